This design comes from an exercise in tuning for small area, a short achievable clock period and few clock cycles on the open sky130 flow, not from production work.
Only simulation tests tie the RTL to the original design; equivalence was not proved.
Order is by start time. A run may have started before the one above it ended, and the first run may already hold edits.
Not every run is shown, and edits may drop behaviour that the tests do not exercise.

File: flow/design.v
`timescale 1ns/10ps
module  CONV(
	input				clk,
	input				reset,
	output	reg			busy,	
	input				ready,	
	output	reg [11:0]	iaddr,
	input		[19:0]	idata,	
	output	reg  		cwr,
	output	reg [11:0]	caddr_wr,
	output	reg [19:0]	cdata_wr,
	output	reg 		crd,
	output	reg [11:0]	caddr_rd,
	input		[19:0] 	cdata_rd,
	output	reg	[2:0] 	csel
	);
localparam 	K1 = 20'sh0A89E,
			K2 = 20'sh092D5,
			K3 = 20'sh06D43,
			K4 = 20'sh01004,
			K5 = 20'shF8F71,
			K6 = 20'shF6E54,
			K7 = 20'shFA6D7,
			K8 = 20'shFC834,
			K9 = 20'shFAC19,
			bias = 20'sh01310;
reg 		[5:0] 	x, y;
reg 		[4:0] 	state, next;
reg signed	[39:0] 	sum;
reg signed	[19:0] 	data, kernel; 
wire 	[11:0]	position;
assign	position = (y << 6) + x;
wire 	[39:0] 	multi;
assign	multi = data * kernel;
wire bigger;
assign bigger = (cdata_rd > cdata_wr);
always @ (posedge clk or posedge reset) begin
	if(reset) begin
		busy <= 0;
		iaddr <= 0;
		cwr <= 0;
		caddr_wr <= 0;
		cdata_wr <= 0;
		crd <= 0;
		caddr_rd <= 0;
		csel <= 0;
		state <= 0;
		sum <= 0;
		x <= 0;
		y <= 0;
	end
	else begin
		if(!busy) begin
			if(ready) begin
				busy <= 1;
			end
		end
		else begin
			state <= next;
			case (state)
				5'd0: begin
					iaddr <= position - 65;
					sum <=  0;
					csel <= 3'b000;
					cwr <= 0;
				end
				5'd1: begin
					data <= $signed(idata);
					kernel <= K1;
				end
				5'd2: begin
					iaddr <= position - 64;
					if(x != 0 && y != 0) begin
						sum <= sum + multi;
					end
				end
				5'd3: begin
					data <= $signed(idata);
					kernel <= K2;
				end
				5'd4: begin
					iaddr <= position - 63;
					if(y != 0) begin
						sum <= sum + multi;
					end
				end
				5'd5: begin
					data <= $signed(idata);
					kernel <= K3;
				end
				5'd6: begin
					iaddr <= position - 1;
					if(x != 63 && y != 0) begin
						sum <= sum + multi;
					end
				end
				5'd7: begin
					data <= $signed(idata);
					kernel <= K4;
				end
				5'd8: begin
					iaddr <= position;
					if(x != 0) begin
						sum <= sum + multi;	
					end
				end
				5'd9: begin
					data <= $signed(idata);
					kernel <= K5;
				end
				5'd10: begin
					iaddr <= position + 1;
					sum <= sum + multi;
				end
				5'd11: begin
					data <= $signed(idata);
					kernel <= K6;
				end
				5'd12: begin
					iaddr <= position + 63;
					if(x != 63) begin
						sum <= sum + multi; 
					end
				end
				5'd13: begin
					data <= $signed(idata);
					kernel <= K7;
				end
				5'd14: begin
					iaddr <= position + 64;
					if(x != 0 && y != 63) begin
						sum <= sum + multi;
					end
				end
				5'd15: begin
					data <= $signed(idata);
					kernel <= K8;
				end
				5'd16: begin
					iaddr <= position + 65;
					if(y != 63) begin
						sum <= sum + multi;
					end
				end
				5'd17: begin
					data <= $signed(idata);
					kernel <= K9;
				end
				5'd18: begin
					if(x != 63 && y != 63) begin
						sum <= sum + multi;
					end
				end
				5'd19: begin
					if(sum[15] == 1) begin
						cdata_wr <= sum[35:16] + bias + 1;
					end
					else begin
						cdata_wr <= sum[35:16] + bias;
					end
				end
				5'd20: begin
					csel <= 3'b001;
					cwr <= 1;
					caddr_wr <= position;
					if(cdata_wr[19] == 1) begin
						cdata_wr <= 0; 
					end				
					if(x == 63 && y == 63) begin
						x <= 0;
						y <= 0;
					end
					else begin
						if(x == 63) begin
							x <= 0;
							y <= y + 1;
						end
						else begin
							x <= x + 1;
						end
					end
				end
				5'd21: begin
					cwr <= 0;
					crd <= 1;
					cdata_wr <= 0;
					caddr_rd <= 0;
					caddr_wr <= 0;
				end
				5'd22: begin  
					caddr_rd <= caddr_rd + 1;
					if(bigger) begin
						cdata_wr <= cdata_rd;
					end
				end
				5'd23: begin
					caddr_rd <= caddr_rd + 63;
					if(bigger) begin
						cdata_wr <= cdata_rd;
					end
				end
				5'd24: begin
					caddr_rd <= caddr_rd + 1;
					if(bigger) begin
						cdata_wr <= cdata_rd;
					end		
				end
				5'd25: begin
					cwr <= 1;
					crd <= 0;
					csel <= 3'b011;
					if(caddr_rd[6:0] == 7'b1111111) begin  
						caddr_rd <= caddr_rd + 1;					
					end
					else begin
						caddr_rd <= caddr_rd - 63;						
					end									
					if(bigger) begin
						cdata_wr <= cdata_rd;
					end
				end
				5'd26: begin
					if(caddr_wr == 1023) begin
						csel <= 3'b000;
						cwr <= 0;
						crd <= 0;
						busy <= 0;
					end
					else begin
						csel <= 3'b001;
						cwr <= 0;
						crd <= 1;
						cdata_wr <= 0;
						caddr_wr <= caddr_wr + 1;
					end
				end
			endcase
		end
	end
end
always @ (*) begin
	next = 0;
	if(busy) begin 
		if(state >= 0 && state <= 19) begin
			next = state + 1;
		end
		else if(state == 20) begin
			if(x == 63 && y == 63) 
				next = 5'd21;
			else 
				next = 5'd0;		
		end
		else if(state >= 21 && state <= 25) begin
			next = state + 1;
		end
		else if(state == 26) begin	
			if(caddr_wr == 1023) 
				next = 5'd26;
			else	
				next = 5'd22;
		end
		else begin
			next = 0;
		end
	end
end
endmodule
File: flow/run.sh
#!/bin/bash
# synth_recipe.tcl (not shown) runs the flow's synth.tcl, then flattens the netlist and writes it again
# the make line also repeats each setting of config.mk as NAME=value (left out here)
make -C /OpenROAD-flow-scripts/flow DESIGN_CONFIG=/design/flow/config.mk WORK_HOME=/design/flow/orfs CLKGATE_MAP_FILE= SYNTH_SCRIPT=/design/flow/synth_recipe.tcl finish
File: flow/config.mk
export PLATFORM = sky130hd
export DESIGN_NAME = CONV
export DESIGN_NICKNAME = CONV
export VERILOG_FILES = /design/flow/design.v
export SDC_FILE = /design/flow/constraint.sdc
export NUM_CORES = 4
export LEC_CHECK = 0
export CAP_MARGIN = 20
export CORE_MARGIN = 2
export CORE_UTILIZATION = 40
export SLEW_MARGIN = 20
File: flow/constraint.sdc
create_clock -name core_clock -period 10.0 [get_ports {clk}]
set_input_delay 2.0000 -clock core_clock [delete_from_list [all_inputs] [get_ports {clk}]]
set_output_delay 2.0000 -clock core_clock [all_outputs]
set_load 0.01 [all_outputs]
==> impl_metrics.toml, run 1 <==
[run_status]
run_status = "timing/DRC/antenna clean"

[synth]
ys_ff_latch = 151
ys_seq_area_share_pct = 15.93
synth_most_common_cell = "inv_1"
synth_edf_count = 37
yosys-top-cells-area = "fa_1 (34%), dfrtp_1 (11%), inv_1 (10%)"
syn_area_um2 = 24890
yosys-top-cells-count = "inv_1 (682), fa_1 (421), nand2_1 (302)"
synth_top_area_cell = "fa_1"
yosysWarnings = 1
synthCells = 2821
synthFlopType = "dfrtp_1"
syn_area_per_cell_um2 = 8.823
synth_nets = 3452
async_reset_ff_share_pct = 75.50
synth_cell_types = 88
synth_top_area_share_pct = 33.86

[finish]
nNetsFinal = 3459
utilization_pct = 44.03
design_area_um2 = 27120
layout-area-overhead-vs-synth_pct = 8.968
drive_above_1_share_pct = 2.465

[place]
dpl.hpwl_mm = 50.39
io_buffers = 103
gp_congestion = 0.8812
place_area_um2 = 26520

[route]
wl_per_cell_um = 17.44
drtIter0Drc = 1026
met3_length_mm = 2.311
wl_met2_mm = 33.43
vias = 18919
viasPerCell = 5.144
routed_wl_mm = 64.14
ant_nets = 0
top_layer = "met4"
drtPass1Iterations = 5
drc = 0
m1WireLength_mm = 27.05

[clocking]
root_buffer = "clkbuf_16"
path_clk_slew_ps = 70
cts-buffers-inserted = 17
clk_latency_ps = 490
cts-hold-fix-buffers = 0
cts_tree = "built"
cts_resized = 0
cts.sinks = 151
htreeDepth = 4
clockBufferDepth = 2
postCtsSetupBuffers = 0

[sta]
skew_ps = 15.25
worst_slew_pin_slew_ps = 1179
fin_crit_sh_pct = 81.95
min_period_ps = 8195
setup-violations-final = 0
worst_slew_margin_rel_pct = 21.38
tns_ps = 0
hold_viol_final = 0
rsz0062_at_grt = "false"
fmax_mhz = 122.0
slew_violations = 0

[worst_setup_path]
required_ps = 10380
setup.worst_path.end_class = "flip-flop"
cp_slowest_cell = "edfxtp_1"
crit_path_start_kind = "flip-flop"
worst-setup-path-type = "flip-flop to flip-flop"
crit_top_cell = "fa_1"
path_max_fanout = 20
slowest_delay_ps = 900
arrival_ps = 8570
path_cells = "nand2_1 > inv_1 > fa_1 > inv_1 > fa_1 > fa_1 > inv_1 > fa_1 > fa_1 > fa_1 > inv_1 > fa_1 > inv_1 > ha_1 > nand4_1 > or3_1 > a211oi_2 > o211ai_1 > a311oi_2 > nor3_1 > o41ai_1"

[floorplan]
start_util_pct = 40.41
num_rows = 91
dieArea_um2 = 64240
dieWidth_um = 253.5
die_y_um = 253.5
io_pins = 105
core-area_um2 = 61600

[hold_path]
hold_path.class = "flip-flop to flip-flop"

[grt]
antenna_found_initial = 0
grt_overflow = 0
grt_pass1_vias = 20636
grt_pass1_wl_mm = 107.7
grt_max_degree = 65
grt.total_usage_pct = 21.23

[job]
maxCapViolCount = 0
==> registers in the layout, indices dropped and copies added, names as in the netlist, 12 cells and up <==
signal    count
caddr_rd     12
caddr_wr     12
cdata_wr     20
data         20
iaddr        12
kernel       17
sum          36
==> final cells by class <==
cell class / instances / area [um2]
Antenna cell: 1 / 2.502
Clock buffer: 20 / 479.2
Clock inverter: 11 / 105.1
Fill cell: 5990 / 34480
Inverter: 684 / 2570
Multi-Input combinational cell: 1859 / 17830
Sequential cell: 151 / 3964
Tap cell: 837 / 1047
Timing Repair Buffer: 115 / 1129
==> final timing paths <==
check                          start     endpoint  slack, ps  cells past startpoint
max                        kernel[0]      sum[34]       1800                     21
min                           sum[4]       sum[4]        500                      2
max reg2reg                kernel[0]      sum[34]       1800                     21
min reg2reg                   sum[4]       sum[4]        500                      2
max in group asynchronous      reset     iaddr[1]       6590                      3
min in group asynchronous      reset  caddr_rd[9]       1970                      2
==> per-stage QoR <==
step                instances  setup slack, ps  hold WS (ps)
CTS                      3676             1774         500.1
finish                   3678             1805         498.8
floorplan                2821             2838         443.2
global route             3677             1242         512.2
global placement         3645             1971         462.9
detailed placement       3645             1819         476.4
==> layout by cell type (no fill, tap or decap), types with 24 or more instances in the layout <==
| cell type | count |
|---|---|
| a21o_1 | 24 |
| a21oi_1 | 109 |
| a22o_1 | 30 |
| and2_1 | 163 |
| clkdlybuf4s50_1 | 103 |
| dfrtp_1 | 114 |
| edfxtp_1 | 37 |
| fa_1 | 421 |
| ha_1 | 167 |
| inv_1 | 681 |
| mux2i_1 | 24 |
| nand2_1 | 302 |
| nand3_1 | 41 |
| nor2_1 | 120 |
| nor3_1 | 29 |
| o21ai_0 | 99 |
| xnor2_1 | 67 |
==> kinds of logic after synthesis <==
kind of cell    after synthesis  synth area share (%)
compound gates              412                 10.78
xor+xnor                     82                 2.885
fa+ha+maj                   588                 42.26
buf+inv                     811                 12.51
flops                       151                 15.93
mux                          28                 1.191
other cells                   1               0.01507
simple gates                748                 14.43
==> critical path: cells and delay by family, from the launching register on <==
family                   cells  cell delay, ps
AO/OA/AOI/OAI                4            1190
adder cells (fa/ha/maj)      8            3840
buffers and inverters        5             690
flip-flops                   1             900
AND/OR/NAND/NOR              4            1440
==> routing by layer <==
metal | global-route usage, % | up-vias
met2 | 37.67 | 390
li1 | - | 8735
met4 | 5.985 | 0
met1 | 26.92 | 9712
met5 | 0 | -
met3 | 2.960 | 82
Testbench counts, summed over its fixed seeds: cycles 1,093,656.
Power of run 1 is not shown: the default activity estimate is doubtful for this run.
--- run 2: outline of the changes from run 1 ---
flow/design.v: 267 -> 1414 lines; modules unchanged: 0
  CONV: edited, 266 -> 1413 lines, shown in part
==> module CONV, changes in run 2, first 73 of 1666 lines <==
@@ -1,266 +1,1413 @@
-module  CONV(
+module CONV(
 	input				clk,
 	input				reset,
-	output	reg			busy,	
-	input				ready,	
-	output	reg [11:0]	iaddr,
-	input		[19:0]	idata,	
+	output	reg			busy,
+	input				ready,
+	output	reg	[11:0]	iaddr,
+	input		[19:0]	idata,
 	output	reg  		cwr,
 	output	reg [11:0]	caddr_wr,
 	output	reg [19:0]	cdata_wr,
 	output	reg 		crd,
-	output	reg [11:0]	caddr_rd,
+	output		[11:0]	caddr_rd,
 	input		[19:0] 	cdata_rd,
-	output	reg	[2:0] 	csel
+	output		[2:0] 	csel
 	);
-localparam 	K1 = 20'sh0A89E,
-			K2 = 20'sh092D5,
-			K3 = 20'sh06D43,
-			K4 = 20'sh01004,
-			K5 = 20'shF8F71,
-			K6 = 20'shF6E54,
-			K7 = 20'shFA6D7,
-			K8 = 20'shFC834,
-			K9 = 20'shFAC19,
-			bias = 20'sh01310;
-reg 		[5:0] 	x, y;
-reg 		[4:0] 	state, next;
-reg signed	[39:0] 	sum;
-reg signed	[19:0] 	data, kernel; 
-wire 	[11:0]	position;
-assign	position = (y << 6) + x;
-wire 	[39:0] 	multi;
-assign	multi = data * kernel;
-wire bigger;
-assign bigger = (cdata_rd > cdata_wr);
-always @ (posedge clk or posedge reset) begin
-	if(reset) begin
-		busy <= 0;
-		iaddr <= 0;
-		cwr <= 0;
-		caddr_wr <= 0;
-		cdata_wr <= 0;
-		crd <= 0;
-		caddr_rd <= 0;
-		csel <= 0;
-		state <= 0;
-		sum <= 0;
-		x <= 0;
-		y <= 0;
+localparam [35:0] C0 = {20'h01310, 16'h8000};
+reg  [12:0] L;         
+reg  [1:0]  ph;        
+reg         scan_done;
+reg         g;         
+wire        run = (busy | ready) & ~scan_done;
+wire        cend = (ph == 2'd2);
+wire [12:0] Linc = L + 13'd1;
+wire [12:0] Ln  = (run & cend) ? Linc : L;
+wire [1:0]  phn = ~run ? ph : cend ? ((Linc[12:6] == 7'd0) ? 2'd1 : 2'd0) : ph + 2'd1;
+wire [6:0]  rown = Ln[12:6] + {5'd0, phn} - 7'd1;
+always @(posedge clk or posedge reset) begin
+	if (reset) begin
+		L <= 13'd0;
+		ph <= 2'd1;
+		scan_done <= 1'b0;
==> impl_metrics.toml, run 2 <==
[grt]
grt_use_met2_pct = 35.65
grtUsageMet1_pct = 36.21
grt.total_usage_pct = 24.35
antenna_found_initial = 1
top_usage_layer = "met1"
grt_use_met3_pct = 4.172
grt_pass1_wl_mm = 144.7
grt_overflow = 0
grt_max_degree = 82
grt_pass1_vias = 23300

[sta]
hold_viol_final = 0
tns_ps = 0
setup-violations-final = 0
fmax_mhz = 189.4
fin_crit_sh_pct = 52.79
slew_violations = 0
skew_ps = 23.94
min_period_ps = 5279
worst_slew_pin_slew_ps = 1202
worst_slew_margin_rel_pct = 19.01
rsz0062_at_grt = "false"

[finish]
diodes = 0
layout-area-overhead-vs-synth_pct = 10.70
final_common_cell = "inv_1"
final_cell_mix = "inv_1 (535), fa_1 (371), dfxtp_1 (291)"
nNetsFinal = 3889
drive_above_1_share_pct = 7.811
fin_cells = 4281

[worst_setup_path]
required_ps = 10480
timing.rr.end = "A2c[16]"
crit_path_start_kind = "flip-flop"
arrival_ps = 5750
reg2regPathDepth = 14
path_max_fanout = 74
worst-setup-path-type = "flip-flop to flip-flop"
r2r-start = "ph1[0]"
setup.worst_path.end_class = "flip-flop"
regToRegSetupSlack_ps = 4720

[clocking]
clockBufferDepth = 3
cts_resized = 0
cts_tree = "built"
path_clk_slew_ps = 70
postCtsSetupBuffers = 0
clk_latency_ps = 610
cts-buffers-inserted = 45
cts.sinks = 374
cts-hold-fix-buffers = 0
root_buffer = "clkbuf_16"
htreeDepth = 2

[floorplan]
dieArea_um2 = 78740
core-area_um2 = 75820
die_y_um = 280.6
start_util_pct = 40.37
io_pins = 105
dieWidth_um = 280.6
num_rows = 101

[synth]
synth_most_common_cell = "inv_1"
synth_nets = 3893
async_reset_ff_share_pct = 6.684
synth_cell_types = 73
synth_top_area_cell = "fa_1"
yosys-top-cells-area = "fa_1 (24%), dfxtp_1 (19%), ha_1 (8.5%)"
synthFlopType = "dfxtp_1"
ys_ff_latch = 374
synth_edf_count = 52
syn_area_per_cell_um2 = 9.354
yosys-top-cells-count = "inv_1 (536), fa_1 (371), dfxtp_1 (297)"
ys_seq_area_share_pct = 26.58
yosysWarnings = 1
syn_area_um2 = 30610
synthCells = 3272
synth_top_area_share_pct = 24.27

[place]
io_buffers = 102
gp_congestion = 0.9731
dp_cells = 4199
dpl.hpwl_mm = 74.71

[hold_path]
whs_endpoint = "e2"
hold_path.class = "flip-flop to flip-flop"
worstHoldPathCells = 1
worstHoldStart = "col0_1"

[route]
routed_wl_mm = 94.37
vias = 23078
drtPass1Iterations = 9
viasPerCell = 5.391
ant_nets = 0
wl_per_cell_um = 22.04
drc = 0
drtIter0Drc = 2390

[job]
maxCapViolCount = 0

[run_status]
run_status = "timing/DRC/antenna clean"
## run 2: cell types whose count changed after synthesis, moves of 56 or more
| cell | change |
|---|---|
| nor2b_1 | +87 |
| dfxtp_1 | +297 |
| mux2_2 | +134 |
| a21oi_1 | +56 |
| nor2_1 | +152 |
| inv_1 | -146 |
| dfrtp_1 | -90 |
| and2_1 | -131 |
## run 2: how the worst max path moves through the flow
stage            from      end  slack, ps  cells after the start
3_5_place_dp    ready        g       4770                     16
3_3_place_gp    ready        g       4790                     16
5_1_grt        ph1[0]  A0c[16]       4610                     14
2_1_floorplan   ready        g       5600                     15
4_1_cts        ph1[0]  A2c[16]       4850                     14
6_report       ph1[0]  A2c[16]       4720                     14
## run 2: through the flow
stage / setup slack (ps) / hold slack (ps) / instance area (um2) / utilization (%)
CTS: 4854 / 380.6 / 33870 / 44.67
floorplan: 5605 / 346.8 / 30610 / -
global placement: 4795 / 357.6 / 32350 / 42.67
finish: 4721 / 382.1 / 33880 / 44.68
detailed placement: 4765 / 360.3 / 32350 / 42.67
global route: 4606 / 390.3 / 33880 / 44.68
## run 2: worst max-delay path, cell delays in order, from the launching register on
cell and delay [ps]:
dfxtp_4 800, inv_2 380, nand2_2 330, buf_4 510, inv_1 80, buf_4 280, a21boi_0 220, nor2_1 90
fa_1 550, inv_1 60, fa_1 450, fa_1 530, inv_1 60, fa_1 460, mux2_2 270
## run 2: cells by family after synthesis
kind of cell    after synthesis  share of synthesized area, %
compound gates              532                         10.80
xor+xnor                     62                         1.774
fa+ha+maj                   578                         32.73
buf+inv                     711                         8.846
flops                       374                         26.58
mux                         205                         7.277
other cells                   2                       0.02454
simple gates                808                         11.97
## run 2: layer usage
layer  vias to the layer above  share of wire (%)
met5                         -              0.012
met4                         2                3.4
met3                       172                8.7
met2                      1065                 42
met1                     11329                 46
li1                      10510                  -
## run 2: cell type report
cell class,count,area [um2]
sequential,374,8150
clock inverter,24,287.8
fill,7402,41940
multi-input combinational,2187,19800
clock buffer,58,1235
inverter,540,2027
timing repair buffer,120,1156
tap,978,1224
Testbench counts for the RTL of run 2, summed over its fixed seeds: cycles 146,784.
Power of run 2 is not shown: the default activity estimate is doubtful for this run.
==> run 3: too many edits to list; what changed since run 2 <==
flow/design.v: 1414 -> 1305 lines; modules unchanged: 0
  CONV: edited, 1413 -> 1304 lines, shown in part
==> module CONV, changes in run 3, first 71 of 2547 lines <==
@@ -14,5 +14,4 @@
 	output		[2:0] 	csel
 	);
-localparam [35:0] C0 = {20'h01310, 16'h8000};
 reg  [12:0] L;         
 reg  [1:0]  ph;        
@@ -40,1319 +39,1208 @@
 	g <= rown[6];
 end
+reg [19:0] p0;
+reg [2:0]  phq;        
+reg        vq, cendq, firstq, x0q, x62q, x63q, col0q, row0q;
+always @(posedge clk) begin
+	p0     <= g ? 20'd0 : idata;
+	phq    <= {ph == 2'd2, ph == 2'd1, ph == 2'd0};
+	cendq  <= cend;
+	firstq <= (ph == 2'd0) | ((L[12:6] == 7'd0) & (ph == 2'd1));
+	x0q    <= (L[5:0] == 6'd0);
+	x62q   <= (L[5:0] == 6'd62);
+	x63q   <= (L[5:0] == 6'd63);
+	col0q  <= (L == 13'd0);
+	row0q  <= (L[12:6] == 7'd0);
+end
 reg [19:0] p;
 reg [21:0] p3;
-reg [2:0]  ph1;        
-reg        v1, cend1, x0_1, x63_1, first1, col0_1;
-wire [21:0] idata3 = {{2{idata[19]}}, idata} + {idata[19], idata, 1'b0};
+reg        v1, cend1, first1, x62_1, x63_1, col0_1, row0_1;
+reg [2:0] sL0;
+reg [2:0] sL1;
+reg [2:0] sC0;
+reg [2:0] sC1;
+reg [2:0] sR0;
+reg actR0;
+reg [2:0] sR1;
+reg actR1;
 always @(posedge clk or posedge reset) begin
-	if (reset) v1 <= 1'b0;
-	else v1 <= run;
+	if (reset) begin
+		vq <= 1'b0;
+		v1 <= 1'b0;
+	end else begin
+		vq <= run;
+		v1 <= vq;
+	end
 end
 always @(posedge clk) begin
-	p     <= g ? 20'd0 : idata;
-	p3    <= g ? 22'd0 : idata3;
-	ph1   <= {ph == 2'd2, ph == 2'd1, ph == 2'd0};
-	cend1 <= cend;
-	x0_1  <= (L[5:0] == 6'd0);
-	x63_1 <= (L[5:0] == 6'd63);
-	first1 <= (ph == 2'd0) | ((L[12:6] == 7'd0) & (ph == 2'd1));
-	col0_1 <= (L == 13'd0);
+	p      <= p0;
+	p3     <= {{2{p0[19]}}, p0} + {p0[19], p0, 1'b0};
+	cend1  <= cendq;
+	first1 <= firstq;
+	x62_1  <= x62q;
+	x63_1  <= x63q;
+	col0_1 <= col0q;
+	row0_1 <= row0q;
+	sL0 <= phq;
+	sL1 <= phq;
+	sC0 <= phq;
+	sC1 <= phq;
+	sR0 <= x0q ? 3'b000 : phq;
+	actR0 <= ~x0q;
--- a/flow/config.mk
+++ b/flow/config.mk
@@ -6,6 +6,8 @@
 export NUM_CORES = 4
 export LEC_CHECK = 0
+export ABC_CLOCK_PERIOD_IN_PS = 3000
 export CAP_MARGIN = 20
 export CORE_MARGIN = 2
 export CORE_UTILIZATION = 40
+export SETUP_SLACK_MARGIN = 5
 export SLEW_MARGIN = 20
==> impl_metrics.toml, run 3 <==
[run_status]
run_status = "timing/DRC/antenna clean"

[worst_setup_path]
regToRegSetupSlack_ps = 5170
arrival_ps = 5310
reg2regPathDepth = 11
cp_slowest_cell = "nand2_1"
required_ps = 10480
path_buf_inv = 4
setup.worst_path.end_class = "flip-flop"
slowest_delay_ps = 600
crit_top_cell = "fa_1"
critical-path-top-delay-family = "adder cells"
path_cells = "buf_4 > clkinv_1 > buf_4 > nand2_1 > nand2_1 > fa_1 > fa_1 > fa_1 > inv_1 > fa_1 > mux2_2"
path_max_fanout = 51
cp.depth = 11
crit_path_start_kind = "flip-flop"
worst-setup-path-type = "flip-flop to flip-flop"

[finish]
nNetsFinal = 3578
layout-area-overhead-vs-synth_pct = 12.27
diodes = 0
final_common_cell = "inv_1"
drive_above_1_share_pct = 9.629
fillCellCount = 6982
final_cell_mix = "inv_1 (487), fa_1 (346), dfxtp_1 (337)"

[synth]
synthFlopType = "dfxtp_1"
syn_area_um2 = 29750
synth_nets = 3561
yosys-top-cells-area = "fa_1 (23%), dfxtp_1 (23%), ha_1 (6.6%)"
yosys-top-cells-count = "inv_1 (488), fa_1 (346), dfxtp_1 (342)"
synth_most_common_cell = "inv_1"
yosysWarnings = 1
synth_top_area_share_pct = 23.29
synth_edf_count = 52
syn_area_per_cell_um2 = 9.866
synth_cell_types = 73
synthCells = 3015
async_reset_ff_share_pct = 6.190
synth_top_area_cell = "fa_1"
ys_ff_latch = 420
ys_seq_area_share_pct = 30.46

[place]
dpl.hpwl_mm = 69.77
gp_congestion = 0.9670
io_buffers = 102

[floorplan]
core-area_um2 = 73330
dieWidth_um = 276.7
dieArea_um2 = 76560
io_pins = 105
start_util_pct = 40.56
die_y_um = 276.7
num_rows = 99

[clocking]
clk_latency_ps = 620
path_clk_slew_ps = 70
postCtsSetupBuffers = 0
cts-buffers-inserted = 52
clockBufferDepth = 3
htreeDepth = 2
root_buffer = "clkbuf_16"
cts.sinks = 420
cts_tree = "built"

[grt]
grt_pass1_wl_mm = 142.9
grt_overflow = 0
antenna_found_initial = 1
grt_max_degree = 148
grt_pass1_vias = 22685
grt.total_usage_pct = 24.50

[sta]
setup-violations-final = 0
fmax_mhz = 206.9
skew_ps = 34.04
fin_crit_sh_pct = 48.34
slew_violations = 0
tns_ps = 0
min_period_ps = 4834
rsz0062_at_grt = "false"
hold_viol_final = 0
worst_slew_pin_slew_ps = 1147
worst_slew_margin_rel_pct = 23.53

[job]
maxCapViolCount = 0

[hold_path]
hold_path.class = "flip-flop to flip-flop"
worstHoldPathCells = 0

[route]
drtPass1Iterations = 8
routed_wl_mm = 92.75
drtIter0Drc = 2351
drc = 0
ant_nets = 0
wl_per_cell_um = 23.00
vias = 22030
viasPerCell = 5.462
run 3: cell count changes after synthesis, sizes merged, moves of 20 or more:
cell    delta
inv       -51
fa        -25
nor2     -121
a21oi     -53
dfxtp     +45
o211ai    +40
a21boi    -31
o21ai     -42
ha        -50
a22oi     +31
o221ai    +20
nor2b     -27
o22ai     +20
run 3: logic make-up after synthesis:
kind of cell	Yosys count	share of synthesized area, %
simple gates	649	9.960
flops	420	30.46
buf+inv	663	8.526
compound gates	496	11.26
other cells	2	0.02525
mux	216	7.937
xor+xnor	66	1.943
fa+ha+maj	503	29.89
run 3: cell type report:
class                      count  area [um2]  share of cell area, %
multi-input combinational   1932       18190                  54.47
inverter                     495        1858                  5.563
clock inverter                24       330.3                 0.9891
clock buffer                  72        1489                  4.458
sequential                   420        9069                  27.15
tap                          959        1200                  3.593
timing repair buffer         131        1259                  3.769
run 3: metrics by stage:
step	area (um2)	instances	utilization, %	worst slack, ps	hold slack [ps]
global route	33400	4033	45.54	5003	341.6
detailed placement	31570	3937	43.05	4811	312.8
CTS	33390	4033	45.53	5110	327.9
finish	33400	4033	45.54	5166	326.5
floorplan	29750	3015	-	5528	309.6
global placement	31560	3937	43.04	4819	310.6
run 3: path summary, 6_finish.rpt:
kind                       endpoint    from
max                         A0c[18]  sL0[1]
min                           x63_1    x63q
max reg2reg                 A0c[18]  sL0[1]
min reg2reg                   x63_1    x63q
max in group asynchronous      L[6]   reset
min in group asynchronous      busy   reset
run 3: metal layers:
| metal | GRT usage (%) | part of all wire [%] |
|---|---|---|
| met2 | 36.58 | 43 |
| met5 | 0 | 0.011 |
| met3 | 6.657 | 11 |
| met4 | 7.957 | 3.5 |
| met1 | 34.39 | 43 |
run 3: repair_timing:
action | in CTS | in global routing
hold buffers | 0 | 0
gates resized for setup | 0 | 2
setup endpoints to repair | 0 | 8
run 3: worst reg2reg max path, cell delays in order, from the launching register on:
cell and delay, ps:
dfxtp_2 310, buf_4 530, clkinv_1 300, buf_4 300, nand2_1 620, nand2_1 350
fa_1 590, fa_1 430, fa_1 490, inv_1 50, fa_1 470, mux2_2 270
Testbench counts for the RTL of run 3, summed over its fixed seeds: cycles 146,796.
Power of run 3 is not shown: the default activity estimate is doubtful for this run.
==> run 4: changes to the inputs <==
==> flow/flow/run.sh (new file) <==
#!/bin/bash
export SETUP_SLACK_MARGIN=7
cp standard.sh standard_copy.sh.log 2>/dev/null
bash standard.sh > standard.log 2>&1
==> flow/standard.sh (new file) <==
#!/bin/bash
# synth_recipe.tcl (not shown) runs the flow's synth.tcl, then flattens the netlist and writes it again
# the make line also repeats each setting of config.mk as NAME=value (left out here)
make -C /OpenROAD-flow-scripts/flow DESIGN_CONFIG=/design/flow/config.mk WORK_HOME=/design/flow/orfs CLKGATE_MAP_FILE= SYNTH_SCRIPT=/design/flow/synth_recipe.tcl "${@:-finish}"
--- a/flow/config.mk
+++ b/flow/config.mk
@@ -10,4 +10,3 @@
 export CORE_MARGIN = 2
 export CORE_UTILIZATION = 40
-export SETUP_SLACK_MARGIN = 5
 export SLEW_MARGIN = 20
removed: flow/run.sh
==> impl_metrics.toml, run 4 <==
[synth]
synth-simple-area-share_pct = 9.960
async_reset_ff_share_pct = 6.190
synth_most_common_cell = "inv_1"
syn_area_um2 = 29750
yosys.area_share.adder_pct = 29.89
synthCells = 3015
synth_top_family_by_area = "adder cells"
ys_ff_latch = 420
syn_area_per_cell_um2 = 9.866
synth_cell_types = 73
yosysWarnings = 1
synthMuxAreaShare_pct = 7.937
yosys-top-cells-count = "inv_1 (488), fa_1 (346), dfxtp_1 (342)"
synthFlopType = "dfxtp_1"
yosys-top-cells-area = "fa_1 (23%), dfxtp_1 (23%), ha_1 (6.6%)"
synth_nets = 3561
synthXorXnorAreaFrac_pct = 1.943
synth_edf_count = 52
synth_top_area_cell = "fa_1"
ys_seq_area_share_pct = 30.46
synth_top_area_share_pct = 23.29
synth_compound_area_share_pct = 11.26

[sta]
worst_slew_pin_slew_ps = 964.8
setup-violations-final = 0
hold_viol_final = 0
rsz0062_at_grt = "true"
slew_violations = 0
worst_slew_margin_rel_pct = 35.68
fin_crit_sh_pct = 38.27
fmax_mhz = 261.3
skew_ps = 40.11
tns_ps = 0
min_period_ps = 3827

[hold_path]
worstHoldStart = "row0q"
hold_path.class = "flip-flop to flip-flop"
worstHoldPathCells = 0
whs_endpoint = "row0_1"

[floorplan]
core-area_um2 = 73330
io_pins = 105
num_rows = 99
start_util_pct = 40.56
die_y_um = 276.7
dieWidth_um = 276.7
dieArea_um2 = 76560

[clocking]
htreeDepth = 2
clockBufferDepth = 3
root_buffer = "clkbuf_16"
cts-buffers-inserted = 51
clk_latency_ps = 640
cts.sinks = 420
cts_tree = "built"
path_clk_slew_ps = 60

[finish]
final_cell_mix = "inv_1 (375), dfxtp_1 (301), nand2_1 (240)"
layout-area-overhead-vs-synth_pct = 31.12
nNetsFinal = 3862
final_common_cell = "inv_1"
fillCellCount = 6373
drive_above_1_share_pct = 32.93
design_area_um2 = 39000

[job]
maxCapViolCount = 0

[route]
top_layer = "met5"
drc = 0
viasPerCell = 5.741
drtIter0Drc = 2467
drtPass1Iterations = 11
vias = 24799
ant_nets = 0
wl_per_cell_um = 26.69
routed_wl_mm = 115.3
wl_met2_mm = 48.36
met3_length_mm = 15.09
m1WireLength_mm = 43.96

[grt]
grt_overflow = 0
grt_max_degree = 52
antenna_found_initial = 5
grt_pass1_wl_mm = 171.2
grt.total_usage_pct = 29.96
grt_pass1_vias = 25874

[place]
io_buffers = 102
dpl.hpwl_mm = 75.10
place_area_um2 = 31970
gp_congestion = 0.9973

[worst_setup_path]
crit_path_start_kind = "flip-flop"
timing.rr.end = "A2c[17]"
path_cells = "nor3_2 > nor3b_2 > xor2_1 > buf_2"
arrival_ps = 1830
regToRegSetupSlack_ps = 6300
setup.worst_path.end_class = "primary output"
worst-setup-path-type = "flip-flop to primary output"
r2r-start = "p[16]"
cp_slowest_cell = "edfxtp_1"
required_ps = 8000
startpoint = "caddr_wr[7]"
path_max_fanout = 3
slowest_delay_ps = 430
reg2regPathDepth = 9

[run_status]
run_status = "timing/DRC/antenna clean"
## run 4: cell counts after synthesis
No cell type changed its count.
## run 4: metrics by stage
stage | std cells | utilization (%) | hold WS [ps] | setup WS, ps
floorplan | 3015 | - | 309.6 | 5819
global placement | 3935 | 43.60 | 313.0 | 5164
detailed placement | 3935 | 43.60 | 316.4 | 5123
CTS | 4252 | 51.58 | 318.6 | 6184
global route | 4319 | 53.19 | 316.4 | 6073
finish | 4320 | 53.19 | 323.1 | 6173
## run 4: final cells by class
cell class | count | area (um2) | share of cell area (%)
multi-input cells | 1935 | 20190 | 51.76
flip-flops and latches | 420 | 9165 | 23.50
repair buffers | 411 | 4633 | 11.88
inverters | 495 | 2019 | 5.178
clock buffers | 69 | 1414 | 3.625
well taps | 959 | 1200 | 3.076
clock inverters | 27 | 361.6 | 0.9271
repair inverters | 2 | 17.52 | 0.04491
diodes | 2 | 5.005 | 0.01283
## run 4: kinds of logic after synthesis
group / count (synthesis)
adders and majority gates: 503
AOI/OAI and AO/OA: 496
other: 2
muxes: 216
DFF: 420
buffers and inverters: 663
and+or+nand+nor: 649
xor gates and xnor gates: 66
## run 4: layer usage
layer / vias up / global-route usage [%]
met4: 4 / 15.40
met5: - / 0
met3: 479 / 11.29
met1: 12253 / 37.98
met2: 1502 / 44.54
li1: 10561 / -
## run 4: how the worst max path moves through the flow
stage,depth (start not counted),slack (ps),endpoint
final,4,6170,caddr_rd[11]
after detailed placement,9,5120,A2c[14]
after global placement,9,5160,A2c[14]
after global routing,4,6070,caddr_rd[11]
after floorplan,16,5820,g
after CTS,4,6180,caddr_rd[11]
## run 4: critical path: cells and delay by family, from the launching register on
kind	cells	cell delay, ps
XOR/XNOR	1	160
AND/OR/NAND/NOR	2	440
flip-flops	1	430
buffers and inverters	1	150
## run 4: timing repair
action,CTS,global route
endpoints found under the setup margin,287,247
pin swaps,156,118
resized for setup,773,192
cloned,33,0
endpoints found under the hold margin,0,0
hold buffers,0,0
buffers inserted,188,66
Power of run 4 is not shown: the default activity estimate is doubtful for this run.
==> run 5: changes to the inputs <==
--- a/flow/design.v
+++ b/flow/design.v
@@ -11,5 +11,5 @@
 	output	reg [19:0]	cdata_wr,
 	output	reg 		crd,
-	output		[11:0]	caddr_rd,
+	output	reg	[11:0]	caddr_rd,
 	input		[19:0] 	cdata_rd,
 	output		[2:0] 	csel
@@ -40,21 +40,7 @@
 	g <= rown[6];
 end
-reg [19:0] p0;
-reg [2:0]  phq;        
-reg        vq, cendq, firstq, x0q, x62q, x63q, col0q, row0q;
-always @(posedge clk) begin
-	p0     <= g ? 20'd0 : idata;
-	phq    <= {ph == 2'd2, ph == 2'd1, ph == 2'd0};
-	cendq  <= cend;
-	firstq <= (ph == 2'd0) | ((L[12:6] == 7'd0) & (ph == 2'd1));
-	x0q    <= (L[5:0] == 6'd0);
-	x62q   <= (L[5:0] == 6'd62);
-	x63q   <= (L[5:0] == 6'd63);
-	col0q  <= (L == 13'd0);
-	row0q  <= (L[12:6] == 7'd0);
-end
 reg [19:0] p;
 reg [21:0] p3;
-reg        v1, cend1, first1, x62_1, x63_1, col0_1, row0_1;
+reg        v1, cend1, first1, x62_1, col0_1, row0_1, cinit1;
 reg [2:0] sL0;
 reg [2:0] sL1;
@@ -65,22 +51,20 @@
 reg [2:0] sR1;
 reg actR1;
+wire [2:0]  phq = {ph == 2'd2, ph == 2'd1, ph == 2'd0};
+wire        x0q = (L[5:0] == 6'd0);
+wire [21:0] idata3 = {{2{idata[19]}}, idata} + {idata[19], idata, 1'b0};
 always @(posedge clk or posedge reset) begin
-	if (reset) begin
-		vq <= 1'b0;
-		v1 <= 1'b0;
-	end else begin
-		vq <= run;
-		v1 <= vq;
-	end
+	if (reset) v1 <= 1'b0;
+	else v1 <= run;
 end
 always @(posedge clk) begin
-	p      <= p0;
-	p3     <= {{2{p0[19]}}, p0} + {p0[19], p0, 1'b0};
-	cend1  <= cendq;
-	first1 <= firstq;
-	x62_1  <= x62q;
-	x63_1  <= x63q;
-	col0_1 <= col0q;
-	row0_1 <= row0q;
+	p      <= g ? 20'd0 : idata;
+	p3     <= g ? 22'd0 : idata3;
+	cend1  <= cend;
+	first1 <= (ph == 2'd0) | ((L[12:6] == 7'd0) & (ph == 2'd1));
+	x62_1  <= (L[5:0] == 6'd62);
+	col0_1 <= (L == 13'd0);
+	row0_1 <= (L[12:6] == 7'd0);
+	cinit1 <= (L[5:0] == 6'd0) & ((ph == 2'd0) | ((L[12:6] == 7'd0) & (ph == 2'd1)));
 	sL0 <= phq;
 	sL1 <= phq;
@@ -92,9 +76,12 @@
 	actR1 <= ~x0q;
 end
-reg [35:0] A0s, A0c, A1s, A1c, A2s, A2c;   
+reg [35:0] RAs, RAc, RBs, RBc, RCs, RCc;
 wire [35:0] INJ = row0_1 ? (x62_1 ? 36'h47c816091 : 36'hb58421121) : (x62_1 ? 36'h6b13968a3 : 36'h8fada1933);
-wire [35:0] aLs = first1 ? INJ : A2s;
-wire [35:0] aLc = first1 ? 36'd0 : A2c;
-wire [35:0] CINIT = v1 ? 36'h41639f130 : 36'hd6a81f120;
+wire [35:0] aLs = first1 ? INJ : RCs;
+wire [35:0] aLc = first1 ? 36'd0 : RCc;
+wire [35:0] aCs = cinit1 ? (row0_1 ? 36'hd6a81f120 : 36'h41639f130) : first1 ? RCs : RBs;
+wire [35:0] aCc = cinit1 ? 36'd0 : first1 ? RCc : RBc;
+wire [35:0] aRs = first1 ? RBs : RAs;
+wire [35:0] aRc = first1 ? RBc : RAc;
 wire tL_w1 = (~p[0] & sL0[2]);
 wire tL_w2 = (~p[0] & sL0[0]) | (~p[1] & sL0[2]);
@@ -593,72 +580,72 @@
 wire tC_w126 = (p[18] & sC1[0]) | (~p[18] & sC1[1]) | (~p[19] & sC1[2]);
 wire tC_w127 = (~p[19] & sC1[0]) | (p[19] & (sC1[1] | sC1[2]));
-wire tC_w128 = A1s[12] ^ A1c[12];
-wire tC_w129 = A1s[12] & A1c[12];
-wire tC_w130 = A1s[13] ^ A1c[13] ^ tC_w14;
-wire tC_w131 = (A1s[13] & A1c[13]) | (A1s[13] & tC_w14) | (A1c[13] & tC_w14);
-wire tC_w132 = A1s[14] ^ A1c[14] ^ tC_w15;
-wire tC_w133 = (A1s[14] & A1c[14]) | (A1s[14] & tC_w15) | (A1c[14] & tC_w15);
+wire tC_w128 = aCs[12] ^ aCc[12];
+wire tC_w129 = aCs[12] & aCc[12];
+wire tC_w130 = aCs[13] ^ aCc[13] ^ tC_w14;
+wire tC_w131 = (aCs[13] & aCc[13]) | (aCs[13] & tC_w14) | (aCc[13] & tC_w14);
+wire tC_w132 = aCs[14] ^ aCc[14] ^ tC_w15;
+wire tC_w133 = (aCs[14] & aCc[14]) | (aCs[14] & tC_w15) | (aCc[14] & tC_w15);
 wire tC_w134 = tC_w33 ^ tC_w51;
 wire tC_w135 = tC_w33 & tC_w51;
-wire tC_w136 = A1s[15] ^ A1c[15] ^ tC_w16;
-wire tC_w137 = (A1s[15] & A1c[15]) | (A1s[15] & tC_w16) | (A1c[15] & tC_w16);
+wire tC_w136 = aCs[15] ^ aCc[15] ^ tC_w16;
+wire tC_w137 = (aCs[15] & aCc[15]) | (aCs[15] & tC_w16) | (aCc[15] & tC_w16);
 wire tC_w138 = tC_w34 ^ tC_w52 ^ tC_w71;
 wire tC_w139 = (tC_w34 & tC_w52) | (tC_w34 & tC_w71) | (tC_w52 & tC_w71);
-wire tC_w140 = A1s[16] ^ A1c[16] ^ tC_w17;
-wire tC_w141 = (A1s[16] & A1c[16]) | (A1s[16] & tC_w17) | (A1c[16] & tC_w17);
+wire tC_w140 = aCs[16] ^ aCc[16] ^ tC_w17;
+wire tC_w141 = (aCs[16] & aCc[16]) | (aCs[16] & tC_w17) | (aCc[16] & tC_w17);
 wire tC_w142 = tC_w35 ^ tC_w53 ^ tC_w72;
 wire tC_w143 = (tC_w35 & tC_w53) | (tC_w35 & tC_w72) | (tC_w53 & tC_w72);
-wire tC_w144 = A1s[17] ^ A1c[17] ^ tC_w18;
-wire tC_w145 = (A1s[17] & A1c[17]) | (A1s[17] & tC_w18) | (A1c[17] & tC_w18);
+wire tC_w144 = aCs[17] ^ aCc[17] ^ tC_w18;
+wire tC_w145 = (aCs[17] & aCc[17]) | (aCs[17] & tC_w18) | (aCc[17] & tC_w18);
 wire tC_w146 = tC_w36 ^ tC_w54 ^ tC_w73;
 wire tC_w147 = (tC_w36 & tC_w54) | (tC_w36 & tC_w73) | (tC_w54 & tC_w73);
-wire tC_w148 = A1s[18] ^ A1c[18] ^ tC_w19;
-wire tC_w149 = (A1s[18] & A1c[18]) | (A1s[18] & tC_w19) | (A1c[18] & tC_w19);
+wire tC_w148 = aCs[18] ^ aCc[18] ^ tC_w19;
+wire tC_w149 = (aCs[18] & aCc[18]) | (aCs[18] & tC_w19) | (aCc[18] & tC_w19);
 wire tC_w150 = tC_w37 ^ tC_w55 ^ tC_w74;
 wire tC_w151 = (tC_w37 & tC_w55) | (tC_w37 & tC_w74) | (tC_w55 & tC_w74);
-wire tC_w152 = A1s[19] ^ A1c[19] ^ tC_w20;
-wire tC_w153 = (A1s[19] & A1c[19]) | (A1s[19] & tC_w20) | (A1c[19] & tC_w20);
+wire tC_w152 = aCs[19] ^ aCc[19] ^ tC_w20;
+wire tC_w153 = (aCs[19] & aCc[19]) | (aCs[19] & tC_w20) | (aCc[19] & tC_w20);
 wire tC_w154 = tC_w38 ^ tC_w56 ^ tC_w75;
 wire tC_w155 = (tC_w38 & tC_w56) | (tC_w38 & tC_w75) | (tC_w56 & tC_w75);
-wire tC_w156 = A1s[20] ^ A1c[20] ^ tC_w39;
-wire tC_w157 = (A1s[20] & A1c[20]) | (A1s[20] & tC_w39) | (A1c[20] & tC_w39);
+wire tC_w156 = aCs[20] ^ aCc[20] ^ tC_w39;
+wire tC_w157 = (aCs[20] & aCc[20]) | (aCs[20] & tC_w39) | (aCc[20] & tC_w39);
 wire tC_w158 = tC_w57 ^ tC_w76;
 wire tC_w159 = tC_w57 & tC_w76;
-wire tC_w160 = A1s[21] ^ A1c[21] ^ tC_w40;
-wire tC_w161 = (A1s[21] & A1c[21]) | (A1s[21] & tC_w40) | (A1c[21] & tC_w40);
+wire tC_w160 = aCs[21] ^ aCc[21] ^ tC_w40;
+wire tC_w161 = (aCs[21] & aCc[21]) | (aCs[21] & tC_w40) | (aCc[21] & tC_w40);
 wire tC_w162 = tC_w58 ^ tC_w77;
 wire tC_w163 = tC_w58 & tC_w77;
-wire tC_w164 = A1s[22] ^ A1c[22] ^ tC_w59;
-wire tC_w165 = (A1s[22] & A1c[22]) | (A1s[22] & tC_w59) | (A1c[22] & tC_w59);
-wire tC_w166 = A1s[23] ^ A1c[23];
-wire tC_w167 = A1s[23] & A1c[23];
-wire tC_w168 = A1s[24] ^ A1c[24];
-wire tC_w169 = A1s[24] & A1c[24];
-wire tC_w170 = A1s[25] ^ A1c[25];
-wire tC_w171 = A1s[25] & A1c[25];
-wire tC_w172 = A1s[4] ^ A1c[4];
-wire tC_w173 = A1s[4] & A1c[4];
-wire tC_w174 = A1s[5] ^ A1c[5] ^ tC_w6;
-wire tC_w175 = (A1s[5] & A1c[5]) | (A1s[5] & tC_w6) | (A1c[5] & tC_w6);
-wire tC_w176 = A1s[6] ^ A1c[6] ^ tC_w7;
-wire tC_w177 = (A1s[6] & A1c[6]) | (A1s[6] & tC_w7) | (A1c[6] & tC_w7);
-wire tC_w178 = A1s[7] ^ A1c[7] ^ tC_w8;
-wire tC_w179 = (A1s[7] & A1c[7]) | (A1s[7] & tC_w8) | (A1c[7] & tC_w8);
+wire tC_w164 = aCs[22] ^ aCc[22] ^ tC_w59;
+wire tC_w165 = (aCs[22] & aCc[22]) | (aCs[22] & tC_w59) | (aCc[22] & tC_w59);
+wire tC_w166 = aCs[23] ^ aCc[23];
+wire tC_w167 = aCs[23] & aCc[23];
+wire tC_w168 = aCs[24] ^ aCc[24];
+wire tC_w169 = aCs[24] & aCc[24];
+wire tC_w170 = aCs[25] ^ aCc[25];
+wire tC_w171 = aCs[25] & aCc[25];
+wire tC_w172 = aCs[4] ^ aCc[4];
+wire tC_w173 = aCs[4] & aCc[4];
+wire tC_w174 = aCs[5] ^ aCc[5] ^ tC_w6;
+wire tC_w175 = (aCs[5] & aCc[5]) | (aCs[5] & tC_w6) | (aCc[5] & tC_w6);
+wire tC_w176 = aCs[6] ^ aCc[6] ^ tC_w7;
+wire tC_w177 = (aCs[6] & aCc[6]) | (aCs[6] & tC_w7) | (aCc[6] & tC_w7);
+wire tC_w178 = aCs[7] ^ aCc[7] ^ tC_w8;
+wire tC_w179 = (aCs[7] & aCc[7]) | (aCs[7] & tC_w8) | (aCc[7] & tC_w8);
 wire tC_w180 = tC_w26 ^ tC_w44;
 wire tC_w181 = tC_w26 & tC_w44;
-wire tC_w182 = A1s[8] ^ A1c[8] ^ tC_w9;
-wire tC_w183 = (A1s[8] & A1c[8]) | (A1s[8] & tC_w9) | (A1c[8] & tC_w9);
+wire tC_w182 = aCs[8] ^ aCc[8] ^ tC_w9;
+wire tC_w183 = (aCs[8] & aCc[8]) | (aCs[8] & tC_w9) | (aCc[8] & tC_w9);
 wire tC_w184 = tC_w27 ^ tC_w45 ^ tC_w64;
 wire tC_w185 = (tC_w27 & tC_w45) | (tC_w27 & tC_w64) | (tC_w45 & tC_w64);
-wire tC_w186 = A1s[9] ^ A1c[9] ^ tC_w10;
-wire tC_w187 = (A1s[9] & A1c[9]) | (A1s[9] & tC_w10) | (A1c[9] & tC_w10);
+wire tC_w186 = aCs[9] ^ aCc[9] ^ tC_w10;
+wire tC_w187 = (aCs[9] & aCc[9]) | (aCs[9] & tC_w10) | (aCc[9] & tC_w10);
 wire tC_w188 = tC_w28 ^ tC_w46 ^ tC_w65;
 wire tC_w189 = (tC_w28 & tC_w46) | (tC_w28 & tC_w65) | (tC_w46 & tC_w65);
-wire tC_w190 = A1s[10] ^ A1c[10] ^ tC_w11;
-wire tC_w191 = (A1s[10] & A1c[10]) | (A1s[10] & tC_w11) | (A1c[10] & tC_w11);
+wire tC_w190 = aCs[10] ^ aCc[10] ^ tC_w11;
+wire tC_w191 = (aCs[10] & aCc[10]) | (aCs[10] & tC_w11) | (aCc[10] & tC_w11);
 wire tC_w192 = tC_w29 ^ tC_w47 ^ tC_w66;
 wire tC_w193 = (tC_w29 & tC_w47) | (tC_w29 & tC_w66) | (tC_w47 & tC_w66);
-wire tC_w194 = A1s[11] ^ A1c[11] ^ tC_w12;
-wire tC_w195 = (A1s[11] & A1c[11]) | (A1s[11] & tC_w12) | (A1c[11] & tC_w12);
+wire tC_w194 = aCs[11] ^ aCc[11] ^ tC_w12;
+wire tC_w195 = (aCs[11] & aCc[11]) | (aCs[11] & tC_w12) | (aCc[11] & tC_w12);
 wire tC_w196 = tC_w30 ^ tC_w48 ^ tC_w67;
 wire tC_w197 = (tC_w30 & tC_w48) | (tC_w30 & tC_w67) | (tC_w48 & tC_w67);
@@ -719,30 +706,30 @@
 wire tC_w252 = tC_w81 ^ tC_w100 ^ tC_w118;
 wire tC_w253 = (tC_w81 & tC_w100) | (tC_w81 & tC_w118) | (tC_w100 & tC_w118);
-wire tC_w254 = tC_w171 ^ A1s[26] ^ A1c[26];
-wire tC_w255 = (tC_w171 & A1s[26]) | (tC_w171 & A1c[26]) | (A1s[26] & A1c[26]);
+wire tC_w254 = tC_w171 ^ aCs[26] ^ aCc[26];
+wire tC_w255 = (tC_w171 & aCs[26]) | (tC_w171 & aCc[26]) | (aCs[26] & aCc[26]);
 wire tC_w256 = tC_w82 ^ tC_w101 ^ tC_w119;
 wire tC_w257 = (tC_w82 & tC_w101) | (tC_w82 & tC_w119) | (tC_w101 & tC_w119);
-wire tC_w258 = A1s[27] ^ A1c[27] ^ tC_w83;
-wire tC_w259 = (A1s[27] & A1c[27]) | (A1s[27] & tC_w83) | (A1c[27] & tC_w83);
+wire tC_w258 = aCs[27] ^ aCc[27] ^ tC_w83;
+wire tC_w259 = (aCs[27] & aCc[27]) | (aCs[27] & tC_w83) | (aCc[27] & tC_w83);
 wire tC_w260 = tC_w102 ^ tC_w120;
 wire tC_w261 = tC_w102 & tC_w120;
-wire tC_w262 = A1s[28] ^ A1c[28] ^ tC_w84;
-wire tC_w263 = (A1s[28] & A1c[28]) | (A1s[28] & tC_w84) | (A1c[28] & tC_w84);
+wire tC_w262 = aCs[28] ^ aCc[28] ^ tC_w84;
+wire tC_w263 = (aCs[28] & aCc[28]) | (aCs[28] & tC_w84) | (aCc[28] & tC_w84);
 wire tC_w264 = tC_w103 ^ tC_w121;
 wire tC_w265 = tC_w103 & tC_w121;
-wire tC_w266 = A1s[29] ^ A1c[29] ^ tC_w85;
-wire tC_w267 = (A1s[29] & A1c[29]) | (A1s[29] & tC_w85) | (A1c[29] & tC_w85);
+wire tC_w266 = aCs[29] ^ aCc[29] ^ tC_w85;
+wire tC_w267 = (aCs[29] & aCc[29]) | (aCs[29] & tC_w85) | (aCc[29] & tC_w85);
 wire tC_w268 = tC_w104 ^ tC_w122;
 wire tC_w269 = tC_w104 & tC_w122;
-wire tC_w270 = A1s[30] ^ A1c[30] ^ tC_w86;
-wire tC_w271 = (A1s[30] & A1c[30]) | (A1s[30] & tC_w86) | (A1c[30] & tC_w86);
+wire tC_w270 = aCs[30] ^ aCc[30] ^ tC_w86;
+wire tC_w271 = (aCs[30] & aCc[30]) | (aCs[30] & tC_w86) | (aCc[30] & tC_w86);
 wire tC_w272 = tC_w105 ^ tC_w123;
 wire tC_w273 = tC_w105 & tC_w123;
-wire tC_w274 = A1s[31] ^ A1c[31] ^ tC_w106;
-wire tC_w275 = (A1s[31] & A1c[31]) | (A1s[31] & tC_w106) | (A1c[31] & tC_w106);
-wire tC_w276 = A1s[2] ^ A1c[2];
-wire tC_w277 = A1s[2] & A1c[2];
-wire tC_w278 = A1s[3] ^ A1c[3] ^ tC_w4;
-wire tC_w279 = (A1s[3] & A1c[3]) | (A1s[3] & tC_w4) | (A1c[3] & tC_w4);
+wire tC_w274 = aCs[31] ^ aCc[31] ^ tC_w106;
+wire tC_w275 = (aCs[31] & aCc[31]) | (aCs[31] & tC_w106) | (aCc[31] & tC_w106);
+wire tC_w276 = aCs[2] ^ aCc[2];
+wire tC_w277 = aCs[2] & aCc[2];
+wire tC_w278 = aCs[3] ^ aCc[3] ^ tC_w4;
+wire tC_w279 = (aCs[3] & aCc[3]) | (aCs[3] & tC_w4) | (aCc[3] & tC_w4);
 wire tC_w280 = tC_w172 ^ tC_w5 ^ tC_w23;
 wire tC_w281 = (tC_w172 & tC_w5) | (tC_w172 & tC_w23) | (tC_w5 & tC_w23);
@@ -801,14 +788,14 @@
 wire tC_w334 = tC_w271 ^ tC_w273 ^ tC_w274;
 wire tC_w335 = (tC_w271 & tC_w273) | (tC_w271 & tC_w274) | (tC_w273 & tC_w274);
-wire tC_w336 = tC_w275 ^ A1s[32] ^ A1c[32];
-wire tC_w337 = (tC_w275 & A1s[32]) | (tC_w275 & A1c[32]) | (A1s[32] & A1c[32]);
-wire tC_w338 = A1s[33] ^ A1c[33];
-wire tC_w339 = A1s[33] & A1c[33];
-wire tC_w340 = A1s[34] ^ A1c[34];
-wire tC_w341 = A1s[34] & A1c[34];
-wire tC_w342 = A1s[0] ^ A1c[0];
-wire tC_w343 = A1s[0] & A1c[0];
-wire tC_w344 = A1s[1] ^ A1c[1] ^ tC_w2;
-wire tC_w345 = (A1s[1] & A1c[1]) | (A1s[1] & tC_w2) | (A1c[1] & tC_w2);
+wire tC_w336 = tC_w275 ^ aCs[32] ^ aCc[32];
+wire tC_w337 = (tC_w275 & aCs[32]) | (tC_w275 & aCc[32]) | (aCs[32] & aCc[32]);
+wire tC_w338 = aCs[33] ^ aCc[33];
+wire tC_w339 = aCs[33] & aCc[33];
+wire tC_w340 = aCs[34] ^ aCc[34];
+wire tC_w341 = aCs[34] & aCc[34];
+wire tC_w342 = aCs[0] ^ aCc[0];
+wire tC_w343 = aCs[0] & aCc[0];
+wire tC_w344 = aCs[1] ^ aCc[1] ^ tC_w2;
+wire tC_w345 = (aCs[1] & aCc[1]) | (aCs[1] & tC_w2) | (aCc[1] & tC_w2);
 wire tC_w346 = tC_w276 ^ tC_w3 ^ tC_w21;
 wire tC_w347 = (tC_w276 & tC_w3) | (tC_w276 & tC_w21) | (tC_w3 & tC_w21);
@@ -877,6 +864,6 @@
 wire tC_w410 = tC_w339 ^ tC_w340 ^ tC_w127;
 wire tC_w411 = (tC_w339 & tC_w340) | (tC_w339 & tC_w127) | (tC_w340 & tC_w127);
-wire tC_w412 = tC_w341 ^ A1s[35] ^ A1c[35];
-wire tC_w413 = (tC_w341 & A1s[35]) | (tC_w341 & A1c[35]) | (A1s[35] & A1c[35]);
+wire tC_w412 = tC_w341 ^ aCs[35] ^ aCc[35];
+wire tC_w413 = (tC_w341 & aCs[35]) | (tC_w341 & aCc[35]) | (aCs[35] & aCc[35]);
 wire [35:0] tCs = {tC_w411, tC_w409, tC_w407, tC_w405, tC_w403, tC_w401, tC_w399, tC_w397, tC_w395, tC_w393, tC_w391, tC_w389, tC_w387, tC_w385, tC_w383, tC_w381, tC_w379, tC_w377, tC_w375, tC_w373, tC_w371, tC_w369, tC_w367, tC_w365, tC_w363, tC_w361, tC_w359, tC_w357, tC_w355, tC_w353, tC_w351, tC_w349, tC_w347, tC_w345, tC_w343, tC_w342};
 wire [35:0] tCc = {tC_w412, tC_w410, tC_w408, tC_w406, tC_w404, tC_w402, tC_w400, tC_w398, tC_w396, tC_w394, tC_w392, tC_w390, tC_w388, tC_w386, tC_w384, tC_w382, tC_w380, tC_w378, tC_w376, tC_w374, tC_w372, tC_w370, tC_w368, tC_w366, tC_w364, tC_w362, tC_w360, tC_w358, tC_w356, tC_w354, tC_w352, tC_w350, tC_w348, tC_w346, tC_w344, tC_w1};
@@ -992,46 +979,46 @@
 wire tR_w110 = (p3[20] & sR1[0]) | (~p[18] & sR1[1]) | (~p3[20] & sR1[2]);
 wire tR_w111 = (~p3[21] & sR1[0]) | (p[19] & sR1[1]) | (p3[21] & sR1[2]);
-wire tR_w112 = A0s[13] ^ A0c[13];
-wire tR_w113 = A0s[13] & A0c[13];
-wire tR_w114 = A0s[14] ^ A0c[14] ^ tR_w15;
-wire tR_w115 = (A0s[14] & A0c[14]) | (A0s[14] & tR_w15) | (A0c[14] & tR_w15);
-wire tR_w116 = A0s[15] ^ A0c[15] ^ tR_w16;
-wire tR_w117 = (A0s[15] & A0c[15]) | (A0s[15] & tR_w16) | (A0c[15] & tR_w16);
-wire tR_w118 = A0s[16] ^ A0c[16] ^ tR_w17;
-wire tR_w119 = (A0s[16] & A0c[16]) | (A0s[16] & tR_w17) | (A0c[16] & tR_w17);
-wire tR_w120 = A0s[17] ^ A0c[17] ^ tR_w18;
-wire tR_w121 = (A0s[17] & A0c[17]) | (A0s[17] & tR_w18) | (A0c[17] & tR_w18);
-wire tR_w122 = A0s[18] ^ A0c[18] ^ tR_w19;
-wire tR_w123 = (A0s[18] & A0c[18]) | (A0s[18] & tR_w19) | (A0c[18] & tR_w19);
-wire tR_w124 = A0s[19] ^ A0c[19] ^ tR_w20;
-wire tR_w125 = (A0s[19] & A0c[19]) | (A0s[19] & tR_w20) | (A0c[19] & tR_w20);
-wire tR_w126 = A0s[20] ^ A0c[20] ^ tR_w21;
-wire tR_w127 = (A0s[20] & A0c[20]) | (A0s[20] & tR_w21) | (A0c[20] & tR_w21);
-wire tR_w128 = A0s[21] ^ A0c[21] ^ tR_w22;
-wire tR_w129 = (A0s[21] & A0c[21]) | (A0s[21] & tR_w22) | (A0c[21] & tR_w22);
-wire tR_w130 = A0s[22] ^ A0c[22];
-wire tR_w131 = A0s[22] & A0c[22];
-wire tR_w132 = A0s[23] ^ A0c[23];
-wire tR_w133 = A0s[23] & A0c[23];
-wire tR_w134 = A0s[24] ^ A0c[24];
-wire tR_w135 = A0s[24] & A0c[24];
-wire tR_w136 = A0s[25] ^ A0c[25];
-wire tR_w137 = A0s[25] & A0c[25];
-wire tR_w138 = A0s[7] ^ A0c[7];
-wire tR_w139 = A0s[7] & A0c[7];
-wire tR_w140 = A0s[8] ^ A0c[8] ^ tR_w9;
-wire tR_w141 = (A0s[8] & A0c[8]) | (A0s[8] & tR_w9) | (A0c[8] & tR_w9);
-wire tR_w142 = A0s[9] ^ A0c[9] ^ tR_w10;
-wire tR_w143 = (A0s[9] & A0c[9]) | (A0s[9] & tR_w10) | (A0c[9] & tR_w10);
-wire tR_w144 = A0s[10] ^ A0c[10] ^ tR_w11;
-wire tR_w145 = (A0s[10] & A0c[10]) | (A0s[10] & tR_w11) | (A0c[10] & tR_w11);
+wire tR_w112 = aRs[13] ^ aRc[13];
+wire tR_w113 = aRs[13] & aRc[13];
+wire tR_w114 = aRs[14] ^ aRc[14] ^ tR_w15;
+wire tR_w115 = (aRs[14] & aRc[14]) | (aRs[14] & tR_w15) | (aRc[14] & tR_w15);
+wire tR_w116 = aRs[15] ^ aRc[15] ^ tR_w16;
+wire tR_w117 = (aRs[15] & aRc[15]) | (aRs[15] & tR_w16) | (aRc[15] & tR_w16);
+wire tR_w118 = aRs[16] ^ aRc[16] ^ tR_w17;
+wire tR_w119 = (aRs[16] & aRc[16]) | (aRs[16] & tR_w17) | (aRc[16] & tR_w17);
+wire tR_w120 = aRs[17] ^ aRc[17] ^ tR_w18;
+wire tR_w121 = (aRs[17] & aRc[17]) | (aRs[17] & tR_w18) | (aRc[17] & tR_w18);
+wire tR_w122 = aRs[18] ^ aRc[18] ^ tR_w19;
+wire tR_w123 = (aRs[18] & aRc[18]) | (aRs[18] & tR_w19) | (aRc[18] & tR_w19);
+wire tR_w124 = aRs[19] ^ aRc[19] ^ tR_w20;
+wire tR_w125 = (aRs[19] & aRc[19]) | (aRs[19] & tR_w20) | (aRc[19] & tR_w20);
+wire tR_w126 = aRs[20] ^ aRc[20] ^ tR_w21;
+wire tR_w127 = (aRs[20] & aRc[20]) | (aRs[20] & tR_w21) | (aRc[20] & tR_w21);
+wire tR_w128 = aRs[21] ^ aRc[21] ^ tR_w22;
+wire tR_w129 = (aRs[21] & aRc[21]) | (aRs[21] & tR_w22) | (aRc[21] & tR_w22);
+wire tR_w130 = aRs[22] ^ aRc[22];
+wire tR_w131 = aRs[22] & aRc[22];
+wire tR_w132 = aRs[23] ^ aRc[23];
+wire tR_w133 = aRs[23] & aRc[23];
+wire tR_w134 = aRs[24] ^ aRc[24];
+wire tR_w135 = aRs[24] & aRc[24];
+wire tR_w136 = aRs[25] ^ aRc[25];
+wire tR_w137 = aRs[25] & aRc[25];
+wire tR_w138 = aRs[7] ^ aRc[7];
+wire tR_w139 = aRs[7] & aRc[7];
+wire tR_w140 = aRs[8] ^ aRc[8] ^ tR_w9;
+wire tR_w141 = (aRs[8] & aRc[8]) | (aRs[8] & tR_w9) | (aRc[8] & tR_w9);
+wire tR_w142 = aRs[9] ^ aRc[9] ^ tR_w10;
+wire tR_w143 = (aRs[9] & aRc[9]) | (aRs[9] & tR_w10) | (aRc[9] & tR_w10);
+wire tR_w144 = aRs[10] ^ aRc[10] ^ tR_w11;
+wire tR_w145 = (aRs[10] & aRc[10]) | (aRs[10] & tR_w11) | (aRc[10] & tR_w11);
 wire tR_w146 = tR_w30 ^ tR_w49;
 wire tR_w147 = tR_w30 & tR_w49;
-wire tR_w148 = A0s[11] ^ A0c[11] ^ tR_w12;
-wire tR_w149 = (A0s[11] & A0c[11]) | (A0s[11] & tR_w12) | (A0c[11] & tR_w12);
+wire tR_w148 = aRs[11] ^ aRc[11] ^ tR_w12;
+wire tR_w149 = (aRs[11] & aRc[11]) | (aRs[11] & tR_w12) | (aRc[11] & tR_w12);
 wire tR_w150 = tR_w31 ^ tR_w50 ^ tR_w69;
 wire tR_w151 = (tR_w31 & tR_w50) | (tR_w31 & tR_w69) | (tR_w50 & tR_w69);
-wire tR_w152 = A0s[12] ^ A0c[12] ^ tR_w13;
-wire tR_w153 = (A0s[12] & A0c[12]) | (A0s[12] & tR_w13) | (A0c[12] & tR_w13);
+wire tR_w152 = aRs[12] ^ aRc[12] ^ tR_w13;
+wire tR_w153 = (aRs[12] & aRc[12]) | (aRs[12] & tR_w13) | (aRc[12] & tR_w13);
 wire tR_w154 = tR_w32 ^ tR_w51 ^ tR_w70;
 wire tR_w155 = (tR_w32 & tR_w51) | (tR_w32 & tR_w70) | (tR_w51 & tR_w70);
@@ -1088,30 +1075,30 @@
 wire tR_w206 = tR_w64 ^ tR_w83 ^ tR_w102;
 wire tR_w207 = (tR_w64 & tR_w83) | (tR_w64 & tR_w102) | (tR_w83 & tR_w102);
-wire tR_w208 = tR_w137 ^ A0s[26] ^ A0c[26];
-wire tR_w209 = (tR_w137 & A0s[26]) | (tR_w137 & A0c[26]) | (A0s[26] & A0c[26]);
+wire tR_w208 = tR_w137 ^ aRs[26] ^ aRc[26];
+wire tR_w209 = (tR_w137 & aRs[26]) | (tR_w137 & aRc[26]) | (aRs[26] & aRc[26]);
 wire tR_w210 = tR_w65 ^ tR_w84 ^ tR_w103;
 wire tR_w211 = (tR_w65 & tR_w84) | (tR_w65 & tR_w103) | (tR_w84 & tR_w103);
-wire tR_w212 = A0s[27] ^ A0c[27] ^ tR_w66;
-wire tR_w213 = (A0s[27] & A0c[27]) | (A0s[27] & tR_w66) | (A0c[27] & tR_w66);
+wire tR_w212 = aRs[27] ^ aRc[27] ^ tR_w66;
+wire tR_w213 = (aRs[27] & aRc[27]) | (aRs[27] & tR_w66) | (aRc[27] & tR_w66);
 wire tR_w214 = tR_w85 ^ tR_w104;
 wire tR_w215 = tR_w85 & tR_w104;
-wire tR_w216 = A0s[28] ^ A0c[28] ^ tR_w67;
-wire tR_w217 = (A0s[28] & A0c[28]) | (A0s[28] & tR_w67) | (A0c[28] & tR_w67);
+wire tR_w216 = aRs[28] ^ aRc[28] ^ tR_w67;
+wire tR_w217 = (aRs[28] & aRc[28]) | (aRs[28] & tR_w67) | (aRc[28] & tR_w67);
 wire tR_w218 = tR_w86 ^ tR_w105;
 wire tR_w219 = tR_w86 & tR_w105;
-wire tR_w220 = A0s[29] ^ A0c[29] ^ tR_w87;
-wire tR_w221 = (A0s[29] & A0c[29]) | (A0s[29] & tR_w87) | (A0c[29] & tR_w87);
-wire tR_w222 = A0s[30] ^ A0c[30];
-wire tR_w223 = A0s[30] & A0c[30];
-wire tR_w224 = A0s[31] ^ A0c[31];
-wire tR_w225 = A0s[31] & A0c[31];
-wire tR_w226 = A0s[3] ^ A0c[3];
-wire tR_w227 = A0s[3] & A0c[3];
-wire tR_w228 = A0s[4] ^ A0c[4] ^ tR_w5;
-wire tR_w229 = (A0s[4] & A0c[4]) | (A0s[4] & tR_w5) | (A0c[4] & tR_w5);
-wire tR_w230 = A0s[5] ^ A0c[5] ^ tR_w6;
-wire tR_w231 = (A0s[5] & A0c[5]) | (A0s[5] & tR_w6) | (A0c[5] & tR_w6);
-wire tR_w232 = A0s[6] ^ A0c[6] ^ tR_w7;
-wire tR_w233 = (A0s[6] & A0c[6]) | (A0s[6] & tR_w7) | (A0c[6] & tR_w7);
+wire tR_w220 = aRs[29] ^ aRc[29] ^ tR_w87;
+wire tR_w221 = (aRs[29] & aRc[29]) | (aRs[29] & tR_w87) | (aRc[29] & tR_w87);
+wire tR_w222 = aRs[30] ^ aRc[30];
+wire tR_w223 = aRs[30] & aRc[30];
+wire tR_w224 = aRs[31] ^ aRc[31];
+wire tR_w225 = aRs[31] & aRc[31];
+wire tR_w226 = aRs[3] ^ aRc[3];
+wire tR_w227 = aRs[3] & aRc[3];
+wire tR_w228 = aRs[4] ^ aRc[4] ^ tR_w5;
+wire tR_w229 = (aRs[4] & aRc[4]) | (aRs[4] & tR_w5) | (aRc[4] & tR_w5);
+wire tR_w230 = aRs[5] ^ aRc[5] ^ tR_w6;
+wire tR_w231 = (aRs[5] & aRc[5]) | (aRs[5] & tR_w6) | (aRc[5] & tR_w6);
+wire tR_w232 = aRs[6] ^ aRc[6] ^ tR_w7;
+wire tR_w233 = (aRs[6] & aRc[6]) | (aRs[6] & tR_w7) | (aRc[6] & tR_w7);
 wire tR_w234 = tR_w138 ^ tR_w8 ^ tR_w27;
 wire tR_w235 = (tR_w138 & tR_w8) | (tR_w138 & tR_w27) | (tR_w8 & tR_w27);
@@ -1164,16 +1151,16 @@
 wire tR_w282 = tR_w223 ^ tR_w224 ^ tR_w89;
 wire tR_w283 = (tR_w223 & tR_w224) | (tR_w223 & tR_w89) | (tR_w224 & tR_w89);
-wire tR_w284 = tR_w225 ^ A0s[32] ^ A0c[32];
-wire tR_w285 = (tR_w225 & A0s[32]) | (tR_w225 & A0c[32]) | (A0s[32] & A0c[32]);
-wire tR_w286 = A0s[33] ^ A0c[33];
-wire tR_w287 = A0s[33] & A0c[33];
-wire tR_w288 = A0s[34] ^ A0c[34];
-wire tR_w289 = A0s[34] & A0c[34];
-wire tR_w290 = A0s[0] ^ A0c[0];
-wire tR_w291 = A0s[0] & A0c[0];
-wire tR_w292 = A0s[1] ^ A0c[1] ^ tR_w2;
-wire tR_w293 = (A0s[1] & A0c[1]) | (A0s[1] & tR_w2) | (A0c[1] & tR_w2);
-wire tR_w294 = A0s[2] ^ A0c[2] ^ tR_w3;
-wire tR_w295 = (A0s[2] & A0c[2]) | (A0s[2] & tR_w3) | (A0c[2] & tR_w3);
+wire tR_w284 = tR_w225 ^ aRs[32] ^ aRc[32];
+wire tR_w285 = (tR_w225 & aRs[32]) | (tR_w225 & aRc[32]) | (aRs[32] & aRc[32]);
+wire tR_w286 = aRs[33] ^ aRc[33];
+wire tR_w287 = aRs[33] & aRc[33];
+wire tR_w288 = aRs[34] ^ aRc[34];
+wire tR_w289 = aRs[34] & aRc[34];
+wire tR_w290 = aRs[0] ^ aRc[0];
+wire tR_w291 = aRs[0] & aRc[0];
+wire tR_w292 = aRs[1] ^ aRc[1] ^ tR_w2;
+wire tR_w293 = (aRs[1] & aRc[1]) | (aRs[1] & tR_w2) | (aRc[1] & tR_w2);
+wire tR_w294 = aRs[2] ^ aRc[2] ^ tR_w3;
+wire tR_w295 = (aRs[2] & aRc[2]) | (aRs[2] & tR_w3) | (aRc[2] & tR_w3);
 wire tR_w296 = tR_w226 ^ tR_w4 ^ tR_w23;
 wire tR_w297 = (tR_w226 & tR_w4) | (tR_w226 & tR_w23) | (tR_w4 & tR_w23);
@@ -1240,28 +1227,26 @@
 wire tR_w358 = tR_w287 ^ tR_w288 ^ tR_w111;
 wire tR_w359 = (tR_w287 & tR_w288) | (tR_w287 & tR_w111) | (tR_w288 & tR_w111);
-wire tR_w360 = tR_w289 ^ A0s[35] ^ A0c[35];
-wire tR_w361 = (tR_w289 & A0s[35]) | (tR_w289 & A0c[35]) | (A0s[35] & A0c[35]);
+wire tR_w360 = tR_w289 ^ aRs[35] ^ aRc[35];
+wire tR_w361 = (tR_w289 & aRs[35]) | (tR_w289 & aRc[35]) | (aRs[35] & aRc[35]);
 wire [35:0] tRs = {tR_w359, tR_w357, tR_w355, tR_w353, tR_w351, tR_w349, tR_w347, tR_w345, tR_w343, tR_w341, tR_w339, tR_w337, tR_w335, tR_w333, tR_w331, tR_w329, tR_w327, tR_w325, tR_w323, tR_w321, tR_w319, tR_w317, tR_w315, tR_w313, tR_w311, tR_w309, tR_w307, tR_w305, tR_w303, tR_w301, tR_w299, tR_w297, tR_w295, tR_w293, tR_w291, tR_w290};
 wire [35:0] tRc = {tR_w360, tR_w358, tR_w356, tR_w354, tR_w352, tR_w350, tR_w348, tR_w346, tR_w344, tR_w342, tR_w340, tR_w338, tR_w336, tR_w334, tR_w332, tR_w330, tR_w328, tR_w326, tR_w324, tR_w322, tR_w320, tR_w318, tR_w316, tR_w314, tR_w312, tR_w310, tR_w308, tR_w306, tR_w304, tR_w302, tR_w300, tR_w298, tR_w296, tR_w294, tR_w292, tR_w1};
-wire a1init = ~v1 | (cend1 & x63_1);
 always @(posedge clk) begin
-	A0s <= cend1 ? tCs : tRs;
-	A0c <= cend1 ? tCc : tRc;
-	A2s <= cend1 ? tRs : tLs;
-	A2c <= cend1 ? tRc : tLc;
-	A1s <= a1init ? CINIT : cend1 ? tLs : tCs;
-	A1c <= a1init ? 36'd0 : cend1 ? tLc : tCc;
+	RAs <= tRs;
+	RAc <= tRc;
+	RBs <= tCs;
+	RBc <= tCc;
+	RCs <= tLs;
+	RCc <= tLc;
 end
 reg         e2;        
 reg         csel1;     
-reg         pr1, pr2, pr3, q;
+reg         pr1, pr2, q;
 reg  [11:0] oa;        
-reg  [19:0] M, Rr;
-wire [35:0] osum = A2s + A2c;
+reg  [19:0] M;
+wire [35:0] osum = RAs + RAc;
 assign csel = {1'b0, csel1, 1'b1};
-assign caddr_rd = {caddr_wr[11:6] - 6'd1, caddr_wr[5:1], pr2};
 wire pair_start = cwr & ~csel1 & caddr_wr[6] & ~caddr_wr[0];
 wire pair_end   = cwr & ~csel1 & caddr_wr[6] &  caddr_wr[0];
-wire [19:0] mr = (Rr > M) ? Rr : M;
+wire [19:0] mr = (cdata_rd > M) ? cdata_rd : M;
 wire [19:0] mw = (cdata_wr > M) ? cdata_wr : M;
 always @(posedge clk or posedge reset) begin
@@ -1273,5 +1258,4 @@
 		pr1 <= 1'b0;
 		pr2 <= 1'b0;
-		pr3 <= 1'b0;
 		q <= 1'b0;
 	end else begin
@@ -1280,5 +1264,4 @@
 		pr1 <= pair_start;
 		pr2 <= pr1;
-		pr3 <= pr2;
 		crd <= pair_start | pr1;
 		q <= pair_end;
@@ -1288,5 +1271,5 @@
 end
 always @(posedge clk) begin
-	Rr <= cdata_rd;
+	caddr_rd <= {caddr_wr[11:6] - 6'd1, caddr_wr[5:1], pr1};
 	if (!busy) oa <= 12'd0;
 	else if (e2) oa <= oa + 12'd1;
@@ -1301,5 +1284,5 @@
 	end
 	if (pair_start) M <= cdata_wr;
-	else if (pr2 | pr3) M <= mr;
+	else if (pr1 | pr2) M <= mr;
 end
 endmodule
==> flow/flow/run.sh (replaced) <==
#!/bin/bash
export SETUP_SLACK_MARGIN=6.5
bash standard.sh > standard.log 2>&1
==> impl_metrics.toml, run 5 <==
[route]
vias = 21428
drtIter0Drc = 2054
viasPerCell = 5.472
ant_nets = 0
wl_per_cell_um = 22.27
drtPass1Iterations = 9
routed_wl_mm = 87.19
drc = 0

[floorplan]
dieWidth_um = 270.0
dieArea_um2 = 72910
start_util_pct = 40.42
core-area_um2 = 70030
io_pins = 105
die_y_um = 270.0
num_rows = 97

[sta]
fin_crit_sh_pct = 35.99
fmax_mhz = 277.9
worst_slew_pin_slew_ps = 983.1
tns_ps = 0
setup-violations-final = 0
worst_slew_margin_rel_pct = 34.45
rsz0062_at_grt = "true"
skew_ps = 17.40
min_period_ps = 3599
slew_violations = 0
hold_viol_final = 0

[finish]
final_common_cell = "inv_1"
design_area_um2 = 32930
regArea_um2 = 8297
drive_above_1_share_pct = 13.85
fillCellCount = 6514
nNetsFinal = 3484
multiInputGateArea_um2 = 18370
layout-area-overhead-vs-synth_pct = 16.31
final_cell_mix = "inv_1 (436), fa_1 (344), dfxtp_1 (293)"

[synth]
synth_top_area_cell = "fa_1"
yosys-top-cells-area = "fa_1 (24%), dfxtp_1 (22%), ha_1 (6.9%)"
yosys-top-cells-count = "inv_1 (445), fa_1 (346), dfxtp_1 (305)"
synth_nets = 3399
synth_most_common_cell = "inv_1"
ys_ff_latch = 381
synthFlopType = "dfxtp_1"
synth_top_area_share_pct = 24.47
syn_area_um2 = 28310
async_reset_ff_share_pct = 6.299
syn_area_per_cell_um2 = 9.922
synthCells = 2853
synth_edf_count = 52
yosysWarnings = 1
ys_seq_area_share_pct = 29.21
synth_cell_types = 82

[worst_setup_path]
cp_slowest_cell = "ha_4"
worst-setup-path-type = "primary input to flip-flop"
setup.worst_path.end_class = "flip-flop"
crit_path_start_kind = "primary input"
slowest_delay_ps = 270
crit_top_cell = "ha_4"
path_buf_inv = 3
arrival_ps = 4120
r2r-start = "p[14]"
path_cells = "buf_6 > o21ai_4 > nor2_4 > and2_4 > xor2_4 > inv_2 > ha_4 > inv_4 > ha_4 > a21o_1 > a21oi_2 > o21bai_1 > a21oi_1 > xor2_1 > xnor2_1"
path_max_fanout = 4
required_ps = 10520
startpoint = "ready"
critical-path-top-delay-family = "compound AO/OA/AOI/OAI gates"

[clocking]
root_buffer = "clkbuf_16"
cts_tree = "built"
path_clk_slew_ps = 60
cts-buffers-inserted = 45
cts.sinks = 381
htreeDepth = 2
clk_latency_ps = 590
clockBufferDepth = 3

[place]
io_buffers = 102
gp_congestion = 0.9532
dpl.hpwl_mm = 65.53
place_area_um2 = 30240

[grt]
grt_pass1_wl_mm = 134.1
grt_max_degree = 80
antenna_found_initial = 2
grt.total_usage_pct = 23.77
grt_overflow = 0
grt_pass1_vias = 22312

[hold_path]
worstHoldStart = "pr1"
hold_path.class = "flip-flop to flip-flop"

[job]
maxCapViolCount = 0

[run_status]
run_status = "timing/DRC/antenna clean"
==> run 5: path summary, 6_finish.rpt <==
kind	slack (ps)	end	depth (start not counted)
worst max-delay path	6400	g	15
min in group asynchronous	1800	busy	2
worst max register to register	6570	RCc[16]	7
worst min register to register	420	caddr_rd[0]	0
worst min-delay path	420	caddr_rd[0]	0
max in group asynchronous	7780	e2	2
==> run 5: through the flow <==
| stage | hold slack [ps] | util [%] | std cells | worst slack [ps] |
|---|---|---|---|---|
| finish | 417.8 | 47.02 | 3916 | 6401 |
| CTS | 431.4 | 46.28 | 3893 | 6361 |
| global placement | 395.2 | 43.19 | 3768 | 5228 |
| detailed placement | 417.7 | 43.19 | 3768 | 5180 |
| floorplan | 366.1 | - | 2853 | 6011 |
| global route | 430.2 | 47.01 | 3915 | 6273 |
==> run 5: routing by layer <==
layer  routed length, um  vias to the layer above  share of wire [%]  GRT usage (%)
li1                    -                     9593                  -              -
met5                   0                        -                  0              0
met4                2798                        0                3.2          7.164
met2               37440                     1006                 43          35.87
met3                8066                      172                9.3          5.076
met1               38890                    10657                 45          34.14
==> run 5: layout make-up <==
cell class              count  share of cell area, %
flip-flops and latches    381                  25.20
inverters                 450                  5.187
diodes                      2                0.01520
repair buffers            182                  5.541
well taps                 940                  3.572
clock inverters            23                 0.7638
multi-input cells        1878                  55.80
clock buffers              60                  3.926
==> run 5: cells by family (layout without fill, tap and decap cells) <==
| family | count (synthesis) | after routing | share of synthesized area (%) |
|---|---|---|---|
| buffers and inverters | 598 | 715 | 8.093 |
| AOI/OAI and AO/OA | 456 | 459 | 11.03 |
| muxes | 171 | 171 | 6.484 |
| DFF | 381 | 381 | 29.21 |
| other | 2 | 4 | 0.02653 |
| xor gates and xnor gates | 67 | 67 | 2.073 |
| adders and majority gates | 503 | 503 | 31.41 |
| and+or+nand+nor | 675 | 676 | 11.67 |
==> run 5: timing repair <==
action | 4_1_cts | 5_1_grt
gates cloned | 5 | 4
setup endpoints to repair | 177 | 83
gates resized for setup | 145 | 83
hold buffers | 0 | 0
pin swaps | 31 | 42
setup buffers | 37 | 17
Testbench counts for the RTL of run 5, summed over its fixed seeds: cycles 146,784.
Power of run 5 is not shown: the default activity estimate is doubtful for this run.
==> run 6: changes to the inputs <==
==> flow/flow/run.sh (replaced) <==
#!/bin/bash
export SETUP_SLACK_MARGIN=7.0
bash standard.sh > standard.log 2>&1
==> impl_metrics.toml, run 6 <==
[sta]
fin_crit_sh_pct = 36.40
rsz0062_at_grt = "true"
min_period_ps = 3640
hold_viol_final = 0
skew_ps = 21.42
setup-violations-final = 0
worst_slew_pin_slew_ps = 893.6
worst_slew_margin_rel_pct = 40.43
tns_ps = 0
fmax_mhz = 274.7
slew_violations = 0

[clocking]
cts.sinks = 381
root_buffer = "clkbuf_16"
cts_tree = "built"
clk_latency_ps = 590
path_clk_slew_ps = 60
cts-hold-fix-buffers = 0
htreeDepth = 2
clockBufferDepth = 3
cts-buffers-inserted = 46

[job]
maxCapViolCount = 0

[place]
gp_congestion = 0.9472
dpl.hpwl_mm = 65.51
io_buffers = 102

[hold_path]
hold_path.class = "flip-flop to flip-flop"

[synth]
ys_seq_area_share_pct = 29.21
synthFlopType = "dfxtp_1"
synthCells = 2853
syn_area_um2 = 28310
synth_compound_area_share_pct = 11.03
syn_area_per_cell_um2 = 9.922
synth_nets = 3399
synth_edf_count = 52
synth_cell_types = 82
synth_top_family_by_area = "adder cells"
synth_top_area_cell = "fa_1"
yosys-top-cells-count = "inv_1 (445), fa_1 (346), dfxtp_1 (305)"
synth_most_common_cell = "inv_1"
yosys.area_share.adder_pct = 31.41
synthMuxAreaShare_pct = 6.484
async_reset_ff_share_pct = 6.299
synth-simple-area-share_pct = 11.67
yosys-top-cells-area = "fa_1 (24%), dfxtp_1 (22%), ha_1 (6.9%)"
synth_top_area_share_pct = 24.47
synthXorXnorAreaFrac_pct = 2.073
ys_ff_latch = 381
yosysWarnings = 1

[finish]
diodes = 0
final_common_cell = "inv_1"
drive_above_1_share_pct = 29.57
final_cell_mix = "inv_1 (372), dfxtp_1 (270), fa_1 (263)"
nNetsFinal = 3695
fillCellCount = 6104
layout-area-overhead-vs-synth_pct = 29.55

[grt]
grt.total_usage_pct = 25.31
grt_pass1_vias = 23564
grt_max_degree = 75
antenna_found_initial = 0
grt_pass1_wl_mm = 142.0
grt_overflow = 0

[route]
ant_nets = 0
drtIter0Drc = 2450
routed_wl_mm = 95.10
drtPass1Iterations = 9
viasPerCell = 5.508
drc = 0
vias = 22724
wl_per_cell_um = 23.05

[floorplan]
dieArea_um2 = 72910
dieWidth_um = 270.0
core-area_um2 = 70030
num_rows = 97
start_util_pct = 40.42
die_y_um = 270.0
io_pins = 105

[worst_setup_path]
crit_path_start_kind = "primary input"
worst-setup-path-type = "primary input to flip-flop"
path_max_fanout = 3
setup.worst_path.end_class = "flip-flop"
arrival_ps = 4090
required_ps = 10450

[run_status]
run_status = "timing/DRC/antenna clean"
==> run 6: through the flow <==
stage	worst slack, ps	hold WS (ps)	util (%)	cell area (um2)	instances
after floorplan	6011	366.1	-	29060	2853
after global placement	5220	402.2	43.63	30550	3774
after detailed placement	5171	409.1	43.63	30550	3774
after CTS	6269	422.2	50.02	35020	4033
after global routing	6259	457.0	52.37	36670	4126
final	6360	423.4	52.37	36670	4126
==> run 6: worst paths after layout <==
check	from	endpoint	slack, ps	depth (start not counted)
worst max-delay path	idata[2]	p3[20]	6360	12
worst min-delay path	pr1	caddr_rd[0]	420	0
worst max register to register	L[5]	iaddr[11]	6560	18
worst min register to register	pr1	caddr_rd[0]	420	0
max in group asynchronous	reset	e2	7760	2
min in group asynchronous	reset	pr1	1810	2
==> run 6: cell type report <==
cell class / count / area [um2] / area share [%]
timing repair buffer: 391 / 4385 / 11.96
multi-input combinational: 1879 / 19460 / 53.06
clock inverter: 21 / 207.7 / 0.5664
sequential: 381 / 8343 / 22.75
tap: 940 / 1176 / 3.207
clock buffer: 64 / 1351 / 3.685
inverter: 450 / 1749 / 4.770
==> run 6: repair_timing <==
action / 4_1_cts / 5_1_grt
setup buffers: 145 / 79
gates cloned: 29 / 14
pin swaps: 159 / 135
gates resized for setup: 652 / 201
setup endpoints to repair: 329 / 240
==> run 6: per-layer routing <==
layer  wire length (um)  vias up  GRT usage, %
met1              40050    11118         35.16
met4               4446        0         10.16
met5                  0        -             0
met2              40590     1290         38.15
li1                   -    10022             -
met3              10010      294         5.779
==> run 6: cells by family after synthesis <==
family / after synthesis
AO/OA/AOI/OAI: 456
XOR/XNOR: 67
buffers and inverters: 598
adder cells (fa/ha/maj): 503
multiplexers: 171
AND/OR/NAND/NOR: 675
flip-flops: 381
other: 2
==> run 6: worst max-delay path: stages <==
cell      delay (ps)
buf_8            110
buf_12           110
ha_4             170
a211oi_4         220
o211ai_1         220
a221oi_4         320
a21oi_2          100
and4_1           170
o31a_1           260
o21a_1           190
o21ai_1          130
a21oi_1           90
Power of run 6 is not shown: the default activity estimate is doubtful for this run.
==> run 7: changes to the inputs <==
--- a/flow/design.v
+++ b/flow/design.v
@@ -19,5 +19,5 @@
 reg         scan_done;
 reg         g;         
-wire        run = (busy | ready) & ~scan_done;
+wire        run = busy & ~scan_done;
 wire        cend = (ph == 2'd2);
 wire [12:0] Linc = L + 13'd1;
@@ -40,7 +40,22 @@
 	g <= rown[6];
 end
+reg [19:0] p0;
+reg [2:0]  phq;        
+reg        vq, cendq, firstq, x0q, x62q, x63q, col0q, row0q, cinitq;
+always @(posedge clk) begin
+	p0     <= g ? 20'd0 : idata;
+	phq    <= {ph == 2'd2, ph == 2'd1, ph == 2'd0};
+	cendq  <= cend;
+	firstq <= (ph == 2'd0) | ((L[12:6] == 7'd0) & (ph == 2'd1));
+	x0q    <= (L[5:0] == 6'd0);
+	x62q   <= (L[5:0] == 6'd62);
+	x63q   <= (L[5:0] == 6'd63);
+	col0q  <= (L == 13'd0);
+	row0q  <= (L[12:6] == 7'd0);
+	cinitq <= (L[5:0] == 6'd0) & ((ph == 2'd0) | ((L[12:6] == 7'd0) & (ph == 2'd1)));
+end
 reg [19:0] p;
 reg [21:0] p3;
-reg        v1, cend1, first1, x62_1, col0_1, row0_1, cinit1;
+reg        v1, cend1, first1, x62_1, x63_1, col0_1, row0_1, cinit1;
 reg [2:0] sL0;
 reg [2:0] sL1;
@@ -51,20 +66,23 @@
 reg [2:0] sR1;
 reg actR1;
-wire [2:0]  phq = {ph == 2'd2, ph == 2'd1, ph == 2'd0};
-wire        x0q = (L[5:0] == 6'd0);
-wire [21:0] idata3 = {{2{idata[19]}}, idata} + {idata[19], idata, 1'b0};
 always @(posedge clk or posedge reset) begin
-	if (reset) v1 <= 1'b0;
-	else v1 <= run;
+	if (reset) begin
+		vq <= 1'b0;
+		v1 <= 1'b0;
+	end else begin
+		vq <= run;
+		v1 <= vq;
+	end
 end
 always @(posedge clk) begin
-	p      <= g ? 20'd0 : idata;
-	p3     <= g ? 22'd0 : idata3;
-	cend1  <= cend;
-	first1 <= (ph == 2'd0) | ((L[12:6] == 7'd0) & (ph == 2'd1));
-	x62_1  <= (L[5:0] == 6'd62);
-	col0_1 <= (L == 13'd0);
-	row0_1 <= (L[12:6] == 7'd0);
-	cinit1 <= (L[5:0] == 6'd0) & ((ph == 2'd0) | ((L[12:6] == 7'd0) & (ph == 2'd1)));
+	p      <= p0;
+	p3     <= {{2{p0[19]}}, p0} + {p0[19], p0, 1'b0};
+	cend1  <= cendq;
+	first1 <= firstq;
+	x62_1  <= x62q;
+	x63_1  <= x63q;
+	col0_1 <= col0q;
+	row0_1 <= row0q;
+	cinit1 <= cinitq;
 	sL0 <= phq;
 	sL1 <= phq;
==> flow/flow/run.sh (replaced) <==
#!/bin/bash
export SETUP_SLACK_MARGIN=6.5
bash standard.sh > standard.log 2>&1
==> impl_metrics.toml, run 7 <==
[run_status]
run_status = "timing/DRC/antenna clean"

[clocking]
htreeDepth = 2
clk_latency_ps = 610
cts_tree = "built"
clockBufferDepth = 3
cts-hold-fix-buffers = 0
path_clk_slew_ps = 60
root_buffer = "clkbuf_16"
cts-buffers-inserted = 49
cts.sinks = 411

[hold_path]
hold_path.class = "flip-flop to flip-flop"

[route]
drtPass1Iterations = 6
drtIter0Drc = 2161
viasPerCell = 5.440
drc = 0
ant_nets = 0
vias = 21487
wl_per_cell_um = 22.43
routed_wl_mm = 88.61

[worst_setup_path]
worst-setup-path-type = "primary input to flip-flop"
arrival_ps = 3880
setup.worst_path.end_class = "flip-flop"
crit_path_start_kind = "primary input"
required_ps = 10340
path_cells = "buf_8 > ha_4 > a21o_1 > a21o_1 > a21o_1 > a21o_1 > a21oi_2 > o21ai_2 > a2111oi_4 > buf_4 > o21bai_4"
cp_slowest_cell = "a2111oi_4"
crit_top_cell = "a21o_1"
path_max_fanout = 5
slowest_delay_ps = 400

[floorplan]
dieWidth_um = 272.5
start_util_pct = 40.34
die_y_um = 272.5
core-area_um2 = 71490
io_pins = 105
dieArea_um2 = 74260
num_rows = 98

[sta]
worst_slew_pin_slew_ps = 995.8
rsz0062_at_grt = "true"
slew_violations = 0
skew_ps = 25.85
fmax_mhz = 282.7
fin_crit_sh_pct = 35.37
hold_viol_final = 0
hold_ws_ps = 323.2
tns_ps = 0
layout_setup_ws_ps = 6463
min_period_ps = 3537
setup-violations-final = 0
worst_slew_margin_rel_pct = 33.52

[synth]
synth_edf_count = 52
async_reset_ff_share_pct = 6.083
synth_nets = 3408
syn_area_um2 = 28840
synth_cell_types = 80
yosys-top-cells-area = "fa_1 (24%), dfxtp_1 (23%), ha_1 (6.8%)"
yosysWarnings = 1
ys_seq_area_share_pct = 30.77
synth_top_area_cell = "fa_1"
yosys-top-cells-count = "inv_1 (435), fa_1 (346), dfxtp_1 (334)"
synth_most_common_cell = "inv_1"
syn_area_per_cell_um2 = 10.08
synthCells = 2862
synth_top_area_share_pct = 24.02
ys_ff_latch = 411
synthFlopType = "dfxtp_1"

[place]
dp_cells = 3796
io_buffers = 102
pre_cts_ws_ps = 5419
dpl.hpwl_mm = 67.03
gp_congestion = 0.9453

[grt]
grt_max_degree = 82
grt_overflow = 0
grtUsageMet1_pct = 33.14
grt_pass1_vias = 22373
grt_pass1_wl_mm = 134.8
grt.total_usage_pct = 23.85
top_usage_layer = "met2"
antenna_found_initial = 0
grt_use_met3_pct = 5.000
grt_use_met2_pct = 37.06

[job]
maxCapViolCount = 0

[finish]
layout-area-overhead-vs-synth_pct = 15.82
fillCellCount = 6644
final_cell_mix = "inv_1 (430), fa_1 (346), dfxtp_1 (322)"
fin_cells = 3950
drive_above_1_share_pct = 12.34
nNetsFinal = 3506
final_common_cell = "inv_1"
-- run 7: kinds of logic after synthesis --
group	synth area share, %
buf+inv	7.641
flops	30.77
other cells	0.02604
compound gates	10.86
simple gates	11.33
xor+xnor	2.213
mux	6.330
fa+ha+maj	30.83
-- run 7: cell type report --
type                    count  area [um2]  share of cell area, %
multi-input cells        1873       18100                  54.19
flip-flops and latches    411        8901                  26.65
well taps                 950        1189                  3.559
diodes                      1       2.502               0.007492
clock buffers              74        1494                  4.473
repair buffers            186        1869                  5.597
inverters                 439        1675                  5.016
clock inverters            16       171.4                 0.5132
-- run 7: stage by stage --
stage	util (%)	cell area [um2]
finish	46.72	33400
global route	46.72	33400
CTS	45.97	32870
detailed placement	43.04	30770
global placement	43.04	30770
floorplan	-	28900
-- run 7: worst paths after layout --
kind                             start  slack (ps)  cells past startpoint      to
max                        cdata_rd[5]        6460                     11    M[1]
min                             firstq         320                      0  first1
max reg2reg                       L[4]        6560                     17       g
min reg2reg                     firstq         320                      0  first1
max in group asynchronous        reset        7880                      3   ph[0]
min in group asynchronous        reset        1770                      3    busy
-- run 7: critical path: cells and delay by family --
family                     cells  cell delay, ps
AOI/OAI and AO/OA              8            1370
buffers and inverters          2             310
adders and majority gates      1             200
-- run 7: repair_timing --
item	CTS	global route
gates resized for setup	113	57
gates cloned	5	5
endpoints found under the setup margin	174	68
pin swaps	22	26
setup buffers	22	31
-- run 7: routing by layer --
layer | up-vias | part of all wire (%)
met5 | - | 0
met3 | 174 | 9.0
met2 | 957 | 44
met1 | 10709 | 43
li1 | 9647 | -
met4 | 0 | 3.5
Testbench counts for the RTL of run 7, summed over its fixed seeds: cycles 146,808.
Power of run 7 is not shown: the default activity estimate is doubtful for this run.
==> run 8: changes to the inputs <==
==> flow/flow/run.sh (replaced) <==
#!/bin/bash
export SETUP_SLACK_MARGIN=6.8
bash standard.sh > standard.log 2>&1
==> impl_metrics.toml, run 8 <==
[run_status]
run_status = "timing/DRC/antenna clean"

[sta]
setup-violations-final = 0
worst_slew_pin_slew_ps = 817.0
slew_violations = 0
hold_viol_final = 0
min_period_ps = 3523
tns_ps = 0
fin_crit_sh_pct = 35.23
rsz0062_at_grt = "true"
worst_slew_margin_rel_pct = 45.46
fmax_mhz = 283.9
skew_ps = 32.34

[worst_setup_path]
crit_top_cell = "a21o_1"
path_cells = "buf_8 > ha_4 > a21o_1 > a21o_1 > a21o_1 > a21o_1 > a21oi_2 > o21ai_2 > a2111oi_4 > buf_6 > o21bai_4"
slowest_delay_ps = 360
worst-setup-path-type = "primary input to flip-flop"
crit_path_start_kind = "primary input"
path_max_fanout = 5
arrival_ps = 3870
critical_path.endpoint = "M[6]"
r2r-start = "p[7]"
timing.rr.end = "RBc[19]"
cp_slowest_cell = "a2111oi_4"
setup.worst_path.end_class = "flip-flop"
required_ps = 10350
startpoint = "cdata_rd[5]"
reg2regPathDepth = 8
regToRegSetupSlack_ps = 6640

[floorplan]
dieWidth_um = 272.5
num_rows = 98
die_y_um = 272.5
start_util_pct = 40.34
io_pins = 105
dieArea_um2 = 74260
core-area_um2 = 71490

[hold_path]
worstHoldPathCells = 0
hold_path.class = "flip-flop to flip-flop"

[finish]
layout-area-overhead-vs-synth_pct = 22.13
nNetsFinal = 3611
final_common_cell = "inv_1"
drive_above_1_share_pct = 20.73
final_cell_mix = "inv_1 (400), dfxtp_1 (313), fa_1 (299)"

[synth]
synth_top_area_cell = "fa_1"
yosysWarnings = 1
yosys-top-cells-area = "fa_1 (24%), dfxtp_1 (23%), ha_1 (6.8%)"
synthCells = 2862
synth_edf_count = 52
synth_most_common_cell = "inv_1"
ys_ff_latch = 411
ys_seq_area_share_pct = 30.77
synth_top_area_share_pct = 24.02
yosys-top-cells-count = "inv_1 (435), fa_1 (346), dfxtp_1 (334)"
synth_nets = 3408
syn_area_per_cell_um2 = 10.08
synthFlopType = "dfxtp_1"
synth_cell_types = 80
async_reset_ff_share_pct = 6.083
syn_area_um2 = 28840

[grt]
grt_max_degree = 75
grt.total_usage_pct = 23.75
antenna_found_initial = 2
grt_use_met3_pct = 4.947
grt_use_met2_pct = 37.10
grtUsageMet1_pct = 32.05
top_usage_layer = "met2"
grt_pass1_wl_mm = 135.1
grt_pass1_vias = 22843
grt_overflow = 0

[clocking]
cts-hold-fix-buffers = 0
cts_tree = "built"
clk_latency_ps = 610
root_buffer = "clkbuf_16"
htreeDepth = 2
clockBufferDepth = 3
cts.sinks = 411
path_clk_slew_ps = 60
cts-buffers-inserted = 47

[job]
maxCapViolCount = 0

[place]
io_buffers = 102
dpl.hpwl_mm = 64.04
gp_congestion = 0.9990

[route]
drtIter0Drc = 2363
ant_nets = 0
drtPass1Iterations = 9
drc = 0
wl_per_cell_um = 22.43
routed_wl_mm = 90.89
vias = 22407
viasPerCell = 5.528
run 8: worst min path at each step:
stage | startpoint | to | slack, ps
floorplan | firstq | first1 | 310
global route | row0q | row0_1 | 330
finish | row0q | row0_1 | 320
global placement | col0q | col0_1 | 310
CTS | row0q | row0_1 | 330
detailed placement | row0q | row0_1 | 310
run 8: metrics by stage:
stage	cell area, um2	hold WS (ps)	util [%]	setup WS [ps]	std cells
floorplan	29050	309.5	-	6151	2862
global placement	30800	312.5	43.08	5421	3795
detailed placement	30800	314.7	43.08	5376	3795
CTS	34200	325.3	47.84	6460	3997
global route	35220	328.0	49.26	6436	4052
finish	35220	324.9	49.27	6477	4053
run 8: worst max-delay path, delay by kind of cell:
family / cells / cell delay [ps]
buffers and inverters: 2 / 300
adder cells (fa/ha/maj): 1 / 210
AO/OA/AOI/OAI: 8 / 1350
run 8: routing by layer:
layer | wire length (um) | part of all wire [%]
met1 | 36660 | 40
met2 | 40490 | 45
met3 | 9236 | 10
met4 | 4505 | 5.0
met5 | 0 | 0
run 8: what timing repair did:
action	4_1_cts	5_1_grt
setup buffers	96	44
pin swaps	85	74
setup endpoints to repair	240	171
resized for setup	402	135
cloned	20	11
hold endpoints to repair	0	0
run 8: cell type report:
| cell class | instances | area, um2 |
|---|---|---|
| multi-input cells | 1874 | 18660 |
| diodes | 1 | 2.502 |
| inverters | 439 | 1697 |
| clock buffers | 66 | 1349 |
| well taps | 950 | 1189 |
| clock inverters | 20 | 275.3 |
| fillers | 6363 | 36270 |
| flip-flops and latches | 411 | 8936 |
| repair buffers | 292 | 3110 |
run 8: cells by family (layout without fill, tap and decap cells):
family                   count (synthesis)  after routing  share of synthesized area, %
XOR/XNOR                                72             72                         2.213
AO/OA/AOI/OAI                          455            459                         10.86
other                                    2              3                       0.02604
buffers and inverters                  582            817                         7.641
AND/OR/NAND/NOR                        667            668                         11.33
multiplexers                           170            170                         6.330
adder cells (fa/ha/maj)                503            503                         30.83
flip-flops                             411            411                         30.77
Power of run 8 is not shown: the default activity estimate is doubtful for this run.
## Run 9: large edit since run 8, in outline
flow/design.v: 1306 -> 1329 lines; modules unchanged: 0
  CONV: edited, 1305 -> 1328 lines, shown in part
==> module CONV as of run 9, first 70 of 1328 lines <==
module CONV(
	input				clk,
	input				reset,
	output	reg			busy,
	input				ready,
	output	reg	[11:0]	iaddr,
	input		[19:0]	idata,
	output	reg  		cwr,
	output	reg [11:0]	caddr_wr,
	output	reg [19:0]	cdata_wr,
	output	reg 		crd,
	output	reg	[11:0]	caddr_rd,
	input		[19:0] 	cdata_rd,
	output		[2:0] 	csel
	);
reg  [12:0] L;         
reg  [1:0]  ph;        
reg         scan_done;
reg         g;         
wire        run = busy & ~scan_done;
wire        cend = (ph == 2'd2);
wire [12:0] Linc = L + 13'd1;
wire [12:0] Ln  = (run & cend) ? Linc : L;
wire [1:0]  phn = ~run ? ph : cend ? ((Linc[12:6] == 7'd0) ? 2'd1 : 2'd0) : ph + 2'd1;
wire [6:0]  rown = Ln[12:6] + {5'd0, phn} - 7'd1;
always @(posedge clk or posedge reset) begin
	if (reset) begin
		L <= 13'd0;
		ph <= 2'd1;
		scan_done <= 1'b0;
	end else begin
		L <= Ln;
		ph <= phn;
		if (run & cend & L[12]) scan_done <= 1'b1;
	end
end
always @(posedge clk) begin
	iaddr <= {rown[5:0], Ln[5:0]};
	g <= rown[6];
end
reg [19:0] p0;
reg [2:0]  phq;        
reg        vq, cendq, firstq, x0q, x62q, x63q, col0q, row0q, cinitq;
always @(posedge clk) begin
	p0     <= g ? 20'd0 : idata;
	phq    <= {ph == 2'd2, ph == 2'd1, ph == 2'd0};
	cendq  <= cend;
	firstq <= (ph == 2'd0) | ((L[12:6] == 7'd0) & (ph == 2'd1));
	x0q    <= (L[5:0] == 6'd0);
	x62q   <= (L[5:0] == 6'd62);
	x63q   <= (L[5:0] == 6'd63);
	col0q  <= (L == 13'd0);
	row0q  <= (L[12:6] == 7'd0);
	cinitq <= (L[5:0] == 6'd0) & ((ph == 2'd0) | ((L[12:6] == 7'd0) & (ph == 2'd1)));
end
reg [19:0] p;
reg [21:0] p3;
reg        v1, cend1, first1, x62_1, x63_1, col0_1, row0_1, cinit1;
reg [2:0] sL0;
reg [2:0] sL1;
reg [2:0] sC0;
reg [2:0] sC1;
reg [2:0] sR0;
reg actR0;
reg [2:0] sR1;
reg actR1;
always @(posedge clk or posedge reset) begin
	if (reset) begin
		vq <= 1'b0;
		v1 <= 1'b0;
==> flow/flow/run.sh (replaced) <==
#!/bin/bash
export SETUP_SLACK_MARGIN=6.5
bash standard.sh > standard.log 2>&1
==> impl_metrics.toml, run 9 <==
[route]
wl_per_cell_um = 21.78
ant_nets = 0
drtIter0Drc = 1892
drc = 0
routed_wl_mm = 84.08
viasPerCell = 5.351
drtPass1Iterations = 8
vias = 20655

[worst_setup_path]
path_buf_inv = 2
reg2regPathDepth = 9
crit_top_cell = "fa_1"
cp_slowest_cell = "fa_1"
timing.rr.end = "RCc[21]"
setup.worst_path.end_class = "flip-flop"
arrival_ps = 3940
regToRegSetupSlack_ps = 6530
worst-setup-path-type = "flip-flop to flip-flop"
path_cells = "inv_1 > ha_1 > nand2_1 > a21boi_1 > fa_1 > fa_1 > fa_1 > inv_1 > fa_1"
path_max_fanout = 6
slowest_delay_ps = 500
required_ps = 10470
r2r-start = "row0_1"
critical-path-top-delay-family = "adder cells"
crit_path_start_kind = "flip-flop"

[hold_path]
whs_endpoint = "col0_1"
worstHoldPathCells = 0
worstHoldStart = "col0q"
hold_path.class = "flip-flop to flip-flop"

[finish]
drive_above_1_share_pct = 11.21
final_cell_mix = "inv_1 (446), fa_1 (353), dfxtp_1 (339)"
fin_cells = 3860
layout-area-overhead-vs-synth_pct = 15.13
fillCellCount = 6563
nNetsFinal = 3420
final_common_cell = "inv_1"

[sta]
hold_viol_final = 0
slew_violations = 0
fin_crit_sh_pct = 34.66
layout_setup_ws_ps = 6534
tns_ps = 0
rsz0062_at_grt = "true"
skew_ps = 21.53
setup-violations-final = 0
worst_slew_margin_rel_pct = 25.87
min_period_ps = 3466
fmax_mhz = 288.5
worst_slew_pin_slew_ps = 1110

[grt]
grt_overflow = 0
grt_max_degree = 82
grt.total_usage_pct = 22.60
grt_pass1_vias = 21737
antenna_found_initial = 0
grt_pass1_wl_mm = 128.7

[floorplan]
start_util_pct = 40.37
dieArea_um2 = 74320
io_pins = 105
die_y_um = 272.6
core-area_um2 = 71490
num_rows = 98
dieWidth_um = 272.6

[synth]
synthCells = 2798
async_reset_ff_share_pct = 6.019
ys_ff_latch = 432
synth_top_area_cell = "dfxtp_1"
synthFlopType = "dfxtp_1"
yosys-top-cells-count = "inv_1 (448), dfxtp_1 (354), fa_1 (353)"
syn_area_per_cell_um2 = 10.32
synth_top_area_share_pct = 24.55
synth_most_common_cell = "inv_1"
ys_seq_area_share_pct = 32.22
synth_nets = 3349
syn_area_um2 = 28860
synth_cell_types = 70
synth_edf_count = 52
yosys-top-cells-area = "dfxtp_1 (25%), fa_1 (24%), ha_1 (6.7%)"
yosysWarnings = 1

[place]
dp_cells = 3736
io_buffers = 102
pre_cts_ws_ps = 5350
gp_congestion = 0.9362
dpl.hpwl_mm = 60.22

[job]
maxCapViolCount = 0

[clocking]
clockBufferDepth = 3
cts_tree = "built"
htreeDepth = 2
cts-buffers-inserted = 50
clk_latency_ps = 610
cts.sinks = 432
root_buffer = "clkbuf_16"
path_clk_slew_ps = 60

[run_status]
run_status = "timing/DRC/antenna clean"
## run 9: cell families (layout without fill, tap and decap cells)
kind of cell	count (synthesis)	count (layout)	synth area share, %
buffers and inverters	595	706	7.777
AND/OR/NAND/NOR	581	581	9.875
adder cells (fa/ha/maj)	508	508	31.20
XOR/XNOR	69	69	2.168
flip-flops	432	432	32.22
AO/OA/AOI/OAI	428	428	9.915
other	2	3	0.02602
multiplexers	183	183	6.811
## run 9: area by class of cell
cell class,count,area [um2],area share [%]
diodes,1,2.502,0.007531
clock buffers,69,1434,4.315
clock inverters,23,346.6,1.043
repair buffers,164,1704,5.129
inverters,450,1698,5.110
well taps,950,1189,3.577
flip-flops and latches,432,9331,28.08
multi-input cells,1771,17520,52.74
## run 9: what timing repair did
action                     4_1_cts  5_1_grt
pin swaps                       13       12
setup buffers                   22        3
gates cloned                     2        4
gates resized for setup         85       34
hold buffers                     0        0
setup endpoints to repair      170       66
## run 9: stage by stage
stage | hold WS, ps | utilization [%] | instance area [um2]
global route | 332.3 | 46.48 | 33230
detailed placement | 312.1 | 43.11 | 30820
finish | 323.1 | 46.48 | 33230
global placement | 313.8 | 43.08 | 30790
CTS | 322.8 | 46.13 | 32980
floorplan | 309.6 | - | 28880
## run 9: worst max path at each step
stage	start	depth (start not counted)	endpoint	slack, ps
finish	row0_1	9	RCc[21]	6530
global placement	first1	12	RCc[14]	5400
floorplan	first1	11	RBc[17]	6580
global route	first1	12	RCc[14]	6370
detailed placement	first1	12	RCc[14]	5350
CTS	first1	12	RCc[14]	6440
## run 9: per-layer routing
| layer | routed length (um) | part of all wire (%) | track usage (%) |
|---|---|---|---|
| met5 | 0 | 0 | 0 |
| met1 | 36690 | 44 | 32.21 |
| met2 | 36130 | 43 | 33.85 |
| met3 | 8367 | 10 | 5.000 |
| met4 | 2892 | 3.4 | 7.808 |
Testbench counts for the RTL of run 9, summed over its fixed seeds: cycles 146,808.
Power of run 9 is not shown: the default activity estimate is doubtful for this run.
==> run 10: changes to the inputs <==
==> flow/flow/run.sh (replaced) <==
#!/bin/bash
export SETUP_SLACK_MARGIN=6.7
bash standard.sh > standard.log 2>&1
==> impl_metrics.toml, run 10 <==
[synth]
synthXorXnorAreaFrac_pct = 2.168
synth_most_common_cell = "inv_1"
synth_edf_count = 52
ys_ff_latch = 432
yosysWarnings = 1
yosys.area_share.adder_pct = 31.20
synth_top_area_share_pct = 24.55
synthFlopType = "dfxtp_1"
synthMuxAreaShare_pct = 6.811
synth_top_family_by_area = "adder cells"
ys_seq_area_share_pct = 32.22
yosys-top-cells-count = "inv_1 (448), dfxtp_1 (354), fa_1 (353)"
async_reset_ff_share_pct = 6.019
syn_area_per_cell_um2 = 10.32
syn_area_um2 = 28860
synth-simple-area-share_pct = 9.876
synth_cell_types = 70
synthCells = 2798
synth_compound_area_share_pct = 9.915
yosys-top-cells-area = "dfxtp_1 (25%), fa_1 (24%), ha_1 (6.7%)"
synth_nets = 3349
synth_top_area_cell = "dfxtp_1"

[worst_setup_path]
arrival_ps = 3910
required_ps = 10550
worst-setup-path-type = "flip-flop to flip-flop"
setup.worst_path.end_class = "flip-flop"
crit_path_start_kind = "flip-flop"
path_max_fanout = 8
regToRegSetupSlack_ps = 6630

[clocking]
clk_latency_ps = 600
cts-buffers-inserted = 51
cts.sinks = 432
htreeDepth = 2
cts_tree = "built"
clockBufferDepth = 3
root_buffer = "clkbuf_16"
path_clk_slew_ps = 60

[floorplan]
num_rows = 98
start_util_pct = 40.37
die_y_um = 272.6
io_pins = 105
dieArea_um2 = 74320
core-area_um2 = 71490
dieWidth_um = 272.6

[place]
dpl.hpwl_mm = 61.39
io_buffers = 102
gp_congestion = 0.9573
place_area_um2 = 30770
dp_cells = 3732

[run_status]
run_status = "timing/DRC/antenna clean"

[route]
routed_wl_mm = 89.00
vias = 21131
viasPerCell = 5.360
ant_nets = 0
wl_per_cell_um = 22.58
drtPass1Iterations = 6
drtIter0Drc = 1995
drc = 0

[finish]
layout-area-overhead-vs-synth_pct = 19.82
nNetsFinal = 3502
fin_cells = 3942
final_common_cell = "inv_1"
fillCellCount = 6490
drive_above_1_share_pct = 17.52
utilization_pct = 48.38
final_cell_mix = "inv_1 (431), fa_1 (334), dfxtp_1 (328)"
design_area_um2 = 34580

[grt]
grt_overflow = 0
antenna_found_initial = 0
grt_max_degree = 84
grt_pass1_vias = 22246
grt.total_usage_pct = 23.56
grt_pass1_wl_mm = 133.6

[sta]
worst_slew_pin_slew_ps = 1015
hold_viol_final = 0
tns_ps = 0
min_period_ps = 3367
fin_crit_sh_pct = 33.67
rsz0062_at_grt = "true"
worst_slew_margin_rel_pct = 32.21
slew_violations = 0
skew_ps = 20.59
setup-violations-final = 0
fmax_mhz = 297.0

[hold_path]
hold_path.class = "flip-flop to flip-flop"

[job]
maxCapViolCount = 0
run 10: changes by cell type in the layout (fill, tap and decap cells not counted), moves of 13 or more:
cell / before / now
clkdlybuf4s50_1: 65 / 42
buf_2: 0 / 14
fa_2: 0 / 19
inv_1: 446 / 431
buf_4: 41 / 93
nor2_1: 132 / 119
fa_1: 353 / 334
run 10: final timing paths:
path | startpoint | end | cells past startpoint
worst max-delay path | first1 | RAc[20] | 10
worst min-delay path | cinitq | cinit1 | 0
worst max register to register | first1 | RAc[20] | 10
worst min register to register | cinitq | cinit1 | 0
max in group asynchronous | reset | e2 | 2
min in group asynchronous | reset | pr1 | 2
run 10: cells by family after synthesis:
group                      count (synthesis)
other                                      2
buffers and inverters                    595
adders and majority gates                508
DFF                                      432
and+or+nand+nor                          581
AOI/OAI and AO/OA                        428
muxes                                    183
xor gates and xnor gates                  69
run 10: what timing repair did:
action | 4_1_cts | 5_1_grt
cloned | 13 | 9
pin swaps | 16 | 56
setup buffers | 61 | 33
setup endpoints to repair | 231 | 80
gates resized for setup | 235 | 133
hold buffers | 0 | 0
run 10: routing by layer:
metal,wire length [um],up-vias,GRT usage [%]
li1,-,9435,-
met1,37170,10345,32.35
met2,38880,1097,36.51
met3,9071,254,5.131
met4,3878,0,8.777
met5,0,-,0
run 10: final cells by class:
class | instances | area (um2) | area share, %
Multi-Input combinational cell | 1772 | 17870 | 51.66
Inverter | 450 | 1710 | 4.946
Clock buffer | 70 | 1438 | 4.157
Tap cell | 950 | 1189 | 3.437
Timing Repair Buffer | 243 | 2665 | 7.706
Clock inverter | 23 | 347.8 | 1.006
Sequential cell | 432 | 9358 | 27.06
Timing Repair inverter | 1 | 7.507 | 0.02171
Antenna cell | 1 | 2.502 | 0.007236
run 10: stage by stage:
stage / hold WS (ps) / setup WS [ps]
final: 324.3 / 6633
after global routing: 328.3 / 6497
after CTS: 325.3 / 6570
after detailed placement: 312.7 / 5517
after global placement: 311.2 / 5554
after floorplan: 309.6 / 6703
run 10: worst max-delay path: stages, from the launching register on:
cell	delay, ps
dfxtp_4	430
buf_12	170
buf_12	110
buf_16	130
mux2_4	310
fa_1	550
inv_2	40
fa_2	470
fa_1	560
inv_2	40
fa_2	500
Power of run 10 is not shown: the default activity estimate is doubtful for this run.
==> run 11: changes to the inputs <==
==> flow/flow/run.sh (replaced) <==
#!/bin/bash
export SETUP_SLACK_MARGIN=6.6
export BUFFER_PORTS_ARGS="-buffer_cell sky130_fd_sc_hd__buf_2"
bash standard.sh > standard.log 2>&1
==> impl_metrics.toml, run 11 <==
[floorplan]
num_rows = 98
dieWidth_um = 272.6
die_y_um = 272.6
io_pins = 105
start_util_pct = 40.37
core-area_um2 = 71490
dieArea_um2 = 74320

[worst_setup_path]
path_max_fanout = 11
worst-setup-path-type = "flip-flop to flip-flop"
reg2regPathDepth = 7
required_ps = 10470
arrival_ps = 3870
setup.worst_path.end_class = "flip-flop"
crit_path_start_kind = "flip-flop"

[synth]
synthMuxAreaShare_pct = 6.811
synthCells = 2798
synthXorXnorAreaFrac_pct = 2.168
synth_edf_count = 52
synth_top_area_cell = "dfxtp_1"
syn_area_um2 = 28860
ys_ff_latch = 432
async_reset_ff_share_pct = 6.019
synth_compound_area_share_pct = 9.915
synth_top_area_share_pct = 24.55
synth_nets = 3349
yosysWarnings = 1
synth-simple-area-share_pct = 9.876
synthFlopType = "dfxtp_1"
synth_cell_types = 70
yosys-top-cells-area = "dfxtp_1 (25%), fa_1 (24%), ha_1 (6.7%)"
yosys-top-cells-count = "inv_1 (448), dfxtp_1 (354), fa_1 (353)"
ys_seq_area_share_pct = 32.22
synth_top_family_by_area = "adder cells"
synth_most_common_cell = "inv_1"
syn_area_per_cell_um2 = 10.32
yosys.area_share.adder_pct = 31.20

[finish]
layout-area-overhead-vs-synth_pct = 15.68
final_cell_mix = "inv_1 (443), fa_1 (351), dfxtp_1 (335)"
diodes = 0
drive_above_1_share_pct = 16.50
utilization_pct = 46.71
final_common_cell = "inv_1"
fillCellCount = 6495
regArea_um2 = 9343
multiInputGateArea_um2 = 17670
nNetsFinal = 3442

[route]
vias = 20869
wl_per_cell_um = 22.42
drc = 0
top_layer = "met4"
m1WireLength_mm = 37.55
routed_wl_mm = 87.07
wl_met2_mm = 37.47
drtPass1Iterations = 10
met3_length_mm = 8.362
drtIter0Drc = 2157
ant_nets = 0
viasPerCell = 5.374

[grt]
antenna_found_initial = 2
grt_pass1_vias = 21784
grt_max_degree = 85
grt_overflow = 0
grt_pass1_wl_mm = 129.7
grt.total_usage_pct = 22.75

[sta]
fmax_mhz = 293.8
min_period_ps = 3404
hold_viol_final = 0
worst_slew_pin_slew_ps = 1017
skew_ps = 17.55
worst_slew_margin_rel_pct = 32.04
hold_ws_ps = 313.7
setup-violations-final = 0
fin_crit_sh_pct = 34.04
rsz0062_at_grt = "true"
tns_ps = 0
slew_violations = 0

[clocking]
cts.sinks = 432
cts_tree = "built"
root_buffer = "clkbuf_16"
clockBufferDepth = 3
path_clk_slew_ps = 60
clk_latency_ps = 610
htreeDepth = 2
cts-buffers-inserted = 51

[place]
dpl.hpwl_mm = 61.00
gp_congestion = 0.9434
io_buffers = 102

[run_status]
run_status = "timing/DRC/antenna clean"

[hold_path]
worstHoldPathCells = 0
hold_path.class = "flip-flop to flip-flop"

[job]
maxCapViolCount = 0
run 11: cell counts after synthesis:
Identical to the previous run, type by type.
run 11: timing repair:
item                                    4_1_cts  5_1_grt
hold endpoints to repair                      0        0
pin swaps                                    13       15
buffers inserted                             12       21
endpoints found under the setup margin      142       48
hold buffers                                  0        0
cloned                                        4       15
resized for setup                            74       67
run 11: through the flow:
step | setup slack [ps] | std cells | instance area, um2
after floorplan | 6587 | 2798 | 28890
after global placement | 5748 | 3734 | 30280
after detailed placement | 5692 | 3736 | 30320
after CTS | 6493 | 3847 | 32620
after global routing | 6374 | 3883 | 33390
final | 6596 | 3883 | 33390
run 11: cell families (layout without fill, tap and decap cells):
family / count (synthesis) / in the layout
compound gates: 428 / 428
xor+xnor: 69 / 69
fa+ha+maj: 508 / 508
buf+inv: 595 / 729
flops: 432 / 432
mux: 183 / 183
other cells: 2 / 2
simple gates: 581 / 582
run 11: area by class of cell:
| class | instances | share of cell area (%) |
|---|---|---|
| flip-flops and latches | 432 | 27.98 |
| well taps | 950 | 3.560 |
| multi-input cells | 1772 | 52.93 |
| clock buffers | 73 | 4.531 |
| clock inverters | 22 | 0.9556 |
| repair buffers | 183 | 4.894 |
| inverters | 450 | 5.126 |
| repair inverters | 1 | 0.02248 |
run 11: critical path, cell delays in order, from the launching register on:
cell and delay, ps:
dfxtp_1 900, nor2_2 140, a211oi_2 290, fa_1 490, fa_1 430, fa_1 510, inv_1 50, fa_1 440
run 11: final timing paths:
kind / start / endpoint / slack (ps)
min in group asynchronous: reset / busy / 1420
worst max-delay path: p[12] / RBc[18] / 6600
worst max register to register: p[12] / RBc[18] / 6600
worst min-delay path: cinitq / cinit1 / 310
max in group asynchronous: reset / ph[0] / 8020
worst min register to register: cinitq / cinit1 / 310
run 11: per-layer routing:
| metal | vias to the layer above | GRT usage (%) |
|---|---|---|
| li1 | 9324 | - |
| met1 | 10265 | 32.07 |
| met2 | 1047 | 34.45 |
| met3 | 233 | 5.008 |
| met4 | 0 | 8.010 |
| met5 | - | 0 |
Power of run 11 is not shown: the default activity estimate is doubtful for this run.
==> run 12: changes to the inputs <==
==> flow/flow/run.sh (replaced) <==
#!/bin/bash
export SETUP_SLACK_MARGIN=6.7
export BUFFER_PORTS_ARGS="-buffer_cell sky130_fd_sc_hd__buf_2"
bash standard.sh > standard.log 2>&1
--- a/flow/config.mk
+++ b/flow/config.mk
@@ -9,4 +9,4 @@
 export CAP_MARGIN = 20
 export CORE_MARGIN = 2
-export CORE_UTILIZATION = 40
+export CORE_UTILIZATION = 60
 export SLEW_MARGIN = 20
==> impl_metrics.toml, run 12 <==
[run_status]
run_status = "timing/DRC/antenna clean"

[clocking]
cts_tree = "built"
root_buffer = "clkbuf_16"
htreeDepth = 2
cts-buffers-inserted = 49
path_clk_slew_ps = 60
cts-hold-fix-buffers = 0
clk_latency_ps = 600
clockBufferDepth = 3
cts.sinks = 432

[finish]
regArea_um2 = 9350
layout-area-overhead-vs-synth_pct = 14.98
multiInputGateArea_um2 = 17720
design_area_um2 = 33180
drive_above_1_share_pct = 17.93
nNetsFinal = 3461
fin_cells = 3567
final_common_cell = "inv_1"
fillCellCount = 3680
final_cell_mix = "inv_1 (433), fa_1 (344), dfxtp_1 (332)"

[synth]
yosys-top-cells-count = "inv_1 (448), dfxtp_1 (354), fa_1 (353)"
synth_nets = 3349
synthXorXnorAreaFrac_pct = 2.168
synth_top_area_share_pct = 24.55
syn_area_per_cell_um2 = 10.32
synthMuxAreaShare_pct = 6.811
synth-simple-area-share_pct = 9.876
ys_ff_latch = 432
yosys-top-cells-area = "dfxtp_1 (25%), fa_1 (24%), ha_1 (6.7%)"
synth_edf_count = 52
async_reset_ff_share_pct = 6.019
synth_top_family_by_area = "adder cells"
syn_area_um2 = 28860
synthFlopType = "dfxtp_1"
yosysWarnings = 1
synth_cell_types = 70
synth_compound_area_share_pct = 9.915
synth_most_common_cell = "inv_1"
ys_seq_area_share_pct = 32.22
yosys.area_share.adder_pct = 31.20
synthCells = 2798
synth_top_area_cell = "dfxtp_1"

[grt]
grt.total_usage_pct = 34.48
grt_max_degree = 82
grt_pass1_vias = 22110
grt_pass1_wl_mm = 129.3
antenna_found_initial = 1
grt_overflow = 0

[route]
vias = 21365
ant_nets = 0
wl_per_cell_um = 24.43
m1WireLength_mm = 35.84
top_layer = "met4"
wl_met2_mm = 37.36
drc = 0
met3_length_mm = 10.37
routed_wl_mm = 87.15
viasPerCell = 5.990
drtIter0Drc = 2484
drtPass1Iterations = 6

[worst_setup_path]
cp_slowest_cell = "dfxtp_1"
slowest_delay_ps = 860
setup.worst_path.end_class = "flip-flop"
crit_path_start_kind = "flip-flop"
path_cells = "a21boi_0 > fa_1 > fa_1 > fa_1 > inv_1 > fa_1"
path_max_fanout = 12
crit_top_cell = "fa_1"
arrival_ps = 3810
worst-setup-path-type = "flip-flop to flip-flop"
required_ps = 10470

[sta]
hold_viol_final = 0
worst_slew_margin_rel_pct = 27.97
fmax_mhz = 299.8
tns_ps = 0
layout_setup_ws_ps = 6665
fin_crit_sh_pct = 33.35
slew_violations = 0
rsz0062_at_grt = "true"
min_period_ps = 3335
setup-violations-final = 0
worst_slew_pin_slew_ps = 1079
skew_ps = 20.15

[floorplan]
core-area_um2 = 47650
num_rows = 80
start_util_pct = 60.58
dieWidth_um = 223.3
io_pins = 105
die_y_um = 223.3
dieArea_um2 = 49870

[place]
dpl.hpwl_mm = 59.61
dp_cells = 3398
io_buffers = 102
place_area_um2 = 29860
pre_cts_ws_ps = 5610
gp_congestion = 0.9480

[hold_path]
hold_path.class = "flip-flop to flip-flop"

[job]
maxCapViolCount = 0
==> run 12: final cells by class <==
type,instances,share of cell area (%)
flip-flops and latches,432,28.18
clock inverters,24,1.082
well taps,615,2.319
inverters,450,5.166
multi-input cells,1772,53.39
repair inverters,1,0.02262
repair buffers,204,5.629
diodes,1,0.007541
clock buffers,68,4.212
==> run 12: through the flow <==
stage | hold WS [ps] | util [%]
6_report | 324.7 | 69.65
2_1_floorplan | 309.6 | -
5_1_grt | 328.5 | 69.64
4_1_cts | 325.5 | 67.96
3_5_place_dp | 312.1 | 62.67
3_3_place_gp | 310.7 | 62.65
==> run 12: routing by layer <==
metal / vias up / global-route usage (%)
met5: - / 0
met4: 0 / 12.75
met3: 241 / 9.904
met2: 1242 / 51.21
met1: 10530 / 48.33
li1: 9352 / -
==> run 12: worst paths after layout <==
check                           startpoint      end  slack (ps)  cells after the start
max in group asynchronous            reset       e2        8130                      3
worst max-delay path                 p3[8]  RBc[17]        6660                      6
worst min-delay path                firstq   first1         320                      0
min in group asynchronous            reset     L[5]        1510                      3
worst max register to register       p3[8]  RBc[17]        6660                      6
worst min register to register      firstq   first1         320                      0
==> run 12: critical path: cells and delay by family (launching register included) <==
family	cells	cell delay, ps
adder cells (fa/ha/maj)	4	1980
flip-flops	1	860
AO/OA/AOI/OAI	1	320
buffers and inverters	1	60
==> run 12: what timing repair did <==
item	CTS	global route
setup endpoints to repair	158	75
gates resized for setup	89	94
setup buffers	27	28
pin swaps	13	39
hold endpoints to repair	0	0
cloned	9	11
==> run 12: cell families (layout without fill, tap and decap cells) <==
kind of cell,count (synthesis),count (layout)
buf+inv,595,747
simple gates,581,582
fa+ha+maj,508,508
flops,432,432
compound gates,428,428
mux,183,183
xor+xnor,69,69
other cells,2,3
Power of run 12 is not shown: the default activity estimate is doubtful for this run.
==> run 13: changes to the inputs <==
--- a/flow/design.v
+++ b/flow/design.v
@@ -40,22 +40,7 @@
 	g <= rown[6];
 end
-reg [19:0] p0;
-reg [2:0]  phq;        
-reg        vq, cendq, firstq, x0q, x62q, x63q, col0q, row0q, cinitq;
-always @(posedge clk) begin
-	p0     <= g ? 20'd0 : idata;
-	phq    <= {ph == 2'd2, ph == 2'd1, ph == 2'd0};
-	cendq  <= cend;
-	firstq <= (ph == 2'd0) | ((L[12:6] == 7'd0) & (ph == 2'd1));
-	x0q    <= (L[5:0] == 6'd0);
-	x62q   <= (L[5:0] == 6'd62);
-	x63q   <= (L[5:0] == 6'd63);
-	col0q  <= (L == 13'd0);
-	row0q  <= (L[12:6] == 7'd0);
-	cinitq <= (L[5:0] == 6'd0) & ((ph == 2'd0) | ((L[12:6] == 7'd0) & (ph == 2'd1)));
-end
 reg [19:0] p;
 reg [21:0] p3;
-reg        v1, cend1, first1, x62_1, x63_1, col0_1, row0_1, cinit1;
+reg        v1, cend1, first1, x62_1, col0_1, row0_1, cinit1;
 reg [2:0] sL0;
 reg [2:0] sL1;
@@ -66,23 +51,20 @@
 reg [2:0] sR1;
 reg actR1;
+wire [2:0]  phq = {ph == 2'd2, ph == 2'd1, ph == 2'd0};
+wire        x0q = (L[5:0] == 6'd0);
+wire [21:0] idata3 = {{2{idata[19]}}, idata} + {idata[19], idata, 1'b0};
 always @(posedge clk or posedge reset) begin
-	if (reset) begin
-		vq <= 1'b0;
-		v1 <= 1'b0;
-	end else begin
-		vq <= run;
-		v1 <= vq;
-	end
+	if (reset) v1 <= 1'b0;
+	else v1 <= run;
 end
 always @(posedge clk) begin
-	p      <= p0;
-	p3     <= {{2{p0[19]}}, p0} + {p0[19], p0, 1'b0};
-	cend1  <= cendq;
-	first1 <= firstq;
-	x62_1  <= x62q;
-	x63_1  <= x63q;
-	col0_1 <= col0q;
-	row0_1 <= row0q;
-	cinit1 <= cinitq;
+	p      <= g ? 20'd0 : idata;
+	p3     <= g ? 22'd0 : idata3;
+	cend1  <= cend;
+	first1 <= (ph == 2'd0) | ((L[12:6] == 7'd0) & (ph == 2'd1));
+	x62_1  <= (L[5:0] == 6'd62);
+	col0_1 <= (L == 13'd0);
+	row0_1 <= (L[12:6] == 7'd0);
+	cinit1 <= (L[5:0] == 6'd0) & ((ph == 2'd0) | ((L[12:6] == 7'd0) & (ph == 2'd1)));
 	sL0 <= phq;
 	sL1 <= phq;
==> impl_metrics.toml, run 13 <==
[clocking]
cts-hold-fix-buffers = 0
path_clk_slew_ps = 60
root_buffer = "clkbuf_16"
htreeDepth = 2
cts-buffers-inserted = 47
cts.sinks = 402
cts_tree = "built"
clockBufferDepth = 3
clk_latency_ps = 630

[grt]
grt_max_degree = 58
grt_pass1_wl_mm = 134.2
grt_pass1_vias = 22627
grt.total_usage_pct = 36.24
grt_overflow = 0
antenna_found_initial = 0

[finish]
fin_cells = 3553
drive_above_1_share_pct = 20.47
final_common_cell = "inv_1"
multiInputGateArea_um2 = 17940
final_cell_mix = "inv_1 (430), fa_1 (328), dfxtp_1 (300)"
fillCellCount = 3441
diodes = 0
nNetsFinal = 3458
layout-area-overhead-vs-synth_pct = 17.06
regArea_um2 = 8743

[place]
dpl.hpwl_mm = 61.02
gp_congestion = 0.9802
io_buffers = 102
dp_cells = 3369

[worst_setup_path]
r2r-start = "first1"
reg2regPathDepth = 11
path_max_fanout = 3
worst-setup-path-type = "primary input to flip-flop"
required_ps = 10450
setup.worst_path.end_class = "flip-flop"
regToRegSetupSlack_ps = 6610
arrival_ps = 4020
crit_path_start_kind = "primary input"
timing.rr.end = "RBc[16]"

[sta]
min_period_ps = 3573
tns_ps = 0
worst_slew_margin_rel_pct = 23.36
skew_ps = 30.34
worst_slew_pin_slew_ps = 1148
rsz0062_at_grt = "true"
slew_violations = 0
setup-violations-final = 0
hold_viol_final = 0
fin_crit_sh_pct = 35.73
fmax_mhz = 279.9

[synth]
synth_top_area_share_pct = 24.97
yosysWarnings = 1
ys_ff_latch = 402
synth_edf_count = 52
synth_top_area_cell = "fa_1"
syn_area_per_cell_um2 = 10.22
yosys-top-cells-count = "inv_1 (449), fa_1 (353), dfxtp_1 (325)"
synthFlopType = "dfxtp_1"
synthCells = 2770
synth_most_common_cell = "inv_1"
synth_nets = 3321
yosys-top-cells-area = "fa_1 (25%), dfxtp_1 (23%), ha_1 (6.9%)"
async_reset_ff_share_pct = 6.219
syn_area_um2 = 28310
ys_seq_area_share_pct = 30.72
synth_cell_types = 72

[floorplan]
dieArea_um2 = 48930
core-area_um2 = 46560
dieWidth_um = 221.2
die_y_um = 221.2
start_util_pct = 60.80
io_pins = 105
num_rows = 79

[route]
drc = 0
wl_per_cell_um = 24.83
routed_wl_mm = 88.21
viasPerCell = 6.003
vias = 21330
drtPass1Iterations = 7
ant_nets = 0
drtIter0Drc = 1876

[hold_path]
worstHoldStart = "pr2"
hold_path.class = "flip-flop to flip-flop"
whs_endpoint = "pr3"
worstHoldPathCells = 0

[job]
maxCapViolCount = 0

[run_status]
run_status = "timing/DRC/antenna clean"
run 13: cell types whose count changed after synthesis, sizes merged, moves of 5 or more:
cell / previous run / this run
nor4: 0 / 5
dfxtp: 354 / 325
nor2b: 100 / 93
nand2: 173 / 158
xor2: 19 / 24
a22o: 1 / 18
nor3: 13 / 20
and3: 19 / 6
xnor2: 49 / 39
o22ai: 14 / 8
nor2: 135 / 140
mux2i: 79 / 74
o21ai: 87 / 94
run 13: kinds of logic (layout without fill, tap and decap cells):
group	after synthesis	after routing	share of synthesized area [%]
AOI/OAI and AO/OA	448	448	10.76
xor gates and xnor gates	64	64	2.029
adders and majority gates	508	508	31.82
buffers and inverters	597	772	7.983
DFF	402	402	30.72
muxes	177	177	6.714
other	2	2	0.02653
and+or+nand+nor	572	573	9.950
run 13: worst max-delay path by stage:
stage / startpoint / to / depth (start not counted)
after floorplan: idata[0] / p3[19] / 12
after global placement: first1 / RBc[13] / 10
after detailed placement: first1 / RBc[12] / 10
after CTS: idata[1] / p3[19] / 13
after global routing: idata[1] / p3[17] / 13
final: idata[1] / p3[18] / 11
run 13: stage by stage:
| step | hold WS, ps | worst slack, ps | util [%] | cell area, um2 |
|---|---|---|---|---|
| 6_report | 386.3 | 6427 | 71.17 | 33130 |
| 3_3_place_gp | 365.5 | 5596 | 63.14 | 29400 |
| 5_1_grt | 399.1 | 6254 | 71.17 | 33130 |
| 3_5_place_dp | 369.5 | 5551 | 63.14 | 29400 |
| 2_1_floorplan | 354.6 | 6092 | - | 28430 |
| 4_1_cts | 384.7 | 6438 | 69.79 | 32490 |
run 13: area by class of cell:
type	count	area share, %
Timing Repair Buffer	232	6.910
Tap cell	607	2.292
Inverter	452	5.204
Multi-Input combinational cell	1772	54.15
Clock buffer	62	3.961
Clock inverter	26	1.091
Sequential cell	402	26.39
run 13: layer usage:
layer | vias to the layer above | global-route usage (%) | wire length (um)
met5 | - | 0 | 0
met1 | 10458 | 44.81 | 33280
met2 | 1107 | 58.90 | 40670
met3 | 421 | 6.892 | 7401
li1 | 9344 | - | -
met4 | 0 | 22.56 | 6859
run 13: timing repair:
action | in CTS | in global routing
buffers inserted | 50 | 23
pin swaps | 33 | 52
resized for setup | 148 | 99
cloned | 16 | 6
setup endpoints to repair | 203 | 85
run 13: critical path, cell delays in order:
cell and delay (ps):
buf_8 110, ha_4 220, a21o_1 150, a21o_1 210, a2111oi_4 360, o31ai_2 120, o31a_1 310, a31oi_4 190
nand2b_1 80, a211oi_1 200, nor3_1 80
Testbench counts for the RTL of run 13, summed over its fixed seeds: cycles 146,796.
Power of run 13 is not shown: the default activity estimate is doubtful for this run.
==> run 14: changes to the inputs <==
--- a/flow/config.mk
+++ b/flow/config.mk
@@ -10,3 +10,5 @@
 export CORE_MARGIN = 2
 export CORE_UTILIZATION = 60
+export CTS_CLUSTER_DIAMETER = 100
+export CTS_CLUSTER_SIZE = 20
 export SLEW_MARGIN = 20
==> impl_metrics.toml, run 14 <==
[run_status]
run_status = "timing/DRC/antenna clean"

[worst_setup_path]
slowest_delay_ps = 360
cp_slowest_cell = "a2111oi_4"
crit_top_cell = "a21o_1"
path_cells = "buf_8 > ha_4 > a21o_1 > a21o_1 > a2111oi_4 > o31ai_2 > o31a_1 > a31oi_4 > nand2b_1 > a211oi_1 > nor3_1"
path_max_fanout = 3
arrival_ps = 4020
required_ps = 10430
setup.worst_path.end_class = "flip-flop"
worst-setup-path-type = "primary input to flip-flop"
crit_path_start_kind = "primary input"

[synth]
yosys-top-cells-count = "inv_1 (449), fa_1 (353), dfxtp_1 (325)"
synth_cell_types = 72
synth_top_area_share_pct = 24.97
ys_ff_latch = 402
synth_edf_count = 52
syn_area_per_cell_um2 = 10.22
synth_nets = 3321
synthFlopType = "dfxtp_1"
synth_most_common_cell = "inv_1"
yosysWarnings = 1
ys_seq_area_share_pct = 30.72
async_reset_ff_share_pct = 6.219
synthCells = 2770
synth_top_area_cell = "fa_1"
yosys-top-cells-area = "fa_1 (25%), dfxtp_1 (23%), ha_1 (6.9%)"
syn_area_um2 = 28310

[sta]
fin_crit_sh_pct = 35.90
setup-violations-final = 0
fmax_mhz = 278.6
slew_violations = 0
tns_ps = 0
hold_viol_final = 0
min_period_ps = 3590
worst_slew_pin_slew_ps = 1121
skew_ps = 28.35
worst_slew_margin_rel_pct = 25.18
rsz0062_at_grt = "true"

[clocking]
cts.sinks = 402
root_buffer = "clkbuf_16"
cts-buffers-inserted = 24
clockBufferDepth = 3
htreeDepth = 1
path_clk_slew_ps = 90
clk_latency_ps = 600
cts_tree = "built"

[place]
dpl.hpwl_mm = 61.02
place_area_um2 = 29400
gp_congestion = 0.9802
io_buffers = 102

[route]
drtIter0Drc = 1893
vias = 21290
ant_nets = 0
drtPass1Iterations = 6
drc = 0
viasPerCell = 6.033
routed_wl_mm = 88.81
wl_per_cell_um = 25.16

[finish]
drive_above_1_share_pct = 19.54
layout-area-overhead-vs-synth_pct = 13.94
diodes = 0
nNetsFinal = 3460
final_cell_mix = "inv_1 (428), fa_1 (328), dfxtp_1 (300)"
final_common_cell = "inv_1"
design_area_um2 = 32250

[floorplan]
core-area_um2 = 46560
start_util_pct = 60.80
die_y_um = 221.2
dieArea_um2 = 48930
dieWidth_um = 221.2
io_pins = 105
num_rows = 79

[grt]
grt_use_met3_pct = 7.038
grtUsageMet1_pct = 44.32
top_usage_layer = "met2"
antenna_found_initial = 2
grt.total_usage_pct = 35.59
grt_pass1_vias = 22302
grt_use_met2_pct = 58.21
grt_pass1_wl_mm = 132.1
grt_overflow = 0
grt_max_degree = 58

[hold_path]
hold_path.class = "flip-flop to flip-flop"

[job]
maxCapViolCount = 0
run 14: cell counts after synthesis:
No cell type changed its count.
run 14: what timing repair did:
| action | CTS | global route |
|---|---|---|
| buffers inserted | 52 | 48 |
| pin swaps | 23 | 48 |
| gates resized for setup | 134 | 105 |
| hold buffers | 0 | 0 |
| setup endpoints to repair | 203 | 93 |
| cloned | 13 | 7 |
run 14: logic make-up after synthesis:
group                    after synthesis  share of synthesized area [%]
flip-flops                           402                          30.72
buffers and inverters                597                          7.983
other                                  2                        0.02653
XOR/XNOR                              64                          2.029
AO/OA/AOI/OAI                        448                          10.76
adder cells (fa/ha/maj)              508                          31.82
AND/OR/NAND/NOR                      572                          9.950
multiplexers                         177                          6.714
run 14: cell type report:
class	count	area, um2
Multi-Input combinational cell	1772	17920
Fill cell	3578	14300
Sequential cell	402	8745
Timing Repair Buffer	257	2422
Inverter	452	1727
Tap cell	607	759.5
Clock buffer	35	641.9
Clock inverter	4	38.79
run 14: path summary, 6_finish.rpt:
check                          from  endpoint  slack, ps  depth (start not counted)
max in group asynchronous     reset      busy       8080                          2
hold reg to reg                 pr2       pr3        390                          0
setup reg to reg             p3[17]   RBc[18]       6610                          7
hold / removal                  pr2       pr3        390                          0
min in group asynchronous     reset     ph[1]       1480                          2
setup / recovery           idata[1]    p3[18]       6410                         11
run 14: per-stage QoR:
step	instances	hold WS (ps)	util (%)	setup WS (ps)
floorplan	2770	354.6	-	6092
global placement	3369	365.5	63.14	5596
detailed placement	3369	369.5	63.14	5551
CTS	3473	387.1	67.42	6418
global route	3529	401.2	69.28	6232
finish	3529	387.4	69.28	6410
run 14: critical path, delay by kind of cell:
kind,cells,cell delay (ps)
AO/OA/AOI/OAI,7,1540
adder cells (fa/ha/maj),1,220
AND/OR/NAND/NOR,2,160
buffers and inverters,1,110
run 14: metal layers:
metal	vias up	part of all wire (%)
li1	9324	-
met3	388	9.1
met5	-	0.0079
met2	1115	46
met4	2	7.2
met1	10461	37
Power of run 14 is not shown: the default activity estimate is doubtful for this run.
==> run 15: changes to the inputs <==
--- a/flow/design.v
+++ b/flow/design.v
@@ -40,7 +40,22 @@
 	g <= rown[6];
 end
+reg [19:0] p0;
+reg [2:0]  phq;        
+reg        vq, cendq, firstq, x0q, x62q, x63q, col0q, row0q, cinitq;
+always @(posedge clk) begin
+	p0     <= g ? 20'd0 : idata;
+	phq    <= {ph == 2'd2, ph == 2'd1, ph == 2'd0};
+	cendq  <= cend;
+	firstq <= (ph == 2'd0) | ((L[12:6] == 7'd0) & (ph == 2'd1));
+	x0q    <= (L[5:0] == 6'd0);
+	x62q   <= (L[5:0] == 6'd62);
+	x63q   <= (L[5:0] == 6'd63);
+	col0q  <= (L == 13'd0);
+	row0q  <= (L[12:6] == 7'd0);
+	cinitq <= (L[5:0] == 6'd0) & ((ph == 2'd0) | ((L[12:6] == 7'd0) & (ph == 2'd1)));
+end
 reg [19:0] p;
 reg [21:0] p3;
-reg        v1, cend1, first1, x62_1, col0_1, row0_1, cinit1;
+reg        v1, cend1, first1, x62_1, x63_1, col0_1, row0_1, cinit1;
 reg [2:0] sL0;
 reg [2:0] sL1;
@@ -51,20 +66,23 @@
 reg [2:0] sR1;
 reg actR1;
-wire [2:0]  phq = {ph == 2'd2, ph == 2'd1, ph == 2'd0};
-wire        x0q = (L[5:0] == 6'd0);
-wire [21:0] idata3 = {{2{idata[19]}}, idata} + {idata[19], idata, 1'b0};
 always @(posedge clk or posedge reset) begin
-	if (reset) v1 <= 1'b0;
-	else v1 <= run;
+	if (reset) begin
+		vq <= 1'b0;
+		v1 <= 1'b0;
+	end else begin
+		vq <= run;
+		v1 <= vq;
+	end
 end
 always @(posedge clk) begin
-	p      <= g ? 20'd0 : idata;
-	p3     <= g ? 22'd0 : idata3;
-	cend1  <= cend;
-	first1 <= (ph == 2'd0) | ((L[12:6] == 7'd0) & (ph == 2'd1));
-	x62_1  <= (L[5:0] == 6'd62);
-	col0_1 <= (L == 13'd0);
-	row0_1 <= (L[12:6] == 7'd0);
-	cinit1 <= (L[5:0] == 6'd0) & ((ph == 2'd0) | ((L[12:6] == 7'd0) & (ph == 2'd1)));
+	p      <= p0;
+	p3     <= {{2{p0[19]}}, p0} + {p0[19], p0, 1'b0};
+	cend1  <= cendq;
+	first1 <= firstq;
+	x62_1  <= x62q;
+	x63_1  <= x63q;
+	col0_1 <= col0q;
+	row0_1 <= row0q;
+	cinit1 <= cinitq;
 	sL0 <= phq;
 	sL1 <= phq;
==> impl_metrics.toml, run 15 <==
[run_status]
run_status = "timing/DRC/antenna clean"

[place]
dp_cells = 3398
gp_congestion = 0.9480
io_buffers = 102
dpl.hpwl_mm = 59.61

[route]
drtIter0Drc = 2329
drtPass1Iterations = 8
routed_wl_mm = 85.91
ant_nets = 0
viasPerCell = 6.030
drc = 0
wl_per_cell_um = 24.47
vias = 21165

[clocking]
cts-buffers-inserted = 25
clockBufferDepth = 3
cts.sinks = 432
clk_latency_ps = 610
cts_tree = "built"
htreeDepth = 1
root_buffer = "clkbuf_16"
cts-hold-fix-buffers = 0
path_clk_slew_ps = 100

[floorplan]
dieWidth_um = 223.3
core-area_um2 = 47650
num_rows = 80
io_pins = 105
start_util_pct = 60.58
die_y_um = 223.3
dieArea_um2 = 49870

[synth]
synth_top_area_cell = "dfxtp_1"
synth_nets = 3349
synthCells = 2798
synth_edf_count = 52
ys_seq_area_share_pct = 32.22
ys_ff_latch = 432
yosys-top-cells-count = "inv_1 (448), dfxtp_1 (354), fa_1 (353)"
synth_most_common_cell = "inv_1"
synth_top_area_share_pct = 24.55
syn_area_per_cell_um2 = 10.32
yosysWarnings = 1
async_reset_ff_share_pct = 6.019
yosys-top-cells-area = "dfxtp_1 (25%), fa_1 (24%), ha_1 (6.7%)"
synthFlopType = "dfxtp_1"
syn_area_um2 = 28860
synth_cell_types = 70

[worst_setup_path]
crit_top_cell = "fa_1"
worst-setup-path-type = "flip-flop to flip-flop"
required_ps = 10470
arrival_ps = 3830
crit_path_start_kind = "flip-flop"
path_max_fanout = 10
path_cells = "nor2_1 > a211oi_2 > fa_1 > fa_1 > fa_1 > inv_1 > fa_1"
setup.worst_path.end_class = "flip-flop"
slowest_delay_ps = 810
cp_slowest_cell = "dfxtp_1"

[finish]
layout-area-overhead-vs-synth_pct = 11.37
drive_above_1_share_pct = 16.38
final_cell_mix = "inv_1 (431), fa_1 (338), dfxtp_1 (333)"
fin_cells = 3510
final_common_cell = "inv_1"
nNetsFinal = 3434

[sta]
skew_ps = 34.52
rsz0062_at_grt = "true"
slew_violations = 0
tns_ps = 0
min_period_ps = 3367
setup-violations-final = 0
hold_viol_final = 0
fmax_mhz = 297.0
worst_slew_margin_rel_pct = 27.96
worst_slew_pin_slew_ps = 1079
hold_ws_ps = 326.5
fin_crit_sh_pct = 33.67

[grt]
grt_max_degree = 75
grt_pass1_wl_mm = 128.9
grt_pass1_vias = 21808
grt_overflow = 0
antenna_found_initial = 2
grt.total_usage_pct = 34.22

[hold_path]
hold_path.class = "flip-flop to flip-flop"

[job]
maxCapViolCount = 0
## run 15: cell types whose count changed after synthesis, sizes merged, moves of 10 or more
cell	change
and3	+13
dfxtp	+29
nand2	+15
a22o	-17
xnor2	+10
## run 15: path summary, 6_finish.rpt
check	start	endpoint	slack, ps	cells past startpoint
min in group asynchronous	reset	v1	1500	3
max in group asynchronous	reset	crd	8140	3
setup / recovery	p[10]	RBc[16]	6630	7
setup reg to reg	p[10]	RBc[16]	6630	7
hold / removal	firstq	first1	330	0
hold reg to reg	firstq	first1	330	0
## run 15: kinds of logic (layout without fill, tap and decap cells)
family | count (synthesis) | in the layout | synth area share [%]
DFF | 432 | 432 | 32.22
muxes | 183 | 183 | 6.811
other | 2 | 3 | 0.02602
buffers and inverters | 595 | 690 | 7.777
adders and majority gates | 508 | 508 | 31.20
and+or+nand+nor | 581 | 582 | 9.875
AOI/OAI and AO/OA | 428 | 428 | 9.915
xor gates and xnor gates | 69 | 69 | 2.168
## run 15: critical path: cells and delay by family, from the launching register on
family | cells | cell delay [ps]
adder cells (fa/ha/maj) | 4 | 1920
buffers and inverters | 1 | 50
flip-flops | 1 | 810
AND/OR/NAND/NOR | 1 | 190
AO/OA/AOI/OAI | 1 | 270
## run 15: layout make-up
type / count / area, um2
Antenna cell: 1 / 2.502
Clock inverter: 3 / 32.53
Clock buffer: 35 / 663.1
Timing Repair Buffer: 201 / 1856
Tap cell: 615 / 769.5
Multi-Input combinational cell: 1772 / 17740
Timing Repair inverter: 1 / 7.507
Sequential cell: 432 / 9351
Inverter: 450 / 1719
Fill cell: 3779 / 15500
## run 15: repair_timing
item                                    4_1_cts  5_1_grt
gates cloned                                 10       11
resized for setup                            96       91
endpoints found under the setup margin      158       91
pin swaps                                    14       35
setup buffers                                26       25
## run 15: stage by stage
stage | setup WS, ps | area (um2) | utilization [%]
2_1_floorplan | 6703 | 28920 | -
3_3_place_gp | 5654 | 29850 | 62.65
3_5_place_dp | 5610 | 29860 | 62.67
4_1_cts | 6666 | 31420 | 65.94
5_1_grt | 6586 | 32140 | 67.46
6_report | 6633 | 32140 | 67.46
## run 15: layer usage
metal  GRT usage [%]  part of all wire [%]
met5               0                     0
met2           51.21                    43
met1           48.53                    41
met3           9.219                    12
met4           11.40                   4.2
Testbench counts for the RTL of run 15, summed over its fixed seeds: cycles 146,808.
Power of run 15 is not shown: the default activity estimate is doubtful for this run.
==> run 16: changes to the inputs <==
--- a/flow/config.mk
+++ b/flow/config.mk
@@ -9,5 +9,5 @@
 export CAP_MARGIN = 20
 export CORE_MARGIN = 2
-export CORE_UTILIZATION = 60
+export CORE_UTILIZATION = 70
 export CTS_CLUSTER_DIAMETER = 100
 export CTS_CLUSTER_SIZE = 20
==> impl_metrics.toml, run 16 <==
[run_status]
run_status = "timing/DRC/antenna clean"

[synth]
synthMuxAreaShare_pct = 6.811
yosys-top-cells-count = "inv_1 (448), dfxtp_1 (354), fa_1 (353)"
synth_compound_area_share_pct = 9.915
synth_nets = 3349
synthCells = 2798
synthXorXnorAreaFrac_pct = 2.168
ys_ff_latch = 432
synth_cell_types = 70
synth-simple-area-share_pct = 9.876
ys_seq_area_share_pct = 32.22
synth_top_family_by_area = "adder cells"
synth_top_area_cell = "dfxtp_1"
synth_edf_count = 52
yosys-top-cells-area = "dfxtp_1 (25%), fa_1 (24%), ha_1 (6.7%)"
synth_top_area_share_pct = 24.55
yosys.area_share.adder_pct = 31.20
synth_most_common_cell = "inv_1"
syn_area_um2 = 28860
async_reset_ff_share_pct = 6.019
syn_area_per_cell_um2 = 10.32
synthFlopType = "dfxtp_1"
yosysWarnings = 1

[worst_setup_path]
crit_path_start_kind = "flip-flop"
critical-path-top-delay-family = "adder cells"
path_cells = "buf_16 > buf_12 > buf_16 > mux2_2 > fa_1 > inv_1 > fa_2 > fa_1 > inv_2 > fa_1"
reg2regPathDepth = 10
setup.worst_path.end_class = "flip-flop"
r2r-start = "first1"
slowest_delay_ps = 540
timing.rr.end = "RAc[20]"
required_ps = 10460
regToRegSetupSlack_ps = 6570
crit_top_cell = "fa_1"
worst-setup-path-type = "flip-flop to flip-flop"
arrival_ps = 3890
cp_slowest_cell = "fa_1"
path_buf_inv = 5
path_max_fanout = 7

[finish]
layout-area-overhead-vs-synth_pct = 12.41
diodes = 0
multiInputGateArea_um2 = 17830
fillCellCount = 2628
design_area_um2 = 32440
final_common_cell = "inv_1"
drive_above_1_share_pct = 18.13
final_cell_mix = "inv_1 (427), dfxtp_1 (330), fa_1 (323)"
regArea_um2 = 9358
nNetsFinal = 3461

[grt]
grt_max_degree = 82
grt_overflow = 0
antenna_found_initial = 0
grt_pass1_wl_mm = 131.8
grt_pass1_vias = 22781
grt.total_usage_pct = 40.14

[job]
maxCapViolCount = 0

[floorplan]
dieWidth_um = 207.1
die_y_um = 207.1
io_pins = 105
num_rows = 74
core-area_um2 = 40740
dieArea_um2 = 42870
start_util_pct = 70.84

[hold_path]
worstHoldPathCells = 0
hold_path.class = "flip-flop to flip-flop"
worstHoldStart = "firstq"
whs_endpoint = "first1"

[clocking]
root_buffer = "clkbuf_16"
cts.sinks = 432
path_clk_slew_ps = 110
cts_tree = "built"
htreeDepth = 1
cts-hold-fix-buffers = 0
clockBufferDepth = 3
clk_latency_ps = 600
cts-buffers-inserted = 25

[route]
drtIter0Drc = 3051
drtPass1Iterations = 7
viasPerCell = 6.357
routed_wl_mm = 87.48
ant_nets = 0
wl_per_cell_um = 25.32
vias = 21965
drc = 0

[sta]
skew_ps = 31.60
setup-violations-final = 0
worst_slew_pin_slew_ps = 1042
min_period_ps = 3432
rsz0062_at_grt = "true"
tns_ps = 0
fmax_mhz = 291.4
fin_crit_sh_pct = 34.32
layout_setup_ws_ps = 6568
slew_violations = 0
hold_viol_final = 0
worst_slew_margin_rel_pct = 30.45
hold_ws_ps = 313.3

[place]
dpl.hpwl_mm = 59.05
gp_congestion = 0.9725
pre_cts_ws_ps = 5176
io_buffers = 102
place_area_um2 = 29740
-- run 16: cell counts after synthesis --
Identical to the previous run, type by type.
-- run 16: worst reg2reg max path: stages, from the launching register on --
cell	delay, ps
dfxtp_4	430
buf_16	160
buf_12	120
buf_16	120
mux2_2	350
fa_1	540
inv_1	60
fa_2	450
fa_1	530
inv_2	50
fa_1	490
-- run 16: area by class of cell --
type	instances	area share [%]
Multi-Input combinational cell	1772	54.97
Timing Repair inverter	1	0.02314
Inverter	450	5.268
Clock buffer	38	2.079
Clock inverter	2	0.05399
Tap cell	532	2.052
Timing Repair Buffer	228	6.710
Sequential cell	432	28.84
-- run 16: cells by family after synthesis --
family / Yosys count
multiplexers: 183
AO/OA/AOI/OAI: 428
flip-flops: 432
AND/OR/NAND/NOR: 581
buffers and inverters: 595
other: 2
adder cells (fa/ha/maj): 508
XOR/XNOR: 69
-- run 16: through the flow --
stage,instances,utilization (%)
final,3455,79.64
after global routing,3455,79.64
after CTS,3415,77.87
after detailed placement,3317,73.01
after global placement,3317,72.99
after floorplan,2798,-
-- run 16: worst max-delay path by stage --
| stage | from | to | slack (ps) | cells past startpoint |
|---|---|---|---|---|
| CTS | first1 | RBc[14] | 6600 | 10 |
| detailed placement | first1 | RBc[15] | 5180 | 10 |
| global placement | first1 | RBc[15] | 5280 | 10 |
| floorplan | first1 | RCc[16] | 6700 | 9 |
| finish | first1 | RAc[20] | 6570 | 10 |
| global route | first1 | RAc[20] | 6550 | 10 |
-- run 16: per-layer routing --
layer | wire length, um | part of all wire (%) | global-route usage, % | vias up
met2 | 37660 | 43 | 59.48 | 1607
met1 | 32860 | 38 | 54.72 | 10657
li1 | - | - | - | 9327
met5 | 0 | 0 | 0 | -
met4 | 4750 | 5.4 | 16.01 | 0
met3 | 12220 | 14 | 13.57 | 374
-- run 16: timing repair --
action                                  4_1_cts  5_1_grt
setup buffers                                40       35
cloned                                       18        5
pin swaps                                    27       50
endpoints found under the setup margin      152       79
gates resized for setup                     125      109
Power of run 16 is not shown: the default activity estimate is doubtful for this run.
==> run 17: changes to the inputs <==
--- a/flow/design.v
+++ b/flow/design.v
@@ -1280,6 +1280,6 @@
 reg         csel1;     
 reg         pr1, pr2, pr3, q;
-reg  [11:0] oa;        
 reg  [19:0] M, Rr;
+wire [11:0] oprev = csel1 ? {caddr_wr[9:5], 1'b1, caddr_wr[4:0], 1'b1} : caddr_wr;
 wire [35:0] osum = RAs + RAc;
 assign csel = {1'b0, csel1, 1'b1};
@@ -1313,9 +1313,10 @@
 	Rr <= cdata_rd;
 	caddr_rd <= {caddr_wr[11:6] - 6'd1, caddr_wr[5:1], pr1};
-	if (!busy) oa <= 12'd0;
-	else if (e2) oa <= oa + 12'd1;
-	if (e2) begin
+	if (!busy) begin
 		csel1 <= 1'b0;
-		caddr_wr <= oa;
+		caddr_wr <= 12'hfff;
+	end else if (e2) begin
+		csel1 <= 1'b0;
+		caddr_wr <= oprev + 12'd1;
 		cdata_wr <= osum[35] ? 20'd0 : osum[35:16];
 	end else if (q) begin
--- a/flow/config.mk
+++ b/flow/config.mk
@@ -9,5 +9,5 @@
 export CAP_MARGIN = 20
 export CORE_MARGIN = 2
-export CORE_UTILIZATION = 70
+export CORE_UTILIZATION = 60
 export CTS_CLUSTER_DIAMETER = 100
 export CTS_CLUSTER_SIZE = 20
==> impl_metrics.toml, run 17 <==
[grt]
grt_max_degree = 82
antenna_found_initial = 1
grt_pass1_vias = 21559
grt.total_usage_pct = 33.72
grt_overflow = 0
grt_pass1_wl_mm = 127.0

[hold_path]
hold_path.class = "flip-flop to flip-flop"

[clocking]
htreeDepth = 1
clk_latency_ps = 590
clockBufferDepth = 3
root_buffer = "clkbuf_16"
cts_tree = "built"
cts-buffers-inserted = 24
path_clk_slew_ps = 90
cts.sinks = 420
cts-hold-fix-buffers = 0

[synth]
synth_most_common_cell = "inv_1"
yosysWarnings = 1
synthFlopType = "dfxtp_1"
synth_top_area_share_pct = 24.64
ys_seq_area_share_pct = 31.08
synthCells = 2832
yosys-top-cells-count = "inv_1 (456), dfxtp_1 (354), fa_1 (353)"
yosys-top-cells-area = "dfxtp_1 (25%), fa_1 (25%), ha_1 (6.7%)"
synth_edf_count = 40
async_reset_ff_share_pct = 6.190
synth_cell_types = 78
ys_ff_latch = 420
synth_top_area_cell = "dfxtp_1"
syn_area_per_cell_um2 = 10.16
syn_area_um2 = 28770
synth_nets = 3383

[sta]
fmax_mhz = 298.2
rsz0062_at_grt = "true"
tns_ps = 0
skew_ps = 25.79
fin_crit_sh_pct = 33.54
hold_viol_final = 0
setup-violations-final = 0
worst_slew_margin_rel_pct = 33.57
worst_slew_pin_slew_ps = 995.2
slew_violations = 0
min_period_ps = 3354

[worst_setup_path]
regToRegSetupSlack_ps = 6650
crit_path_start_kind = "flip-flop"
required_ps = 10460
path_cells = "buf_12 > buf_16 > clkbuf_16 > mux2_4 > fa_2 > inv_2 > fa_2 > fa_1 > inv_1 > fa_1"
path_max_fanout = 7
slowest_delay_ps = 570
worst-setup-path-type = "flip-flop to flip-flop"
arrival_ps = 3820
cp_slowest_cell = "fa_2"
setup.worst_path.end_class = "flip-flop"

[floorplan]
start_util_pct = 60.50
dieWidth_um = 223.0
num_rows = 80
die_y_um = 223.0
io_pins = 105
core-area_um2 = 47550
dieArea_um2 = 49710

[place]
io_buffers = 102
place_area_um2 = 29680
gp_congestion = 0.9448
dpl.hpwl_mm = 59.55

[route]
drc = 0
vias = 21266
routed_wl_mm = 84.58
ant_nets = 0
drtIter0Drc = 2231
wl_per_cell_um = 24.02
drtPass1Iterations = 7
viasPerCell = 6.040

[job]
maxCapViolCount = 0

[finish]
final_common_cell = "inv_1"
drive_above_1_share_pct = 15.83
nNetsFinal = 3447
layout-area-overhead-vs-synth_pct = 10.37
design_area_um2 = 31750
final_cell_mix = "inv_1 (444), fa_1 (337), dfxtp_1 (321)"
diodes = 0

[run_status]
run_status = "timing/DRC/antenna clean"
[run 17: cell count changes in the layout (fill, tap and decap cells not counted), sizes merged, moves of 8 or more]
cell	change
buf	-29
o21ai	+16
edfxtp	-12
nand2	+12
o22ai	+12
and2	-10
bufbuf	-10
o211ai	+9
inv	+8
[run 17: kinds of logic after synthesis]
| group | Yosys count | share of synthesized area [%] |
|---|---|---|
| muxes | 182 | 6.798 |
| other | 2 | 0.02611 |
| xor gates and xnor gates | 70 | 2.179 |
| and+or+nand+nor | 568 | 9.482 |
| AOI/OAI and AO/OA | 469 | 11.06 |
| DFF | 420 | 31.08 |
| buffers and inverters | 613 | 8.068 |
| adders and majority gates | 508 | 31.31 |
[run 17: final timing paths]
path                            depth (start not counted)  startpoint  endpoint
worst max-delay path                                   10      first1   RAc[21]
worst min-delay path                                    0      firstq    first1
worst max register to register                         10      first1   RAc[21]
worst min register to register                          0      firstq    first1
max in group asynchronous                               3       reset     ph[0]
min in group asynchronous                               3       reset      L[0]
[run 17: final cells by class]
cell class                      count  area (um2)
Clock buffer                       36       666.9
Inverter                          458        1734
Timing Repair Buffer              191        1718
Multi-Input combinational cell   1801       17860
Fill cell                        3859       15800
Sequential cell                   420        9001
Tap cell                          615       769.5
[run 17: repair_timing]
item                                    CTS  global route
pin swaps                                 8            25
endpoints found under the setup margin  189            73
gates cloned                              9             8
buffers inserted                         28            20
resized for setup                        95            89
[run 17: worst max-delay path, delay by kind of cell, from the launching register on]
kind       cells  cell delay (ps)
mux            1              310
buf+inv        5              560
flops          1              410
fa+ha+maj      4             1940
[run 17: metrics by stage]
step / util, % / setup slack (ps) / cells / hold WS [ps]
final: 66.78 / 6646 / 3521 / 324.6
after detailed placement: 62.43 / 5603 / 3420 / 313.2
after floorplan: - / 6698 / 2832 / 309.6
after CTS: 65.51 / 6619 / 3493 / 324.9
after global placement: 62.43 / 5679 / 3420 / 310.7
after global routing: 66.78 / 6583 / 3521 / 331.8
[run 17: per-layer routing]
layer / vias up / wire, um / global-route usage, %
met2: 1194 / 36490 / 50.84
met5: - / 0 / 0
met3: 240 / 9631 / 7.191
li1: 9371 / - / -
met4: 0 / 3648 / 11.76
met1: 10461 / 34810 / 48.49
Testbench counts for the RTL of run 17, summed over its fixed seeds: cycles 146,808.
Power of run 17 is left out: the tool's default activity adds up to more than one toggle a clock period on the data nets, which glitch-free logic cannot reach.
==> run 18: changes to the inputs <==
==> flow/flow/run.sh (replaced) <==
#!/bin/bash
export SETUP_SLACK_MARGIN=6.9
export BUFFER_PORTS_ARGS="-buffer_cell sky130_fd_sc_hd__buf_2"
bash standard.sh > standard.log 2>&1
==> impl_metrics.toml, run 18 <==
[run_status]
run_status = "timing/DRC/antenna clean"

[clocking]
cts-hold-fix-buffers = 0
cts-buffers-inserted = 26
path_clk_slew_ps = 90
htreeDepth = 1
cts_tree = "built"
clk_latency_ps = 600
clockBufferDepth = 3
root_buffer = "clkbuf_16"
cts.sinks = 420

[synth]
synth_most_common_cell = "inv_1"
syn_area_um2 = 28770
synthCells = 2832
synth_top_area_cell = "dfxtp_1"
synth_edf_count = 40
synth_cell_types = 78
ys_seq_area_share_pct = 31.08
ys_ff_latch = 420
async_reset_ff_share_pct = 6.190
synth_top_area_share_pct = 24.64
synth_nets = 3383
syn_area_per_cell_um2 = 10.16
synthFlopType = "dfxtp_1"
yosys-top-cells-area = "dfxtp_1 (25%), fa_1 (25%), ha_1 (6.7%)"
yosysWarnings = 1
yosys-top-cells-count = "inv_1 (456), dfxtp_1 (354), fa_1 (353)"

[sta]
hold_viol_final = 0
worst_slew_pin_slew_ps = 1089
setup-violations-final = 0
rsz0062_at_grt = "true"
fin_crit_sh_pct = 33.28
layout_setup_ws_ps = 6672
slew_violations = 0
worst_slew_margin_rel_pct = 27.29
min_period_ps = 3328
fmax_mhz = 300.4
tns_ps = 0
skew_ps = 29.18

[grt]
grt_overflow = 0
grt_use_met2_pct = 55.14
grt_pass1_vias = 23025
grt_pass1_wl_mm = 138.5
grt.total_usage_pct = 37.08
grtUsageMet1_pct = 49.75
grt_max_degree = 49
top_usage_layer = "met2"
antenna_found_initial = 1
grt_use_met3_pct = 11.84

[floorplan]
die_y_um = 223.0
num_rows = 80
io_pins = 105
core-area_um2 = 47550
dieArea_um2 = 49710
dieWidth_um = 223.0
start_util_pct = 60.50

[place]
pre_cts_ws_ps = 5397
io_buffers = 102
dp_cells = 3424
dpl.hpwl_mm = 60.25
gp_congestion = 0.9850

[finish]
nNetsFinal = 3568
fin_cells = 3648
multiInputGateArea_um2 = 18480
drive_above_1_share_pct = 24.81
layout-area-overhead-vs-synth_pct = 18.82
regArea_um2 = 9062
final_common_cell = "inv_1"
fillCellCount = 3465
final_cell_mix = "inv_1 (398), dfxtp_1 (309), fa_1 (280)"

[route]
drtPass1Iterations = 8
vias = 22329
drtIter0Drc = 2684
routed_wl_mm = 92.20
wl_per_cell_um = 25.27
viasPerCell = 6.121
ant_nets = 0
drc = 0

[hold_path]
worstHoldPathCells = 0
hold_path.class = "flip-flop to flip-flop"

[worst_setup_path]
cp_slowest_cell = "or3_4"
crit_path_start_kind = "flip-flop"
path_max_fanout = 5
critical-path-top-delay-family = "adder cells"
cp.depth = 12
path_buf_inv = 6
setup.worst_path.end_class = "flip-flop"
reg2regPathDepth = 12
arrival_ps = 3810
slowest_delay_ps = 450
required_ps = 10480
path_cells = "buf_12 > inv_4 > buf_12 > or3_4 > o21ai_4 > fa_1 > inv_1 > fa_1 > inv_2 > fa_2 > inv_2 > fa_2"
worst-setup-path-type = "flip-flop to flip-flop"

[job]
maxCapViolCount = 0
[run 18: cell counts after synthesis]
No cell type changed its count.
[run 18: kinds of logic after synthesis]
logic type | Yosys count | share of synthesized area, %
flops | 420 | 31.08
simple gates | 568 | 9.482
buf+inv | 613 | 8.068
other cells | 2 | 0.02611
compound gates | 469 | 11.06
xor+xnor | 70 | 2.179
mux | 182 | 6.798
fa+ha+maj | 508 | 31.31
[run 18: worst paths after layout]
path | startpoint | to | slack (ps)
max | first1 | RCc[14] | 6670
min | row0q | row0_1 | 330
max reg2reg | first1 | RCc[14] | 6670
min reg2reg | row0q | row0_1 | 330
max in group asynchronous | reset | ph[0] | 8190
min in group asynchronous | reset | L[0] | 1480
[run 18: layer usage]
layer / up-vias / wire length, um
li1: 9609 / -
met1: 10895 / 35410
met2: 1458 / 39800
met3: 365 / 12050
met4: 2 / 4930
met5: - / 13
[run 18: through the flow]
stage                     instance area (um2)  utilization [%]  hold WS (ps)
final                                   34180            71.89         328.0
after global routing                    34170            71.88         333.0
after CTS                               33260            69.95         329.9
after detailed placement                29770            62.61         313.5
after global placement                  29770            62.61         311.0
after floorplan                         29050                -         309.5
[run 18: repair_timing]
action | CTS | global route
cloned | 27 | 3
setup buffers | 115 | 35
setup endpoints to repair | 285 | 171
resized for setup | 275 | 177
pin swaps | 71 | 98
[run 18: worst reg2reg max path, delay by kind of cell (launching register included)]
| family | cells | cell delay, ps |
|---|---|---|
| flops | 1 | 400 |
| simple gates | 1 | 450 |
| compound gates | 1 | 90 |
| buf+inv | 6 | 580 |
| fa+ha+maj | 4 | 1720 |
[run 18: cell type report]
class	count	area share [%]
Clock buffer	38	2.222
Antenna cell	2	0.01464
Tap cell	615	2.251
Clock inverter	4	0.2489
Multi-Input combinational cell	1801	54.08
Inverter	458	5.099
Sequential cell	420	26.51
Timing Repair Buffer	310	9.573
Power of run 18 is left out for the same reason.
==> run 19: changes to the inputs <==
==> flow/flow/run.sh (replaced) <==
#!/bin/bash
export SETUP_SLACK_MARGIN=6.7
export BUFFER_PORTS_ARGS="-buffer_cell sky130_fd_sc_hd__buf_2"
bash standard.sh > standard.log 2>&1
--- a/flow/config.mk
+++ b/flow/config.mk
@@ -13,2 +13,3 @@
 export CTS_CLUSTER_SIZE = 20
 export SLEW_MARGIN = 20
+export TNS_END_PERCENT = 20
==> impl_metrics.toml, run 19 <==
[sta]
worst_slew_margin_rel_pct = 32.86
hold_viol_final = 0
fin_crit_sh_pct = 33.99
tns_ps = 0
skew_ps = 22.77
setup-violations-final = 0
rsz0062_at_grt = "true"
fmax_mhz = 294.2
min_period_ps = 3399
slew_violations = 0
worst_slew_pin_slew_ps = 1006

[synth]
ys_seq_area_share_pct = 31.08
synth_cell_types = 78
synth_nets = 3383
synth_top_area_cell = "dfxtp_1"
syn_area_per_cell_um2 = 10.16
async_reset_ff_share_pct = 6.190
yosys-top-cells-area = "dfxtp_1 (25%), fa_1 (25%), ha_1 (6.7%)"
ys_ff_latch = 420
synth_most_common_cell = "inv_1"
yosys-top-cells-count = "inv_1 (456), dfxtp_1 (354), fa_1 (353)"
syn_area_um2 = 28770
synthCells = 2832
yosysWarnings = 1
synth_top_area_share_pct = 24.64
synth_edf_count = 40
synthFlopType = "dfxtp_1"

[finish]
final_common_cell = "inv_1"
nNetsFinal = 3427
fin_cells = 3506
fillCellCount = 3814
drive_above_1_share_pct = 13.53
final_cell_mix = "inv_1 (453), fa_1 (352), dfxtp_1 (335)"
layout-area-overhead-vs-synth_pct = 8.938

[worst_setup_path]
setup.worst_path.end_class = "primary output"
arrival_ps = 1400
path_buf_inv = 2
cp_slowest_cell = "dfxtp_1"
path_max_fanout = 21
slowest_delay_ps = 320
required_ps = 8000
worst-setup-path-type = "flip-flop to primary output"
path_cells = "buf_4 > buf_2"
critical-path-top-delay-family = "buffers and inverters"
crit_path_start_kind = "flip-flop"

[place]
gp_congestion = 0.9534
io_buffers = 102
dp_cells = 3424
dpl.hpwl_mm = 60.18

[grt]
grt_max_degree = 74
grt_pass1_wl_mm = 127.4
antenna_found_initial = 4
grt_overflow = 0
grt.total_usage_pct = 33.82
grt_pass1_vias = 21778

[floorplan]
die_y_um = 223.0
num_rows = 80
io_pins = 105
dieArea_um2 = 49710
core-area_um2 = 47550
dieWidth_um = 223.0
start_util_pct = 60.50

[route]
ant_nets = 0
drtPass1Iterations = 6
drc = 0
viasPerCell = 5.988
vias = 20993
routed_wl_mm = 82.76
drtIter0Drc = 2123
wl_per_cell_um = 23.60

[clocking]
htreeDepth = 1
cts_tree = "built"
cts-hold-fix-buffers = 0
cts-buffers-inserted = 25
root_buffer = "clkbuf_16"
cts.sinks = 420
path_clk_slew_ps = 90
clockBufferDepth = 3
clk_latency_ps = 610

[hold_path]
hold_path.class = "flip-flop to flip-flop"

[run_status]
run_status = "timing/DRC/antenna clean"

[job]
maxCapViolCount = 0
run 19: kinds of logic (layout without fill, tap and decap cells):
logic type,count (synthesis),count (layout),synth area share [%]
mux,182,182,6.798
other cells,2,3,0.02611
fa+ha+maj,508,508,31.31
xor+xnor,70,70,2.179
buf+inv,613,670,8.068
compound gates,469,469,11.06
simple gates,568,569,9.482
flops,420,420,31.08
run 19: metal layers:
layer	share of wire, %	global-route usage (%)	vias to the layer above
li1	-	-	9311
met1	41	47.29	10288
met2	43	50.84	1173
met3	12	9.193	217
met4	4.0	12.12	4
met5	0.031	0	-
run 19: what timing repair did:
action	CTS	global route
cloned	9	1
setup endpoints to repair	186	115
pin swaps	5	2
setup buffers	21	8
hold endpoints to repair	0	0
resized for setup	74	27
run 19: cell type report:
cell class | count | area, um2 | area share, %
antenna | 1 | 2.502 | 0.007985
timing repair buffer | 170 | 1434 | 4.576
multi-input combinational | 1800 | 17660 | 56.35
tap | 615 | 769.5 | 2.455
timing repair inverter | 1 | 7.507 | 0.02396
sequential | 420 | 8981 | 28.66
clock buffer | 36 | 666.9 | 2.128
inverter | 458 | 1732 | 5.526
clock inverter | 5 | 85.08 | 0.2715
run 19: path summary, 6_finish.rpt:
| check | startpoint | to | slack [ps] | cells past startpoint |
|---|---|---|---|---|
| worst max register to register | p3[2] | RCc[12] | 6610 | 7 |
| max in group asynchronous | reset | ph[0] | 8190 | 3 |
| worst max-delay path | csel1 | csel[1] | 6600 | 2 |
| worst min register to register | col0q | col0_1 | 330 | 0 |
| min in group asynchronous | reset | L[4] | 1470 | 3 |
| worst min-delay path | col0q | col0_1 | 330 | 0 |
run 19: worst register-to-register path, cell delays in order (launching register included):
cell and delay, ps:
dfxtp_1 700, clkinv_1 640, o22ai_1 610, fa_1 270
inv_1 60, fa_1 500, inv_1 60, fa_1 450
run 19: stage by stage:
| stage | worst slack, ps | hold WS [ps] | instance area [um2] | util [%] |
|---|---|---|---|---|
| after global placement | 5700 | 311.3 | 29700 | 62.47 |
| after detailed placement | 5687 | 316.4 | 29700 | 62.47 |
| after floorplan | 6240 | 309.6 | 28770 | - |
| after global routing | 6466 | 338.5 | 31340 | 65.91 |
| final | 6601 | 333.2 | 31340 | 65.91 |
| after CTS | 6442 | 331.7 | 31140 | 65.49 |
Power of run 19 is left out for the same reason.
==> run 20: changes to the inputs <==
==> flow/flow/run.sh (replaced) <==
#!/bin/bash
export SETUP_SLACK_MARGIN=6.6
export BUFFER_PORTS_ARGS="-buffer_cell sky130_fd_sc_hd__buf_2"
bash standard.sh > standard.log 2>&1
--- a/flow/config.mk
+++ b/flow/config.mk
@@ -13,3 +13,2 @@
 export CTS_CLUSTER_SIZE = 20
 export SLEW_MARGIN = 20
-export TNS_END_PERCENT = 20
==> impl_metrics.toml, run 20 <==
[synth]
synth_top_area_cell = "dfxtp_1"
ys_ff_latch = 420
syn_area_um2 = 28770
synth_most_common_cell = "inv_1"
synth_nets = 3383
synthFlopType = "dfxtp_1"
synth_edf_count = 40
ys_seq_area_share_pct = 31.08
async_reset_ff_share_pct = 6.190
yosys-top-cells-count = "inv_1 (456), dfxtp_1 (354), fa_1 (353)"
yosysWarnings = 1
yosys-top-cells-area = "dfxtp_1 (25%), fa_1 (25%), ha_1 (6.7%)"
syn_area_per_cell_um2 = 10.16
synthCells = 2832
synth_cell_types = 78
synth_top_area_share_pct = 24.64

[floorplan]
start_util_pct = 60.50
dieArea_um2 = 49710
dieWidth_um = 223.0
num_rows = 80
core-area_um2 = 47550
die_y_um = 223.0
io_pins = 105

[sta]
fmax_mhz = 294.3
min_period_ps = 3398
worst_slew_margin_rel_pct = 26.77
rsz0062_at_grt = "true"
hold_viol_final = 0
worst_slew_pin_slew_ps = 1097
slew_violations = 0
setup-violations-final = 0
skew_ps = 24.29
layout_setup_ws_ps = 6602
tns_ps = 0
fin_crit_sh_pct = 33.98

[clocking]
cts_tree = "built"
cts-buffers-inserted = 24
cts.sinks = 420
clk_latency_ps = 600
clockBufferDepth = 3
htreeDepth = 1
cts-hold-fix-buffers = 0
root_buffer = "clkbuf_16"
path_clk_slew_ps = 90

[place]
dp_cells = 3421
pre_cts_ws_ps = 5506
dpl.hpwl_mm = 60.16
place_area_um2 = 29690
io_buffers = 102
gp_congestion = 0.9566

[route]
wl_per_cell_um = 24.27
viasPerCell = 6.050
drc = 0
vias = 21255
ant_nets = 0
drtPass1Iterations = 8
routed_wl_mm = 85.25
drtIter0Drc = 2602

[finish]
fin_cells = 3513
final_common_cell = "inv_1"
nNetsFinal = 3440
layout-area-overhead-vs-synth_pct = 9.530
design_area_um2 = 31510
drive_above_1_share_pct = 14.53
diodes = 0
final_cell_mix = "inv_1 (451), fa_1 (348), dfxtp_1 (331)"

[grt]
grt_pass1_vias = 21560
grt_pass1_wl_mm = 128.9
grt_overflow = 0
antenna_found_initial = 1
grt_max_degree = 82
grt.total_usage_pct = 34.25

[hold_path]
hold_path.class = "flip-flop to flip-flop"

[worst_setup_path]
slowest_delay_ps = 970
cp_slowest_cell = "dfxtp_1"
required_ps = 10470
crit_path_start_kind = "flip-flop"
path_max_fanout = 12
worst-setup-path-type = "flip-flop to flip-flop"
setup.worst_path.end_class = "flip-flop"
path_cells = "o22ai_1 > fa_1 > inv_1 > fa_1 > fa_1 > inv_1 > fa_1"
crit_top_cell = "fa_1"
arrival_ps = 3860

[run_status]
run_status = "timing/DRC/antenna clean"

[job]
maxCapViolCount = 0
-- run 20: worst paths after layout --
check / end / depth (start not counted) / from / slack, ps
min in group asynchronous: cwr / 3 / reset / 1480
min: row0_1 / 0 / row0q / 330
max in group asynchronous: ph[0] / 3 / reset / 8180
min reg2reg: row0_1 / 0 / row0q / 330
max: RBc[19] / 7 / p3[18] / 6600
max reg2reg: RBc[19] / 7 / p3[18] / 6600
-- run 20: kinds of logic (layout without fill, tap and decap cells) --
group	count (synthesis)	in the layout	share of synthesized area [%]
xor+xnor	70	70	2.179
flops	420	420	31.08
buf+inv	613	677	8.068
compound gates	469	470	11.06
other cells	2	2	0.02611
simple gates	568	569	9.482
fa+ha+maj	508	508	31.31
mux	182	182	6.798
-- run 20: repair_timing --
item                       CTS  global route
gates cloned                 8             6
resized for setup           61            66
setup buffers               15            28
pin swaps                    5            14
setup endpoints to repair  159            96
-- run 20: final cells by class --
cell class | count | area (um2)
Tap cell | 615 | 769.5
Fill cell | 3882 | 16040
Inverter | 458 | 1739
Multi-Input combinational cell | 1801 | 17740
Sequential cell | 420 | 8994
Clock buffer | 35 | 663.1
Timing Repair Buffer | 184 | 1600
-- run 20: metrics by stage --
step                      util [%]  hold WS [ps]
after floorplan                  -         309.6
final                        66.27         326.2
after global placement       62.42         312.1
after CTS                    65.06         327.9
after detailed placement     62.46         312.0
after global routing         66.27         337.6
-- run 20: critical path, delay by kind of cell, from the launching register on --
family	cells	cell delay [ps]
compound gates	1	250
buf+inv	2	110
fa+ha+maj	4	1940
flops	1	970
-- run 20: layer usage --
layer  vias up  global-route usage, %  share of wire, %
met3       265                  9.114                12
met5         -                      0                 0
li1       9316                      -                 -
met1     10452                  48.36                40
met2      1222                  51.44                43
met4         0                  11.63               4.9
Power of run 20 is left out for the same reason.
==> run 21: changes to the inputs <==
==> flow/flow/run.sh (replaced) <==
#!/bin/bash
export SETUP_SLACK_MARGIN=6.7
export BUFFER_PORTS_ARGS="-buffer_cell sky130_fd_sc_hd__buf_2"
bash standard.sh > standard.log 2>&1
--- a/flow/config.mk
+++ b/flow/config.mk
@@ -12,3 +12,4 @@
 export CTS_CLUSTER_DIAMETER = 100
 export CTS_CLUSTER_SIZE = 20
+export PLACE_DENSITY = 0.75
 export SLEW_MARGIN = 20
==> impl_metrics.toml, run 21 <==
[run_status]
run_status = "timing/DRC/antenna clean"

[clocking]
clockBufferDepth = 3
cts-buffers-inserted = 26
htreeDepth = 1
cts-hold-fix-buffers = 0
clk_latency_ps = 600
path_clk_slew_ps = 90
cts_tree = "built"
root_buffer = "clkbuf_16"
cts.sinks = 420

[grt]
grt_max_degree = 83
grt.total_usage_pct = 33.52
grt_pass1_wl_mm = 127.5
grt_pass1_vias = 22518
antenna_found_initial = 0
grt_overflow = 0

[synth]
ys_seq_area_share_pct = 31.08
synthCells = 2832
synth_nets = 3383
syn_area_um2 = 28770
ys_ff_latch = 420
synth_edf_count = 40
yosys-top-cells-area = "dfxtp_1 (25%), fa_1 (25%), ha_1 (6.7%)"
yosys-top-cells-count = "inv_1 (456), dfxtp_1 (354), fa_1 (353)"
async_reset_ff_share_pct = 6.190
synth_top_area_share_pct = 24.64
synth_most_common_cell = "inv_1"
synth_cell_types = 78
synthFlopType = "dfxtp_1"
synth_top_area_cell = "dfxtp_1"
yosysWarnings = 1
syn_area_per_cell_um2 = 10.16

[floorplan]
core-area_um2 = 47550
dieWidth_um = 223.0
start_util_pct = 60.50
die_y_um = 223.0
num_rows = 80
dieArea_um2 = 49710
io_pins = 105

[sta]
slew_violations = 0
fmax_mhz = 296.7
rsz0062_at_grt = "true"
worst_slew_margin_rel_pct = 30.53
skew_ps = 31.35
setup-violations-final = 0
hold_viol_final = 0
worst_slew_pin_slew_ps = 1041
fin_crit_sh_pct = 33.71
tns_ps = 0
min_period_ps = 3371

[worst_setup_path]
required_ps = 10490
crit_path_start_kind = "flip-flop"
regToRegSetupSlack_ps = 6630
worst-setup-path-type = "flip-flop to flip-flop"
path_max_fanout = 10
timing.rr.end = "RBc[20]"
arrival_ps = 3860
r2r-start = "p[8]"
reg2regPathDepth = 7
critical_path.endpoint = "RBc[20]"
startpoint = "p[8]"
setup.worst_path.end_class = "flip-flop"

[job]
maxCapViolCount = 0

[route]
drtIter0Drc = 2670
vias = 21541
drc = 0
wl_per_cell_um = 23.82
routed_wl_mm = 83.92
viasPerCell = 6.114
ant_nets = 0
drtPass1Iterations = 10

[finish]
drive_above_1_share_pct = 15.38
final_common_cell = "inv_1"
layout-area-overhead-vs-synth_pct = 10.40
nNetsFinal = 3442
fillCellCount = 3608
design_area_um2 = 31760
final_cell_mix = "inv_1 (453), fa_1 (346), dfxtp_1 (322)"

[place]
io_buffers = 102
gp_congestion = 0.9798
dpl.hpwl_mm = 58.22
place_area_um2 = 29680

[hold_path]
hold_path.class = "flip-flop to flip-flop"
==> run 21: cell types whose count changed in the layout (fill, tap and decap cells not counted), moves of 3 or more <==
| cell | change |
|---|---|
| dfxtp_1 | -9 |
| dfxtp_2 | +9 |
| nor2_1 | -4 |
| bufbuf_16 | +3 |
==> run 21: what timing repair did <==
action	in CTS	in global routing
buffers inserted	25	17
resized for setup	86	67
gates cloned	11	5
setup endpoints to repair	199	84
pin swaps	8	17
endpoints found under the hold margin	0	0
==> run 21: cell type report <==
type / count / area (um2) / area share (%)
clock buffers: 40 / 734.5 / 2.313
multi-input cells: 1801 / 17780 / 56.00
diodes: 1 / 2.502 / 0.007880
repair buffers: 184 / 1670 / 5.260
clock inverters: 4 / 52.55 / 0.1655
inverters: 458 / 1739 / 5.477
flip-flops and latches: 420 / 9005 / 28.36
well taps: 615 / 769.5 / 2.423
==> run 21: layer usage <==
metal | share of wire (%) | track usage [%] | up-vias
met4 | 5.4 | 15.26 | 0
met5 | 0 | 0 | -
met1 | 38 | 44.36 | 10486
li1 | - | - | 9360
met2 | 44 | 51.86 | 1389
met3 | 13 | 8.995 | 306
==> run 21: worst min-delay path by stage <==
stage | from | slack [ps] | end | depth (start not counted)
after floorplan | cinitq | 310 | cinit1 | 0
after global placement | row0q | 310 | row0_1 | 0
after detailed placement | row0q | 310 | row0_1 | 0
after CTS | cinitq | 330 | cinit1 | 0
after global routing | cinitq | 340 | cinit1 | 0
final | row0q | 330 | row0_1 | 0
==> run 21: cell families (layout without fill, tap and decap cells) <==
| logic type | after synthesis | in the layout | share of synthesized area (%) |
|---|---|---|---|
| muxes | 182 | 182 | 6.798 |
| DFF | 420 | 420 | 31.08 |
| xor gates and xnor gates | 70 | 70 | 2.179 |
| and+or+nand+nor | 568 | 569 | 9.482 |
| adders and majority gates | 508 | 508 | 31.31 |
| AOI/OAI and AO/OA | 469 | 470 | 11.06 |
| buffers and inverters | 613 | 686 | 8.068 |
| other | 2 | 3 | 0.02611 |
==> run 21: through the flow <==
step	setup WS (ps)	cells	util (%)	hold WS (ps)
floorplan	6698	2832	-	309.6
global placement	5759	3420	62.43	313.2
detailed placement	5743	3420	62.43	312.1
CTS	6584	3500	65.84	329.2
global route	6576	3522	66.79	335.7
finish	6629	3523	66.79	327.4
==> run 21: worst max-delay path: stages, from the launching register on <==
cell and delay [ps]:
dfxtp_1 770, nor2_1 240, a21oi_1 220, fa_1 490, fa_1 490, fa_1 560, inv_1 60, fa_1 440
Power of run 21 is left out for the same reason.
==> run 22: changes to the inputs <==
--- a/flow/config.mk
+++ b/flow/config.mk
@@ -10,6 +10,5 @@
 export CORE_MARGIN = 2
 export CORE_UTILIZATION = 60
-export CTS_CLUSTER_DIAMETER = 100
-export CTS_CLUSTER_SIZE = 20
-export PLACE_DENSITY = 0.75
+export CTS_CLUSTER_DIAMETER = 110
+export CTS_CLUSTER_SIZE = 25
 export SLEW_MARGIN = 20
==> impl_metrics.toml, run 22 <==
[run_status]
run_status = "timing/DRC/antenna clean"

[floorplan]
die_y_um = 223.0
core-area_um2 = 47550
io_pins = 105
start_util_pct = 60.50
dieArea_um2 = 49710
dieWidth_um = 223.0
num_rows = 80

[synth]
synth_top_area_cell = "dfxtp_1"
synthXorXnorAreaFrac_pct = 2.179
yosys-top-cells-count = "inv_1 (456), dfxtp_1 (354), fa_1 (353)"
synth_nets = 3383
synth_top_area_share_pct = 24.64
synthMuxAreaShare_pct = 6.798
synth_most_common_cell = "inv_1"
syn_area_um2 = 28770
synth-simple-area-share_pct = 9.482
yosys-top-cells-area = "dfxtp_1 (25%), fa_1 (25%), ha_1 (6.7%)"
yosysWarnings = 1
synth_cell_types = 78
yosys.area_share.adder_pct = 31.31
ys_seq_area_share_pct = 31.08
ys_ff_latch = 420
synthCells = 2832
synth_top_family_by_area = "adder cells"
async_reset_ff_share_pct = 6.190
syn_area_per_cell_um2 = 10.16
synth_edf_count = 40
synth_compound_area_share_pct = 11.06
synthFlopType = "dfxtp_1"

[clocking]
cts-buffers-inserted = 20
clockBufferDepth = 3
root_buffer = "clkbuf_16"
cts.sinks = 420
path_clk_slew_ps = 110
cts_tree = "built"
htreeDepth = 1
clk_latency_ps = 580
cts-hold-fix-buffers = 0

[grt]
grt_overflow = 0
grt.total_usage_pct = 33.86
grt_pass1_wl_mm = 127.1
grt_max_degree = 76
grt_pass1_vias = 21559
antenna_found_initial = 1

[worst_setup_path]
slowest_delay_ps = 880
cp_slowest_cell = "dfxtp_1"
worst-setup-path-type = "flip-flop to flip-flop"
path_buf_inv = 3
critical-path-top-delay-family = "adder cells"
arrival_ps = 3880
required_ps = 10450
setup.worst_path.end_class = "flip-flop"
path_max_fanout = 12
path_cells = "a222oi_1 > inv_1 > fa_1 > inv_1 > fa_2 > fa_1 > inv_1 > fa_1"
crit_path_start_kind = "flip-flop"

[route]
routed_wl_mm = 86.76
vias = 21317
drtIter0Drc = 2327
ant_nets = 0
wl_per_cell_um = 24.55
drtPass1Iterations = 7
viasPerCell = 6.032
drc = 0

[sta]
setup-violations-final = 0
tns_ps = 0
worst_slew_pin_slew_ps = 969.5
skew_ps = 23.13
worst_slew_margin_rel_pct = 35.28
layout_setup_ws_ps = 6573
fin_crit_sh_pct = 34.27
slew_violations = 0
hold_viol_final = 0
rsz0062_at_grt = "true"
fmax_mhz = 291.8
min_period_ps = 3427

[hold_path]
hold_path.class = "flip-flop to flip-flop"

[finish]
drive_above_1_share_pct = 16.51
layout-area-overhead-vs-synth_pct = 10.87
diodes = 0
nNetsFinal = 3460
final_cell_mix = "inv_1 (440), fa_1 (340), dfxtp_1 (319)"
final_common_cell = "inv_1"

[job]
maxCapViolCount = 0

[place]
dpl.hpwl_mm = 59.55
pre_cts_ws_ps = 5603
io_buffers = 102
gp_congestion = 0.9448
run 22: cell counts after synthesis:
Identical to the previous run, type by type.
run 22: cell type report:
| class | count | area, um2 |
|---|---|---|
| well taps | 615 | 769.5 |
| clock buffers | 31 | 573.1 |
| clock inverters | 1 | 5.005 |
| flip-flops and latches | 420 | 9006 |
| multi-input cells | 1801 | 17850 |
| repair buffers | 208 | 1947 |
| inverters | 458 | 1748 |
| fillers | 3843 | 15650 |
run 22: cells by family (layout without fill, tap and decap cells):
logic type	Yosys count	count (layout)
other cells	2	2
buf+inv	613	698
xor+xnor	70	70
simple gates	568	569
compound gates	469	470
flops	420	420
mux	182	182
fa+ha+maj	508	508
run 22: per-layer routing:
metal	share of wire, %	vias up	GRT usage (%)
li1	-	9373	-
met1	40	10444	47.69
met2	43	1243	51.12
met3	13	257	9.351
met4	4.8	0	10.61
met5	0	-	0
run 22: stage by stage:
step | hold WS (ps) | instances | utilization [%] | area (um2)
after floorplan | 309.6 | 2832 | - | 28800
after global placement | 310.7 | 3420 | 62.43 | 29680
after detailed placement | 313.2 | 3420 | 62.43 | 29680
after CTS | 324.4 | 3488 | 65.30 | 31050
after global routing | 329.8 | 3534 | 67.08 | 31890
final | 318.3 | 3534 | 67.08 | 31890
run 22: final timing paths:
path	startpoint	to	slack [ps]	depth (start not counted)
setup / recovery	p3[18]	RAc[18]	6570	8
hold / removal	firstq	first1	320	0
setup reg to reg	p3[18]	RAc[18]	6570	8
hold reg to reg	firstq	first1	320	0
max in group asynchronous	reset	ph[0]	8160	3
min in group asynchronous	reset	busy	1500	3
run 22: what timing repair did:
item,4_1_cts,5_1_grt
setup endpoints to repair,190,83
pin swaps,9,30
resized for setup,96,96
setup buffers,27,35
gates cloned,9,11
run 22: worst reg2reg max path, cell delays in order, from the launching register on:
cell      delay [ps]
dfxtp_1          880
a222oi_1         260
inv_1            160
fa_1             440
inv_1            110
fa_2             460
fa_1             500
inv_1             50
fa_1             430
Power of run 22 is left out for the same reason.

[static timing again, ports no longer ideal]
How much do the figures lean on ideal ports? The routed layouts below were timed once more, with nothing changed but the port constraints. Step 1 sets driving cells, clkbuf_16 on the clock port and buf_2 on the other inputs (assumed; they add their load-dependent delay and slew). Step 2 adds t to the input delays and takes it off the output delays; t is the mean of the earliest and latest rising clock arrival at the registers after step 1. Input paths then give back, and output paths get back, about the clock's delay inside the block. a / b / c = ideal / step 1 / step 2; a / b = the first two.
run | shift t [ns] | setup WS [ns] | worst setup path at the end
run 1 | 0.546 | 1.805 / 1.805 / 1.805 | register to register
run 2 | 0.655 | 4.721 / 4.721 / 4.721 | register to register
run 3 | 0.662 | 5.166 / 5.166 / 4.673 | input to register
run 4 | 0.697 | 6.173 / 6.097 / 5.736 | input to register
run 5 | 0.645 | 6.401 / 6.432 / 5.787 | input to register
run 6 | 0.644 | 6.360 / 6.383 / 5.739 | input to register
run 7 | 0.657 | 6.463 / 6.480 / 5.828 | input to register
run 8 | 0.663 | 6.477 / 6.503 / 5.840 | input to register
run 9 | 0.663 | 6.534 / 6.491 / 6.534 | register to register
run 10 | 0.660 | 6.633 / 6.633 / 6.633 | register to register
run 11 | 0.666 | 6.596 / 6.596 / 6.596 | register to register
run 12 | 0.654 | 6.665 / 6.665 / 6.665 | register to register
run 13 | 0.674 | 6.427 / 6.448 / 5.773 | input to register
run 14 | 0.647 | 6.410 / 6.427 / 5.780 | input to register
run 15 | 0.653 | 6.633 / 6.633 / 6.633 | register to register
run 16 | 0.649 | 6.568 / 6.568 / 6.568 | register to register
run 17 | 0.643 | 6.646 / 6.646 / 6.646 | register to register
run 18 | 0.651 | 6.672 / 6.672 / 6.672 | register to register
run 19 | 0.653 | 6.601 / 6.541 / 6.607 | register to register
run 20 | 0.641 | 6.602 / 6.599 / 6.602 | register to register
run 21 | 0.651 | 6.629 / 6.629 / 6.629 | register to register
run 22 | 0.629 | 6.573 / 6.573 / 6.573 | register to register
After both steps every run listed still meets setup and hold. The setup slack of run 13, which loses most, moves by +0.021 ns with the drivers and by -0.654 ns with both steps.
